This design comes from an exercise in tuning for small area, a short achievable clock period and few clock cycles per item on the open sky130 flow, not from production work.
RTL that was checked went through simulation tests only; none was proved equivalent to the original.
The runs stand in the order in which they began. Some may have run side by side, so a run need not build on the results above it, and the first need not be the original design.
Not every run is shown, and edits may drop behaviour that the tests do not exercise.
No functional check of the RTL was part of runs 2, 3 and 5.
Power figures rest on the tool's default switching activity, not on a simulated workload.

==> flow/design.v <==
module flop #(
  parameter width=1
  )(
  input clk,
  input rst,
  input set,
  input enable, 
  input [width-1:0] d,
  output reg [width-1:0] q);
  always @(posedge clk) begin
    if (enable)
      q <= d;
    if (set)
      q <= {width{1'b1}};
    if (rst)
      q <= 0;
  end
endmodule
module decoder #(
  parameter BITS = 1
  )(
  input  [BITS-1:0]      in,
  output [(1<<BITS)-1:0] out);
  genvar i;
  generate
    for (i = 0; i < (1<<BITS); i=i+1) begin : dec
      assign out[i] = (in == i);
    end
  endgenerate
endmodule
module premux #(
  parameter W = 32,
  parameter N = 16
  )(
  input [N-1:0]     sel,
  input [(N*W)-1:0] in,
  output [W-1:0]    out);
  /*verilator lint_off UNOPTFLAT*/
  wire [W-1:0] steps [0:N];
  genvar i;
  generate
    for(i = 0; i < N; i=i+1) begin : premux_gen
      assign steps[i+1] = steps[i] | ({W{sel[i]}} & in[i*W+:W]);
    end
  endgenerate
  /*verilator lint_on UNOPTFLAT*/
  assign steps[0] = 0;
  assign out = steps[N];
endmodule
module mux #(
  parameter W = 32,
  parameter N = 16
  )(
  input [$clog2(N)-1:0] sel,
  input [(N*W)-1:0]     in,
  output [W-1:0]        out);
  wire [N-1:0] sel_onehot;
  decoder #($clog2(N)) decoder(
    .in(sel),
    .out(sel_onehot));
  premux #(W,N) premux(
    .sel(sel_onehot),
    .in(in),
    .out(out));
endmodule
module rca #(
  parameter W = 32
  )(
  input          sub,
  input [W-1:0]  a,
  input [W-1:0]  b,
  output [W-1:0] c);
  wire [W-1:0] op1 = a;
  wire [W-1:0] op2 = b ^ {W{sub}};
  wire [W-1:0] g = op1 & op2;
  wire [W-1:0] p = op1 ^ op2;
  /*verilator lint_off UNOPTFLAT*/
  wire [W:0] carry;
  assign carry = {g | (p & carry[W-1:0]), sub};
  /*verilator lint_on UNOPTFLAT*/
  assign c = p ^ carry[W-1:0];
endmodule
/*verilator lint_off WIDTH*/
/*verilator lint_off UNOPTFLAT*/
module shf #(
  parameter W = 32,
  parameter RIGHT = 1
  )(
  input                  sgn,
  input [W-1:0]          a,
  input [$clog2(W)-1:0]  b,
  output [W-1:0]         c);
  localparam B = $clog2(W);
  wire [(W*3)-1:0] shf_acc [B:0];
  wire [W-1:0] oz = -(sgn & RIGHT & a[W-1]);
  assign shf_acc[0] = {oz, a, {W{1'b0}}};
  genvar i;
  generate
    if (RIGHT)
      for (i = 0; i < B; i = i + 1) begin : rshf_outer
        wire [W-1:0] shf_i;
        mux #(32, 2) rshf_mux (.sel(b[i]),
            .in({shf_acc[i][(W+(2**i)) +: W], shf_acc[i][W +: W]}),
            .out(shf_i));
        assign shf_acc[i+1] = {oz , shf_i, {W{1'b0}}};
      end
    else
      for (i = 0; i < B; i = i + 1) begin : lshf_outer
        wire [W-1:0] shf_i;
        mux #(32, 2) lshf_mux (.sel(b[i]),
            .in({shf_acc[i][(W-(2**i)) +: W], shf_acc[i][W +: W]}),
            .out(shf_i));
        assign shf_acc[i+1] = {oz, shf_i, {W{1'b0}}};
      end
  endgenerate
  assign c = shf_acc[B][W+:W]; 
endmodule
/*verilator lint_on UNOPTFLAT*/
/*verilator lint_on WIDTH*/
/*verilator lint_off WIDTH*/
/*verilator lint_off UNOPTFLAT*/
module cmp_ls #(
  parameter W = 32
  )(
  input          sgn,
  input [W-1:0]  a,
  input [W-1:0]  b,
  output [W-1:0] out);
  wire [W-1:0] found;
  wire [W-1:0] cmp_res;
  assign found[W-1] = a[W-1] ^ b[W-1];
  assign cmp_res[W-1] = ~a[W-1] & b[W-1];
  genvar i;
  generate
    for (i = W-2; i >= 0; i=i-1) begin : cmp_gen
      assign found[i] = found[i+1] | (a[i] ^ b[i]);
      mux #(1, 2) cmp_res_mux (.sel(found[i+1]), .in({cmp_res[i+1], ~a[i] & b[i]}), .out(cmp_res[i]));
    end
  endgenerate
  wire opp_sgn = found[W-1];
  assign out = {31'b0, cmp_res[0] ^ (sgn & opp_sgn & ~(a == b))};
endmodule
/*verilator lint_on UNOPTFLAT*/
/*verilator lint_on WIDTH*/
/*verilator lint_off WIDTH*/
/*verilator lint_off UNOPTFLAT*/
module privector #(
  parameter BITS = 32,
  parameter SEARCH_BIT = 1
  )(
  input [BITS-1:0] in,
  output invalid,
  output  [BITS-1:0] out);
  wire [BITS-1:0] partial_out [$clog2(BITS):0];
  wire [BITS-1:0] found [$clog2(BITS):0];
  genvar i;      
  generate
    if (SEARCH_BIT) begin
      assign partial_out[0] = in;
      assign found[0] = in;
    end else begin
      assign partial_out[0] = ~in;
      assign found[0] = ~in;
    end
  endgenerate
  localparam B = BITS - 1;
  generate
    for (i = 0; i < $clog2(BITS); i = i + 1) begin : prienc_outer
      genvar j;
      localparam base_prop = BITS - (1 << i); 
      localparam bit_mask = 1 << i;
      for (j = 0; j < BITS; j = j + 1) begin : prienc_inner
        localparam prop_idx = ((j >> i) << i) | bit_mask; 
        if (~j & bit_mask) begin
          assign partial_out[i+1][B-j] = ~found[i][B-prop_idx] & partial_out[i][B-j];
          assign found[i+1][B-j] = found[i][B-prop_idx] | found[i][B-j];
        end else begin 
          assign partial_out[i+1][B-j] = partial_out[i][B-j];
          assign found[i+1][B-j] = found[i][B-j];
        end
      end
    end
  endgenerate
  assign out = partial_out[$clog2(BITS)];
  assign invalid = ~|partial_out[0];
endmodule
/*verilator lint_on UNOPTFLAT*/
/*verilator lint_on WIDTH*/
module encoder #(
  parameter BITS = 1
  )(
  input [BITS-1:0]          in,
  output                    invalid,
  output [$clog2(BITS)-1:0] out);
  assign invalid = ~|in;
  /*verilator lint_off WIDTH*/
  wire [(BITS>>1)-1:0] encode_bits [$clog2(BITS)-1:0];
  genvar i;
  genvar k;
  generate
    for (i = 0; i < BITS; i=i+1) begin : enc_outer
      genvar j;
      for (j = 0; j < $clog2(BITS); j=j+1) begin : enc_inner
        localparam k = ((i >> (j+1)) << j) | (i & ((1 << j)-1));
        if ((i >> j) & 1) 
          assign encode_bits[j][k] = in[i];
      end
    end
    for (i = 0; i < $clog2(BITS); i=i+1) begin : enc_assign
      assign out[i] = |encode_bits[i];
    end
  endgenerate
  /*verilator lint_on WIDTH*/
endmodule
module alu_simple(
  input [4:0]       op,
  input [31:0]      op1,
  input [31:0]      op2,
  output [31:0] sc_result);
  wire [31:0] p_vector;
  wire p_vec_zero;
  privector #(32, 1) p_vector_prippf (.in(op1 & ~op2), .invalid(p_vec_zero),
    .out(p_vector));
  wire [4:0] p_index;
  encoder #(32) p_index_enc (.in(p_vector), .invalid(), .out(p_index));
  wire [31:0] add_res;
  rca #(32) adder(.sub(op[3]), .a(op1), .b(op2), .c(add_res));  
  wire [31:0] sll_res;
  shf #(32, 0) lshf(.sgn(1'b0), .a(op1), .b(op2[4:0]), .c(sll_res));  
  wire [31:0] slt_res;
  cmp_ls #(32) slt (.sgn(1'b1), .a(op1), .b(op2), .out(slt_res));
  wire [31:0] sltu_res;
  cmp_ls #(32) sltu(.sgn(1'b0), .a(op1), .b(op2), .out(sltu_res));
  wire [31:0] xorseq_res;
  mux #(32, 2) xor_mux (.sel(op[3]), .in({{31'b0,op1 == op2}, op1^op2}), .out(xorseq_res));  
  wire [31:0] srl_res;
  shf #(32, 1) rshf(.sgn(op[3]), .a(op1), .b(op2[4:0]), .c(srl_res));
  wire [31:0] or_res = op1 | op2;
  wire [31:0] and_res = op1 & op2;
  wire [31:0] basic_res;
  mux #(32, 8) basic_alu_mux (.sel(op[2:0]), 
    .in({and_res, or_res, srl_res, xorseq_res, sltu_res, slt_res, sll_res, add_res}),
    .out(basic_res));
  wire [31:0] pfind_res = {p_vec_zero, 26'b0, p_index};
  wire [31:0] pclear_res = op1 ^ p_vector;
  wire [31:0] prio_res;
  mux #(32, 2) prio_mux (.sel(op[0]), .in({pclear_res, pfind_res}), .out(prio_res));
  mux #(32, 2) sc_result_mux (.sel(op[4]), .in({prio_res, basic_res}), .out(sc_result));
endmodule
module mul(
  input         clk,
  input         rst,
  input         req,
  input [1:0]   op,
  input [31:0]  op1,
  input [31:0]  op2,
  output        done,
  output [31:0] result,
  input         stall);
  wire        x0;
  wire [3:0]  iter;
  wire [65:0] acc;
  wire [1:0]  state;
  wire INIT_STATE = ~|state;
  wire PROG_STATE = state[0];
  wire PROG_FINAL_STATE = state[1];
  wire op1_sgn = op1[31] & (op[1] ^ op[0]);
  wire [65:0] acc_se = $signed(acc) >>> 2;
  wire x2, x1;
  wire single, double, neg;
  assign {x2, x1} = acc[1:0];
  assign single = x1 ^ x0;
  assign double = ((~x2 & x1 & x0) | (x2 & (~x1) & (~x0)));
  assign neg = x2;
  wire [33:0] pp_single = { {2{op1_sgn}}, op1 };
  wire [33:0] pp_double = { op1_sgn, op1, 1'b0 };
  wire [33:0] pp_unsigned;
  wire [33:0] pp_signed = {34{neg}} ^ pp_unsigned;
  premux #(34, 2) pp_unsigned_mux (.sel({double, single}), 
      .in({pp_double, pp_single}), .out(pp_unsigned));
  wire [33:0] pp_final = {34{x0 & ~(~op[1] & op[0])}} & {2'b0, op1};
  wire [33:0] ptl_prod_i;
  mux #(34, 2) ptl_prod_i_mux (.sel(PROG_FINAL_STATE),
      .in({pp_final, pp_signed}), .out(ptl_prod_i));
  wire [35:0] ptl_prod = {ptl_prod_i,1'b0,x0};
  wire        x0_c;
  wire [3:0]  iter_c;
  wire [65:0] acc_c;
  wire [1:0]  next_state;
  wire [63:0] mul_result = acc_c[63:0];
  assign done = PROG_FINAL_STATE;
  mux #(32, 2) result_mux (.sel(|op[1:0]), .in(mul_result), .out(result));
  wire iter_done = ~|iter[3:1] & iter[0];
  wire state_enable = (INIT_STATE & req) | (PROG_STATE & iter_done) | (PROG_FINAL_STATE & ~stall);
  flop #(2) state_flop (.clk(clk), .rst(rst), .set(1'b0), .enable(state_enable), .d(next_state), 
      .q(state));
  assign next_state = {PROG_STATE, INIT_STATE};
  flop x0_flop (.clk(clk), .rst(INIT_STATE), .set(1'b0), .enable(PROG_STATE), .d(x0_c), .q(x0));
  assign x0_c = acc[1] & state[0];
  flop #(4) iter_flop (.clk(clk), .rst(INIT_STATE), .set(1'b0), .enable(PROG_STATE), 
      .d(iter_c), .q(iter));
    rca #(.W(4)) iter_c_adder ( 
        .sub (1'b1), 
        .a (iter), 
        .b (4'h1), 
        .c (iter_c)); 
;
  wire [35:0] acc_sum;
    rca #(.W(36)) acc_sum_adder ( 
        .sub (1'b0), 
        .a (acc_se[65:30]), 
        .b (ptl_prod), 
        .c (acc_sum)); 
;
  flop #(66) acc_flop (.clk(clk), .rst(1'b0), .set(1'b0), .enable(~PROG_FINAL_STATE),
      .d(acc_c), .q(acc));
  wire [65:0] acc_init = {34'b0, op2};
  wire [65:0] acc_prog = {acc_sum, acc_se[29:0]};
  mux #(66, 2) acc_c_mux (.sel(~INIT_STATE), .in({acc_prog, acc_init}), .out(acc_c));
endmodule
module div(
  input         clk,
  input         rst,
  input         req,
  input [1:0]   op,
  input [31:0]  op1,
  input [31:0]  op2,
  output        done,
  output [31:0] result,
  input         stall);
  wire [4:0]  d_iter;
  wire [63:0] d_acc;
  wire [1:0]  d_state;
  wire dvd_sgn = op1[31] & ~op[0];
  wire [31:0] op1_2c;
    rca #(.W(32)) op1_2c_adder ( 
        .sub (1'b0), 
        .a (~op1), 
        .b (32'b1), 
        .c (op1_2c)); 
;
  wire [31:0] dvd;
  mux #(32, 2) dvd_mux (.sel(dvd_sgn), .in({op1_2c, op1}), .out(dvd));
  wire dsor_sgn = op2[31] & ~op[0];
  wire [33:0] dsor_inv = {2'b00, op2};
  wire [33:0] dsor_2c;
    rca #(.W(34)) dsor_2c_adder ( 
        .sub (1'b0), 
        .a (~dsor_inv), 
        .b (34'b1), 
        .c (dsor_2c)); 
;
  wire [33:0] dsor;
  mux #(34, 2) dsor_mux (.sel(dsor_sgn), .in({{2'b11, op2}, dsor_2c}), .out(dsor));
  wire [33:0] ptl_rem = {1'b0,d_acc[63:31]};
  wire [33:0] cmp_res;
    rca #(.W(34)) cmp_res_adder ( 
        .sub (1'b0), 
        .a (ptl_rem), 
        .b (dsor), 
        .c (cmp_res)); 
;
  wire [31:0] ptl_rem_n;
  mux #(32, 2) ptl_rem_n_mux (.sel(cmp_res[33]), .in({ptl_rem[31:0], cmp_res[31:0]}), 
    .out(ptl_rem_n));
  wire [31:0] d_shf = {d_acc[30:0],~cmp_res[33]};
  wire [31:0] div_result;
  mux #(32, 2) div_result_mux (.sel(op[1]), .in(d_acc), .out(div_result));
  wire INIT_STATE = ~|d_state;
  wire PROG_STATE = d_state[0];
  wire PROG_FINAL_STATE = d_state[1];
  wire invert_result = dvd_sgn ^ (~op[1] & dsor_sgn);
  wire [31:0] div_result_2c;
    rca #(.W(32)) div_result_2c_adder ( 
        .sub (1'b0), 
        .a (~div_result), 
        .b (1), 
        .c (div_result_2c)); 
;
  assign done = PROG_FINAL_STATE;
  mux #(32, 2) result_mux (.sel(invert_result), .in({div_result_2c, div_result}), .out(result));
  wire [4:0]  d_iter_c;
  wire [63:0] d_acc_c;
  wire [1:0]  d_next_state;
  wire iter_done = ~|d_iter[4:1] & d_iter[0];
  wire d_state_enable = (INIT_STATE & req) | (PROG_STATE & iter_done) | (PROG_FINAL_STATE & ~stall);
  flop #(2) d_state_flop (.clk(clk), .rst(rst), .set(1'b0), .enable(d_state_enable),
      .d(d_next_state), .q(d_state));
  assign d_next_state = {PROG_STATE, INIT_STATE};
  flop #(5) d_iter_flop (.clk(clk), .rst(INIT_STATE), .set(1'b0), .enable(PROG_STATE),
      .d(d_iter_c), .q(d_iter));
    rca #(.W(5)) d_iter_c_adder ( 
        .sub (1'b1), 
        .a (d_iter), 
        .b (5'h1), 
        .c (d_iter_c)); 
;
  flop #(64) d_acc_flop (.clk(clk), .rst(1'b0), .set(1'b0), .enable(~PROG_FINAL_STATE),
      .d(d_acc_c), .q(d_acc));
  wire [63:0] d_acc_init = {32'b0, dvd};
  wire [63:0] d_acc_prog = {ptl_rem_n, d_shf};
  mux #(64, 2) d_acc_c_mux (.sel(~INIT_STATE), .in({d_acc_prog, d_acc_init}), .out(d_acc_c));
endmodule
module mcalu(
  input             clk,
  input             rst,
  input             exers_mcalu_issue,
  input [4:0]       exers_mcalu_op,
  input [6:0]       exers_robid,
  input [5:0]       exers_rd,
  input [31:0]      exers_op1,
  input [31:0]      exers_op2,
  output            mcalu_stall,
  output            mcalu_valid,
  output            mcalu_error,
  output [4:0]      mcalu_ecause,
  output [6:0]      mcalu_robid,
  output [5:0]      mcalu_rd,
  output [31:0]     mcalu_result,
  input             wb_mcalu_stall,
  input             rob_flush);
  wire        valid;
  wire [4:0]  op;
  wire [6:0]  robid;
  wire [5:0]  rd;
  wire [31:0] op1;
  wire [31:0] op2;
  flop valid_flop (.clk(clk), .set(1'b0), .rst(rst|rob_flush), .enable(~mcalu_stall),
    .d(exers_mcalu_issue), .q(valid));
  flop #(5) op_flop (.clk(clk), .set(1'b0), .rst(1'b0), .enable(~mcalu_stall),
    .d(exers_mcalu_op), .q(op));
  flop #(7) robid_flop (.clk(clk), .set(1'b0), .rst(1'b0), .enable(~mcalu_stall),
    .d(exers_robid), .q(robid));
  flop #(6) rd_flop (.clk(clk), .set(1'b0), .rst(1'b0), .enable(~mcalu_stall),
    .d(exers_rd), .q(rd));
  flop #(32) op1_flop (.clk(clk), .set(1'b0), .rst(1'b0), .enable(~mcalu_stall),
    .d(exers_op1), .q(op1));
  flop #(32) op2_flop (.clk(clk), .set(1'b0), .rst(1'b0), .enable(~mcalu_stall),
    .d(exers_op2), .q(op2));
  wire        mul_done, div_done;
  wire [31:0] sc_result, mul_result, div_result;
  wire is_mc_op = &op[4:3];
  wire done = ~is_mc_op | mul_done | div_done;
  assign mcalu_valid = valid & done;
  assign mcalu_error = 0;
  assign mcalu_ecause = 0;
  assign mcalu_robid = robid;
  assign mcalu_rd = rd;
  assign mcalu_stall = valid & (~done | wb_mcalu_stall);
  wire [31:0] comp_result;
  mux #(32, 2) comp_result_flop (.sel(op[2]), .in({div_result, mul_result}), .out(comp_result));
  mux #(32, 2) mcalu_result_flop (.sel(is_mc_op), .in({comp_result, sc_result}), .out(mcalu_result));
  alu_simple sc_alu(
    .op(op),
    .op1(op1),
    .op2(op2),
    .sc_result(sc_result));
  mul mul(
    .clk(clk),
    .rst(rst | rob_flush),
    .req(valid & is_mc_op & ~op[2]),
    .op(op[1:0]),
    .op1(op1),
    .op2(op2),
    .done(mul_done),
    .result(mul_result),
    .stall(wb_mcalu_stall));
  div div(
    .clk(clk),
    .rst(rst | rob_flush),
    .req(valid & is_mc_op & op[2]),
    .op(op[1:0]),
    .op1(op1),
    .op2(op2),
    .done(div_done),
    .result(div_result),
    .stall(wb_mcalu_stall));
endmodule
==> flow/run.sh <==
#!/bin/bash
# synth_recipe.tcl (not shown) runs the flow's synth.tcl, then flattens the netlist and writes it again
# the make line also repeats each setting of config.mk as NAME=value (left out here)
make -C /OpenROAD-flow-scripts/flow DESIGN_CONFIG=/design/flow/config.mk WORK_HOME=/design/flow/orfs CLKGATE_MAP_FILE= SYNTH_SCRIPT=/design/flow/synth_recipe.tcl finish
==> flow/config.mk <==
export PLATFORM = sky130hd
export DESIGN_NAME = mcalu
export DESIGN_NICKNAME = mcalu
export VERILOG_FILES = /design/flow/design.v
export SDC_FILE = /design/flow/constraint.sdc
export NUM_CORES = 4
export LEC_CHECK = 0
export CAP_MARGIN = 20
export CORE_MARGIN = 2
export CORE_UTILIZATION = 40
export SLEW_MARGIN = 20
==> flow/constraint.sdc <==
create_clock -name core_clock -period 20.0 [get_ports {clk}]
set_input_delay 4.0000 -clock core_clock [delete_from_list [all_inputs] [get_ports {clk}]]
set_output_delay 4.0000 -clock core_clock [all_outputs]
set_load 0.01 [all_outputs]
==> results.json, run 1 <==
{
  "status": "timing/DRC/antenna clean",
  "rsz0062_at_grt": "no",
  "crit_top_cell": "fa_2",
  "final.setup_skew_ns": 0.0441,
  "setup_violations": 0,
  "drive_gt1_share_pct": 11.5,
  "cts_buffers": 29,
  "routabilityCongestion": 1.03,
  "async_flop_share_pct": 0,
  "die_h_um": 247,
  "ys.flop_type": "edfxtp_1",
  "core.rowCount": 89,
  "clockBufferDepth": 3,
  "clk_latency_ns": 0.62,
  "cp_max_fo": 2,
  "critical_path.top_delay_family": "adder cells",
  "whs_ns": 0.473,
  "wire_per_inst_um": 30.6,
  "grt_usage_pct": 33.8,
  "synth.area.top_cells": "edfxtp_1 27%, ha_1 12%, fa_1 8.0%",
  "synth_top_area_share_pct": 26.9,
  "place_area_um2": 25900,
  "synth_cells": 2526,
  "crit_type": "register to output port",
  "cts_tree": "done",
  "die_x_um": 247,
  "hp-class": "register to register",
  "grt_first_pass_wirelength_um": 148000,
  "slowest_delay_ns": 0.51,
  "dieArea_um2": 61100,
  "hpwlAfterDp_um": 77400,
  "htreeDepth": 1,
  "area_delta_synth_final_pct": 13.9,
  "root_buffer": "clkbuf_16",
  "cts_hold_buf": 0,
  "max_slew_margin_pct": 28.2,
  "grt_max_degree": 96,
  "start_util_pct": 40.3,
  "layout.nets": 3003,
  "wl_um": 103000,
  "period_share_pct": 97.2,
  "synth.avg_cell_area_um2": 9.36,
  "drt_iter0_drc": 2587,
  "antenna_found_initial": 6,
  "dr.pass1.iters": 8,
  "worst-path-buf-inv": 3,
  "max_slew.worst_pin.slew_ns": 1.07,
  "drc": 0,
  "peakVddDrop_v": 0.0000688,
  "ioPinCount": 140,
  "yosysMostFrequentCell": "nand2_1",
  "crit_slowest_cell": "fa_1",
  "clkSlewWorstSetupHoldPaths_ns": 0.06,
  "synth-seq-cells": 227,
  "ys_seq_area_share_pct": 28.2,
  "clock_sinks": 227,
  "max_cap_violations": 0,
  "hold_viol": 0,
  "start_kind": "register",
  "post_cts_buffers": 0,
  "vias": 21200,
  "synth_cell_types": 87,
  "finalInstanceArea_um2": 26900,
  "grt-ovfl-total": 0,
  "yosysTopAreaCell": "edfxtp_1",
  "first_global_vias": 20500,
  "viasPerCell": 6.25,
  "synth_edf_count": 212,
  "min_period_ns": 19.45,
  "syn-cell-area_um2": 23600,
  "maxSlewViolCount": 0,
  "crit_required_ns": 16.00,
  "yosys_warnings": 19,
  "p_per_area_nw_per_um2": 61.2,
  "core_area_um2": 58700,
  "fmax_mhz": 51.4,
  "p_leak_nw": 10.7,
  "endpoint_kind": "output port",
  "port_buffers": 133,
  "power.total_mw": 1.65,
  "ant_nets": 0,
  "worstPathArrival_ns": 15.45,
  "synthTopCellsByCount": "291 x nand2_1, 233 x ha_1, 217 x nor2_1"
}
==> per-layer routing <==
layer  global-route usage (%)  vias up  wire length (um)  share of wire [%]
li1                         -     9366                 -                  -
met1                     46.4    10400             43300                 42
met2                     50.7     1214             44600                 43
met3                     6.75      211              9640                9.3
met4                     16.5        4              5950                5.7
met5                        0        -                26              0.025
==> placed cells by master, fill, tap and decap left out, types with 9 or more instances in the layout <==
master	Yosys	layout
dfxtp_1	15	13
maj3_1	23	23
o21ai_0	206	203
o2111ai_1	9	9
nor3_1	26	25
a21oi_1	210	210
or4_1	14	14
o211ai_1	30	30
xor2_1	34	33
clkinv_1	2	9
or2_2	15	15
edfxtp_1	212	212
clkbuf_16	0	29
mux2i_1	91	91
mux4_1	13	13
nand2_1	291	289
ha_1	233	232
nor2b_1	15	14
nor2_1	217	213
o22ai_1	34	34
fa_2	0	32
a221oi_1	45	44
mux4_2	53	53
fa_1	94	62
xnor2_1	39	37
inv_1	99	97
or3_1	29	29
mux2_2	11	11
a22oi_1	32	32
a211oi_1	10	10
clkdlybuf4s50_1	0	131
buf_4	9	108
a31oi_1	16	16
and2_1	38	37
nand3_1	21	21
==> worst paths after layout <==
| path | startpoint | endpoint | slack [ns] | depth (start not counted) |
|---|---|---|---|---|
| setup / recovery | mul.acc_flop.q[0] | mcalu_result[31] | 0.55 | 41 |
| hold / removal | div.d_iter_flop.q[1] | div.d_iter_flop.q[1] | 0.47 | 2 |
| setup reg to reg | op_flop.q[0] | div.d_acc_flop.q[48] | 2.67 | 43 |
| hold reg to reg | div.d_iter_flop.q[1] | div.d_iter_flop.q[1] | 0.47 | 2 |
==> logic make-up (layout without fill, tap and decap cells) <==
| logic type | Yosys count | after routing | synth area share [%] |
|---|---|---|---|
| simple gates | 710 | 710 | 13.7 |
| compound gates | 678 | 678 | 17.6 |
| fa+ha+maj | 350 | 350 | 21.3 |
| buf+inv | 318 | 398 | 5.54 |
| flops | 227 | 227 | 28.2 |
| mux | 169 | 169 | 10.9 |
| xor+xnor | 73 | 73 | 2.70 |
| other cells | 1 | 7 | 0.0159 |
==> what timing repair did <==
item,CTS,global route
resized for setup,23,19
pin swaps,2,2
endpoints found under the setup margin,3,3
==> flip-flops by register name (all words and copies together), names as in the netlist <==
name / flops
div.d_state_flop.q: 2
mul.iter_flop.q: 4
div.d_acc_flop.q: 64
div.d_iter_flop.q: 5
mul.acc_flop.q: 66
mul.x0_flop.q: 1
valid_flop.q: 1
rd_flop.q: 6
robid_flop.q: 7
mul.state_flop.q: 2
op_flop.q: 5
op1_flop.q: 32
op2_flop.q: 32
==> cell type report <==
type	instances	area (um^2)
tap	773	967
fill	5597	31700
sequential	227	6670
timing repair buffer	242	2150
antenna	1	2.50
clock inverter	19	158
inverter	103	387
clock buffer	34	744
multi-input combinational	1986	15900
==> stage by stage <==
stage / utilization [%] / cells / setup TNS [ns] / worst slack [ns]
final: 45.9 / 3385 / 0 / 0.554
after global routing: 45.9 / 3384 / 0 / 0.00598
after CTS: 45.8 / 3384 / 0 / 0.00419
after detailed placement: 44.2 / 3331 / -0.710 / -0.473
after global placement: 44.2 / 3331 / -0.261 / -0.242
after floorplan: - / 2531 / 0 / 0.0115
==> power breakdown <==
group          switching, mW  leakage [nW]  internal [mW]
Clock                  0.224         0.444          0.291
Sequential            0.0192          2.48          0.544
Combinational          0.362          7.80          0.210
==> worst register-to-register path: cells and delay by family, from the launching register on <==
kind | cells | cell delay (ns)
adders and majority gates | 31 | 13.43
buffers and inverters | 5 | 1.63
AOI/OAI and AO/OA | 3 | 0.73
xor gates and xnor gates | 1 | 0.71
DFF | 1 | 0.36
and+or+nand+nor | 3 | 0.32
Testbench counts, summed over its fixed seeds: cycles 50,245, items 3,200.
==> run 2: changes to the inputs <==
==> flow/design.v (replaced) <==
module mcalu(
  input             clk,
  input             rst,
  input             exers_mcalu_issue,
  input [4:0]       exers_mcalu_op,
  input [6:0]       exers_robid,
  input [5:0]       exers_rd,
  input [31:0]      exers_op1,
  input [31:0]      exers_op2,
  output            mcalu_stall,
  output            mcalu_valid,
  output            mcalu_error,
  output [4:0]      mcalu_ecause,
  output [6:0]      mcalu_robid,
  output [5:0]      mcalu_rd,
  output [31:0]     mcalu_result,
  input             wb_mcalu_stall,
  input             rob_flush);
  localparam ST_EX  = 2'd0;   
  localparam ST_IT  = 2'd1;   
  localparam ST_FIN = 2'd2;   
  localparam ST_C9  = 2'd3;   
  reg        stall_q;
  reg        v_ir;
  reg [4:0]  op;
  reg [6:0]  robid;
  reg [5:0]  rd;
  reg [31:0] A, B;
  reg [3:0]  bx;
  reg [32:0] H;
  reg        x0;
  reg        bs;
  reg [1:0]  st;
  reg [3:0]  cnt;
  reg        nq;
  reg        cin;
  reg        v_o;
  reg [31:0] res_o;
  reg [6:0]  robid_o;
  reg [5:0]  rd_o;
  assign mcalu_stall  = stall_q;
  assign mcalu_valid  = v_o;
  assign mcalu_error  = 1'b0;
  assign mcalu_ecause = 5'b0;
  assign mcalu_robid  = robid_o;
  assign mcalu_rd     = rd_o;
  assign mcalu_result = res_o;
  wire kill   = rst | rob_flush;
  wire is_md  = op[4] & op[3];
  wire is_mul = is_md & ~op[2];
  wire is_div = is_md & op[2];
  wire s_ex  = (st == ST_EX);
  wire s_it  = (st == ST_IT);
  wire s_fin = (st == ST_FIN);
  wire s_c9  = (st == ST_C9);
  function [31:0] rev32(input [31:0] x);
    integer i;
    begin
      for (i = 0; i < 32; i = i + 1) rev32[i] = x[31-i];
    end
  endfunction
  function [5:0] clz32(input [31:0] x);
    integer i;
    reg found;
    begin
      clz32 = 6'd32;
      found = 1'b0;
      for (i = 31; i >= 0; i = i - 1)
        if (!found && x[i]) begin
          clz32 = 31 - i;
          found = 1'b1;
        end
    end
  endfunction
  wire        sub  = op[3] | (op[1] & ~op[2]);
  wire [32:0] asum = {1'b0, A} + {1'b0, B ^ {32{sub}}} + {32'b0, sub};
  wire        lt_u = ~asum[32];
  wire        lt_s = (A[31] ^ B[31]) ? A[31] : asum[31];
  wire        sa     = ~op[0] & A[31];
  wire        nb     = ~op[0] & B[31];
  wire [5:0]  lza    = clz32(A ^ {32{sa}});
  wire [5:0]  lzb    = clz32(B ^ {32{nb}});
  wire [6:0]  kc     = {1'b0, lzb} - {1'b0, lza} + {6'b0, sa};
  wire        b_zero = ~|B;
  wire        early  = kc[6] | b_zero;
  wire [4:0]  kcl    = kc[5] ? 5'd31 : kc[4:0];
  wire        sh_left = ~op[2];
  wire [31:0] sx_lo   = is_div ? (B ^ {32{~nb}}) : (sh_left ? A : rev32(A));
  wire        sh_fill = is_div ? ~nb : (~sh_left & op[3] & A[31]);
  wire [4:0]  sh_amt  = is_div ? (kcl | 5'd1) : B[4:0];
  reg  [35:0] sh_out;
  integer si;
  always @(*) begin
    sh_out = {{4{is_div}}, sx_lo};
    for (si = 0; si < 5; si = si + 1)
      if (sh_amt[si]) sh_out = (sh_out << (1 << si)) | ((36'd1 << (1 << si)) - 36'd1) & {36{sh_fill}};
  end
  wire [31:0] sh_res = sh_left ? sh_out[31:0] : rev32(sh_out[31:0]);
  wire [31:0] px = A & ~B;
  reg  [31:0] pseen;
  integer pi;
  always @(*) begin
    pseen[0] = 1'b0;
    for (pi = 1; pi < 32; pi = pi + 1) pseen[pi] = pseen[pi-1] | px[pi-1];
  end
  wire [31:0] pm = px & ~pseen;
  reg  [4:0]  pidx;
  integer pj;
  always @(*) begin
    pidx = 5'd0;
    for (pj = 0; pj < 32; pj = pj + 1)
      pidx = pidx | ({5{pm[pj]}} & pj[4:0]);
  end
  reg [31:0] alu_res;
  always @(*) begin
    if (op[4])
      alu_res = op[0] ? (A ^ pm) : {~|px, 26'b0, pidx};
    else
      case (op[2:0])
        3'd0: alu_res = asum[31:0];
        3'd1: alu_res = sh_res;
        3'd2: alu_res = {31'b0, lt_s};
        3'd3: alu_res = {31'b0, lt_u};
        3'd4: alu_res = op[3] ? {31'b0, A == B} : (A ^ B);
        3'd5: alu_res = sh_res;
        3'd6: alu_res = A | B;
        default: alu_res = A & B;
      endcase
  end
  wire        ma_sgn = (op[1] ^ op[0]) & A[31];
  wire [36:0] m1 = {{5{ma_sgn}}, A};
  wire [36:0] m2 = {m1[35:0], 1'b0};
  wire [4:0]  mb = s_c9 ? 5'b00001 : {B[3:0], x0};
  wire d0_neg = mb[2];
  wire d0_one = mb[1] ^ mb[0];
  wire d0_two = (mb[2] & ~mb[1] & ~mb[0]) | (~mb[2] & mb[1] & mb[0]);
  wire d1_neg = mb[4];
  wire d1_one = mb[3] ^ mb[2];
  wire d1_two = (mb[4] & ~mb[3] & ~mb[2]) | (~mb[4] & mb[3] & mb[2]);
  wire [36:0] mag0 = ({37{d0_one}} & m1) | ({37{d0_two}} & m2);
  wire [36:0] mag1 = ({37{d1_one}} & m1) | ({37{d1_two}} & m2);
  wire [36:0] pp0  = mag0 ^ {37{d0_neg}};
  wire [36:0] pp1  = {(mag1[34:0] ^ {35{d1_neg}}), 1'b0, d0_neg};
  wire [36:0] hx   = {{4{H[32]}}, H};
  wire [36:0] msum = hx + pp0 + pp1 + {34'b0, d1_neg, 2'b0};
  wire        need9 = op[1] & bs;
  wire [31:0] mlo_n = {msum[3:0], B[31:4]};
  wire [36:0] e0   = {bx[3], bx, B};
  wire [36:0] e1   = {bx[3], bx[3], bx, B[31:1]};
  wire [36:0] t1   = {5'b0, A} + e0 + {36'b0, cin};
  wire        q1   = ~t1[36];
  wire [31:0] r1   = q1 ? t1[31:0] : A;
  wire [36:0] t2   = {5'b0, r1} + e1 + {36'b0, cin};
  wire        q2   = ~t2[36];
  wire [31:0] r2   = q2 ? t2[31:0] : r1;
  wire [31:0] qn   = {H[29:0], q1, q2};
  wire [31:0] xsel    = (is_div & op[1]) ? A : ((is_mul & ~op[1] & ~op[0]) ? B : H[31:0]);
  wire [31:0] neg_in  = s_fin ? xsel : A;
  wire        neg_do  = s_fin ? (is_div & nq) : sa;
  wire [31:0] neg_out = (neg_in ^ {32{neg_do}}) + {31'b0, neg_do};
  wire [31:0] early_res = op[1] ? A : (b_zero ? {{31{~sa}}, 1'b1} : 32'b0);
  wire fin_mul = is_mul & ((s_ex & (cnt == 4'd7) & ~need9) | s_c9 | s_fin);
  wire fin_div = is_div & ((s_ex & early) | (s_it & (cnt == 4'd0) & ~nq) | s_fin);
  wire fin     = v_ir & (~is_md | fin_mul | fin_div);
  wire nq_set  = op[1] ? sa : (sa ^ nb);
  wire fc_mul  = is_mul & ((s_ex & (((cnt == 4'd6) & ~need9) | (cnt == 4'd7))) | s_c9 | s_fin);
  wire fc_div  = is_div & ((s_ex & (early | ((kcl[4:1] == 4'd0) & ~nq_set))) |
                           (s_it & (((cnt == 4'd1) & ~nq) | (cnt == 4'd0))) | s_fin);
  wire fc      = ~is_md | fc_mul | fc_div;
  wire blocked = v_o & wb_mcalu_stall;
  wire or_free = ~blocked;
  wire produce = fin & or_free;
  reg [31:0] res_src;
  always @(*) begin
    if (~is_md)
      res_src = alu_res;
    else if (s_fin)
      res_src = neg_out;
    else if (is_div)
      res_src = s_ex ? early_res : (op[1] ? r2 : qn);
    else if (s_c9)
      res_src = msum[31:0];
    else
      res_src = (op[1:0] == 2'b00) ? mlo_n : msum[35:4];
  end
  wire md_in   = exers_mcalu_op[4] & exers_mcalu_op[3];
  wire stall_n = ~kill & (stall_q ? (blocked | (~fin & ~fc))
                                  : (exers_mcalu_issue & (md_in | v_ir | blocked)));
  wire v_ir_n  = ~kill & (stall_q ? ~produce : exers_mcalu_issue);
  wire v_o_n   = ~kill & (produce | blocked);
  always @(posedge clk) begin
    stall_q <= stall_n;
    v_ir    <= v_ir_n;
    v_o     <= v_o_n;
    if (~stall_q) begin
      op    <= exers_mcalu_op;
      robid <= exers_robid;
      rd    <= exers_rd;
      A     <= exers_op1;
      B     <= exers_op2;
      bs    <= exers_op2[31];
      st    <= ST_EX;
      cnt   <= 4'd0;
      H     <= 33'b0;
      x0    <= 1'b0;
    end else if (is_mul) begin
      if (s_ex) begin
        H   <= msum[36:4];
        B   <= mlo_n;
        x0  <= B[3];
        cnt <= cnt + 4'd1;
        if (cnt == 4'd7) st <= need9 ? ST_C9 : ST_FIN;
      end
    end else if (is_div) begin
      if (s_ex) begin
        if (~early) begin
          A   <= neg_out;
          {bx, B} <= sh_out;
          cin <= ~nb;
          nq  <= nq_set;
          cnt <= kcl[4:1];
          st  <= ST_IT;
        end
      end else if (s_it) begin
        A   <= r2;
        {bx, B} <= {bx[3], bx[3], bx, B[31:2]};
        H   <= {1'b0, qn};
        cnt <= cnt - 4'd1;
        if (cnt == 4'd0) st <= ST_FIN;
      end
    end
    if (or_free) begin
      res_o   <= res_src;
      robid_o <= robid;
      rd_o    <= rd;
    end
  end
endmodule
==> run 2 against run 1 <==
Still clean. First-iteration DRC count rose to 2.5 times the previous value. Worst hold slack worse by 0.047 ns. Final cell count up 55%. Clock skew down 0.011 ns. Total power up 100%. Design area up 29%. Via count up 80%. Area after synthesis up 33%. Wire length up 100%. Synthesized cell count up 68%. Critical path type is now register to register. Critical endpoint is now res_o[19]. Largest cell class unchanged. Largest power group unchanged.
==> results.json, run 2 <==
{
  "place_area_um2": 33900,
  "slowest_delay_ns": 1.08,
  "postCtsResizedCells": 0,
  "hold_viol": 0,
  "post_cts_buffers": 0,
  "grt_usage_pct": 49.7,
  "cts_buffers": 17,
  "clk_latency_ns": 0.54,
  "synth.area.top_cells": "edfxtp_1 13%, ha_1 9.9%, xnor2_1 7.3%",
  "synth_edf_count": 134,
  "viasPerCell": 7.23,
  "max_cap_violations": 0,
  "port_buffers": 133,
  "cp_cell_sequence": "clkinv_1 > ha_1 > a21oi_1 > o21ai_0 > a21oi_1 > a21oi_1 > o21a_1 > or2_2 > o21ai_0 > fa_1 > inv_1 > fa_1 > nand2b_1 > a21oi_1 > o21ai_0 > a21bo_2 > o211ai_1 > and2_1 > buf_4 > nor2_1 > a221oi_1 > a21oi_1 > o31ai_1 > or4b_1",
  "worstPathArrival_ns": 11.25,
  "clock_sinks": 177,
  "worstHoldPathCells": 0,
  "period_share_pct": 54.9,
  "first_global_vias": 34400,
  "start_kind": "register",
  "ys.flop_type": "edfxtp_1",
  "grt_max_degree": 65,
  "setup_violations": 0,
  "worst-path-buf-inv": 3,
  "crit_type": "register to register",
  "r2r-start": "B[8]",
  "status": "timing/DRC/antenna clean",
  "core.rowCount": 102,
  "synthTopCellsByCount": "403 x nand2_1, 396 x nor2_1, 378 x a21oi_1",
  "dieArea_um2": 80800,
  "synth_top_area_share_pct": 12.8,
  "layout.nets": 4582,
  "wire_per_inst_um": 39.6,
  "cts_tree": "done",
  "final.setup_skew_ns": 0.0334,
  "top_register": "H",
  "synth_cell_types": 100,
  "die_x_um": 284,
  "core_area_um2": 77600,
  "holdPathEnd": "rd_o[0]",
  "dr.pass1.iters": 9,
  "maxSlewViolCount": 0,
  "synth.avg_cell_area_um2": 7.40,
  "area_delta_synth_final_pct": 10.2,
  "antenna_found_initial": 20,
  "vias": 38000,
  "crit_required_ns": 20.27,
  "critical_path.top_delay_family": "compound AO/OA/AOI/OAI gates",
  "r2r_end": "res_o[19]",
  "ioPinCount": 140,
  "r2r_slack_ns": 9.02,
  "synth_cells": 4248,
  "peakVddDrop_v": 0.0000964,
  "finalInstanceArea_um2": 34600,
  "max_slew.worst_pin.slew_ns": 1.38,
  "drc": 0,
  "layout.cells.most_common_list": "399 x nand2_1, 386 x nor2_1, 378 x a21oi_1",
  "grt_first_pass_wirelength_um": 283000,
  "hpwlAfterDp_um": 155000,
  "min_period_ns": 10.98,
  "synth-seq-cells": 177,
  "routabilityCongestion": 1.13,
  "drive_gt1_share_pct": 7.94,
  "yosysTopAreaCell": "edfxtp_1",
  "ys_seq_area_share_pct": 15.5,
  "final_common_cell": "nand2_1",
  "hp-start": "rd[0]",
  "max_slew_margin_pct": 7.28,
  "rsz0062_at_grt": "no",
  "endpoint_kind": "register",
  "clockBufferDepth": 2,
  "async_flop_share_pct": 0,
  "root_buffer": "clkbuf_16",
  "clkSlewWorstSetupHoldPaths_ns": 0.09,
  "yosysMostFrequentCell": "nand2_1",
  "grt-ovfl-total": 0,
  "htreeDepth": 4,
  "ant_nets": 0,
  "start_util_pct": 40.5,
  "tns_ns": 0,
  "yosys_warnings": 1,
  "p_per_area_nw_per_um2": 96.7,
  "die_h_um": 284,
  "syn-cell-area_um2": 31400,
  "p_leak_nw": 12.9,
  "drt_iter0_drc": 6518,
  "rr_worst_depth": 24,
  "largest_reg_flops": 33,
  "wl_um": 208000,
  "hp-class": "register to register",
  "crit_top_cell": "a21oi_1",
  "cts_hold_buf": 0,
  "fmax_mhz": 91.1,
  "cp_max_fo": 31,
  "crit_slowest_cell": "edfxtp_1"
}
==> run 2: how the worst max path moves through the flow <==
stage,to,slack [ns],startpoint,depth (start not counted)
after CTS,res_o[19],9.68,B[8],24
after global routing,res_o[19],8.91,B[8],24
after global placement,res_o[19],9.73,B[8],24
final,res_o[19],9.02,B[8],24
after detailed placement,res_o[19],9.72,B[8],24
after floorplan,A[0],12.25,B[31],23
==> run 2: layout make-up <==
type / count / area (um^2)
well taps: 1040 / 1300
multi-input cells: 3589 / 24800
repair buffers: 291 / 2520
fillers: 8171 / 43000
diodes: 4 / 10.0
clock buffers: 18 / 429
flip-flops and latches: 177 / 4890
clock inverters: 14 / 188
inverters: 129 / 485
==> run 2: report_power, final <==
group,internal [mW],leakage [nW],switching (mW)
clock network,0.181,0.295,0.218
registers,0.441,1.77,0.0398
logic,0.794,10.8,1.67
==> run 2: cell families (layout without fill, tap and decap cells) <==
family / after synthesis / after routing / share of synthesized area, %
compound gates: 1504 / 1504 / 31.0
buf+inv: 487 / 452 / 6.14
simple gates: 1300 / 1300 / 19.1
mux: 171 / 171 / 6.76
other cells: 1 / 10 / 0.0119
fa+ha+maj: 290 / 290 / 12.6
xor+xnor: 318 / 318 / 8.86
flops: 177 / 177 / 15.5
==> run 2: stage by stage <==
step           hold WS [ns]  utilization, %  std cells  total power [mW]  setup WS, ns
6_report              0.426            44.6       5262              3.35          9.02
5_1_grt               0.433            44.6       5258              3.44          8.91
4_1_cts               0.426            44.5       5254              3.20          9.68
3_5_place_dp          0.405            43.7       5222              2.80          9.72
3_3_place_gp          0.401            43.7       5222              2.81          9.73
2_1_floorplan         0.400               -       4253              1.88         12.25
==> run 2: metal layers <==
layer,vias up,wire length (um),GRT usage (%)
li1,15700,-,-
met1,18300,77500,61.6
met2,3187,83500,70.8
met3,760,29000,18.4
met4,18,18300,34.4
met5,-,105,0
==> run 3: changes to the inputs <==
--- a/flow/design.v
+++ b/flow/design.v
@@ -73,7 +73,8 @@
     end
   endfunction
   wire        sub  = op[3] | (op[1] & ~op[2]);
-  wire [32:0] asum = {1'b0, A} + {1'b0, B ^ {32{sub}}} + {32'b0, sub};
+  wire [32:0] asum;
+  bkadd #(33) u_asum (.a({1'b0, A}), .b({1'b0, B ^ {32{sub}}}), .ci(sub), .s(asum));
   wire        lt_u = ~asum[32];
   wire        lt_s = (A[31] ^ B[31]) ? A[31] : asum[31];
   wire        sa     = ~op[0] & A[31];
@@ -140,17 +141,22 @@
   wire [36:0] mag0 = ({37{d0_one}} & m1) | ({37{d0_two}} & m2);
   wire [36:0] mag1 = ({37{d1_one}} & m1) | ({37{d1_two}} & m2);
   wire [36:0] pp0  = mag0 ^ {37{d0_neg}};
-  wire [36:0] pp1  = {(mag1[34:0] ^ {35{d1_neg}}), 1'b0, d0_neg};
+  wire [36:0] pp1  = {(mag1[34:0] ^ {35{d1_neg}}), d1_neg, d1_neg};
   wire [36:0] hx   = {{4{H[32]}}, H};
-  wire [36:0] msum = hx + pp0 + pp1 + {34'b0, d1_neg, 2'b0};
+  wire [36:0] cs_s = hx ^ pp0 ^ pp1;
+  wire [36:0] cs_c = {(hx[35:0] & pp0[35:0]) | (hx[35:0] & pp1[35:0]) | (pp0[35:0] & pp1[35:0]), d0_neg};
+  wire [36:0] msum;
+  bkadd #(37) u_msum (.a(cs_s), .b(cs_c), .ci(d1_neg), .s(msum));
   wire        need9 = op[1] & bs;
   wire [31:0] mlo_n = {msum[3:0], B[31:4]};
   wire [36:0] e0   = {bx[3], bx, B};
   wire [36:0] e1   = {bx[3], bx[3], bx, B[31:1]};
-  wire [36:0] t1   = {5'b0, A} + e0 + {36'b0, cin};
+  wire [36:0] t1;
+  bkadd #(37) u_t1 (.a({5'b0, A}), .b(e0), .ci(cin), .s(t1));
   wire        q1   = ~t1[36];
   wire [31:0] r1   = q1 ? t1[31:0] : A;
-  wire [36:0] t2   = {5'b0, r1} + e1 + {36'b0, cin};
+  wire [36:0] t2;
+  bkadd #(37) u_t2 (.a({5'b0, r1}), .b(e1), .ci(cin), .s(t2));
   wire        q2   = ~t2[36];
   wire [31:0] r2   = q2 ? t2[31:0] : r1;
   wire [31:0] qn   = {H[29:0], q1, q2};
@@ -213,14 +219,13 @@
       end
     end else if (is_div) begin
       if (s_ex) begin
-        if (~early) begin
-          A   <= neg_out;
-          {bx, B} <= sh_out;
-          cin <= ~nb;
-          nq  <= nq_set;
-          cnt <= kcl[4:1];
-          st  <= ST_IT;
-        end
+        A   <= neg_out;
+        {bx, B} <= sh_out;
+        H   <= {1'b0, {32{b_zero}}};
+        cin <= ~nb;
+        nq  <= nq_set;
+        cnt <= kcl[4:1];
+        st  <= early ? ST_FIN : ST_IT;
       end else if (s_it) begin
         A   <= r2;
         {bx, B} <= {bx[3], bx[3], bx, B[31:2]};
@@ -236,3 +241,30 @@
     end
   end
 endmodule
+module bkadd #(parameter W = 32) (
+  input  [W-1:0] a,
+  input  [W-1:0] b,
+  input          ci,
+  output [W-1:0] s);
+  localparam L = $clog2(W);
+  wire [W-1:0] g0 = a & b;
+  wire [W-1:0] p0 = a ^ b;
+  reg  [W-1:0] G, P;
+  integer i, d;
+  always @(*) begin
+    G = g0;
+    P = p0;
+    G[0] = g0[0] | (p0[0] & ci);
+    for (d = 1; d < W; d = d * 2)
+      for (i = 2*d - 1; i < W; i = i + 2*d) begin
+        G[i] = G[i] | (P[i] & G[i-d]);
+        P[i] = P[i] & P[i-d];
+      end
+    for (d = (1 << (L-1)); d >= 1; d = d / 2)
+      for (i = 3*d - 1; i < W; i = i + 2*d) begin
+        G[i] = G[i] | (P[i] & G[i-d]);
+        P[i] = P[i] & P[i-d];
+      end
+  end
+  assign s = p0 ^ {G[W-2:0], ci};
+endmodule
--- a/flow/config.mk
+++ b/flow/config.mk
@@ -5,7 +5,7 @@
 export SDC_FILE = /design/flow/constraint.sdc
 export NUM_CORES = 4
 export LEC_CHECK = 0
-export CAP_MARGIN = 20
+export CAP_MARGIN = 50
 export CORE_MARGIN = 2
 export CORE_UTILIZATION = 40
-export SLEW_MARGIN = 20
+export SLEW_MARGIN = 80
==> run 3 against run 2 <==
Still clean. Via count is 1.7% lower. Final cell count is 0.40% lower. Synthesized cell count is 7.3% lower. Combinational power is 2% higher. Sequential cell count stayed put. Design area is 22% higher. Largest power group unchanged.
==> results.json, run 3 <==
{
  "hold_viol": 0,
  "grt_usage_pct": 48.6,
  "critical_path.top_delay_family": "buffers and inverters",
  "synth_top_family_by_area": "compound AO/OA/AOI/OAI gates",
  "fmax_mhz": 103,
  "layout.nets": 4655,
  "routabilityCongestion": 1.09,
  "synth_fa_ha_area_share_pct": 15.9,
  "yosys.area_share.xor_xnor_pct": 8.03,
  "vias": 37400,
  "grt_first_pass_wirelength_um": 267000,
  "max_cap_violations": 0,
  "intPower_mw": 1.58,
  "syn-cell-area_um2": 30000,
  "die_x_um": 278,
  "port_buffers": 133,
  "hp-class": "register to register",
  "hpwlAfterDp_um": 149000,
  "synth_edf_count": 134,
  "clk_latency_ns": 0.56,
  "grt_max_degree": 38,
  "area_delta_synth_final_pct": 41.2,
  "place_area_um2": 40300,
  "synth.area.top_cells": "edfxtp_1 13%, ha_1 8.8%, fa_1 7.0%",
  "start_util_pct": 40.4,
  "synth_top_area_share_pct": 13.4,
  "tns_ns": 0,
  "synth.avg_cell_area_um2": 7.62,
  "wl_um": 193000,
  "top_register": "H",
  "cp_max_fo": 25,
  "crit_slowest_cell": "or3_2",
  "min_period_ns": 9.68,
  "clock_sinks": 177,
  "layout.cells.most_common_list": "318 x nand2_1, 307 x a21oi_1, 226 x nor2_1",
  "drive_gt1_share_pct": 28.5,
  "p_sw_mw": 1.81,
  "maxSlewViolCount": 0,
  "worstPathArrival_ns": 9.93,
  "core.rowCount": 100,
  "p_sw_share_pct": 53.4,
  "drt_iter0_drc": 5685,
  "dieArea_um2": 77200,
  "cts_buffers": 17,
  "first_global_vias": 35300,
  "viasPerCell": 7.13,
  "crit_type": "register to register",
  "ys.flop_type": "edfxtp_1",
  "worst-path-buf-inv": 18,
  "htreeDepth": 4,
  "yosysTopAreaCell": "edfxtp_1",
  "dpl_worst_slack_ns": 10.74,
  "antenna_found_initial": 5,
  "final.setup_skew_ns": 0.0449,
  "start_kind": "register",
  "rsz0062_at_grt": "no",
  "synth-simple-area-share_pct": 16.8,
  "slowest_delay_ns": 0.60,
  "root_buffer": "clkbuf_16",
  "muxShareOfSynthArea_pct": 5.22,
  "ant_nets": 0,
  "cts_tree": "done",
  "synth-seq-cells": 177,
  "synth_cells": 3938,
  "crit_required_ns": 20.25,
  "clkPwrFrac_pct": 12.0,
  "finalInstanceArea_um2": 42400,
  "dr.pass1.iters": 6,
  "yosysMostFrequentCell": "a21oi_1",
  "endpoint_kind": "register",
  "drc": 0,
  "p_comb_share_pct": 74.2,
  "largest_reg_flops": 33,
  "clkSlewWorstSetupHoldPaths_ns": 0.09,
  "fin_ws_ns": 10.32,
  "final_common_cell": "nand2_1",
  "whs_ns": 0.420,
  "yosys_warnings": 3,
  "wire_per_inst_um": 36.8,
  "p_per_area_nw_per_um2": 79.9,
  "grt-ovfl-total": 0,
  "async_flop_share_pct": 0,
  "power_frac_seq_pct": 13.9,
  "synth_cell_types": 99,
  "core_area_um2": 74300,
  "clockBufferDepth": 2,
  "post_cts_buffers": 0,
  "postCtsResizedCells": 0,
  "setup_violations": 0,
  "period_share_pct": 48.4,
  "die_h_um": 278,
  "synth_compound_area_share_pct": 31.4,
  "ys_seq_area_share_pct": 16.3,
  "synthTopCellsByCount": "371 x a21oi_1, 367 x o21ai_0, 341 x nand2_1",
  "cts_hold_buf": 0,
  "status": "timing/DRC/antenna clean",
  "p_leak_nw": 15.5,
  "fillCellCount": 6684,
  "peakVddDrop_v": 0.0000949,
  "ioPinCount": 140
}
## run 3: cell types whose count changed after synthesis, moves of 21 or more
cell	delta
o211ai_1	-24
a21o_1	+25
inv_1	+21
nor2_1	-115
ha_1	-36
fa_1	+63
o21a_1	-33
xnor2_1	-42
nand2_1	-62
## run 3: path summary, 6_finish.rpt
kind	start	endpoint	slack, ns	cells after the start
setup / recovery	op[0]	res_o[17]	10.32	37
hold / removal	robid[3]	robid_o[3]	0.42	0
setup reg to reg	op[0]	res_o[17]	10.32	37
hold reg to reg	robid[3]	robid_o[3]	0.42	0
## run 3: final cells by class
| type | instances | area [um^2] | share of cell area [%] |
|---|---|---|---|
| Clock inverter | 14 | 209 | 0.493 |
| Multi-Input combinational cell | 3276 | 28600 | 67.4 |
| Antenna cell | 8 | 20.0 | 0.0473 |
| Tap cell | 969 | 1210 | 2.86 |
| Inverter | 154 | 628 | 1.48 |
| Sequential cell | 177 | 4930 | 11.6 |
| Timing Repair Buffer | 625 | 6340 | 15.0 |
| Clock buffer | 18 | 450 | 1.06 |
## run 3: cells by family (layout without fill, tap and decap cells)
kind of cell,count (synthesis),count (layout)
XOR/XNOR,275,275
buffers and inverters,490,811
adder cells (fa/ha/maj),317,317
AND/OR/NAND/NOR,1063,1063
AO/OA/AOI/OAI,1477,1477
multiplexers,138,138
other,1,14
flip-flops,177,177
## run 3: layer usage
| layer | vias to the layer above | wire [um] | track usage, % | part of all wire, % |
|---|---|---|---|---|
| met1 | 18000 | 70900 | 59.9 | 37 |
| met4 | 0 | 18400 | 36.6 | 9.5 |
| met5 | - | 0 | 0 | 0 |
| met3 | 920 | 25000 | 16.5 | 13 |
| li1 | 15300 | - | - | - |
| met2 | 3158 | 78500 | 69.7 | 41 |
## run 3: per-stage QoR
step	total power, mW	instances	utilization [%]
final	3.38	5241	57.0
after global routing	3.47	5233	57.0
after CTS	3.20	5191	55.2
after detailed placement	2.78	5159	54.3
after global placement	2.37	4862	43.8
after floorplan	1.61	3943	-
## run 3: power by group through the flow
stage / combinational (mW) / clock [mW] / sequential [mW]
detailed placement: 2.31 / 0 / 0.476
finish: 2.51 / 0.405 / 0.469
CTS: 2.32 / 0.404 / 0.468
floorplan: 1.12 / 0 / 0.484
global placement: 1.87 / 0 / 0.494
global route: 2.59 / 0.412 / 0.470
==> run 4: changes to the inputs <==
--- a/flow/design.v
+++ b/flow/design.v
@@ -31,7 +31,7 @@
   reg        x0;
   reg        bs;
   reg [1:0]  st;
-  reg [3:0]  cnt;
+  reg [4:0]  cnt;
   reg        nq;
   reg        cin;
   reg        v_o;
@@ -59,28 +59,18 @@
       for (i = 0; i < 32; i = i + 1) rev32[i] = x[31-i];
     end
   endfunction
-  function [5:0] clz32(input [31:0] x);
-    integer i;
-    reg found;
-    begin
-      clz32 = 6'd32;
-      found = 1'b0;
-      for (i = 31; i >= 0; i = i - 1)
-        if (!found && x[i]) begin
-          clz32 = 31 - i;
-          found = 1'b1;
-        end
-    end
-  endfunction
   wire        sub  = op[3] | (op[1] & ~op[2]);
-  wire [32:0] asum;
-  bkadd #(33) u_asum (.a({1'b0, A}), .b({1'b0, B ^ {32{sub}}}), .ci(sub), .s(asum));
+  wire [36:0] asum;
+  bkadd #(37) u_asum (.a({5'b0, A}),
+                      .b(is_div ? {bx[3], bx, B} : {5'b0, B ^ {32{sub}}}),
+                      .ci(is_div ? cin : sub), .s(asum));
   wire        lt_u = ~asum[32];
   wire        lt_s = (A[31] ^ B[31]) ? A[31] : asum[31];
   wire        sa     = ~op[0] & A[31];
   wire        nb     = ~op[0] & B[31];
-  wire [5:0]  lza    = clz32(A ^ {32{sa}});
-  wire [5:0]  lzb    = clz32(B ^ {32{nb}});
+  wire [5:0]  lza, lzb;
+  lzc32 u_lza (.x(A ^ {32{sa}}), .n(lza));
+  lzc32 u_lzb (.x(B ^ {32{nb}}), .n(lzb));
   wire [6:0]  kc     = {1'b0, lzb} - {1'b0, lza} + {6'b0, sa};
   wire        b_zero = ~|B;
   wire        early  = kc[6] | b_zero;
@@ -88,7 +78,7 @@
   wire        sh_left = ~op[2];
   wire [31:0] sx_lo   = is_div ? (B ^ {32{~nb}}) : (sh_left ? A : rev32(A));
   wire        sh_fill = is_div ? ~nb : (~sh_left & op[3] & A[31]);
-  wire [4:0]  sh_amt  = is_div ? (kcl | 5'd1) : B[4:0];
+  wire [4:0]  sh_amt  = is_div ? kcl : B[4:0];
   reg  [35:0] sh_out;
   integer si;
   always @(*) begin
@@ -112,22 +102,16 @@
     for (pj = 0; pj < 32; pj = pj + 1)
       pidx = pidx | ({5{pm[pj]}} & pj[4:0]);
   end
-  reg [31:0] alu_res;
-  always @(*) begin
-    if (op[4])
-      alu_res = op[0] ? (A ^ pm) : {~|px, 26'b0, pidx};
-    else
-      case (op[2:0])
-        3'd0: alu_res = asum[31:0];
-        3'd1: alu_res = sh_res;
-        3'd2: alu_res = {31'b0, lt_s};
-        3'd3: alu_res = {31'b0, lt_u};
-        3'd4: alu_res = op[3] ? {31'b0, A == B} : (A ^ B);
-        3'd5: alu_res = sh_res;
-        3'd6: alu_res = A | B;
-        default: alu_res = A & B;
-      endcase
-  end
+  wire [2:0]  f = op[2:0];
+  wire [31:0] alu_res =
+      op[4]      ? (op[0] ? (A ^ pm) : {~|px, 26'b0, pidx}) :
+      (f == 3'd0) ? asum[31:0] :
+      (f == 3'd2) ? {31'b0, lt_s} :
+      (f == 3'd3) ? {31'b0, lt_u} :
+      (f == 3'd4) ? (op[3] ? {31'b0, A == B} : (A ^ B)) :
+      (f == 3'd6) ? (A | B) :
+      (f == 3'd7) ? (A & B) :
+                    sh_res;
   wire        ma_sgn = (op[1] ^ op[0]) & A[31];
   wire [36:0] m1 = {{5{ma_sgn}}, A};
   wire [36:0] m2 = {m1[35:0], 1'b0};
@@ -149,29 +133,21 @@
   bkadd #(37) u_msum (.a(cs_s), .b(cs_c), .ci(d1_neg), .s(msum));
   wire        need9 = op[1] & bs;
   wire [31:0] mlo_n = {msum[3:0], B[31:4]};
-  wire [36:0] e0   = {bx[3], bx, B};
-  wire [36:0] e1   = {bx[3], bx[3], bx, B[31:1]};
-  wire [36:0] t1;
-  bkadd #(37) u_t1 (.a({5'b0, A}), .b(e0), .ci(cin), .s(t1));
-  wire        q1   = ~t1[36];
-  wire [31:0] r1   = q1 ? t1[31:0] : A;
-  wire [36:0] t2;
-  bkadd #(37) u_t2 (.a({5'b0, r1}), .b(e1), .ci(cin), .s(t2));
-  wire        q2   = ~t2[36];
-  wire [31:0] r2   = q2 ? t2[31:0] : r1;
-  wire [31:0] qn   = {H[29:0], q1, q2};
+  wire        q1   = ~asum[36];
+  wire [31:0] r1   = q1 ? asum[31:0] : A;
+  wire [31:0] qn   = {H[30:0], q1};
   wire [31:0] xsel    = (is_div & op[1]) ? A : ((is_mul & ~op[1] & ~op[0]) ? B : H[31:0]);
   wire [31:0] neg_in  = s_fin ? xsel : A;
   wire        neg_do  = s_fin ? (is_div & nq) : sa;
   wire [31:0] neg_out = (neg_in ^ {32{neg_do}}) + {31'b0, neg_do};
   wire [31:0] early_res = op[1] ? A : (b_zero ? {{31{~sa}}, 1'b1} : 32'b0);
-  wire fin_mul = is_mul & ((s_ex & (cnt == 4'd7) & ~need9) | s_c9 | s_fin);
-  wire fin_div = is_div & ((s_ex & early) | (s_it & (cnt == 4'd0) & ~nq) | s_fin);
+  wire fin_mul = is_mul & ((s_ex & (cnt == 5'd7) & ~need9) | s_c9 | s_fin);
+  wire fin_div = is_div & ((s_ex & early) | (s_it & (cnt == 5'd0) & ~nq) | s_fin);
   wire fin     = v_ir & (~is_md | fin_mul | fin_div);
   wire nq_set  = op[1] ? sa : (sa ^ nb);
-  wire fc_mul  = is_mul & ((s_ex & (((cnt == 4'd6) & ~need9) | (cnt == 4'd7))) | s_c9 | s_fin);
-  wire fc_div  = is_div & ((s_ex & (early | ((kcl[4:1] == 4'd0) & ~nq_set))) |
-                           (s_it & (((cnt == 4'd1) & ~nq) | (cnt == 4'd0))) | s_fin);
+  wire fc_mul  = is_mul & ((s_ex & (((cnt == 5'd6) & ~need9) | (cnt == 5'd7))) | s_c9 | s_fin);
+  wire fc_div  = is_div & ((s_ex & (early | ((kcl == 5'd0) & ~nq_set))) |
+                           (s_it & (((cnt == 5'd1) & ~nq) | (cnt == 5'd0))) | s_fin);
   wire fc      = ~is_md | fc_mul | fc_div;
   wire blocked = v_o & wb_mcalu_stall;
   wire or_free = ~blocked;
@@ -183,7 +159,7 @@
     else if (s_fin)
       res_src = neg_out;
     else if (is_div)
-      res_src = s_ex ? early_res : (op[1] ? r2 : qn);
+      res_src = s_ex ? early_res : (op[1] ? r1 : qn);
     else if (s_c9)
       res_src = msum[31:0];
     else
@@ -206,7 +182,7 @@
       B     <= exers_op2;
       bs    <= exers_op2[31];
       st    <= ST_EX;
-      cnt   <= 4'd0;
+      cnt   <= 5'd0;
       H     <= 33'b0;
       x0    <= 1'b0;
     end else if (is_mul) begin
@@ -214,8 +190,8 @@
         H   <= msum[36:4];
         B   <= mlo_n;
         x0  <= B[3];
-        cnt <= cnt + 4'd1;
-        if (cnt == 4'd7) st <= need9 ? ST_C9 : ST_FIN;
+        cnt <= cnt + 5'd1;
+        if (cnt == 5'd7) st <= need9 ? ST_C9 : ST_FIN;
       end
     end else if (is_div) begin
       if (s_ex) begin
@@ -224,14 +200,14 @@
         H   <= {1'b0, {32{b_zero}}};
         cin <= ~nb;
         nq  <= nq_set;
-        cnt <= kcl[4:1];
+        cnt <= kcl;
         st  <= early ? ST_FIN : ST_IT;
       end else if (s_it) begin
-        A   <= r2;
-        {bx, B} <= {bx[3], bx[3], bx, B[31:2]};
+        A   <= r1;
+        {bx, B} <= {bx[3], bx, B[31:1]};
         H   <= {1'b0, qn};
-        cnt <= cnt - 4'd1;
-        if (cnt == 4'd0) st <= ST_FIN;
+        cnt <= cnt - 5'd1;
+        if (cnt == 5'd0) st <= ST_FIN;
       end
     end
     if (or_free) begin
@@ -268,3 +244,18 @@
   end
   assign s = p0 ^ {G[W-2:0], ci};
 endmodule
+module lzc32 (
+  input  [31:0] x,
+  output [5:0]  n);
+  wire        z16 = ~|x[31:16];
+  wire [15:0] y16 = z16 ? x[15:0] : x[31:16];
+  wire        z8  = ~|y16[15:8];
+  wire [7:0]  y8  = z8 ? y16[7:0] : y16[15:8];
+  wire        z4  = ~|y8[7:4];
+  wire [3:0]  y4  = z4 ? y8[3:0] : y8[7:4];
+  wire        z2  = ~|y4[3:2];
+  wire [1:0]  y2  = z2 ? y4[1:0] : y4[3:2];
+  wire        z1  = ~y2[1];
+  wire        zz  = ~|x;
+  assign n = zz ? 6'd32 : {1'b0, z16, z8, z4, z2, z1};
+endmodule
--- a/flow/config.mk
+++ b/flow/config.mk
@@ -5,7 +5,7 @@
 export SDC_FILE = /design/flow/constraint.sdc
 export NUM_CORES = 4
 export LEC_CHECK = 0
-export CAP_MARGIN = 50
+export CAP_MARGIN = 20
 export CORE_MARGIN = 2
 export CORE_UTILIZATION = 40
-export SLEW_MARGIN = 80
+export SLEW_MARGIN = 20
==> run 4 against run 3 <==
Still clean. Area after synthesis is 9.4% lower. Combinational power decreased by 21%. Wire length shrank 10%. Critical path type unchanged.
==> results.json, run 4 <==
{
  "status": "timing/DRC/antenna clean",
  "maxSlewViolCount": 0,
  "min_period_ns": 10.03,
  "cp.depth": 25,
  "drc": 0,
  "core_area_um2": 67300,
  "synth.area.top_cells": "edfxtp_1 15%, ha_1 8.4%, xnor2_1 7.7%",
  "r2r_slack_ns": 9.97,
  "crit_slowest_cell": "a21o_1",
  "htreeDepth": 4,
  "max_cap_violations": 0,
  "final_common_cell": "a21oi_1",
  "crit_top_cell": "a211oi_1",
  "layout.cells.most_common_list": "379 x a21oi_1, 307 x o21ai_0, 298 x nand2_1",
  "cts_tree": "done",
  "ys_seq_area_share_pct": 18.0,
  "synth_cells": 3579,
  "synth_edf_count": 134,
  "routabilityCongestion": 1.13,
  "route.met2.wl_um": 65900,
  "endpoint_kind": "register",
  "fin_cells": 4455,
  "worst-path-buf-inv": 2,
  "grt_max_degree": 58,
  "cts_hold_buf": 0,
  "yosys_warnings": 2,
  "dp.cells": 4403,
  "postCtsResizedCells": 0,
  "tns_ns": 0,
  "crit_required_ns": 20.31,
  "critical_path.top_delay_family": "compound AO/OA/AOI/OAI gates",
  "fin_ws_ns": 9.97,
  "syn-cell-area_um2": 27200,
  "synth_top_area_share_pct": 14.8,
  "crit_type": "register to register",
  "yosysMostFrequentCell": "a21oi_1",
  "peakVddDrop_v": 0.0000849,
  "p_per_area_nw_per_um2": 95.3,
  "ant_nets": 0,
  "top_layer": "met5",
  "first_global_vias": 30000,
  "ioPinCount": 140,
  "period_share_pct": 50.1,
  "viasPerCell": 7.40,
  "grt_usage_pct": 47.9,
  "final.setup_skew_ns": 0.0183,
  "fmax_mhz": 99.7,
  "cp_max_fo": 24,
  "async_flop_share_pct": 0,
  "antenna_found_initial": 27,
  "slowest_delay_ns": 0.82,
  "drive_gt1_share_pct": 7.88,
  "drt_iter0_drc": 6363,
  "startpoint": "op[0]",
  "power.total_mw": 2.87,
  "p_leak_nw": 11.5,
  "r2r-start": "op[0]",
  "clk_latency_ns": 0.53,
  "largest_reg_flops": 33,
  "fillCellCount": 6946,
  "clkSlewWorstSetupHoldPaths_ns": 0.08,
  "clock_sinks": 178,
  "max_slew.worst_pin.slew_ns": 1.33,
  "port_buffers": 133,
  "grt-ovfl-total": 0,
  "max_slew_margin_pct": 11.2,
  "synth.avg_cell_area_um2": 7.59,
  "dpl_worst_slack_ns": 10.64,
  "post_cts_buffers": 0,
  "layout.nets": 3893,
  "hold_viol": 0,
  "synthTopCellsByCount": "386 x a21oi_1, 311 x o21ai_0, 300 x nand2_1",
  "setup_violations": 0,
  "rsz0062_at_grt": "no",
  "clockBufferDepth": 2,
  "r2r_end": "res_o[2]",
  "root_buffer": "clkbuf_16",
  "dieArea_um2": 70100,
  "hpwlAfterDp_um": 124000,
  "ys.flop_type": "edfxtp_1",
  "cts_buffers": 17,
  "start_util_pct": 40.4,
  "dr.pass1.iters": 11,
  "hp-class": "register to register",
  "core.rowCount": 95,
  "synth-seq-cells": 178,
  "endpoint": "res_o[2]",
  "worstPathArrival_ns": 10.34,
  "routed-wl-met3_um": 27600,
  "wl_um": 173000,
  "wl_met1_um": 59200,
  "rr_worst_depth": 25,
  "synth_cell_types": 109,
  "yosysTopAreaCell": "edfxtp_1",
  "vias": 33000,
  "grt_first_pass_wirelength_um": 237000,
  "top_register": "H",
  "die_h_um": 265,
  "area_delta_synth_final_pct": 10.8,
  "wire_per_inst_um": 38.9,
  "start_kind": "register",
  "die_x_um": 265
}
[run 4: cell types whose count changed after synthesis, sizes merged, moves of 33 or more]
cell and change:
a211oi -43, clkbuf -36, fa -33, nand2 -41, o21ai -47, xor2 -35
[run 4: cell type report]
cell class | instances | area, um^2 | share of cell area, %
Clock buffer | 17 | 425 | 1.41
Timing Repair Buffer | 269 | 2350 | 7.81
Tap cell | 873 | 1090 | 3.63
Clock inverter | 15 | 140 | 0.465
Multi-Input combinational cell | 2943 | 20600 | 68.5
Inverter | 142 | 533 | 1.77
Sequential cell | 178 | 4910 | 16.3
Antenna cell | 18 | 45.0 | 0.150
[run 4: cell families (layout without fill, tap and decap cells)]
| group | after synthesis | in the layout | synth area share, % |
|---|---|---|---|
| simple gates | 959 | 959 | 16.4 |
| xor+xnor | 259 | 259 | 8.35 |
| flops | 178 | 178 | 18.0 |
| other cells | 1 | 24 | 0.0138 |
| compound gates | 1326 | 1326 | 31.0 |
| mux | 138 | 138 | 5.59 |
| fa+ha+maj | 255 | 255 | 13.7 |
| buf+inv | 463 | 443 | 6.87 |
[run 4: layer usage]
| layer | up-vias | track usage (%) |
|---|---|---|
| met2 | 3060 | 64.9 |
| met1 | 15700 | 55.1 |
| li1 | 13200 | - |
| met4 | 32 | 41.9 |
| met5 | - | 3.33 |
| met3 | 1051 | 23.7 |
[run 4: worst min-delay path by stage]
| stage | start | endpoint | slack [ns] | depth (start not counted) |
|---|---|---|---|---|
| 2_1_floorplan | rd[0] | rd_o[0] | 0.40 | 0 |
| 5_1_grt | robid[3] | robid_o[3] | 0.43 | 0 |
| 3_3_place_gp | rd[3] | rd_o[3] | 0.40 | 0 |
| 6_report | rd[0] | rd_o[0] | 0.42 | 0 |
| 4_1_cts | rd[2] | rd_o[2] | 0.42 | 0 |
| 3_5_place_dp | rd[2] | rd_o[2] | 0.40 | 0 |
[run 4: metrics by stage]
step | utilization [%] | hold WS (ns) | area, um^2
after global placement | 43.8 | 0.400 | 29500
final | 44.8 | 0.422 | 30100
after CTS | 44.7 | 0.422 | 30000
after floorplan | - | 0.400 | 27200
after detailed placement | 43.8 | 0.405 | 29500
after global routing | 44.7 | 0.430 | 30100
[run 4: where the power goes]
group | internal [mW] | switching [mW]
Clock | 0.165 | 0.199
Sequential | 0.450 | 0.0641
Combinational | 0.654 | 1.34
[run 4: worst register-to-register path: stages, from the launching register on]
cell and delay, ns:
edfxtp_1 0.36, buf_4 0.26, nand2b_1 0.57, or4_1 0.66, mux2i_1 0.68, and4_1 0.28
o21ai_0 0.10, a211oi_1 0.80, a21oi_1 0.18, a221oi_1 0.32, o21ai_1 0.09, a21oi_1 0.72
ha_1 0.35, inv_1 0.06, ha_1 0.30, a211oi_1 0.43, o211ai_1 0.32, nand4_1 0.46
a21o_1 0.82, nand2_1 0.15, o22ai_1 0.28, a211oi_1 0.12, a21oi_1 0.65, a22o_1 0.41
a211oi_1 0.13, o211ai_1 0.33
Testbench counts for the RTL of run 4, summed over its fixed seeds: cycles 15,601, items 3,200.
==> run 5: changes to the inputs <==
--- a/flow/design.v
+++ b/flow/design.v
@@ -16,10 +16,11 @@
   output [31:0]     mcalu_result,
   input             wb_mcalu_stall,
   input             rob_flush);
-  localparam ST_EX  = 2'd0;   
-  localparam ST_IT  = 2'd1;   
-  localparam ST_FIN = 2'd2;   
-  localparam ST_C9  = 2'd3;   
+  localparam ST_EX  = 3'd0;   
+  localparam ST_IT  = 3'd1;   
+  localparam ST_FIN = 3'd2;   
+  localparam ST_C9  = 3'd3;   
+  localparam ST_D1  = 3'd4;   
   reg        stall_q;
   reg        v_ir;
   reg [4:0]  op;
@@ -30,10 +31,11 @@
   reg [32:0] H;
   reg        x0;
   reg        bs;
-  reg [1:0]  st;
+  reg [2:0]  st;
   reg [4:0]  cnt;
   reg        nq;
   reg        cin;
+  reg [4:0]  kq;
   reg        v_o;
   reg [31:0] res_o;
   reg [6:0]  robid_o;
@@ -53,6 +55,7 @@
   wire s_it  = (st == ST_IT);
   wire s_fin = (st == ST_FIN);
   wire s_c9  = (st == ST_C9);
+  wire s_d1  = (st == ST_D1);
   function [31:0] rev32(input [31:0] x);
     integer i;
     begin
@@ -78,7 +81,7 @@
   wire        sh_left = ~op[2];
   wire [31:0] sx_lo   = is_div ? (B ^ {32{~nb}}) : (sh_left ? A : rev32(A));
   wire        sh_fill = is_div ? ~nb : (~sh_left & op[3] & A[31]);
-  wire [4:0]  sh_amt  = is_div ? kcl : B[4:0];
+  wire [4:0]  sh_amt  = is_div ? kq : B[4:0];
   reg  [35:0] sh_out;
   integer si;
   always @(*) begin
@@ -103,36 +106,36 @@
       pidx = pidx | ({5{pm[pj]}} & pj[4:0]);
   end
   wire [2:0]  f = op[2:0];
-  wire [31:0] alu_res =
-      op[4]      ? (op[0] ? (A ^ pm) : {~|px, 26'b0, pidx}) :
-      (f == 3'd0) ? asum[31:0] :
-      (f == 3'd2) ? {31'b0, lt_s} :
-      (f == 3'd3) ? {31'b0, lt_u} :
-      (f == 3'd4) ? (op[3] ? {31'b0, A == B} : (A ^ B)) :
-      (f == 3'd6) ? (A | B) :
-      (f == 3'd7) ? (A & B) :
-                    sh_res;
+  wire        c_alu = ~is_md;
+  wire        c_add = c_alu & ~op[4] & (f == 3'd0);
+  wire        c_sh  = c_alu & ~op[4] & ((f == 3'd1) | (f == 3'd5));
+  wire        c_slt = c_alu & ~op[4] & (f == 3'd2);
+  wire        c_slu = c_alu & ~op[4] & (f == 3'd3);
+  wire        c_xor = c_alu & ~op[4] & (f == 3'd4) & ~op[3];
+  wire        c_seq = c_alu & ~op[4] & (f == 3'd4) & op[3];
+  wire        c_or  = c_alu & ~op[4] & (f == 3'd6);
+  wire        c_and = c_alu & ~op[4] & (f == 3'd7);
+  wire        c_pf  = c_alu & op[4] & ~op[0];
+  wire        c_pc  = c_alu & op[4] & op[0];
   wire        ma_sgn = (op[1] ^ op[0]) & A[31];
-  wire [36:0] m1 = {{5{ma_sgn}}, A};
-  wire [36:0] m2 = {m1[35:0], 1'b0};
-  wire [4:0]  mb = s_c9 ? 5'b00001 : {B[3:0], x0};
-  wire d0_neg = mb[2];
-  wire d0_one = mb[1] ^ mb[0];
-  wire d0_two = (mb[2] & ~mb[1] & ~mb[0]) | (~mb[2] & mb[1] & mb[0]);
-  wire d1_neg = mb[4];
-  wire d1_one = mb[3] ^ mb[2];
-  wire d1_two = (mb[4] & ~mb[3] & ~mb[2]) | (~mb[4] & mb[3] & mb[2]);
-  wire [36:0] mag0 = ({37{d0_one}} & m1) | ({37{d0_two}} & m2);
-  wire [36:0] mag1 = ({37{d1_one}} & m1) | ({37{d1_two}} & m2);
-  wire [36:0] pp0  = mag0 ^ {37{d0_neg}};
-  wire [36:0] pp1  = {(mag1[34:0] ^ {35{d1_neg}}), d1_neg, d1_neg};
-  wire [36:0] hx   = {{4{H[32]}}, H};
-  wire [36:0] cs_s = hx ^ pp0 ^ pp1;
-  wire [36:0] cs_c = {(hx[35:0] & pp0[35:0]) | (hx[35:0] & pp1[35:0]) | (pp0[35:0] & pp1[35:0]), d0_neg};
-  wire [36:0] msum;
-  bkadd #(37) u_msum (.a(cs_s), .b(cs_c), .ci(d1_neg), .s(msum));
+  wire [40:0] m1 = {{9{ma_sgn}}, A};
+  wire [40:0] m2 = {m1[39:0], 1'b0};
+  function [2:0] booth(input [2:0] m);
+    booth = {(m[2] & ~m[1] & ~m[0]) | (~m[2] & m[1] & m[0]), m[1] ^ m[0], m[2]};
+  endfunction
+  function [11:0] booth4(input [8:0] m);
+    booth4 = {booth(m[8:6]), booth(m[6:4]), booth(m[4:2]), booth(m[2:0])};
+  endfunction
+  reg  [11:0] bsel;
+  wire [40:0] pp0 = (({41{bsel[1]}}  & m1) | ({41{bsel[2]}}  & m2)) ^ {41{bsel[0]}};
+  wire [40:0] pp1 = (({41{bsel[4]}}  & m1) | ({41{bsel[5]}}  & m2)) ^ {41{bsel[3]}};
+  wire [40:0] pp2 = (({41{bsel[7]}}  & m1) | ({41{bsel[8]}}  & m2)) ^ {41{bsel[6]}};
+  wire [40:0] pp3 = (({41{bsel[10]}} & m1) | ({41{bsel[11]}} & m2)) ^ {41{bsel[9]}};
+  wire [40:0] hx  = {{8{H[32]}}, H};
+  wire [40:0] nv  = {34'b0, bsel[9], 1'b0, bsel[6], 1'b0, bsel[3], 1'b0, bsel[0]};
+  wire [40:0] msum = hx + pp0 + {pp1[38:0], 2'b0} + {pp2[36:0], 4'b0} + {pp3[34:0], 6'b0} + nv;
   wire        need9 = op[1] & bs;
-  wire [31:0] mlo_n = {msum[3:0], B[31:4]};
+  wire [31:0] mlo_n = {msum[7:0], B[31:8]};
   wire        q1   = ~asum[36];
   wire [31:0] r1   = q1 ? asum[31:0] : A;
   wire [31:0] qn   = {H[30:0], q1};
@@ -141,30 +144,40 @@
   wire        neg_do  = s_fin ? (is_div & nq) : sa;
   wire [31:0] neg_out = (neg_in ^ {32{neg_do}}) + {31'b0, neg_do};
   wire [31:0] early_res = op[1] ? A : (b_zero ? {{31{~sa}}, 1'b1} : 32'b0);
-  wire fin_mul = is_mul & ((s_ex & (cnt == 5'd7) & ~need9) | s_c9 | s_fin);
+  wire fin_mul = is_mul & ((s_ex & (cnt == 5'd3) & ~need9) | s_c9 | s_fin);
   wire fin_div = is_div & ((s_ex & early) | (s_it & (cnt == 5'd0) & ~nq) | s_fin);
   wire fin     = v_ir & (~is_md | fin_mul | fin_div);
   wire nq_set  = op[1] ? sa : (sa ^ nb);
-  wire fc_mul  = is_mul & ((s_ex & (((cnt == 5'd6) & ~need9) | (cnt == 5'd7))) | s_c9 | s_fin);
-  wire fc_div  = is_div & ((s_ex & (early | ((kcl == 5'd0) & ~nq_set))) |
+  wire fc_mul  = is_mul & ((s_ex & (((cnt == 5'd2) & ~need9) | (cnt == 5'd3))) | s_c9 | s_fin);
+  wire fc_div  = is_div & ((s_ex & early) | (s_d1 & (cnt == 5'd0) & ~nq) |
                            (s_it & (((cnt == 5'd1) & ~nq) | (cnt == 5'd0))) | s_fin);
   wire fc      = ~is_md | fc_mul | fc_div;
   wire blocked = v_o & wb_mcalu_stall;
   wire or_free = ~blocked;
   wire produce = fin & or_free;
-  reg [31:0] res_src;
-  always @(*) begin
-    if (~is_md)
-      res_src = alu_res;
-    else if (s_fin)
-      res_src = neg_out;
-    else if (is_div)
-      res_src = s_ex ? early_res : (op[1] ? r1 : qn);
-    else if (s_c9)
-      res_src = msum[31:0];
-    else
-      res_src = (op[1:0] == 2'b00) ? mlo_n : msum[35:4];
-  end
+  wire c_fin = is_md & s_fin;
+  wire c_ear = is_div & s_ex;
+  wire c_dr  = is_div & s_it & op[1];
+  wire c_dq  = is_div & s_it & ~op[1];
+  wire c_c9  = is_mul & s_c9;
+  wire c_ml  = is_mul & s_ex & (op[1:0] == 2'b00);
+  wire c_mh  = is_mul & s_ex & (op[1:0] != 2'b00);
+  wire [31:0] res_src =
+      ({32{c_add}} & asum[31:0]) |
+      ({32{c_sh}}  & sh_res) |
+      {31'b0, (c_slt & lt_s) | (c_slu & lt_u) | (c_seq & (A == B))} |
+      ({32{c_xor}} & (A ^ B)) |
+      ({32{c_or}}  & (A | B)) |
+      ({32{c_and}} & (A & B)) |
+      ({32{c_pf}}  & {~|px, 26'b0, pidx}) |
+      ({32{c_pc}}  & (A ^ pm)) |
+      ({32{c_fin}} & neg_out) |
+      ({32{c_ear}} & early_res) |
+      ({32{c_dr}}  & r1) |
+      ({32{c_dq}}  & qn) |
+      ({32{c_c9}}  & msum[31:0]) |
+      ({32{c_ml}}  & mlo_n) |
+      ({32{c_mh}}  & msum[39:8]);
   wire md_in   = exers_mcalu_op[4] & exers_mcalu_op[3];
   wire stall_n = ~kill & (stall_q ? (blocked | (~fin & ~fc))
                                   : (exers_mcalu_issue & (md_in | v_ir | blocked)));
@@ -185,23 +198,28 @@
       cnt   <= 5'd0;
       H     <= 33'b0;
       x0    <= 1'b0;
+      bsel  <= booth4({exers_op2[7:0], 1'b0});
     end else if (is_mul) begin
       if (s_ex) begin
-        H   <= msum[36:4];
+        H   <= msum[40:8];
         B   <= mlo_n;
         x0  <= B[3];
+        bsel <= booth4((cnt == 5'd3) ? 9'b000000001 : B[15:7]);
         cnt <= cnt + 5'd1;
-        if (cnt == 5'd7) st <= need9 ? ST_C9 : ST_FIN;
+        if (cnt == 5'd3) st <= need9 ? ST_C9 : ST_FIN;
       end
     end else if (is_div) begin
       if (s_ex) begin
         A   <= neg_out;
-        {bx, B} <= sh_out;
         H   <= {1'b0, {32{b_zero}}};
         cin <= ~nb;
         nq  <= nq_set;
         cnt <= kcl;
-        st  <= early ? ST_FIN : ST_IT;
+        kq  <= kcl;
+        st  <= early ? ST_FIN : ST_D1;
+      end else if (s_d1) begin
+        {bx, B} <= sh_out;
+        st  <= ST_IT;
       end else if (s_it) begin
         A   <= r1;
         {bx, B} <= {bx[3], bx, B[31:1]};
==> run 5 against run 4 <==
Still clean. Sequential cell count grew 17. Via count grew 6.9%. Worst hold slack gained 0.0051 ns. Register-to-register slack gained 2.6 ns. Fmax grew 35%. Final cell count grew 13%. Wire length grew 7.5%. Global-route usage shrank 3.3 points. Worst setup slack gained 2.6 ns. Critical path depth grew 2. Count of clock-buffer cells in the layout grew 3.
==> results.json, run 5 <==
{
  "setup_violations": 0,
  "grt-ovfl-total": 0,
  "maxSlewViolCount": 0,
  "postCtsResizedCells": 0,
  "peakVddDrop_v": 0.000221,
  "area_delta_synth_final_pct": 9.74,
  "status": "timing/DRC/antenna clean",
  "critical_path.top_delay_family": "compound AO/OA/AOI/OAI gates",
  "synth.avg_cell_area_um2": 7.78,
  "async_flop_share_pct": 0,
  "wire_per_inst_um": 37.1,
  "routabilityCongestion": 1.12,
  "synth-seq-cells": 195,
  "core.rowCount": 102,
  "root_buffer": "clkbuf_16",
  "viasPerCell": 7.02,
  "synth_top_area_share_pct": 14.5,
  "cp_max_fo": 20,
  "dr.pass1.iters": 12,
  "hpwlAfterDp_um": 137000,
  "crit_slowest_cell": "o21ai_1",
  "port_buffers": 133,
  "largest_reg_flops": 33,
  "p_leak_nw": 13.3,
  "clockBufferDepth": 2,
  "min_period_ns": 7.40,
  "post_cts_buffers": 0,
  "cts_buffers": 17,
  "worstPathArrival_ns": 7.86,
  "max_slew_margin_pct": 12.8,
  "clkSlewWorstSetupHoldPaths_ns": 0.09,
  "worst-path-buf-inv": 4,
  "fin_cells": 5020,
  "dp.cells": 4981,
  "startpoint": "A[31]",
  "start_kind": "register",
  "endpoint_kind": "register",
  "wl_um": 186000,
  "die_h_um": 284,
  "r2r-start": "A[31]",
  "crit_type": "register to register",
  "yosysTopAreaCell": "edfxtp_1",
  "hp-class": "register to register",
  "final.setup_skew_ns": 0.0239,
  "ioPinCount": 140,
  "rsz0062_at_grt": "no",
  "final_common_cell": "a21oi_1",
  "p_per_area_nw_per_um2": 143,
  "yosys_warnings": 2,
  "hp-start": "robid[1]",
  "slowest_delay_ns": 0.87,
  "first_global_vias": 32000,
  "drt_iter0_drc": 6240,
  "clock_sinks": 195,
  "synth_cell_types": 97,
  "ant_nets": 0,
  "clk_latency_ns": 0.54,
  "crit_required_ns": 20.46,
  "tns_ns": 0,
  "period_share_pct": 37.0,
  "max_cap_violations": 0,
  "fmax_mhz": 135,
  "start_util_pct": 40.4,
  "htreeDepth": 4,
  "core_area_um2": 77500,
  "dieArea_um2": 80400,
  "max_slew.worst_pin.slew_ns": 1.31,
  "synth.area.top_cells": "edfxtp_1 14%, ha_1 9.1%, xnor2_1 8.2%",
  "grt_first_pass_wirelength_um": 255000,
  "vias": 35200,
  "yosysMostFrequentCell": "a21oi_1",
  "cts_tree": "done",
  "layout.nets": 4400,
  "top_register": "H",
  "synthTopCellsByCount": "319 x a21oi_1, 311 x nand2_1, 293 x xnor2_1",
  "utilization_pct": 44.3,
  "ys.flop_type": "edfxtp_1",
  "grt_max_degree": 63,
  "ys_seq_area_share_pct": 17.3,
  "drive_gt1_share_pct": 7.00,
  "syn-cell-area_um2": 31300,
  "drc": 0,
  "antenna_found_initial": 18,
  "die_x_um": 284,
  "cts_hold_buf": 0,
  "synth_cells": 4018,
  "fillCellCount": 7915,
  "layout.cells.most_common_list": "316 x a21oi_1, 309 x nand2_1, 292 x xnor2_1",
  "hold_viol": 0,
  "synth_edf_count": 151,
  "grt_usage_pct": 44.6,
  "crit_top_cell": "inv_1"
}
[run 5: final timing paths]
path | endpoint | slack, ns | cells past startpoint
min | robid_o[1] | 0.43 | 0
min reg2reg | robid_o[1] | 0.43 | 0
max reg2reg | stall_q | 12.60 | 27
max | stall_q | 12.60 | 27
[run 5: report_power, final]
part	total (mW)	internal (mW)	leakage, nW	switching (mW)
Combinational	3.99	1.24	11.0	2.75
Sequential	0.526	0.497	1.96	0.0295
Clock	0.375	0.168	0.271	0.207
Total	4.89	1.91	13.3	2.98
[run 5: area by class of cell]
cell class	count	area (um^2)	share of cell area, %
Antenna cell	6	15.0	0.0437
Clock buffer	20	447	1.30
Clock inverter	12	119	0.346
Inverter	297	1120	3.26
Multi-Input combinational cell	3166	23400	68.3
Sequential cell	195	5420	15.8
Tap cell	1040	1300	3.79
Timing Repair Buffer	284	2460	7.18
[run 5: through the flow]
stage                     cell area, um^2  setup slack, ns  hold WS, ns  power [mW]
after CTS                           34300            12.81        0.424        4.70
after global placement              33700            12.92        0.402        4.31
after global routing                34300            12.03        0.431        5.03
after floorplan                     31300            12.93        0.400        2.77
final                               34300            12.60        0.427        4.89
after detailed placement            33700            12.84        0.406        4.31
[run 5: kinds of logic (layout without fill, tap and decap cells)]
family / Yosys count / after routing / share of synthesized area (%)
compound gates: 1323 / 1323 / 28.4
xor+xnor: 326 / 326 / 9.13
fa+ha+maj: 352 / 352 / 17.1
buf+inv: 662 / 613 / 8.23
flops: 195 / 195 / 17.3
mux: 114 / 114 / 4.06
other cells: 1 / 12 / 0.0120
simple gates: 1045 / 1045 / 15.8
[run 5: per-layer routing]
layer | share of wire [%] | routed length (um) | vias to the layer above | global-route usage (%)
li1 | - | - | 14600 | -
met1 | 39 | 71700 | 17000 | 58.8
met2 | 39 | 72800 | 2966 | 61.8
met3 | 15 | 27700 | 722 | 16.3
met4 | 7.5 | 13900 | 14 | 26.4
met5 | 0.046 | 86 | - | 0
==> run 6: changes to the inputs <==
--- a/flow/design.v
+++ b/flow/design.v
@@ -20,7 +20,6 @@
   localparam ST_IT  = 3'd1;   
   localparam ST_FIN = 3'd2;   
   localparam ST_C9  = 3'd3;   
-  localparam ST_D1  = 3'd4;   
   reg        stall_q;
   reg        v_ir;
   reg [4:0]  op;
@@ -35,7 +34,8 @@
   reg [4:0]  cnt;
   reg        nq;
   reg        cin;
-  reg [4:0]  kq;
+  reg [5:0]  lzaq, lzbq;
+  reg        bzq;
   reg        v_o;
   reg [31:0] res_o;
   reg [6:0]  robid_o;
@@ -48,40 +48,79 @@
   assign mcalu_rd     = rd_o;
   assign mcalu_result = res_o;
   wire kill   = rst | rob_flush;
-  wire is_md  = op[4] & op[3];
-  wire is_mul = is_md & ~op[2];
-  wire is_div = is_md & op[2];
+  function [18:0] decode(input [4:0] o);
+    reg md;
+    begin
+      md = o[4] & o[3];
+      decode = {
+        ~md & ~o[4] & (o[2:0] == 3'd0),                         
+        ~md & ~o[4] & ((o[2:0] == 3'd1) | (o[2:0] == 3'd5)),    
+        ~md & ~o[4] & (o[2:0] == 3'd2),                         
+        ~md & ~o[4] & (o[2:0] == 3'd3),                         
+        ~md & ~o[4] & (o[2:0] == 3'd4) & ~o[3],                 
+        ~md & ~o[4] & (o[2:0] == 3'd4) & o[3],                  
+        ~md & ~o[4] & (o[2:0] == 3'd6),                         
+        ~md & ~o[4] & (o[2:0] == 3'd7),                         
+        ~md & o[4] & ~o[0],                                     
+        ~md & o[4] & o[0],                                      
+        md,                                                     
+        md & ~o[2],                                             
+        md & o[2],                                              
+        ~md & (o[3] | (o[1] & ~o[2])),                          
+        ~o[2],                                                  
+        o[3] & o[2],                                            
+        o[1] ^ o[0],                                            
+        ~o[0],                                                  
+        md & ~o[2] & (o[1:0] == 2'b00)};                        
+    end
+  endfunction
+  reg [18:0] dq;
+  wire c_add  = dq[18];
+  wire c_sh   = dq[17];
+  wire c_slt  = dq[16];
+  wire c_slu  = dq[15];
+  wire c_xor  = dq[14];
+  wire c_seq  = dq[13];
+  wire c_or   = dq[12];
+  wire c_and  = dq[11];
+  wire c_pf   = dq[10];
+  wire c_pc   = dq[9];
+  wire is_md  = dq[8];
+  wire is_mul = dq[7];
+  wire is_div = dq[6];
+  wire sub    = dq[5];
+  wire sh_left = dq[4];
+  wire sh_sra = dq[3];
+  wire ma_s   = dq[2];
+  wire d_sgn  = dq[1];
+  wire m_lo   = dq[0];
   wire s_ex  = (st == ST_EX);
   wire s_it  = (st == ST_IT);
   wire s_fin = (st == ST_FIN);
   wire s_c9  = (st == ST_C9);
-  wire s_d1  = (st == ST_D1);
   function [31:0] rev32(input [31:0] x);
     integer i;
     begin
       for (i = 0; i < 32; i = i + 1) rev32[i] = x[31-i];
     end
   endfunction
-  wire        sub  = op[3] | (op[1] & ~op[2]);
   wire [36:0] asum;
-  bkadd #(37) u_asum (.a({5'b0, A}),
-                      .b(is_div ? {bx[3], bx, B} : {5'b0, B ^ {32{sub}}}),
-                      .ci(is_div ? cin : sub), .s(asum));
+  bkadd #(37) u_asum (.a({5'b0, A}), .b({bx[3], bx, B ^ {32{sub}}}), .ci(cin), .s(asum));
   wire        lt_u = ~asum[32];
   wire        lt_s = (A[31] ^ B[31]) ? A[31] : asum[31];
-  wire        sa     = ~op[0] & A[31];
-  wire        nb     = ~op[0] & B[31];
-  wire [5:0]  lza, lzb;
-  lzc32 u_lza (.x(A ^ {32{sa}}), .n(lza));
-  lzc32 u_lzb (.x(B ^ {32{nb}}), .n(lzb));
-  wire [6:0]  kc     = {1'b0, lzb} - {1'b0, lza} + {6'b0, sa};
-  wire        b_zero = ~|B;
-  wire        early  = kc[6] | b_zero;
+  wire        sa     = d_sgn & A[31];
+  wire        nb     = d_sgn & B[31];
+  wire        in_sg  = ~exers_mcalu_op[0];
+  wire [5:0]  lza_in, lzb_in;
+  lzs32 u_lza (.x(exers_op1), .sg(in_sg), .n(lza_in));
+  lzs32 u_lzb (.x(exers_op2), .sg(in_sg), .n(lzb_in));
+  wire        b_zero = bzq;
+  wire [6:0]  kc     = {1'b0, lzbq} - {1'b0, lzaq} + {6'b0, sa};
+  wire        early  = kc[6] | bzq;
   wire [4:0]  kcl    = kc[5] ? 5'd31 : kc[4:0];
-  wire        sh_left = ~op[2];
   wire [31:0] sx_lo   = is_div ? (B ^ {32{~nb}}) : (sh_left ? A : rev32(A));
-  wire        sh_fill = is_div ? ~nb : (~sh_left & op[3] & A[31]);
-  wire [4:0]  sh_amt  = is_div ? kq : B[4:0];
+  wire        sh_fill = is_div ? ~nb : (sh_sra & A[31]);
+  wire [4:0]  sh_amt  = is_div ? kcl : B[4:0];
   reg  [35:0] sh_out;
   integer si;
   always @(*) begin
@@ -105,19 +144,7 @@
     for (pj = 0; pj < 32; pj = pj + 1)
       pidx = pidx | ({5{pm[pj]}} & pj[4:0]);
   end
-  wire [2:0]  f = op[2:0];
-  wire        c_alu = ~is_md;
-  wire        c_add = c_alu & ~op[4] & (f == 3'd0);
-  wire        c_sh  = c_alu & ~op[4] & ((f == 3'd1) | (f == 3'd5));
-  wire        c_slt = c_alu & ~op[4] & (f == 3'd2);
-  wire        c_slu = c_alu & ~op[4] & (f == 3'd3);
-  wire        c_xor = c_alu & ~op[4] & (f == 3'd4) & ~op[3];
-  wire        c_seq = c_alu & ~op[4] & (f == 3'd4) & op[3];
-  wire        c_or  = c_alu & ~op[4] & (f == 3'd6);
-  wire        c_and = c_alu & ~op[4] & (f == 3'd7);
-  wire        c_pf  = c_alu & op[4] & ~op[0];
-  wire        c_pc  = c_alu & op[4] & op[0];
-  wire        ma_sgn = (op[1] ^ op[0]) & A[31];
+  wire        ma_sgn = ma_s & A[31];
   wire [40:0] m1 = {{9{ma_sgn}}, A};
   wire [40:0] m2 = {m1[39:0], 1'b0};
   function [2:0] booth(input [2:0] m);
@@ -139,17 +166,17 @@
   wire        q1   = ~asum[36];
   wire [31:0] r1   = q1 ? asum[31:0] : A;
   wire [31:0] qn   = {H[30:0], q1};
-  wire [31:0] xsel    = (is_div & op[1]) ? A : ((is_mul & ~op[1] & ~op[0]) ? B : H[31:0]);
+  wire [31:0] xsel    = (is_div & op[1]) ? A : (m_lo ? B : H[31:0]);
   wire [31:0] neg_in  = s_fin ? xsel : A;
   wire        neg_do  = s_fin ? (is_div & nq) : sa;
-  wire [31:0] neg_out = (neg_in ^ {32{neg_do}}) + {31'b0, neg_do};
   wire [31:0] early_res = op[1] ? A : (b_zero ? {{31{~sa}}, 1'b1} : 32'b0);
+  wire [31:0] neg_out = (neg_in ^ {32{neg_do}}) + {31'b0, neg_do};
   wire fin_mul = is_mul & ((s_ex & (cnt == 5'd3) & ~need9) | s_c9 | s_fin);
   wire fin_div = is_div & ((s_ex & early) | (s_it & (cnt == 5'd0) & ~nq) | s_fin);
   wire fin     = v_ir & (~is_md | fin_mul | fin_div);
   wire nq_set  = op[1] ? sa : (sa ^ nb);
   wire fc_mul  = is_mul & ((s_ex & (((cnt == 5'd2) & ~need9) | (cnt == 5'd3))) | s_c9 | s_fin);
-  wire fc_div  = is_div & ((s_ex & early) | (s_d1 & (cnt == 5'd0) & ~nq) |
+  wire fc_div  = is_div & ((s_ex & (early | ((kcl == 5'd0) & ~nq_set))) |
                            (s_it & (((cnt == 5'd1) & ~nq) | (cnt == 5'd0))) | s_fin);
   wire fc      = ~is_md | fc_mul | fc_div;
   wire blocked = v_o & wb_mcalu_stall;
@@ -160,8 +187,8 @@
   wire c_dr  = is_div & s_it & op[1];
   wire c_dq  = is_div & s_it & ~op[1];
   wire c_c9  = is_mul & s_c9;
-  wire c_ml  = is_mul & s_ex & (op[1:0] == 2'b00);
-  wire c_mh  = is_mul & s_ex & (op[1:0] != 2'b00);
+  wire c_ml  = m_lo & s_ex;
+  wire c_mh  = is_mul & ~m_lo & s_ex;
   wire [31:0] res_src =
       ({32{c_add}} & asum[31:0]) |
       ({32{c_sh}}  & sh_res) |
@@ -189,6 +216,12 @@
     v_o     <= v_o_n;
     if (~stall_q) begin
       op    <= exers_mcalu_op;
+      dq    <= decode(exers_mcalu_op);
+      bx    <= 4'b0;
+      cin   <= ~md_in & (exers_mcalu_op[3] | (exers_mcalu_op[1] & ~exers_mcalu_op[2]));
+      lzaq  <= lza_in;
+      lzbq  <= lzb_in;
+      bzq   <= ~|exers_op2;
       robid <= exers_robid;
       rd    <= exers_rd;
       A     <= exers_op1;
@@ -210,16 +243,13 @@
       end
     end else if (is_div) begin
       if (s_ex) begin
-        A   <= neg_out;
-        H   <= {1'b0, {32{b_zero}}};
-        cin <= ~nb;
-        nq  <= nq_set;
-        cnt <= kcl;
-        kq  <= kcl;
-        st  <= early ? ST_FIN : ST_D1;
-      end else if (s_d1) begin
+        A    <= neg_out;
+        H    <= {1'b0, {32{b_zero}}};
+        cin  <= ~nb;
+        nq   <= nq_set;
         {bx, B} <= sh_out;
-        st  <= ST_IT;
+        cnt  <= kcl;
+        st   <= early ? ST_FIN : ST_IT;
       end else if (s_it) begin
         A   <= r1;
         {bx, B} <= {bx[3], bx, B[31:1]};
@@ -265,15 +295,29 @@
 module lzc32 (
   input  [31:0] x,
   output [5:0]  n);
-  wire        z16 = ~|x[31:16];
-  wire [15:0] y16 = z16 ? x[15:0] : x[31:16];
-  wire        z8  = ~|y16[15:8];
-  wire [7:0]  y8  = z8 ? y16[7:0] : y16[15:8];
-  wire        z4  = ~|y8[7:4];
-  wire [3:0]  y4  = z4 ? y8[3:0] : y8[7:4];
-  wire        z2  = ~|y4[3:2];
-  wire [1:0]  y2  = z2 ? y4[1:0] : y4[3:2];
-  wire        z1  = ~y2[1];
-  wire        zz  = ~|x;
-  assign n = zz ? 6'd32 : {1'b0, z16, z8, z4, z2, z1};
+  wire [7:0] nz;
+  wire [15:0] pz;
+  genvar i;
+  generate
+    for (i = 0; i < 8; i = i + 1) begin : nib
+      wire [3:0] v = x[4*i+3:4*i];
+      assign nz[i] = |v;
+      assign pz[2*i+1:2*i] = v[3] ? 2'd0 : v[2] ? 2'd1 : v[1] ? 2'd2 : 2'd3;
+    end
+  endgenerate
+  wire [2:0] ln = nz[7] ? 3'd0 : nz[6] ? 3'd1 : nz[5] ? 3'd2 : nz[4] ? 3'd3 :
+                  nz[3] ? 3'd4 : nz[2] ? 3'd5 : nz[1] ? 3'd6 : 3'd7;
+  wire [1:0] pl = nz[7] ? pz[15:14] : nz[6] ? pz[13:12] : nz[5] ? pz[11:10] :
+                  nz[4] ? pz[9:8] : nz[3] ? pz[7:6] : nz[2] ? pz[5:4] :
+                  nz[1] ? pz[3:2] : pz[1:0];
+  assign n = (|nz) ? {1'b0, ln, pl} : 6'd32;
+endmodule
+module lzs32 (
+  input  [31:0] x,
+  input         sg,
+  output [5:0]  n);
+  wire [5:0] nzc, noc;
+  lzc32 u_z (.x(x), .n(nzc));
+  lzc32 u_o (.x(~x), .n(noc));
+  assign n = (sg & x[31]) ? noc : nzc;
 endmodule
--- a/flow/config.mk
+++ b/flow/config.mk
@@ -5,6 +5,7 @@
 export SDC_FILE = /design/flow/constraint.sdc
 export NUM_CORES = 4
 export LEC_CHECK = 0
+export ABC_AREA = 1
 export CAP_MARGIN = 20
 export CORE_MARGIN = 2
 export CORE_UTILIZATION = 40
==> run 6 against run 5 <==
Worst setup slack improved by 0.88 ns. Clock power rose by 52%. Combinational power rose by 17%. Total power rose by 19%. Still clean. Largest power group unchanged. Highest routed layer unchanged.
==> results.json, run 6 <==
{
  "status": "timing/DRC/antenna clean",
  "fmax_mhz": 153,
  "drt_iter0_drc": 4759,
  "maxSlewViolCount": 0,
  "start_kind": "register",
  "dr.pass1.iters": 7,
  "drc": 0,
  "tns_ns": 0,
  "cp_max_fo": 15,
  "viasPerCell": 6.34,
  "wire_per_inst_um": 33.0,
  "rsz0062_at_grt": "no",
  "synth_top_area_share_pct": 16.4,
  "vias": 35500,
  "postCtsResizedCells": 0,
  "largest_reg_flops": 33,
  "drive_gt1_share_pct": 5.42,
  "first_global_vias": 33100,
  "max_slew.worst_pin.slew_ns": 1.33,
  "synth.avg_cell_area_um2": 6.90,
  "worstHoldPathCells": 0,
  "hpwlAfterDp_um": 143000,
  "grt_usage_pct": 45.5,
  "yosysTopAreaCell": "edfxtp_1",
  "synthTopCellsByCount": "917 x nand2_1, 553 x inv_1, 395 x nand3_1",
  "grt_max_degree": 65,
  "synth-seq-cells": 217,
  "core_area_um2": 77200,
  "synth.area.top_cells": "edfxtp_1 16%, nand2_1 11%, ha_1 9.3%",
  "dieArea_um2": 79900,
  "setup_violations": 0,
  "layout.cells.most_common_list": "916 x nand2_1, 552 x inv_1, 395 x nand3_1",
  "clk_latency_ns": 0.65,
  "antenna_found_initial": 11,
  "max_slew_margin_pct": 11.0,
  "r2r_slack_ns": 13.48,
  "cts_hold_buf": 0,
  "yosys_warnings": 2,
  "fin_ws_ns": 13.48,
  "peakVddDrop_v": 0.000168,
  "clkSlewWorstSetupHoldPaths_ns": 0.06,
  "grt_first_pass_wirelength_um": 255000,
  "ioPinCount": 140,
  "top_register": "H",
  "ys.flop_type": "edfxtp_1",
  "hold_viol": 0,
  "htreeDepth": 1,
  "cts_tree": "done",
  "period_share_pct": 32.6,
  "ys_seq_area_share_pct": 19.5,
  "hp-class": "register to register",
  "cts_buffers": 31,
  "endpoint_kind": "register",
  "wl_um": 185000,
  "crit_type": "register to register",
  "async_flop_share_pct": 0,
  "post_cts_buffers": 0,
  "r2r-start": "A[7]",
  "routabilityCongestion": 1.08,
  "area_delta_synth_final_pct": 11.1,
  "core.rowCount": 102,
  "layout.nets": 4959,
  "final_common_cell": "nand2_1",
  "ant_nets": 0,
  "die_x_um": 283,
  "synth_cells": 4498,
  "syn-cell-area_um2": 31100,
  "holdPathEnd": "robid_o[2]",
  "final.setup_skew_ns": 0.0341,
  "synth_cell_types": 68,
  "worstPathArrival_ns": 6.85,
  "max_cap_violations": 0,
  "port_buffers": 133,
  "clock_sinks": 217,
  "r2r_end": "res_o[22]",
  "start_util_pct": 40.2,
  "min_period_ns": 6.52,
  "yosysMostFrequentCell": "nand2_1",
  "root_buffer": "clkbuf_16",
  "hp-start": "robid[2]",
  "startpoint": "A[7]",
  "clockBufferDepth": 3,
  "dpl_worst_slack_ns": 13.53,
  "grt-ovfl-total": 0,
  "rr_worst_depth": 19,
  "p_leak_nw": 15.2,
  "die_h_um": 283,
  "synth_edf_count": 170,
  "crit_required_ns": 20.33,
  "p_per_area_nw_per_um2": 169
}
## run 6: changes by cell type in the layout (fill, tap and decap cells not counted), sizes merged, moves of 77 or more
cell    change
a211oi     -77
nand2     +616
xor2      +187
a22oi     -143
xnor2     -234
inv       +272
mux2i      -82
o21ai     +136
o22ai     +130
nand3     +297
## run 6: where the power goes
group | internal, mW | leakage (nW) | total (mW) | switching [mW]
sequential | 0.563 | 2.22 | 0.621 | 0.0576
clock | 0.311 | 0.481 | 0.569 | 0.257
combinational | 1.32 | 12.5 | 4.65 | 3.32
total | 2.20 | 15.2 | 5.84 | 3.64
## run 6: logic make-up after synthesis
logic type | after synthesis | share of synthesized area, %
and+or+nand+nor | 1777 | 24.8
AOI/OAI and AO/OA | 1041 | 19.9
buffers and inverters | 827 | 10.4
adders and majority gates | 356 | 17.4
xor gates and xnor gates | 279 | 8.09
DFF | 217 | 19.5
other | 1 | 0.0121
## run 6: worst max path at each step
| stage | to | slack (ns) | cells after the start |
|---|---|---|---|
| global placement | lzbq[0] | 13.55 | 14 |
| floorplan | lzbq[0] | 14.38 | 13 |
| detailed placement | lzbq[0] | 13.53 | 14 |
| global route | res_o[29] | 13.35 | 20 |
| CTS | res_o[29] | 13.74 | 20 |
| finish | res_o[22] | 13.48 | 19 |
## run 6: layout make-up
cell class                      instances  area (um^2)
Clock buffer                           35          791
Clock inverter                         22          199
Multi-Input combinational cell       3459        21900
Timing Repair Buffer                  239         2130
Sequential cell                       217         6050
Antenna cell                           13         32.5
Inverter                              568         2140
Fill cell                            8237        42700
Tap cell                             1040         1300
## run 6: layer usage
| layer | GRT usage [%] | share of wire (%) |
|---|---|---|
| met1 | 56.6 | 38 |
| met2 | 66.9 | 41 |
| met3 | 11.7 | 11 |
| met4 | 35.6 | 9.5 |
| met5 | 0 | 0.031 |
## run 6: worst max-delay path: stages (launching register included)
cell      delay (ns)
edfxtp_1        0.86
inv_1           0.51
o22ai_1         0.33
xor2_1          0.12
fa_1            0.53
inv_1           0.05
fa_1            0.47
inv_1           0.05
fa_1            0.44
ha_1            0.35
nand2_1         0.09
o21ai_0         0.24
a21oi_1         0.12
o21ai_0         0.46
nand4_1         0.14
nand2_1         0.13
xor2_1          0.50
nor2_1          0.19
nor3_1          0.37
nand3_1         0.23
## run 6: stage by stage
step | power (mW) | instance area [um^2] | hold WS, ns | instances | util [%]
2_1_floorplan | 3.15 | 31100 | 0.400 | 4503 | -
3_3_place_gp | 5.02 | 33400 | 0.401 | 5522 | 43.3
3_5_place_dp | 5.02 | 33400 | 0.408 | 5522 | 43.3
4_1_cts | 5.61 | 34400 | 0.421 | 5579 | 44.6
5_1_grt | 6.07 | 34500 | 0.424 | 5580 | 44.6
6_report | 5.84 | 34500 | 0.419 | 5593 | 44.7
Testbench counts for the RTL of run 6, summed over its fixed seeds: cycles 11,809, items 3,200.
==> run 7: changes to the inputs <==
--- a/flow/design.v
+++ b/flow/design.v
@@ -120,7 +120,7 @@
   wire [4:0]  kcl    = kc[5] ? 5'd31 : kc[4:0];
   wire [31:0] sx_lo   = is_div ? (B ^ {32{~nb}}) : (sh_left ? A : rev32(A));
   wire        sh_fill = is_div ? ~nb : (sh_sra & A[31]);
-  wire [4:0]  sh_amt  = is_div ? kcl : B[4:0];
+  wire [4:0]  sh_amt  = is_div ? (kcl | 5'd1) : B[4:0];
   reg  [35:0] sh_out;
   integer si;
   always @(*) begin
@@ -165,7 +165,16 @@
   wire [31:0] mlo_n = {msum[7:0], B[31:8]};
   wire        q1   = ~asum[36];
   wire [31:0] r1   = q1 ? asum[31:0] : A;
-  wire [31:0] qn   = {H[30:0], q1};
+  wire [36:0] e1   = {bx[3], bx[3], bx, B[31:1]};
+  wire [36:0] t2a, t2b;
+  bkadd #(37) u_t2a (.a({5'b0, A}), .b(e1), .ci(cin), .s(t2a));
+  wire [36:0] e0   = {bx[3], bx, B};
+  wire [36:0] c3s  = {5'b0, A} ^ e0 ^ e1;
+  wire [36:0] c3c  = {({4'b0, A[31:0]} & e0[35:0]) | ({4'b0, A[31:0]} & e1[35:0]) | (e0[35:0] & e1[35:0]), cin};
+  bkadd #(37) u_t2b (.a(c3s), .b(c3c), .ci(cin), .s(t2b));
+  wire        q2   = q1 ? ~t2b[36] : ~t2a[36];
+  wire [31:0] r2   = q1 ? (q2 ? t2b[31:0] : asum[31:0]) : (q2 ? t2a[31:0] : A);
+  wire [31:0] qn   = {H[29:0], q1, q2};
   wire [31:0] xsel    = (is_div & op[1]) ? A : (m_lo ? B : H[31:0]);
   wire [31:0] neg_in  = s_fin ? xsel : A;
   wire        neg_do  = s_fin ? (is_div & nq) : sa;
@@ -176,7 +185,7 @@
   wire fin     = v_ir & (~is_md | fin_mul | fin_div);
   wire nq_set  = op[1] ? sa : (sa ^ nb);
   wire fc_mul  = is_mul & ((s_ex & (((cnt == 5'd2) & ~need9) | (cnt == 5'd3))) | s_c9 | s_fin);
-  wire fc_div  = is_div & ((s_ex & (early | ((kcl == 5'd0) & ~nq_set))) |
+  wire fc_div  = is_div & ((s_ex & (early | ((kcl[4:1] == 4'd0) & ~nq_set))) |
                            (s_it & (((cnt == 5'd1) & ~nq) | (cnt == 5'd0))) | s_fin);
   wire fc      = ~is_md | fc_mul | fc_div;
   wire blocked = v_o & wb_mcalu_stall;
@@ -200,7 +209,7 @@
       ({32{c_pc}}  & (A ^ pm)) |
       ({32{c_fin}} & neg_out) |
       ({32{c_ear}} & early_res) |
-      ({32{c_dr}}  & r1) |
+      ({32{c_dr}}  & r2) |
       ({32{c_dq}}  & qn) |
       ({32{c_c9}}  & msum[31:0]) |
       ({32{c_ml}}  & mlo_n) |
@@ -248,11 +257,11 @@
         cin  <= ~nb;
         nq   <= nq_set;
         {bx, B} <= sh_out;
-        cnt  <= kcl;
+        cnt  <= {1'b0, kcl[4:1]};
         st   <= early ? ST_FIN : ST_IT;
       end else if (s_it) begin
-        A   <= r1;
-        {bx, B} <= {bx[3], bx, B[31:1]};
+        A   <= r2;
+        {bx, B} <= {bx[3], bx[3], bx, B[31:2]};
         H   <= {1'b0, qn};
         cnt <= cnt - 5'd1;
         if (cnt == 5'd0) st <= ST_FIN;
==> run 7 against run 6 <==
Via count grew 14%. Sequential cell count is the same. Final cell count grew 15%. Sequential share of layout area shrank 2.1 points. Sequential power shrank 2%. Non-clock buffer count grew 12. Count of clock-buffer cells in the layout grew 1. Combinational power grew 8.6%. Global-route usage shrank 3.1 points. Core utilization shrank 0.17 points. Total power grew 7.1%. Highest routed layer unchanged.
==> results.json, run 7 <==
{
  "status": "timing/DRC/antenna clean",
  "synth_edf_count": 170,
  "synth_top_family_by_area": "simple AND/OR/NAND/NOR gates",
  "final_common_cell": "nand2_1",
  "hold_viol": 0,
  "drive_gt1_share_pct": 4.59,
  "startpoint": "A[2]",
  "muxShareOfSynthArea_pct": 0.0282,
  "layout.nets": 5827,
  "fin_ws_ns": 13.06,
  "top_register": "H",
  "fillCellCount": 9332,
  "rsz0062_at_grt": "no",
  "antenna_found_initial": 16,
  "endpoint_kind": "register",
  "core.rowCount": 109,
  "clk_latency_ns": 0.64,
  "grt_first_pass_wirelength_um": 276000,
  "ioPinCount": 140,
  "rr_worst_depth": 18,
  "vias": 40300,
  "layout.cells.most_common_list": "1,283 x nand2_1, 597 x inv_1, 476 x nand3_1",
  "die_x_um": 302,
  "dieArea_um2": 91200,
  "r2r_slack_ns": 13.06,
  "first_global_vias": 36800,
  "ant_nets": 0,
  "cts_hold_buf": 0,
  "post_cts_buffers": 0,
  "start_util_pct": 40.3,
  "port_buffers": 133,
  "hpwlAfterDp_um": 153000,
  "crit_type": "register to register",
  "cts_tree": "done",
  "ys_seq_area_share_pct": 17.0,
  "max_cap_violations": 0,
  "yosys_warnings": 2,
  "cts_buffers": 30,
  "clkSlewWorstSetupHoldPaths_ns": 0.07,
  "fmax_mhz": 144,
  "grt_use_met1_pct": 54.9,
  "area_delta_synth_final_pct": 10.5,
  "routabilityCongestion": 1.10,
  "use_met2_pct": 61.3,
  "synth_compound_area_share_pct": 18.1,
  "cp_max_fo": 14,
  "clock_sinks": 217,
  "drt_iter0_drc": 5723,
  "max_slew_margin_pct": 18.4,
  "root_buffer": "clkbuf_16",
  "synth-seq-cells": 217,
  "period_share_pct": 34.7,
  "synth_cell_types": 65,
  "core_area_um2": 88200,
  "hp-start": "robid[2]",
  "synthTopCellsByCount": "1,285 x nand2_1, 599 x inv_1, 476 x nand3_1",
  "wire_per_inst_um": 30.8,
  "synth.area.top_cells": "edfxtp_1 14%, nand2_1 14%, fa_1 11%",
  "synth_top_area_share_pct": 14.4,
  "clockBufferDepth": 3,
  "worstPathArrival_ns": 7.23,
  "whs_ns": 0.417,
  "min_period_ns": 6.94,
  "synth_cells": 5240,
  "ys.flop_type": "edfxtp_1",
  "hp-class": "register to register",
  "maxSlewViolCount": 0,
  "peakVddDrop_v": 0.000291,
  "postCtsResizedCells": 0,
  "synth.avg_cell_area_um2": 6.78,
  "met3_usage_pct": 12.9,
  "drc": 0,
  "yosysMostFrequentCell": "nand2_1",
  "largest_reg_flops": 33,
  "max_slew.worst_pin.slew_ns": 1.21,
  "grt.busiest_layer": "met2",
  "grt_usage_pct": 42.4,
  "r2r_end": "res_o[17]",
  "tns_ns": 0,
  "crit_required_ns": 20.29,
  "final.setup_skew_ns": 0.0250,
  "async_flop_share_pct": 0,
  "grt_max_degree": 78,
  "htreeDepth": 1,
  "grt-ovfl-total": 0,
  "p_leak_nw": 18.1,
  "p_per_area_nw_per_um2": 159,
  "holdPathEnd": "robid_o[2]",
  "utilization_pct": 44.5,
  "dpl_worst_slack_ns": 13.26,
  "syn-cell-area_um2": 35500,
  "die_h_um": 302,
  "start_kind": "register",
  "viasPerCell": 6.25,
  "worstHoldPathCells": 0,
  "wl_um": 199000,
  "yosysTopAreaCell": "edfxtp_1",
  "synth-simple-area-share_pct": 26.7,
  "setup_violations": 0,
  "synth_fa_ha_area_share_pct": 21.1,
  "r2r-start": "A[2]",
  "yosys.area_share.xor_xnor_pct": 7.37,
  "dr.pass1.iters": 8
}
[run 7: changes by cell type after synthesis, sizes merged, moves of 29 or more]
| cell | delta |
|---|---|
| inv | +51 |
| nand2 | +361 |
| ha | +65 |
| fa | +65 |
| a21oi | +73 |
| nor2 | +29 |
| nand3 | +81 |
| o21ai | -32 |
[run 7: area by class of cell]
class	instances	area [um^2]	share of cell area [%]
antenna	9	22.5	0.0574
clock buffer	36	803	2.05
clock inverter	20	241	0.615
inverter	622	2340	5.95
multi-input combinational	4132	26100	66.6
sequential	217	6050	15.4
tap	1165	1460	3.71
timing repair buffer	251	2220	5.67
[run 7: logic make-up after synthesis]
group / after synthesis
AO/OA/AOI/OAI: 1093
XOR/XNOR: 299
adder cells (fa/ha/maj): 486
buffers and inverters: 896
flip-flops: 217
multiplexers: 1
other: 1
AND/OR/NAND/NOR: 2247
[run 7: critical path, stage by stage, from the launching register on]
cell and delay [ns]:
edfxtp_1 0.71, inv_1 0.50, o22ai_1 0.32, xor2_1 0.21, fa_1 0.46, fa_1 0.38, ha_1 0.31, ha_1 0.32
fa_1 0.57, nand3_1 0.12, nand3_1 0.23, a21oi_1 0.42, inv_1 0.11, nand3_1 0.09, o2111ai_1 0.15, xor2_1 0.57
o21bai_1 0.28, a21oi_1 0.51, nand3_1 0.31
[run 7: power by group]
part           internal, mW  switching (mW)
Sequential            0.562          0.0494
Clock                 0.339           0.252
Combinational          1.36            3.69
Total                  2.26            3.99
[run 7: through the flow]
step / std cells / power [mW] / area (um^2)
after floorplan: 5245 / 3.35 / 35600
after global placement: 6386 / 5.38 / 38200
after detailed placement: 6387 / 5.37 / 38200
after CTS: 6443 / 5.99 / 39200
after global routing: 6443 / 6.52 / 39200
final: 6452 / 6.25 / 39300
[run 7: routing by layer]
layer	wire length [um]	part of all wire (%)
met5	115	0.058
met4	15300	7.7
met1	76800	39
met2	81000	41
met3	25500	13
[run 7: worst max-delay path by stage]
stage	end	depth (start not counted)
finish	res_o[17]	18
global route	res_o[11]	18
CTS	res_o[17]	18
detailed placement	lzbq[0]	18
global placement	lzbq[0]	18
floorplan	stall_q	4
Testbench counts for the RTL of run 7, summed over its fixed seeds: cycles 9,844, items 3,200.
==> run 8: changes to the inputs <==
--- a/flow/design.v
+++ b/flow/design.v
@@ -40,6 +40,9 @@
   reg [31:0] res_o;
   reg [6:0]  robid_o;
   reg [5:0]  rd_o;
+  reg        sk_v;
+  reg [6:0]  sk_rob;
+  reg [5:0]  sk_rd;
   assign mcalu_stall  = stall_q;
   assign mcalu_valid  = v_o;
   assign mcalu_error  = 1'b0;
@@ -120,7 +123,7 @@
   wire [4:0]  kcl    = kc[5] ? 5'd31 : kc[4:0];
   wire [31:0] sx_lo   = is_div ? (B ^ {32{~nb}}) : (sh_left ? A : rev32(A));
   wire        sh_fill = is_div ? ~nb : (sh_sra & A[31]);
-  wire [4:0]  sh_amt  = is_div ? (kcl | 5'd1) : B[4:0];
+  wire [4:0]  sh_amt  = is_div ? kcl : B[4:0];
   reg  [35:0] sh_out;
   integer si;
   always @(*) begin
@@ -158,23 +161,15 @@
   wire [40:0] pp1 = (({41{bsel[4]}}  & m1) | ({41{bsel[5]}}  & m2)) ^ {41{bsel[3]}};
   wire [40:0] pp2 = (({41{bsel[7]}}  & m1) | ({41{bsel[8]}}  & m2)) ^ {41{bsel[6]}};
   wire [40:0] pp3 = (({41{bsel[10]}} & m1) | ({41{bsel[11]}} & m2)) ^ {41{bsel[9]}};
-  wire [40:0] hx  = {{8{H[32]}}, H};
+  wire        mfirst = s_ex & (cnt == 5'd0);
+  wire [40:0] hx  = {{8{H[32]}}, H} & {41{~mfirst}};
   wire [40:0] nv  = {34'b0, bsel[9], 1'b0, bsel[6], 1'b0, bsel[3], 1'b0, bsel[0]};
   wire [40:0] msum = hx + pp0 + {pp1[38:0], 2'b0} + {pp2[36:0], 4'b0} + {pp3[34:0], 6'b0} + nv;
   wire        need9 = op[1] & bs;
   wire [31:0] mlo_n = {msum[7:0], B[31:8]};
   wire        q1   = ~asum[36];
   wire [31:0] r1   = q1 ? asum[31:0] : A;
-  wire [36:0] e1   = {bx[3], bx[3], bx, B[31:1]};
-  wire [36:0] t2a, t2b;
-  bkadd #(37) u_t2a (.a({5'b0, A}), .b(e1), .ci(cin), .s(t2a));
-  wire [36:0] e0   = {bx[3], bx, B};
-  wire [36:0] c3s  = {5'b0, A} ^ e0 ^ e1;
-  wire [36:0] c3c  = {({4'b0, A[31:0]} & e0[35:0]) | ({4'b0, A[31:0]} & e1[35:0]) | (e0[35:0] & e1[35:0]), cin};
-  bkadd #(37) u_t2b (.a(c3s), .b(c3c), .ci(cin), .s(t2b));
-  wire        q2   = q1 ? ~t2b[36] : ~t2a[36];
-  wire [31:0] r2   = q1 ? (q2 ? t2b[31:0] : asum[31:0]) : (q2 ? t2a[31:0] : A);
-  wire [31:0] qn   = {H[29:0], q1, q2};
+  wire [31:0] qn   = {H[30:0], q1};
   wire [31:0] xsel    = (is_div & op[1]) ? A : (m_lo ? B : H[31:0]);
   wire [31:0] neg_in  = s_fin ? xsel : A;
   wire        neg_do  = s_fin ? (is_div & nq) : sa;
@@ -185,12 +180,13 @@
   wire fin     = v_ir & (~is_md | fin_mul | fin_div);
   wire nq_set  = op[1] ? sa : (sa ^ nb);
   wire fc_mul  = is_mul & ((s_ex & (((cnt == 5'd2) & ~need9) | (cnt == 5'd3))) | s_c9 | s_fin);
-  wire fc_div  = is_div & ((s_ex & (early | ((kcl[4:1] == 4'd0) & ~nq_set))) |
+  wire fc_div  = is_div & ((s_ex & (early | ((kcl == 5'd0) & ~nq_set))) |
                            (s_it & (((cnt == 5'd1) & ~nq) | (cnt == 5'd0))) | s_fin);
   wire fc      = ~is_md | fc_mul | fc_div;
   wire blocked = v_o & wb_mcalu_stall;
   wire or_free = ~blocked;
-  wire produce = fin & or_free;
+  wire produce = fin & ~sk_v;
+  wire sk_fill = produce & blocked;
   wire c_fin = is_md & s_fin;
   wire c_ear = is_div & s_ex;
   wire c_dr  = is_div & s_it & op[1];
@@ -209,20 +205,23 @@
       ({32{c_pc}}  & (A ^ pm)) |
       ({32{c_fin}} & neg_out) |
       ({32{c_ear}} & early_res) |
-      ({32{c_dr}}  & r2) |
+      ({32{c_dr}}  & r1) |
       ({32{c_dq}}  & qn) |
       ({32{c_c9}}  & msum[31:0]) |
       ({32{c_ml}}  & mlo_n) |
       ({32{c_mh}}  & msum[39:8]);
   wire md_in   = exers_mcalu_op[4] & exers_mcalu_op[3];
-  wire stall_n = ~kill & (stall_q ? (blocked | (~fin & ~fc))
-                                  : (exers_mcalu_issue & (md_in | v_ir | blocked)));
+  wire sk_v_n  = ~kill & (sk_v ? blocked : sk_fill);
+  wire fin_nx  = sk_v ? fin : fc;
+  wire stall_n = ~kill & (stall_q ? (~produce & ~(fin_nx & ~sk_v_n))
+                                  : (exers_mcalu_issue & (md_in | sk_v_n)));
   wire v_ir_n  = ~kill & (stall_q ? ~produce : exers_mcalu_issue);
-  wire v_o_n   = ~kill & (produce | blocked);
+  wire v_o_n   = ~kill & (produce | blocked | sk_v);
   always @(posedge clk) begin
     stall_q <= stall_n;
     v_ir    <= v_ir_n;
     v_o     <= v_o_n;
+    sk_v    <= sk_v_n;
     if (~stall_q) begin
       op    <= exers_mcalu_op;
       dq    <= decode(exers_mcalu_op);
@@ -238,9 +237,9 @@
       bs    <= exers_op2[31];
       st    <= ST_EX;
       cnt   <= 5'd0;
-      H     <= 33'b0;
       x0    <= 1'b0;
       bsel  <= booth4({exers_op2[7:0], 1'b0});
+    end else if (sk_v) begin
     end else if (is_mul) begin
       if (s_ex) begin
         H   <= msum[40:8];
@@ -257,20 +256,26 @@
         cin  <= ~nb;
         nq   <= nq_set;
         {bx, B} <= sh_out;
-        cnt  <= {1'b0, kcl[4:1]};
+        cnt  <= kcl;
         st   <= early ? ST_FIN : ST_IT;
       end else if (s_it) begin
-        A   <= r2;
-        {bx, B} <= {bx[3], bx[3], bx, B[31:2]};
+        A   <= r1;
+        {bx, B} <= {bx[3], bx, B[31:1]};
         H   <= {1'b0, qn};
         cnt <= cnt - 5'd1;
         if (cnt == 5'd0) st <= ST_FIN;
       end
     end
+    if (produce)
+      H <= {1'b0, res_src};
+    if (~sk_v) begin
+      sk_rob <= robid;
+      sk_rd  <= rd;
+    end
     if (or_free) begin
-      res_o   <= res_src;
-      robid_o <= robid;
-      rd_o    <= rd;
+      res_o   <= sk_v ? H[31:0] : res_src;
+      robid_o <= sk_v ? sk_rob : robid;
+      rd_o    <= sk_v ? sk_rd : rd;
     end
   end
 endmodule
==> run 8 against run 7 <==
Largest cell class unchanged. Sequential power is 7.7% higher. Highest routed layer unchanged. Clock skew increased by 0.060 ns. Register-to-register slack lost 0.74 ns. Count of clock-buffer cells in the layout is 1 higher. Critical endpoint is now H[19].
==> results.json, run 8 <==
{
  "cts_tree": "done",
  "viasPerCell": 6.32,
  "max_slew_margin_pct": 19.5,
  "crit_required_ns": 20.41,
  "hold_viol": 0,
  "fmax_mhz": 130,
  "crit_type": "register to register",
  "cp_max_fo": 32,
  "routed-wl-met3_um": 22500,
  "start_kind": "register",
  "maxSlewViolCount": 0,
  "dp.cells": 5700,
  "peakVddDrop_v": 0.000150,
  "antenna_found_initial": 13,
  "root_buffer": "clkbuf_16",
  "htreeDepth": 1,
  "p_per_area_nw_per_um2": 149,
  "synth_cells": 4667,
  "core_area_um2": 80400,
  "synth_edf_count": 202,
  "dpl_worst_slack_ns": 12.57,
  "holdPathEnd": "sk_rd[3]",
  "wl_um": 185000,
  "clockBufferDepth": 3,
  "yosysMostFrequentCell": "nand2_1",
  "tns_ns": 0,
  "synth.avg_cell_area_um2": 6.95,
  "cts_buffers": 29,
  "layout.nets": 5114,
  "route.met2.wl_um": 76800,
  "ioPinCount": 140,
  "hp-start": "sk_rd[3]",
  "die_x_um": 289,
  "drt_iter0_drc": 5171,
  "hp-class": "register to register",
  "synth_top_area_share_pct": 18.7,
  "yosysTopAreaCell": "edfxtp_1",
  "synth_cell_types": 70,
  "ant_nets": 0,
  "top_register": "H",
  "r2r_end": "H[19]",
  "cts_hold_buf": 0,
  "async_flop_share_pct": 0,
  "period_share_pct": 38.4,
  "postCtsResizedCells": 0,
  "top_layer": "met5",
  "max_slew.worst_pin.slew_ns": 1.20,
  "grt_first_pass_wirelength_um": 255000,
  "routabilityCongestion": 1.07,
  "rsz0062_at_grt": "no",
  "rr_worst_depth": 27,
  "syn-cell-area_um2": 32400,
  "dr.pass1.iters": 8,
  "area_delta_synth_final_pct": 10.5,
  "grt_usage_pct": 43.2,
  "die_h_um": 289,
  "p_leak_nw": 16.1,
  "wire_per_inst_um": 32.2,
  "yosys_warnings": 2,
  "hpwlAfterDp_um": 145000,
  "worstHoldPathCells": 2,
  "clkSlewWorstSetupHoldPaths_ns": 0.09,
  "dieArea_um2": 83400,
  "fin_cells": 5759,
  "grt_max_degree": 69,
  "endpoint_kind": "register",
  "r2r_slack_ns": 12.32,
  "vias": 36400,
  "wl_met1_um": 70900,
  "synth-seq-cells": 231,
  "setup_violations": 0,
  "startpoint": "st[1]",
  "utilization_pct": 44.6,
  "start_util_pct": 40.4,
  "worstPathArrival_ns": 8.09,
  "status": "timing/DRC/antenna clean",
  "synthTopCellsByCount": "994 x nand2_1, 528 x inv_1, 385 x nand3_1",
  "clock_sinks": 231,
  "core.rowCount": 104,
  "fin_ws_ns": 12.32,
  "post_cts_buffers": 0,
  "largest_reg_flops": 33,
  "final.setup_skew_ns": 0.0849,
  "drc": 0,
  "port_buffers": 133,
  "ys_seq_area_share_pct": 20.5,
  "drive_gt1_share_pct": 5.50,
  "ys.flop_type": "edfxtp_1",
  "layout.cells.most_common_list": "993 x nand2_1, 526 x inv_1, 385 x nand3_1",
  "final_common_cell": "nand2_1",
  "grt-ovfl-total": 0,
  "min_period_ns": 7.68,
  "clk_latency_ns": 0.68,
  "first_global_vias": 33900,
  "r2r-start": "st[1]",
  "synth.area.top_cells": "edfxtp_1 19%, nand2_1 11%, ha_1 8.9%",
  "max_cap_violations": 0
}
## run 8: final cells by class
| cell class | instances | area, um^2 |
|---|---|---|
| clock buffer | 37 | 818 |
| sequential | 231 | 6650 |
| timing repair buffer | 242 | 2150 |
| antenna | 5 | 12.5 |
| inverter | 547 | 2060 |
| multi-input combinational | 3620 | 22700 |
| fill | 8488 | 44500 |
| clock inverter | 17 | 203 |
| tap | 1060 | 1330 |
## run 8: worst max-delay path, cell delays in order, from the launching register on
cell      delay [ns]
dfxtp_1         0.60
nor2_4          0.08
inv_2           0.38
nor2_2          0.07
buf_4           0.25
nor2_1          0.20
fa_1            0.42
ha_1            0.29
ha_1            0.28
ha_1            0.34
inv_1           0.17
fa_1            0.48
inv_1           0.10
nand3_1         0.07
nand2_1         0.17
a21boi_0        0.24
o21ai_0         0.42
nand2_1         0.13
o21ai_0         0.91
nand2_1         0.12
nand2_1         0.12
xnor2_1         0.34
or2_2           0.24
nand4_1         0.20
nor2_1          0.24
nand3_1         0.28
nand2_1         0.15
o21ai_1         0.08
## run 8: worst max-delay path by stage
stage | depth (start not counted) | endpoint
2_1_floorplan | 10 | lzaq[3]
3_3_place_gp | 30 | res_o[19]
3_5_place_dp | 30 | H[19]
4_1_cts | 30 | H[19]
5_1_grt | 30 | H[19]
6_report | 27 | H[19]
## run 8: logic make-up after synthesis
family                     Yosys count  synth area share, %
adders and majority gates          356                 16.6
AOI/OAI and AO/OA                 1077                 20.2
DFF                                231                 20.5
xor gates and xnor gates           279                 7.83
buffers and inverters              821                 9.94
other                                1               0.0116
and+or+nand+nor                   1901                 24.9
muxes                                1               0.0347
## run 8: layer usage
metal / up-vias / global-route usage, %
li1: 15900 / -
met1: 17500 / 55.4
met2: 2443 / 63.6
met3: 595 / 12.1
met4: 10 / 28.4
met5: - / 0
## run 8: report_power, final
group	leakage, nW	switching (mW)	total, mW	internal, mW
clock	0.490	0.259	0.590	0.331
sequential	2.38	0.0545	0.658	0.603
combinational	13.2	2.96	4.08	1.12
total	16.1	3.28	5.33	2.05
## run 8: stage by stage
stage / cell area, um^2 / hold WS [ns] / total power [mW]
2_1_floorplan: 32500 / 0.418 / 2.84
3_3_place_gp: 34800 / 0.430 / 4.56
3_5_place_dp: 34800 / 0.436 / 4.56
4_1_cts: 35800 / 0.452 / 5.17
5_1_grt: 35900 / 0.475 / 5.53
6_report: 35900 / 0.447 / 5.33
Testbench counts for the RTL of run 8, summed over its fixed seeds: cycles 10,987, items 3,200.
==> run 9: changes to the inputs <==
==> flow/design.v: back to that of run 6 <==
--- a/flow/config.mk
+++ b/flow/config.mk
@@ -8,5 +8,5 @@
 export ABC_AREA = 1
 export CAP_MARGIN = 20
 export CORE_MARGIN = 2
-export CORE_UTILIZATION = 40
+export CORE_UTILIZATION = 55
 export SLEW_MARGIN = 20
==> run 9 against run 8 <==
Worst setup slack better by 0.91 ns. Sequential power is 5.3% lower. Via count is 0.57% higher. Largest cell class unchanged. Total power is 5.7% higher. Clock skew is 0.047 ns lower. Die area is 30% lower. Critical endpoint is now res_o[19]. Non-clock buffer count is 22 lower. Wire length is 10% lower.
==> results.json, run 9 <==
{
  "peakVddDrop_v": 0.000215,
  "cts_tree": "done",
  "synth_cell_types": 68,
  "fin_ws_ns": 13.23,
  "viasPerCell": 6.92,
  "min_period_ns": 6.77,
  "start_util_pct": 55.4,
  "ys.flop_type": "edfxtp_1",
  "grt_max_degree": 74,
  "whs_ns": 0.418,
  "ys_seq_area_share_pct": 19.5,
  "die_h_um": 242,
  "antenna_found_initial": 20,
  "area_delta_synth_final_pct": 9.11,
  "synth.avg_cell_area_um2": 6.90,
  "start_kind": "register",
  "grt-ovfl-total": 0,
  "wl_um": 167000,
  "cp_max_fo": 14,
  "clkPwrFrac_pct": 8.9,
  "first_global_vias": 33300,
  "synth_cells": 4498,
  "synth.area.top_cells": "edfxtp_1 16%, nand2_1 11%, ha_1 9.3%",
  "cts_hold_buf": 0,
  "synthTopCellsByCount": "917 x nand2_1, 553 x inv_1, 395 x nand3_1",
  "final_common_cell": "nand2_1",
  "dieArea_um2": 58400,
  "power_frac_seq_pct": 11.1,
  "setup_violations": 0,
  "vias": 36600,
  "synth-seq-cells": 217,
  "tns_ns": 0,
  "utilization_pct": 60.4,
  "ioPinCount": 140,
  "dp.cells": 5217,
  "p_leak_nw": 15.0,
  "maxSlewViolCount": 0,
  "final.setup_skew_ns": 0.0381,
  "drive_gt1_share_pct": 4.83,
  "p_comb_share_pct": 80.0,
  "syn-cell-area_um2": 31100,
  "largest_reg_flops": 33,
  "die_x_um": 242,
  "clkSlewWorstSetupHoldPaths_ns": 0.06,
  "postCtsResizedCells": 0,
  "max_cap_violations": 0,
  "endpoint_kind": "register",
  "ant_nets": 0,
  "layout.nets": 4936,
  "crit_type": "register to register",
  "yosysMostFrequentCell": "nand2_1",
  "p_sw_mw": 3.50,
  "grt_first_pass_wirelength_um": 235000,
  "synth_edf_count": 170,
  "cts_buffers": 27,
  "fmax_mhz": 148,
  "max_slew_margin_pct": 3.66,
  "drc": 0,
  "core.rowCount": 87,
  "status": "timing/DRC/antenna clean",
  "p_per_area_nw_per_um2": 166,
  "period_share_pct": 33.8,
  "dr.pass1.iters": 12,
  "hpwlAfterDp_um": 125000,
  "top_register": "H",
  "core_area_um2": 56100,
  "root_buffer": "clkbuf_16",
  "async_flop_share_pct": 0,
  "htreeDepth": 1,
  "rsz0062_at_grt": "no",
  "routabilityCongestion": 1.13,
  "intPower_mw": 2.13,
  "clock_sinks": 217,
  "dpl_worst_slack_ns": 13.55,
  "wire_per_inst_um": 31.5,
  "worstPathArrival_ns": 7.08,
  "clk_latency_ns": 0.61,
  "post_cts_buffers": 0,
  "fillCellCount": 5433,
  "grt_usage_pct": 55.4,
  "p_sw_share_pct": 62.1,
  "hp-class": "register to register",
  "max_slew.worst_pin.slew_ns": 1.43,
  "port_buffers": 133,
  "clockBufferDepth": 3,
  "layout.cells.most_common_list": "916 x nand2_1, 552 x inv_1, 395 x nand3_1",
  "drt_iter0_drc": 7138,
  "yosysTopAreaCell": "edfxtp_1",
  "synth_top_area_share_pct": 16.4,
  "fin_cells": 5290,
  "yosys_warnings": 2,
  "hold_viol": 0,
  "crit_required_ns": 20.31
}
[run 9: changes by cell type in the layout (fill, tap and decap cells not counted), sizes merged, moves of 15 or more]
| cell | previous run | this run |
|---|---|---|
| dfxtp | 29 | 47 |
| nand2 | 1001 | 927 |
| diode | 5 | 20 |
| xnor2 | 39 | 59 |
| xor2 | 240 | 220 |
| o211ai | 108 | 82 |
| o21ai | 360 | 390 |
| inv | 542 | 564 |
| edfxtp | 202 | 170 |
| buf | 109 | 86 |
| nor2 | 368 | 284 |
[run 9: path summary, 6_finish.rpt]
check,startpoint,to,slack (ns),cells after the start
setup / recovery,A[2],res_o[19],13.23,20
setup reg to reg,A[2],res_o[19],13.23,20
hold reg to reg,robid[5],robid_o[5],0.42,0
hold / removal,robid[5],robid_o[5],0.42,0
[run 9: cells by family after synthesis]
logic type	synth area share [%]
flops	19.5
xor+xnor	8.09
compound gates	19.9
fa+ha+maj	17.4
other cells	0.0121
simple gates	24.8
buf+inv	10.4
[run 9: stage by stage]
stage	power, mW	area [um^2]
after floorplan	3.15	31100
after global placement	4.74	32900
after detailed placement	4.77	32900
after CTS	5.29	33800
after global routing	5.81	33800
final	5.63	33900
[run 9: metal layers]
| metal | share of wire, % | vias to the layer above | track usage (%) |
|---|---|---|---|
| met5 | 0.13 | - | 1.55 |
| met4 | 11 | 14 | 45.4 |
| met2 | 38 | 3532 | 75.1 |
| li1 | - | 15300 | - |
| met3 | 17 | 1048 | 26.8 |
| met1 | 34 | 16700 | 65.7 |
[run 9: critical path, stage by stage (launching register included)]
cell and delay, ns:
edfxtp_1 0.54, inv_1 0.51, o22ai_1 0.21, xor2_1 0.20, fa_1 0.55, inv_1 0.05, fa_1 0.47, inv_1 0.05
fa_1 0.45, ha_1 0.35, nand3_1 0.11, nand3_1 0.24, nand3_1 0.15, nand2_1 0.14, a21oi_1 0.35, o21ai_0 0.26
xnor2_1 0.64, o21ai_0 0.16, a211oi_1 0.75, o21a_1 0.22, nand3_1 0.07
[run 9: cell type report]
class	count	area [um^2]	area share [%]
diodes	20	50.0	0.148
clock buffers	33	708	2.09
clock inverters	17	154	0.454
inverters	568	2140	6.31
multi-input cells	3459	21800	64.5
flip-flops and latches	217	6050	17.8
well taps	756	946	2.79
repair buffers	220	1990	5.88
[run 9: power by group through the flow]
| stage | combinational (mW) | sequential, mW | clock [mW] |
|---|---|---|---|
| 6_report | 4.51 | 0.623 | 0.503 |
| 5_1_grt | 4.68 | 0.623 | 0.511 |
| 4_1_cts | 4.17 | 0.617 | 0.496 |
| 3_5_place_dp | 4.15 | 0.626 | 0 |
| 3_3_place_gp | 4.12 | 0.622 | 0 |
| 2_1_floorplan | 2.53 | 0.623 | 0 |
Testbench counts for the RTL of run 9, summed over its fixed seeds: cycles 11,809, items 3,200.
==> run 10: changes to the inputs <==
--- a/flow/design.v
+++ b/flow/design.v
@@ -26,6 +26,7 @@
   reg [6:0]  robid;
   reg [5:0]  rd;
   reg [31:0] A, B;
+  reg [31:0] M;       
   reg [3:0]  bx;
   reg [32:0] H;
   reg        x0;
@@ -144,8 +145,8 @@
     for (pj = 0; pj < 32; pj = pj + 1)
       pidx = pidx | ({5{pm[pj]}} & pj[4:0]);
   end
-  wire        ma_sgn = ma_s & A[31];
-  wire [40:0] m1 = {{9{ma_sgn}}, A};
+  wire        ma_sgn = ma_s & M[31];
+  wire [40:0] m1 = {{9{ma_sgn}}, M};
   wire [40:0] m2 = {m1[39:0], 1'b0};
   function [2:0] booth(input [2:0] m);
     booth = {(m[2] & ~m[1] & ~m[0]) | (~m[2] & m[1] & m[0]), m[1] ^ m[0], m[2]};
@@ -225,6 +226,7 @@
       robid <= exers_robid;
       rd    <= exers_rd;
       A     <= exers_op1;
+      M     <= exers_op1;
       B     <= exers_op2;
       bs    <= exers_op2[31];
       st    <= ST_EX;
--- a/flow/config.mk
+++ b/flow/config.mk
@@ -8,5 +8,5 @@
 export ABC_AREA = 1
 export CAP_MARGIN = 20
 export CORE_MARGIN = 2
-export CORE_UTILIZATION = 55
+export CORE_UTILIZATION = 40
 export SLEW_MARGIN = 20
==> run 10 against run 9 <==
Still clean. First-iteration DRC count down 27%. Worst hold slack worse by 0.0038 ns. Final cell count up 7.2%. Critical path type unchanged. Highest routed layer unchanged.
==> results.json, run 10 <==
{
  "crit_type": "register to register",
  "clockBufferDepth": 3,
  "endpoint": "res_o[14]",
  "clock_sinks": 249,
  "synth_cell_types": 72,
  "drc": 0,
  "cts_buffers": 34,
  "synth.avg_cell_area_um2": 7.08,
  "cts_tree": "done",
  "synth_cells": 4559,
  "die_h_um": 288,
  "startpoint": "bsel[4]",
  "top_register": "H",
  "p_comb_share_pct": 76.6,
  "hpwlAfterDp_um": 134000,
  "drive_gt1_share_pct": 4.76,
  "dr.pass1.iters": 7,
  "p_per_area_nw_per_um2": 158,
  "max_cap_violations": 0,
  "port_buffers": 133,
  "htreeDepth": 2,
  "max_slew_margin_pct": 13.2,
  "area_delta_synth_final_pct": 10.7,
  "syn-cell-area_um2": 32300,
  "routabilityCongestion": 1.08,
  "fillCellCount": 8450,
  "synthTopCellsByCount": "906 x nand2_1, 573 x inv_1, 403 x nand3_1",
  "finalInstanceArea_um2": 35700,
  "grt.busiest_layer": "met2",
  "grt-ovfl-total": 0,
  "synth_edf_count": 202,
  "grt_use_met1_pct": 51.5,
  "cts_hold_buf": 0,
  "endpoint_kind": "register",
  "peakVddDrop_v": 0.000196,
  "status": "timing/DRC/antenna clean",
  "clkSlewWorstSetupHoldPaths_ns": 0.06,
  "synth-seq-cells": 249,
  "layout.nets": 5025,
  "setup_violations": 0,
  "synth.area.top_cells": "edfxtp_1 19%, nand2_1 11%, ha_1 9.0%",
  "power_frac_seq_pct": 12.5,
  "antenna_found_initial": 17,
  "maxSlewViolCount": 0,
  "rsz0062_at_grt": "no",
  "wl_um": 171000,
  "p_sw_mw": 3.44,
  "r2r_end": "res_o[14]",
  "ys_seq_area_share_pct": 21.7,
  "r2r-start": "bsel[4]",
  "hold_viol": 0,
  "p_leak_nw": 15.6,
  "first_global_vias": 32900,
  "clk_latency_ns": 0.59,
  "layout.cells.most_common_list": "905 x nand2_1, 573 x inv_1, 402 x nand3_1",
  "yosysTopAreaCell": "edfxtp_1",
  "power.total_mw": 5.66,
  "place_area_um2": 34600,
  "worstPathArrival_ns": 6.60,
  "met3_usage_pct": 13.1,
  "viasPerCell": 6.23,
  "wire_per_inst_um": 30.2,
  "min_period_ns": 6.32,
  "ant_nets": 0,
  "yosysMostFrequentCell": "nand2_1",
  "vias": 35300,
  "clkPwrFrac_pct": 10.8,
  "use_met2_pct": 58.3,
  "ioPinCount": 140,
  "start_kind": "register",
  "post_cts_buffers": 0,
  "core_area_um2": 80200,
  "largest_reg_flops": 33,
  "final_common_cell": "nand2_1",
  "rr_worst_depth": 22,
  "ys.flop_type": "edfxtp_1",
  "core.rowCount": 104,
  "crit_required_ns": 20.28,
  "grt_max_degree": 67,
  "grt_first_pass_wirelength_um": 240000,
  "intPower_mw": 2.21,
  "max_slew.worst_pin.slew_ns": 1.29,
  "p_sw_share_pct": 60.9,
  "synth_top_area_share_pct": 18.8,
  "root_buffer": "clkbuf_16",
  "die_x_um": 288,
  "tns_ns": 0,
  "grt_usage_pct": 40.5,
  "dieArea_um2": 83000,
  "async_flop_share_pct": 0,
  "cp_max_fo": 32,
  "drt_iter0_drc": 5187,
  "period_share_pct": 31.6,
  "fmax_mhz": 158,
  "yosys_warnings": 2,
  "hp-class": "register to register",
  "start_util_pct": 40.3,
  "postCtsResizedCells": 0,
  "final.setup_skew_ns": 0.0346,
  "r2r_slack_ns": 13.68
}
==> run 10: changes by cell type after synthesis, sizes merged, moves of 8 or more <==
cell	before	now
a21oi	250	292
clkbuf	189	163
edfxtp	170	202
inv	560	581
nand2	927	916
nor2	284	308
nor4	22	14
o2111ai	11	22
o211ai	82	98
o21ai	390	345
o22ai	158	147
xor2	220	229
==> run 10: worst min-delay path by stage <==
stage	endpoint	depth (start not counted)	startpoint	slack (ns)
floorplan	rd_o[0]	0	rd[0]	0.40
global placement	robid_o[6]	0	robid[6]	0.40
finish	rd_o[0]	0	rd[0]	0.41
detailed placement	rd_o[0]	0	rd[0]	0.40
global route	rd_o[4]	0	rd[4]	0.42
CTS	rd_o[0]	0	rd[0]	0.42
==> run 10: layout make-up <==
type	instances	area, um^2	area share, %
tap	1060	1330	3.71
multi-input combinational	3486	22100	61.8
clock buffer	40	925	2.59
antenna	7	17.5	0.0490
clock inverter	19	146	0.410
timing repair buffer	220	1980	5.56
sequential	249	7010	19.6
inverter	591	2220	6.22
==> run 10: kinds of logic after synthesis <==
| logic type | synth area share (%) |
|---|---|
| adder cells (fa/ha/maj) | 16.7 |
| flip-flops | 21.7 |
| other | 0.0116 |
| AO/OA/AOI/OAI | 19.8 |
| AND/OR/NAND/NOR | 23.4 |
| XOR/XNOR | 8.33 |
| buffers and inverters | 10.1 |
==> run 10: worst max-delay path: stages (launching register included) <==
cell	delay, ns
edfxtp_1	0.43
inv_1	0.08
buf_4	0.36
o22ai_1	0.18
xor2_1	0.19
fa_1	0.54
inv_1	0.05
fa_1	0.48
inv_1	0.05
fa_1	0.43
ha_1	0.39
nand3_1	0.12
nand3_1	0.28
a21oi_1	0.38
inv_1	0.12
nand2_1	0.08
nand2_1	0.06
xnor2_1	0.76
nor2_1	0.14
a211oi_1	0.25
o211ai_1	0.12
nor2_1	0.36
nand2_1	0.16
==> run 10: per-stage QoR <==
step / hold WS [ns] / utilization [%] / setup slack (ns) / instances
after CTS: 0.416 / 44.5 / 13.80 / 5665
final: 0.414 / 44.6 / 13.68 / 5672
after floorplan: 0.400 / - / 14.36 / 4564
after global routing: 0.425 / 44.5 / 13.45 / 5665
after global placement: 0.401 / 43.2 / 13.49 / 5606
after detailed placement: 0.405 / 43.2 / 13.52 / 5606
==> run 10: power groups by stage <==
stage | combinational, mW | sequential [mW] | clock, mW
floorplan | 2.44 | 0.705 | 0
finish | 4.33 | 0.708 | 0.613
global placement | 4.15 | 0.714 | 0
CTS | 4.15 | 0.705 | 0.619
global route | 4.57 | 0.711 | 0.634
detailed placement | 4.13 | 0.715 | 0
==> run 10: per-layer routing <==
| metal | vias to the layer above | wire length [um] |
|---|---|---|
| met1 | 16700 | 66100 |
| met3 | 600 | 21300 |
| met4 | 22 | 13700 |
| met5 | - | 145 |
| li1 | 15600 | - |
| met2 | 2420 | 70200 |
Testbench counts for the RTL of run 10, summed over its fixed seeds: cycles 11,809, items 3,200.
==> run 11: changes to the inputs <==
--- a/flow/design.v
+++ b/flow/design.v
@@ -26,7 +26,6 @@
   reg [6:0]  robid;
   reg [5:0]  rd;
   reg [31:0] A, B;
-  reg [31:0] M;       
   reg [3:0]  bx;
   reg [32:0] H;
   reg        x0;
@@ -36,6 +35,7 @@
   reg        nq;
   reg        cin;
   reg [5:0]  lzaq, lzbq;
+  reg        paq, pbq;
   reg        bzq;
   reg        v_o;
   reg [31:0] res_o;
@@ -115,8 +115,10 @@
   wire [5:0]  lza_in, lzb_in;
   lzs32 u_lza (.x(exers_op1), .sg(in_sg), .n(lza_in));
   lzs32 u_lzb (.x(exers_op2), .sg(in_sg), .n(lzb_in));
+  wire        pa_in  = in_sg & exers_op1[31] & ~|(~exers_op1[31:1] & exers_op1[30:0]);
+  wire        pb_in  = in_sg & exers_op2[31] & ~|(~exers_op2[31:1] & exers_op2[30:0]);
   wire        b_zero = bzq;
-  wire [6:0]  kc     = {1'b0, lzbq} - {1'b0, lzaq} + {6'b0, sa};
+  wire [6:0]  kc     = {1'b0, lzbq} - {1'b0, lzaq} + {6'b0, paq} - {6'b0, pbq};
   wire        early  = kc[6] | bzq;
   wire [4:0]  kcl    = kc[5] ? 5'd31 : kc[4:0];
   wire [31:0] sx_lo   = is_div ? (B ^ {32{~nb}}) : (sh_left ? A : rev32(A));
@@ -145,8 +147,8 @@
     for (pj = 0; pj < 32; pj = pj + 1)
       pidx = pidx | ({5{pm[pj]}} & pj[4:0]);
   end
-  wire        ma_sgn = ma_s & M[31];
-  wire [40:0] m1 = {{9{ma_sgn}}, M};
+  wire        ma_sgn = ma_s & A[31];
+  wire [40:0] m1 = {{9{ma_sgn}}, A};
   wire [40:0] m2 = {m1[39:0], 1'b0};
   function [2:0] booth(input [2:0] m);
     booth = {(m[2] & ~m[1] & ~m[0]) | (~m[2] & m[1] & m[0]), m[1] ^ m[0], m[2]};
@@ -221,12 +223,13 @@
       bx    <= 4'b0;
       cin   <= ~md_in & (exers_mcalu_op[3] | (exers_mcalu_op[1] & ~exers_mcalu_op[2]));
       lzaq  <= lza_in;
+      paq   <= pa_in;
+      pbq   <= pb_in;
       lzbq  <= lzb_in;
       bzq   <= ~|exers_op2;
       robid <= exers_robid;
       rd    <= exers_rd;
       A     <= exers_op1;
-      M     <= exers_op1;
       B     <= exers_op2;
       bs    <= exers_op2[31];
       st    <= ST_EX;
==> run 11 against run 10 <==
Combinational power fell by 1%. Area after synthesis shrank 2.4%. Core utilization is 0.36 points higher. Clock skew shrank 0.0052 ns. Via count increased by 3.0%. First-iteration DRC count increased by 15%. Global-route usage up 2.9 points. Critical path type unchanged. Largest power group unchanged.
==> results.json, run 11 <==
{
  "status": "timing/DRC/antenna clean",
  "max_cap_violations": 0,
  "routabilityCongestion": 1.08,
  "cts_buffers": 28,
  "p_per_area_nw_per_um2": 156,
  "grt_usage_pct": 43.4,
  "synth.area.top_cells": "edfxtp_1 16%, nand2_1 11%, ha_1 9.2%",
  "synth-seq-cells": 219,
  "period_share_pct": 32.9,
  "wl_um": 182000,
  "r2r_slack_ns": 13.42,
  "synthTopCellsByCount": "884 x nand2_1, 579 x inv_1, 436 x nand3_1",
  "rsz0062_at_grt": "no",
  "finalInstanceArea_um2": 34900,
  "endpoint_kind": "register",
  "layout.cells.most_common_list": "883 x nand2_1, 575 x inv_1, 436 x nand3_1",
  "grt_max_degree": 72,
  "drive_gt1_share_pct": 4.38,
  "ys_seq_area_share_pct": 19.4,
  "cp_max_fo": 35,
  "clock_sinks": 219,
  "crit_required_ns": 20.43,
  "clkPwrFrac_pct": 10.1,
  "synth_cell_types": 64,
  "yosysMostFrequentCell": "nand2_1",
  "setup_violations": 0,
  "crit_slowest_cell": "nand3_1",
  "place_area_um2": 33900,
  "power.total_mw": 5.45,
  "postCtsResizedCells": 0,
  "max_slew_margin_pct": 17.5,
  "clockBufferDepth": 3,
  "start_util_pct": 40.5,
  "post_cts_buffers": 0,
  "synth_edf_count": 172,
  "htreeDepth": 1,
  "dp.cells": 5648,
  "fin_cells": 5706,
  "area_delta_synth_final_pct": 10.8,
  "p_sw_share_pct": 61.5,
  "synth_top_area_share_pct": 16.4,
  "whs_ns": 0.419,
  "async_flop_share_pct": 0,
  "yosysTopAreaCell": "edfxtp_1",
  "crit_type": "register to register",
  "vias": 36400,
  "p_sw_mw": 3.35,
  "hpwlAfterDp_um": 141000,
  "tns_ns": 0,
  "wire_per_inst_um": 31.8,
  "ant_nets": 0,
  "grt-ovfl-total": 0,
  "top_register": "H",
  "final.setup_skew_ns": 0.0294,
  "crit_top_cell": "nand3_1",
  "core_area_um2": 77700,
  "max_slew.worst_pin.slew_ns": 1.23,
  "dr.pass1.iters": 9,
  "largest_reg_flops": 33,
  "yosys_warnings": 2,
  "grt_first_pass_wirelength_um": 252000,
  "p_leak_nw": 15.3,
  "die_x_um": 285,
  "die_h_um": 285,
  "antenna_found_initial": 10,
  "p_comb_share_pct": 78.5,
  "drt_iter0_drc": 5953,
  "dieArea_um2": 81000,
  "ioPinCount": 140,
  "slowest_delay_ns": 0.60,
  "fmax_mhz": 152,
  "peakVddDrop_v": 0.000155,
  "synth.avg_cell_area_um2": 6.81,
  "worstHoldPathCells": 0,
  "fillCellCount": 8233,
  "ys.flop_type": "edfxtp_1",
  "synth_cells": 4626,
  "worstPathArrival_ns": 7.01,
  "start_kind": "register",
  "hold_viol": 0,
  "layout.nets": 5085,
  "rr_worst_depth": 21,
  "port_buffers": 133,
  "viasPerCell": 6.37,
  "hp-class": "register to register",
  "power_frac_seq_pct": 11.4,
  "intPower_mw": 2.10,
  "cts_tree": "done",
  "syn-cell-area_um2": 31500,
  "core.rowCount": 102,
  "maxSlewViolCount": 0,
  "root_buffer": "clkbuf_16",
  "clkSlewWorstSetupHoldPaths_ns": 0.06,
  "min_period_ns": 6.58,
  "first_global_vias": 33700,
  "cp_cell_sequence": "inv_1 > fa_1 > fa_1 > ha_1 > fa_1 > nand3_1 > nand2_1 > nand2_1 > nand4_1 > nand2_1 > buf_4 > clkinv_1 > buf_8 > nand3_1 > nand3_1 > and2_1 > o21ai_0 > nand2_1 > nand3_1 > nand3_1 > nand4_1",
  "final_common_cell": "nand2_1",
  "cts_hold_buf": 0,
  "clk_latency_ns": 0.64,
  "drc": 0
}
run 11: changes by cell type in the layout (fill, tap and decap cells not counted), moves of 16 or more:
cell	before	now
o22ai_1	147	173
a21oi_1	290	274
nand3_1	402	436
o21ai_0	317	394
xnor2_1	50	31
nand2_1	905	883
edfxtp_1	202	172
xor2_1	221	248
o211ai_1	98	71
run 11: logic make-up after synthesis:
logic type	Yosys count	synth area share [%]
fa+ha+maj	359	17.3
xor+xnor	280	7.81
other cells	1	0.0119
flops	219	19.4
simple gates	1829	25.0
buf+inv	854	10.4
compound gates	1084	20.0
run 11: through the flow:
step / setup WS, ns / util (%)
5_1_grt: 13.23 / 44.9
3_3_place_gp: 13.46 / 43.7
6_report: 13.42 / 44.9
2_1_floorplan: 14.51 / -
4_1_cts: 13.61 / 44.9
3_5_place_dp: 13.45 / 43.7
run 11: area by class of cell:
class                      count  area [um^2]  share of cell area (%)
clock buffer                  39          752                    2.15
tap                         1040         1300                    3.73
multi-input combinational   3558        22200                    63.5
timing repair buffer         236         2110                    6.05
inverter                     596         2240                    6.41
sequential                   219         6110                    17.5
clock inverter                13          199                   0.570
antenna                        5         12.5                  0.0358
run 11: layer usage:
layer	global-route usage, %	up-vias	routed length (um)
met1	55.0	17400	67700
met3	12.6	622	23000
met5	0	-	83
met2	62.8	2653	74700
li1	-	15700	-
met4	31.0	12	16000
run 11: worst paths after layout:
path	start	to
hold reg to reg	rd[2]	rd_o[2]
hold / removal	rd[2]	rd_o[2]
setup reg to reg	pbq	res_o[18]
setup / recovery	pbq	res_o[18]
run 11: power by group through the flow:
stage          combinational (mW)  clock [mW]  sequential (mW)
6_report                     4.28       0.550            0.621
5_1_grt                      4.49       0.565            0.623
4_1_cts                      4.08       0.553            0.619
3_5_place_dp                 4.05           0            0.629
3_3_place_gp                 4.05           0            0.627
2_1_floorplan                2.39           0            0.624
run 11: critical path, delay by kind of cell (launching register included):
kind                     cells  cell delay (ns)
buffers and inverters        4             1.40
adder cells (fa/ha/maj)      4             1.52
AO/OA/AOI/OAI                1             0.41
flip-flops                   1             0.47
AND/OR/NAND/NOR             12             2.52
Testbench counts for the RTL of run 11, summed over its fixed seeds: cycles 11,639, items 3,200.
==> run 12: changes to the inputs <==
--- a/flow/design.v
+++ b/flow/design.v
@@ -35,7 +35,6 @@
   reg        nq;
   reg        cin;
   reg [5:0]  lzaq, lzbq;
-  reg        paq, pbq;
   reg        bzq;
   reg        v_o;
   reg [31:0] res_o;
@@ -115,10 +114,8 @@
   wire [5:0]  lza_in, lzb_in;
   lzs32 u_lza (.x(exers_op1), .sg(in_sg), .n(lza_in));
   lzs32 u_lzb (.x(exers_op2), .sg(in_sg), .n(lzb_in));
-  wire        pa_in  = in_sg & exers_op1[31] & ~|(~exers_op1[31:1] & exers_op1[30:0]);
-  wire        pb_in  = in_sg & exers_op2[31] & ~|(~exers_op2[31:1] & exers_op2[30:0]);
   wire        b_zero = bzq;
-  wire [6:0]  kc     = {1'b0, lzbq} - {1'b0, lzaq} + {6'b0, paq} - {6'b0, pbq};
+  wire [6:0]  kc     = {1'b0, lzbq} - {1'b0, lzaq} + {6'b0, sa};
   wire        early  = kc[6] | bzq;
   wire [4:0]  kcl    = kc[5] ? 5'd31 : kc[4:0];
   wire [31:0] sx_lo   = is_div ? (B ^ {32{~nb}}) : (sh_left ? A : rev32(A));
@@ -223,8 +220,6 @@
       bx    <= 4'b0;
       cin   <= ~md_in & (exers_mcalu_op[3] | (exers_mcalu_op[1] & ~exers_mcalu_op[2]));
       lzaq  <= lza_in;
-      paq   <= pa_in;
-      pbq   <= pb_in;
       lzbq  <= lzb_in;
       bzq   <= ~|exers_op2;
       robid <= exers_robid;
--- a/flow/config.mk
+++ b/flow/config.mk
@@ -9,4 +9,5 @@
 export CAP_MARGIN = 20
 export CORE_MARGIN = 2
 export CORE_UTILIZATION = 40
+export GPL_ROUTABILITY_DRIVEN = 0
 export SLEW_MARGIN = 20
==> run 12 against run 11 <==
Combinational power increased by 5.4%. Sequential share of layout area is 0.13 points higher. Core utilization down 0.50 points. Clock skew shrank 0.0055 ns. Largest cell class unchanged. Largest power group unchanged.
==> results.json, run 12 <==
{
  "finalInstanceArea_um2": 34300,
  "cp_cell_sequence": "inv_1 > fa_1 > inv_1 > fa_1 > nand3_1 > nand2_1 > nand3_1 > nand2_1 > nand3_1 > nand2_1 > nand3_1 > nand3_1 > a21oi_1 > o21ai_0 > fa_1 > xnor2_1 > o21ai_0 > a2111oi_0 > o211a_1 > nand3_1 > nor2_1 > nand2_1",
  "worstPathArrival_ns": 7.07,
  "grt.busiest_layer": "met2",
  "multi_input_area_um2": 21900,
  "postCtsResizedCells": 0,
  "synth_edf_count": 170,
  "post_cts_buffers": 0,
  "crit_required_ns": 20.35,
  "htreeDepth": 1,
  "core_area_um2": 77200,
  "cts_tree": "done",
  "ioPinCount": 140,
  "async_flop_share_pct": 0,
  "start_util_pct": 40.2,
  "r2r-start": "A[0]",
  "rr_worst_depth": 22,
  "clk_latency_ns": 0.62,
  "power_frac_seq_pct": 11.0,
  "dieArea_um2": 79900,
  "top_register": "H",
  "largest_reg_flops": 33,
  "wl_um": 161000,
  "drc": 0,
  "max_cap_violations": 0,
  "worstHoldPathCells": 0,
  "hp-start": "rd[0]",
  "die_x_um": 283,
  "crit_type": "register to register",
  "r2r_end": "res_o[29]",
  "clockBufferDepth": 3,
  "layout.nets": 4924,
  "status": "timing/DRC/antenna clean",
  "ys_seq_area_share_pct": 19.5,
  "clock_sinks": 217,
  "viasPerCell": 6.42,
  "cts_buffers": 28,
  "whs_ns": 0.420,
  "antenna_found_initial": 28,
  "start_kind": "register",
  "die_h_um": 283,
  "hold_viol": 0,
  "synthTopCellsByCount": "917 x nand2_1, 553 x inv_1, 395 x nand3_1",
  "fillCellCount": 8073,
  "max_slew.worst_pin.slew_ns": 1.24,
  "port_buffers": 133,
  "root_buffer": "clkbuf_16",
  "first_global_vias": 33000,
  "holdPathEnd": "rd_o[0]",
  "hp-class": "register to register",
  "synth-seq-cells": 217,
  "synth.avg_cell_area_um2": 6.90,
  "crit_slowest_cell": "xnor2_1",
  "use_met2_pct": 54.6,
  "core.rowCount": 102,
  "min_period_ns": 6.72,
  "dp.cells": 5487,
  "met3_usage_pct": 21.4,
  "ys.flop_type": "edfxtp_1",
  "cts_hold_buf": 0,
  "peakVddDrop_v": 0.000174,
  "final.setup_skew_ns": 0.0239,
  "drive_gt1_share_pct": 4.73,
  "p_leak_nw": 15.0,
  "syn-cell-area_um2": 31100,
  "final_common_cell": "nand2_1",
  "synth_cell_types": 68,
  "grt_first_pass_wirelength_um": 230000,
  "worst-path-buf-inv": 2,
  "fin_cells": 5557,
  "vias": 35700,
  "synth_cells": 4498,
  "p_sw_share_pct": 61.9,
  "slowest_delay_ns": 0.74,
  "crit_top_cell": "nand3_1",
  "grt-ovfl-total": 0,
  "synth.area.top_cells": "edfxtp_1 16%, nand2_1 11%, ha_1 9.3%",
  "layout.cells.most_common_list": "916 x nand2_1, 551 x inv_1, 395 x nand3_1",
  "yosys_warnings": 2,
  "cp_max_fo": 10,
  "maxSlewViolCount": 0,
  "max_slew_margin_pct": 16.6,
  "setup_violations": 0,
  "clkSlewWorstSetupHoldPaths_ns": 0.06,
  "period_share_pct": 33.6,
  "yosysTopAreaCell": "edfxtp_1",
  "intPower_mw": 2.18,
  "rsz0062_at_grt": "no",
  "place_area_um2": 33200,
  "p_comb_share_pct": 79.0,
  "endpoint_kind": "register",
  "dr.pass1.iters": 14,
  "power.total_mw": 5.71,
  "grt_usage_pct": 39.8,
  "drt_iter0_drc": 6284,
  "grt_use_met1_pct": 46.3,
  "critical_path.top_delay_family": "compound AO/OA/AOI/OAI gates",
  "synth_top_area_share_pct": 16.4,
  "wire_per_inst_um": 28.9,
  "grt_max_degree": 74,
  "r2r_slack_ns": 13.28,
  "p_sw_mw": 3.53,
  "clkPwrFrac_pct": 10.0,
  "area_delta_synth_final_pct": 10.5,
  "fmax_mhz": 149,
  "yosysMostFrequentCell": "nand2_1",
  "hpwlAfterDp_um": 119000,
  "p_per_area_nw_per_um2": 167,
  "seq_area_um2": 6050,
  "ant_nets": 0,
  "tns_ns": 0
}
## run 12: changes by cell type in the layout (fill, tap and decap cells not counted), moves of 13 or more
cell,delta
a21oi_1,-25
xnor2_1,+19
buf_4,-30
a31oi_1,-13
nand3_1,-41
nor2_1,-38
o21ai_0,-42
xor2_1,-31
nand4_1,-14
inv_1,-24
o22ai_1,-16
nand2_1,+33
## run 12: logic make-up (layout without fill, tap and decap cells)
kind of cell               after synthesis  in the layout  synth area share, %
other                                    1             20               0.0121
DFF                                    217            217                 19.5
adders and majority gates              356            356                 17.4
xor gates and xnor gates               279            279                 8.09
buffers and inverters                  827            827                 10.4
AOI/OAI and AO/OA                     1041           1041                 19.9
and+or+nand+nor                       1777           1777                 24.8
## run 12: worst max-delay path by stage
| stage | cells after the start | to | slack (ns) | from |
|---|---|---|---|---|
| 3_3_place_gp | 10 | lzbq[4] | 13.59 | exers_op2[31] |
| 6_report | 22 | res_o[29] | 13.28 | A[0] |
| 2_1_floorplan | 13 | lzbq[0] | 14.38 | exers_op2[6] |
| 4_1_cts | 18 | res_o[15] | 13.78 | A[20] |
| 3_5_place_dp | 10 | lzbq[4] | 13.59 | exers_op2[31] |
| 5_1_grt | 22 | res_o[27] | 13.24 | A[14] |
## run 12: layout make-up
cell class / count / area share [%]
multi-input combinational: 3459 / 63.8
clock buffer: 37 / 2.36
timing repair buffer: 207 / 5.53
clock inverter: 15 / 0.565
inverter: 568 / 6.23
tap: 1040 / 3.79
sequential: 217 / 17.6
antenna: 14 / 0.102
## run 12: stage by stage
step | util, % | setup slack, ns
after global placement | 43.0 | 13.59
after floorplan | - | 14.38
after CTS | 44.3 | 13.78
after detailed placement | 43.0 | 13.59
final | 44.4 | 13.28
after global routing | 44.4 | 13.24
## run 12: power groups by stage
stage | Clock [mW] | Sequential (mW) | Combinational [mW]
CTS | 0.570 | 0.625 | 4.16
finish | 0.572 | 0.629 | 4.51
global route | 0.587 | 0.631 | 4.71
detailed placement | 0 | 0.634 | 4.13
global placement | 0 | 0.633 | 4.13
floorplan | 0 | 0.623 | 2.53
## run 12: layer usage
metal,up-vias,wire [um]
li1,15300,-
met1,16500,56500
met2,2916,61900
met3,930,26100
met4,28,16000
met5,-,242
Testbench counts for the RTL of run 12, summed over its fixed seeds: cycles 11,809, items 3,200.
==> run 13: changes to the inputs <==
--- a/flow/design.v
+++ b/flow/design.v
@@ -35,6 +35,7 @@
   reg        nq;
   reg        cin;
   reg [5:0]  lzaq, lzbq;
+  reg        paq, pbq;
   reg        bzq;
   reg        v_o;
   reg [31:0] res_o;
@@ -114,8 +115,10 @@
   wire [5:0]  lza_in, lzb_in;
   lzs32 u_lza (.x(exers_op1), .sg(in_sg), .n(lza_in));
   lzs32 u_lzb (.x(exers_op2), .sg(in_sg), .n(lzb_in));
+  wire        pa_in  = in_sg & exers_op1[31] & ~|(~exers_op1[31:1] & exers_op1[30:0]);
+  wire        pb_in  = in_sg & exers_op2[31] & ~|(~exers_op2[31:1] & exers_op2[30:0]);
   wire        b_zero = bzq;
-  wire [6:0]  kc     = {1'b0, lzbq} - {1'b0, lzaq} + {6'b0, sa};
+  wire [6:0]  kc     = {1'b0, lzbq} - {1'b0, lzaq} + {6'b0, paq} - {6'b0, pbq};
   wire        early  = kc[6] | bzq;
   wire [4:0]  kcl    = kc[5] ? 5'd31 : kc[4:0];
   wire [31:0] sx_lo   = is_div ? (B ^ {32{~nb}}) : (sh_left ? A : rev32(A));
@@ -220,6 +223,8 @@
       bx    <= 4'b0;
       cin   <= ~md_in & (exers_mcalu_op[3] | (exers_mcalu_op[1] & ~exers_mcalu_op[2]));
       lzaq  <= lza_in;
+      paq   <= pa_in;
+      pbq   <= pb_in;
       lzbq  <= lzb_in;
       bzq   <= ~|exers_op2;
       robid <= exers_robid;
==> run 13 against run 12 <==
Die area grew 1.5%. Worst setup slack lost 0.14 ns. Sequential share of layout area shrank 0.11 points. Total power shrank 4.5%. Area after synthesis grew 1.5%. Critical path type unchanged.
==> results.json, run 13 <==
{
  "largest_reg_flops": 33,
  "die_x_um": 285,
  "wire_per_inst_um": 29.2,
  "post_cts_buffers": 0,
  "utilization_pct": 44.9,
  "cts_hold_buf": 0,
  "multi_input_area_um2": 22200,
  "dieArea_um2": 81000,
  "ioPinCount": 140,
  "max_slew.worst_pin.slew_ns": 1.36,
  "port_buffers": 133,
  "async_flop_share_pct": 0,
  "holdPathEnd": "rd_o[1]",
  "ys_seq_area_share_pct": 19.4,
  "clock_sinks": 219,
  "min_period_ns": 6.86,
  "peakVddDrop_v": 0.000185,
  "hpwlAfterDp_um": 122000,
  "worstPathArrival_ns": 7.15,
  "r2r-start": "A[5]",
  "crit_required_ns": 20.29,
  "ant_nets": 0,
  "start_util_pct": 40.5,
  "worstHoldPathCells": 0,
  "synth_edf_count": 172,
  "area_delta_synth_final_pct": 10.6,
  "final.setup_skew_ns": 0.0159,
  "dr.pass1.iters": 12,
  "endpoint_kind": "register",
  "drc": 0,
  "synth.area.top_cells": "edfxtp_1 16%, nand2_1 11%, ha_1 9.2%",
  "seq_area_um2": 6110,
  "clockBufferDepth": 3,
  "whs_ns": 0.420,
  "clkSlewWorstSetupHoldPaths_ns": 0.06,
  "p_comb_share_pct": 78.9,
  "fin_cells": 5706,
  "layout.nets": 5072,
  "synth.avg_cell_area_um2": 6.81,
  "synth_top_area_share_pct": 16.4,
  "fmax_mhz": 146,
  "setup_violations": 0,
  "period_share_pct": 34.3,
  "ys.flop_type": "edfxtp_1",
  "power.total_mw": 5.45,
  "rr_worst_depth": 24,
  "cts_tree": "done",
  "grt_first_pass_wirelength_um": 234000,
  "hp-class": "register to register",
  "antenna_found_initial": 28,
  "top_register": "H",
  "clkPwrFrac_pct": 9.6,
  "first_global_vias": 33200,
  "vias": 36400,
  "hold_viol": 0,
  "grt_usage_pct": 39.8,
  "drive_gt1_share_pct": 4.37,
  "startpoint": "A[5]",
  "postCtsResizedCells": 0,
  "intPower_mw": 2.09,
  "cts_buffers": 26,
  "grt-ovfl-total": 0,
  "final_common_cell": "nand2_1",
  "crit_type": "register to register",
  "hp-start": "rd[1]",
  "fillCellCount": 8151,
  "grt_max_degree": 66,
  "wl_um": 167000,
  "maxSlewViolCount": 0,
  "root_buffer": "clkbuf_16",
  "status": "timing/DRC/antenna clean",
  "rsz0062_at_grt": "no",
  "power_frac_seq_pct": 11.5,
  "viasPerCell": 6.39,
  "p_per_area_nw_per_um2": 156,
  "drt_iter0_drc": 6407,
  "start_kind": "register",
  "clk_latency_ns": 0.62,
  "synth_cells": 4626,
  "p_leak_nw": 15.3,
  "core.rowCount": 102,
  "syn-cell-area_um2": 31500,
  "core_area_um2": 77700,
  "die_h_um": 285,
  "htreeDepth": 1,
  "synthTopCellsByCount": "884 x nand2_1, 579 x inv_1, 436 x nand3_1",
  "synth-seq-cells": 219,
  "r2r_end": "res_o[20]",
  "cp_max_fo": 13,
  "yosysMostFrequentCell": "nand2_1",
  "yosysTopAreaCell": "edfxtp_1",
  "max_cap_violations": 0,
  "layout.cells.most_common_list": "883 x nand2_1, 575 x inv_1, 436 x nand3_1",
  "yosys_warnings": 2,
  "p_sw_share_pct": 61.7,
  "dp.cells": 5629,
  "p_sw_mw": 3.36,
  "max_slew_margin_pct": 8.23,
  "r2r_slack_ns": 13.14,
  "synth_cell_types": 64,
  "tns_ns": 0
}
-- run 13: changes by cell type in the layout (fill, tap and decap cells not counted), sizes merged, moves of 23 or more --
| cell | change |
|---|---|
| nor2 | +39 |
| nand3 | +38 |
| nand2 | -41 |
| xnor2 | -28 |
| xor2 | +29 |
| inv | +23 |
| a21oi | +26 |
| o21ai | +27 |
-- run 13: power groups by stage --
stage / sequential, mW / clock, mW / combinational (mW)
2_1_floorplan: 0.624 / 0 / 2.39
3_3_place_gp: 0.630 / 0 / 3.94
3_5_place_dp: 0.632 / 0 / 3.95
4_1_cts: 0.622 / 0.521 / 3.98
5_1_grt: 0.628 / 0.539 / 4.49
6_report: 0.627 / 0.523 / 4.30
-- run 13: kinds of logic after synthesis --
kind of cell / synth area share [%]
AND/OR/NAND/NOR: 25.0
other: 0.0119
AO/OA/AOI/OAI: 20.0
buffers and inverters: 10.4
adder cells (fa/ha/maj): 17.3
XOR/XNOR: 7.81
flip-flops: 19.4
-- run 13: cell type report --
type / count / share of cell area (%)
antenna: 20 / 0.144
inverter: 596 / 6.42
clock buffer: 33 / 2.13
multi-input combinational: 3558 / 63.7
sequential: 219 / 17.5
tap: 1040 / 3.73
timing repair buffer: 225 / 5.87
clock inverter: 15 / 0.492
-- run 13: worst max-delay path, cell delays in order (launching register included) --
cell,delay (ns)
edfxtp_1,0.56
inv_1,0.59
o22ai_1,0.21
xor2_1,0.20
fa_1,0.52
inv_1,0.05
fa_1,0.47
inv_1,0.05
fa_1,0.43
ha_1,0.42
nand3_1,0.12
nand3_1,0.14
nand2_1,0.08
nand2_1,0.07
a21oi_1,0.15
o21ai_0,0.52
nand2_1,0.16
nand2_1,0.13
nand2_1,0.06
nand2_1,0.21
o211ai_1,0.12
a21oi_1,0.22
nand3_1,0.10
nor2_1,0.69
nand3_1,0.25
-- run 13: stage by stage --
stage | setup WS (ns) | area [um^2]
2_1_floorplan | 14.51 | 31500
3_3_place_gp | 13.51 | 33800
3_5_place_dp | 13.55 | 33800
4_1_cts | 13.76 | 34700
5_1_grt | 13.07 | 34800
6_report | 13.14 | 34900
-- run 13: per-layer routing --
layer | global-route usage [%] | up-vias | wire, um
li1 | - | 15700 | -
met1 | 46.7 | 16900 | 58600
met2 | 53.8 | 2919 | 63600
met3 | 21.9 | 841 | 27600
met4 | 29.8 | 28 | 16400
met5 | 1.25 | - | 237
-- run 13: worst max-delay path by stage --
stage	depth (start not counted)	endpoint	slack (ns)
after global routing	24	res_o[20]	13.07
after global placement	8	pbq	13.51
after detailed placement	16	lzbq[0]	13.55
final	24	res_o[20]	13.14
after CTS	20	res_o[13]	13.76
after floorplan	8	lzbq[1]	14.51
Testbench counts for the RTL of run 13, summed over its fixed seeds: cycles 11,639, items 3,200.

-- re-timing with driven ports --
No port has a modelled driver above. Below, the same layouts with a new extraction and two added sets of constraints.
Step 1: set_driving_cell puts a clkbuf_16 on clk and a buf_2 on each other input, an assumption about the parent block.
Step 2, shift: input delay + t, output delay - t, t = (earliest + latest rising clock arrival at the registers) / 2. This alone moves slack from input paths to output paths.
a / b / c = ideal / step 1 / step 2; a / b = the first two.
run | t (ns) | setup slack, ns | worst hold slack (ns) | latest minus earliest clock arrival (ns) | cell pins on the clock port's net
run 1 | 0.667 | 0.554 / 0.489 / 1.157 | 0.473 / 0.473 / 0.473 | 0.045 / 0.045 | 1
run 2 | 0.579 | 9.019 / 9.019 / 9.019 | 0.426 / 0.426 / 0.426 | 0.034 / 0.033 | 1
run 3 | 0.595 | 10.318 / 10.318 / 10.318 | 0.420 / 0.420 / 0.420 | 0.045 / 0.045 | 1
run 4 | 0.587 | 9.974 / 9.974 / 9.974 | 0.422 / 0.422 / 0.422 | 0.018 / 0.019 | 1
run 5 | 0.595 | 12.599 / 12.599 / 12.599 | 0.427 / 0.427 / 0.427 | 0.024 / 0.023 | 1
run 6 | 0.707 | 13.479 / 13.479 / 13.479 | 0.419 / 0.419 / 0.419 | 0.039 / 0.039 | 1
run 7 | 0.699 | 13.057 / 13.057 / 13.057 | 0.417 / 0.417 / 0.417 | 0.025 / 0.025 | 1
run 8 | 0.706 | 12.320 / 12.320 / 12.320 | 0.447 / 0.447 / 0.447 | 0.088 / 0.087 | 1
run 9 | 0.661 | 13.230 / 13.230 / 13.230 | 0.418 / 0.418 / 0.418 | 0.039 / 0.039 | 1
run 10 | 0.645 | 13.676 / 13.676 / 13.545 | 0.414 / 0.414 / 0.414 | 0.035 / 0.035 | 1
run 11 | 0.688 | 13.416 / 13.416 / 13.416 | 0.419 / 0.419 / 0.419 | 0.029 / 0.030 | 1
run 12 | 0.676 | 13.277 / 13.277 / 13.277 | 0.420 / 0.420 / 0.420 | 0.025 / 0.025 | 1
run 13 | 0.673 | 13.135 / 13.135 / 13.135 | 0.420 / 0.420 / 0.420 | 0.017 / 0.016 | 1
After both steps every run listed still meets setup and hold. The setup slack of run 10, which loses most, moves by 0.000 ns with the drivers and by -0.131 ns with both steps.
